Context: an optimization exercise on an open-source flow, tuned for small area. The choices shown serve that exercise and are no tape-out recipe. Where RTL was checked, it was by simulation tests only, not by an equivalence proof against the original. Order is by start time. A run may have started before the one above it ended, and the first run may already hold edits. Some runs may be left out. An edit can pass the tests and still lose a function that they never use. For runs 2 to 4 and 15, only the layout was checked, not whether the RTL still works. No driver is modelled on the clock port, so clocking that relies on it looks cheaper here than on a real chip. Power and IR drop assume default switching activity.

[flow/config.mk]
export PLATFORM = sky130hd
export DESIGN_NAME = jtag
export DESIGN_NICKNAME = jtag
export VERILOG_FILES = /design/flow/design.v
export SDC_FILE = /design/flow/constraint.sdc
export NUM_CORES = 4
export LEC_CHECK = 0
export CAP_MARGIN = 20
export CORE_MARGIN = 2
export CORE_UTILIZATION = 40
export SLEW_MARGIN = 20
[flow/constraint.sdc]
create_clock -name core_clock -period 10.0 [get_ports {TCK}]
set_input_delay 2.0000 -clock core_clock [delete_from_list [all_inputs] [get_ports {TCK}]]
set_output_delay 2.0000 -clock core_clock [all_outputs]
set_load 0.01 [all_outputs]
[flow/design.v]
module jtag (
	input TCK,  
	input TDI,
	output reg TDO,
	input TMS,
  	input HREADY,
  	input HRESP,
  	input [31:0] HRDATA,
  	output reg HWRITE,
  	output reg [1:0] HTRANS,
  	output reg [31:0] HWDATA,
  	output reg [31:0] HADDR
);
parameter REGISTER_SIZE = 32;
parameter IR_SIZE = 4;
parameter STATE_SIZE = 4;
parameter TEST_LOGIC_RESET = 4'h0,
  RUN_TEST_IDLE = 4'hf,
  SELECT_DR_SCAN = 4'he,
  CAPTURE_DR = 4'hd,
  SHIFT_DR = 4'hc,
  EXIT_1_DR = 4'hb,
  PAUSE_DR = 4'ha,
  EXIT_2_DR = 4'h9,
  UPDATE_DR = 4'h8,
  SELECT_IR_SCAN = 4'h7,
  CAPTURE_IR = 4'h6,
  SHIFT_IR = 4'h5,
  EXIT_1_IR = 4'h4,
  PAUSE_IR = 4'h3,
  EXIT_2_IR = 4'h2,
  UPDATE_IR = 4'h1;
  parameter BYPASS = 4'b0000;
  parameter IDCODE = 4'b1000;
  parameter ADDR =   4'b0100;
  parameter WDATA =  4'b1100;
  parameter RDATA =  4'b0010;
  reg [IR_SIZE-1:0] IR;
  reg [IR_SIZE-1:0] LATCH_IR;
  reg [STATE_SIZE-1:0] state;
always @ (posedge TCK)
begin : JTAG
 case(state)
	TEST_LOGIC_RESET : if (TMS == 1'b1) begin
	             state <= TEST_LOGIC_RESET;
	           end else if (TMS == 1'b0) begin
	             state <= RUN_TEST_IDLE;
	           end
	RUN_TEST_IDLE : if (TMS == 1'b1) begin
	            state <= SELECT_DR_SCAN;
	          end else if (TMS == 1'b0) begin
	            state <= RUN_TEST_IDLE;
	          end
	SELECT_DR_SCAN : if (TMS == 1'b1) begin
	            state <= SELECT_IR_SCAN;
	          end else if (TMS == 1'b0) begin
	            state <= CAPTURE_DR;
	          end
	CAPTURE_DR : if (TMS == 1'b1) begin
	            state <= EXIT_1_DR;
	          end else if (TMS == 1'b0) begin
	            state <= SHIFT_DR;
	          end
	SHIFT_DR : if (TMS == 1'b1) begin
	            state <= EXIT_1_DR;
	          end else if (TMS == 1'b0) begin
	            state <= SHIFT_DR;
	          end
	EXIT_1_DR : if (TMS == 1'b1) begin
	            state <= UPDATE_DR;
	          end else if (TMS == 1'b0) begin
	            state <= PAUSE_DR;
	          end
	PAUSE_DR : if (TMS == 1'b1) begin
	            state <= EXIT_2_DR;
	          end else if (TMS == 1'b0) begin
	            state <= PAUSE_DR;
	          end
	EXIT_2_DR : if (TMS == 1'b1) begin
	            state <= UPDATE_DR;
	          end else if (TMS == 1'b0) begin
	            state <= SHIFT_DR;
	          end
	UPDATE_DR : if (TMS == 1'b1) begin
	            state <= SELECT_DR_SCAN;
	          end else if (TMS == 1'b0) begin
	            state <= RUN_TEST_IDLE;
	          end
	SELECT_IR_SCAN : if (TMS == 1'b1) begin
	            state <= TEST_LOGIC_RESET;
	          end else if (TMS == 1'b0) begin
	            state <= CAPTURE_IR;
	          end
	CAPTURE_IR : if (TMS == 1'b1) begin
	            state <= EXIT_1_IR;
	          end else if (TMS == 1'b0) begin
	            state <= SHIFT_IR;
	          end
	SHIFT_IR : if (TMS == 1'b1) begin
	            state <= EXIT_1_IR;
	          end else if (TMS == 1'b0) begin
	            state <= SHIFT_IR;
	          end
	EXIT_1_IR : if (TMS == 1'b1) begin
	            state <= UPDATE_IR;
	          end else if (TMS == 1'b0) begin
	            state <= PAUSE_IR;
	          end
	PAUSE_IR : if (TMS == 1'b1) begin
	            state <= EXIT_2_IR;
	          end else if (TMS == 1'b0) begin
	            state <= PAUSE_IR;
	          end
	EXIT_2_IR : if (TMS == 1'b1) begin
	            state <= UPDATE_IR;
	          end else if (TMS == 1'b0) begin
	            state <= SHIFT_IR;
	          end
	UPDATE_IR : if (TMS == 1'b1) begin
	            state <= SELECT_DR_SCAN;
	          end else if (TMS == 1'b0) begin
	            state <= RUN_TEST_IDLE;
	          end
	default : state <= TEST_LOGIC_RESET;
  endcase
end
wire instruction_tdo;
always @ (posedge TCK)
begin
  if (state == TEST_LOGIC_RESET)
    IR[IR_SIZE-1:0] <= 0;  
  else if(state == CAPTURE_IR)
    IR <= 4'b0000;
  else if(state == SHIFT_IR)
    IR[IR_SIZE-1:0] <= {TDI, IR[IR_SIZE-1:1]};
end
assign instruction_tdo = IR[0];
always @ (negedge TCK)
begin
 if (state == TEST_LOGIC_RESET)
    LATCH_IR <= 4'b0000;
  else if(state == UPDATE_IR)
    LATCH_IR <= IR;
end
wire  bypassed_tdo;
reg   bypass_reg;
always @ (posedge TCK)
begin
  if (state == TEST_LOGIC_RESET)
    bypass_reg <= 1'b0;
  else if (LATCH_IR == BYPASS && state == CAPTURE_DR)
    bypass_reg<= 1'b0;
  else if(LATCH_IR == BYPASS && state == SHIFT_DR)
    bypass_reg<= TDI;
end
assign bypassed_tdo = bypass_reg;
  reg [REGISTER_SIZE-1:0] DR_IDCODE;
wire        idcode_tdo;
always @ (posedge TCK)
begin
  if (state == TEST_LOGIC_RESET)
    DR_IDCODE <= 32'hf0f0f0f0;
  else if(LATCH_IR == IDCODE && state == CAPTURE_DR)
    DR_IDCODE <= 32'hf0f0f0f0;
  else if(LATCH_IR == IDCODE && state == SHIFT_DR)
    DR_IDCODE <=  {TDI, DR_IDCODE[REGISTER_SIZE-1:1]};
end
assign idcode_tdo = DR_IDCODE[0];
reg [REGISTER_SIZE-1:0] DR_ADDR;
wire        addr_tdo;
always @ (posedge TCK)
begin
  if (state == TEST_LOGIC_RESET)
    DR_ADDR <= 32'b0;
  else if(LATCH_IR == ADDR && state == SHIFT_DR)
    DR_ADDR <=  {TDI, DR_ADDR[REGISTER_SIZE-1:1]};
end
assign addr_tdo = DR_ADDR[0];
reg [REGISTER_SIZE-1:0] DR_WDATA;
reg TOGGLE_WRITE;
wire        wdata_tdo;
always @ (posedge TCK)
begin
  if (state == TEST_LOGIC_RESET)
    begin
    	DR_WDATA <= 32'b0;
  		TOGGLE_WRITE <= 1'b0;
          HWRITE <= 1'b0;
      	HWDATA <= 32'b0;
    end
  else if(LATCH_IR == WDATA && state == CAPTURE_DR)
    DR_WDATA <= 32'b0;
  else if(LATCH_IR == WDATA && state == SHIFT_DR)
    DR_WDATA <=  {TDI, DR_WDATA[REGISTER_SIZE-1:1]};
  else if(LATCH_IR == WDATA && state == UPDATE_DR && HREADY == 1'b1)
    begin
    	HWRITE <= 1'b1;
    	TOGGLE_WRITE <= 1'b1;
    end
  else if (TOGGLE_WRITE == 1'b1 && LATCH_IR == WDATA)
    begin
    	TOGGLE_WRITE <= 1'b0;
  		HWDATA <= DR_WDATA;
      	HWRITE <= 1'b0;
    end
end
assign wdata_tdo = DR_WDATA[0];
reg [REGISTER_SIZE-1:0] DR_RDATA;
reg TOGGLE_READ;
wire        rdata_tdo;
always @ (posedge TCK)
begin
  if (state == TEST_LOGIC_RESET)
    begin
    	DR_RDATA <= 32'b0;
  		TOGGLE_READ <= 1'b0;
    end
  else if(LATCH_IR == RDATA && state == SHIFT_DR)
    DR_RDATA <=  {TDI, DR_RDATA[REGISTER_SIZE-1:1]};
  else if(LATCH_IR == RDATA && state == UPDATE_DR && HREADY == 1'b1)
    begin
    	TOGGLE_READ <= 1'b1;
    end
  else if (TOGGLE_READ == 1'b1 && LATCH_IR == RDATA)
    begin
    	TOGGLE_READ <= 1'b0;
  		DR_RDATA <= HRDATA;
    end
end
assign rdata_tdo = DR_RDATA[0];
always @ (posedge TCK)
begin
  if (state == TEST_LOGIC_RESET)
    begin
    	HADDR <= 32'b0;
    end
  else if(LATCH_IR == RDATA && state == UPDATE_DR && HREADY == 1'b1)
    begin
    	HADDR <= DR_ADDR;
    end
  else if(LATCH_IR == WDATA && state == UPDATE_DR && HREADY == 1'b1)
    begin
    	HADDR <= DR_ADDR;
    end
end
always @ (posedge TCK)
begin
  if (state == TEST_LOGIC_RESET)
    begin
    	HTRANS <= 2'b0;
    end
  else if(LATCH_IR == WDATA && state == UPDATE_DR && HREADY == 1'b1)
    begin
      	HTRANS <= 2'b10;
    end
  else if (TOGGLE_WRITE == 1'b1 && LATCH_IR == WDATA)
    begin
      	HTRANS <= 2'b00;
    end
  else if(LATCH_IR == RDATA && state == UPDATE_DR && HREADY == 1'b1)
    begin
      	HTRANS <= 2'b10;
    end
  else if (TOGGLE_READ == 1'b1 && LATCH_IR == RDATA)
    begin
        HTRANS <= 2'b00;
    end
end
always @ (negedge TCK)
  begin
  	if (state == TEST_LOGIC_RESET)
      begin
        TDO <= 1'b0;
      end
    else begin
      case(LATCH_IR)
        RDATA:			 TDO <= rdata_tdo;
        WDATA:			 TDO <= wdata_tdo;
        IDCODE:          TDO <= idcode_tdo;
        ADDR:			 TDO <= addr_tdo;
        default:         TDO <= bypassed_tdo;
      endcase
    end
  end
endmodule
[flow/run.sh]
#!/bin/bash
# synth_recipe.tcl (not shown) runs the flow's synth.tcl, then flattens the netlist and writes it again
# the make line also repeats each setting of config.mk as NAME=value (left out here)
make -C /OpenROAD-flow-scripts/flow DESIGN_CONFIG=/design/flow/config.mk WORK_HOME=/design/flow/orfs CLKGATE_MAP_FILE= SYNTH_SCRIPT=/design/flow/synth_recipe.tcl finish
==> results.py, run 1 <==
metrics = {
    "floorplanning": {
        "die_area_sq_mm": 0.0222,
        "core_sq_mm": 0.0208,
        "die_w_um": 149,
        "start_util_pct": 40.4,
        "ios": 105,
        "row_count": 53,
        "die_h_um": 149,
    },
    "logic_synthesis": {
        "synth_warnings": 1,
        "async_reset_ff_share_pct": 0,
        "synthMuxAreaShare_pct": 4.16,
        "synth_fa_ha_area_share_pct": 0,
        "ys_seq_elements": 209,
        "yosysSeqAreaShare_pct": 50.2,
        "avgSynthCellArea_sq_um": 8.46,
        "yosys_most_used_dff": "dfxtp_1",
        "synth_top_family_by_area": "simple AND/OR/NAND/NOR gates",
        "synth_compound_area_share_pct": 18.6,
        "syn_area_sq_mm": 0.00842,
        "synth_edf_count": 4,
        "synth-simple-area-share_pct": 20.4,
        "syn_inst": 995,
        "synth-xor-area-share_pct": 0,
        "yosysUniqueCellTypes": 46,
    },
    "sta": {
        "setup_viol": 0,
        "rsz0062_at_grt": "false",
        "skew_ns": 0.0583,
        "tightest_slew_ns": 1.06,
        "setup_ws_ns": 1.58,
        "max_slew_margin_pct": 29.2,
        "finalSetupTns_ns": 0,
        "drv_slew": 0,
        "hold_viol": 0,
    },
    "cts": {
        "clkLatencyLatePin_ns": 0.56,
        "clkSinkCount": 209,
        "root_buffer": "clkbuf_16",
        "htreeDepth": 1,
        "cts_setup_buffers": 0,
        "cts_buffer_depth": 3,
        "holdBufCountCts": 0,
        "cts_tree": "built",
        "post_cts_resized": 0,
        "cts_buffers": 24,
        "path_clk_slew_ns": 0.06,
    },
    "critical_path": {
        "crit_end": "TDO",
        "arrival_ns": 6.42,
        "worstPathRequired_ns": 8.00,
        "critPathMaxFanout": 1,
        "worst_setup_path_start_kind": "register",
        "path_cells": "clkdlybuf4s50_1",
        "crit_path_start": "TDO$_SDFF_NP0_",
        "endpoint_kind": "output port",
        "critical_path.slowest_cell": "clkdlybuf4s50_1",
        "cp.depth": 1,
        "reg2reg_slack_ns": 2.38,
        "critPathBufInv": 1,
        "crit_type": "reg -> out",
        "cpLargestDelayFamily": "buffers and inverters",
        "r2r_end": "DR_RDATA[16]$_SDFFE_PP0P_",
        "critPathMaxStageDelay_ns": 0.56,
        "r2r_start": "LATCH_IR[1]$_SDFFE_NP0N_",
        "rr_worst_depth": 5,
    },
    "final_layout": {
        "drive_gt1_share_pct": 9.40,
        "nets": 1093,
        "final_cell_mix": "nand2_1, dfxtp_1, a21oi_1",
        "antenna_cells": 0,
        "final_common_cell": "nand2_1",
        "syn2layout_area_growth_pct": 21.3,
    },
    "global_routing": {
        "antenna_found_initial": 0,
        "grt_use_total_pct": 15.8,
        "grt_pass1_wl_um": 29800,
        "grt_pass1_vias": 6160,
        "overflow": 0,
        "grt_max_degree": 69,
    },
    "route": {
        "route.detailed.drc": 0,
        "wl_per_cell_um": 13.1,
        "wl_met1_um": 8660,
        "top_layer": "met4",
        "ant_nets": 0,
        "drtPass1Iterations": 4,
        "drtIter0Drc": 324,
        "met2_length_um": 7930,
        "via_count": 6582,
        "vias_per_cell": 4.88,
        "wl_um": 17700,
        "dr_wl_met3_um": 835,
    },
    "power_and_ir_drop": {
        "p_seq_share_pct": 45.2,
        "power_switching_share_pct": 26.6,
        "power_density_mw_per_mm2": 219,
        "power_leakage_nw": 3.51,
        "vdd.ir_drop.worst_uv": 108,
        "p_sw_mw": 0.595,
        "combPwrFrac_pct": 13.5,
        "p_int_mw": 1.64,
        "pwr-share-clk_pct": 41.3,
    },
    "flow_run": {
        "drv_cap": 0,
    },
    "placed_design": {
        "dpl.hpwl_um": 10300,
        "dp_slack_ns": 2.14,
        "numPortBuffers": 102,
        "gp_congestion": 0.759,
    },
    "hold_path": {
        "holdCritStartpoint": "DR_IDCODE[3]$_SDFFE_PP0P_",
        "hold_class": "reg -> reg",
    },
    "run_status": {
        "status": "complete, no violations",
    },
}
==> cells by family after synthesis <==
kind of cell           count (synthesis)
flip-flops                           209
AO/OA/AOI/OAI                        251
multiplexers                          35
buffers and inverters                 89
other                                  2
AND/OR/NAND/NOR                      409
==> metal layers <==
layer	track usage, %	vias up
met5	0	-
met4	3.81	0
met3	3.03	22
met2	26.1	107
met1	21.5	3006
li1	-	3447
==> synthesized netlist by cell type, drive strengths merged, types with 4 or more instances <==
library cell | count | share of area, %
nor3 | 8 | 0.61
nand2 | 343 | 15
a211oi | 32 | 4.6
o21ai | 14 | 0.88
a31oi | 4 | 0.30
clkbuf | 20 | 0.91
inv | 5 | 0.22
and2 | 5 | 0.40
mux2i | 35 | 4.2
dfxtp | 205 | 49
nor2b | 9 | 0.67
a21oi | 189 | 11
nand3 | 19 | 1.1
nor2 | 10 | 0.45
o211ai | 4 | 0.36
buf | 64 | 5.5
edfxtp | 4 | 1.4
==> area by class of cell <==
cell class | instances | area, sq um
Clock buffer | 26 | 628
Clock inverter | 23 | 235
Fill cell | 2058 | 10600
Inverter | 4 | 15.0
Multi-Input combinational cell | 700 | 3660
Sequential cell | 209 | 4220
Tap cell | 275 | 344
Timing Repair Buffer | 112 | 1100
==> metrics by stage <==
step / instance area [sq um] / util, % / hold slack (ns) / instances / power [mW]
2_1_floorplan: 8430 / - / 0.432 / 998 / 1.27
3_3_place_gp: 9330 / 44.8 / 0.439 / 1300 / 1.33
3_5_place_dp: 9340 / 44.8 / 0.442 / 1300 / 1.34
4_1_cts: 10200 / 49.0 / 0.451 / 1348 / 2.26
5_1_grt: 10200 / 49.1 / 0.462 / 1349 / 2.35
6_report: 10200 / 49.1 / 0.450 / 1349 / 2.24
==> power by group through the flow <==
| stage | clock [mW] | combinational, mW | sequential [mW] |
|---|---|---|---|
| after global routing | 0.990 | 0.337 | 1.03 |
| after CTS | 0.947 | 0.305 | 1.01 |
| after detailed placement | 0.00373 | 0.304 | 1.03 |
| after floorplan | 0.00373 | 0.272 | 0.994 |
| final | 0.925 | 0.301 | 1.01 |
| after global placement | 0.00373 | 0.297 | 1.03 |
==> how the worst min path moves through the flow <==
stage                                 end  slack [ns]  cells past startpoint
3_3_place_gp    DR_IDCODE[3]$_SDFFE_PP0P_        0.44                      2
4_1_cts        DR_IDCODE[10]$_SDFFE_PP0P_        0.45                      2
5_1_grt         DR_IDCODE[3]$_SDFFE_PP0P_        0.46                      2
2_1_floorplan   DR_IDCODE[0]$_SDFFE_PP0P_        0.43                      2
6_report        DR_IDCODE[2]$_SDFFE_PP0P_        0.45                      2
3_5_place_dp   DR_IDCODE[10]$_SDFFE_PP0P_        0.44                      2
==> inputs of run 2 (changes only) <==
==> flow/design.v (replaced) <==
module jtag (
	input TCK,
	input TDI,
	output TDO,
	input TMS,
	input HREADY,
	input HRESP,
	input [31:0] HRDATA,
	output HWRITE,
	output [1:0] HTRANS,
	output [31:0] HWDATA,
	output [31:0] HADDR
);
  localparam [3:0] TEST_LOGIC_RESET = 4'h0,
    RUN_TEST_IDLE = 4'hf,
    SELECT_DR_SCAN = 4'he,
    CAPTURE_DR = 4'hd,
    SHIFT_DR = 4'hc,
    EXIT_1_DR = 4'hb,
    PAUSE_DR = 4'ha,
    EXIT_2_DR = 4'h9,
    UPDATE_DR = 4'h8,
    SELECT_IR_SCAN = 4'h7,
    CAPTURE_IR = 4'h6,
    SHIFT_IR = 4'h5,
    EXIT_1_IR = 4'h4,
    PAUSE_IR = 4'h3,
    EXIT_2_IR = 4'h2,
    UPDATE_IR = 4'h1;
  localparam [2:0] I_BYPASS = 3'b000, I_OTHER = 3'b001, I_IDCODE = 3'b010,
                   I_WDATA = 3'b011, I_ADDR = 3'b100, I_RDATA = 3'b101;
  reg [3:0] state;
  reg [2:0] ins;
  reg [31:0] sr;      
  reg [31:0] ar;      
  reg [31:0] rd;      
  reg bp;             
  reg act;            
  always @(posedge TCK)
    case (state)
      TEST_LOGIC_RESET: state <= TMS ? TEST_LOGIC_RESET : RUN_TEST_IDLE;
      RUN_TEST_IDLE:    state <= TMS ? SELECT_DR_SCAN : RUN_TEST_IDLE;
      SELECT_DR_SCAN:   state <= TMS ? SELECT_IR_SCAN : CAPTURE_DR;
      CAPTURE_DR:       state <= TMS ? EXIT_1_DR : SHIFT_DR;
      SHIFT_DR:         state <= TMS ? EXIT_1_DR : SHIFT_DR;
      EXIT_1_DR:        state <= TMS ? UPDATE_DR : PAUSE_DR;
      PAUSE_DR:         state <= TMS ? EXIT_2_DR : PAUSE_DR;
      EXIT_2_DR:        state <= TMS ? UPDATE_DR : SHIFT_DR;
      UPDATE_DR:        state <= TMS ? SELECT_DR_SCAN : RUN_TEST_IDLE;
      SELECT_IR_SCAN:   state <= TMS ? TEST_LOGIC_RESET : CAPTURE_IR;
      CAPTURE_IR:       state <= TMS ? EXIT_1_IR : SHIFT_IR;
      SHIFT_IR:         state <= TMS ? EXIT_1_IR : SHIFT_IR;
      EXIT_1_IR:        state <= TMS ? UPDATE_IR : PAUSE_IR;
      PAUSE_IR:         state <= TMS ? EXIT_2_IR : PAUSE_IR;
      EXIT_2_IR:        state <= TMS ? UPDATE_IR : SHIFT_IR;
      default:          state <= TMS ? SELECT_DR_SCAN : RUN_TEST_IDLE;  
    endcase
  wire tlr   = state == TEST_LOGIC_RESET;
  wire cap_dr = state == CAPTURE_DR;
  wire sh_dr = state == SHIFT_DR;
  wire upd_dr = state == UPDATE_DR;
  wire cap_ir = state == CAPTURE_IR;
  wire sh_ir = state == SHIFT_IR;
  wire upd_ir = state == UPDATE_IR;
  wire is_b = ins == I_BYPASS;
  wire is_i = ins == I_IDCODE;
  wire is_s = ins[2:1] == 2'b01;         
  wire is_a = ins == I_ADDR;
  wire is_r = ins == I_RDATA;
  wire is_x = ins == I_WDATA || ins == I_RDATA;
  wire [3:0] ir = sr[31:28];
  reg [2:0] dec;
  always @*
    case (ir)
      4'b0000: dec = I_BYPASS;
      4'b1000: dec = I_IDCODE;
      4'b0100: dec = I_ADDR;
      4'b1100: dec = I_WDATA;
      4'b0010: dec = I_RDATA;
      default: dec = I_OTHER;
    endcase
  always @(posedge TCK)
    if (tlr) ins <= I_BYPASS;
    else if (upd_ir) ins <= dec;
  always @(posedge TCK)
    if (cap_ir || (cap_dr && is_s)) sr <= (cap_dr && is_i) ? 32'hf0f0f0f0 : 32'h0;
    else if (sh_ir || (sh_dr && is_s)) sr <= {TDI, sr[31:1]};
  always @(posedge TCK)
    if (tlr) ar <= 32'h0;
    else if (sh_dr && is_a) ar <= {TDI, ar[31:1]};
  always @(posedge TCK)
    if (tlr) rd <= 32'h0;
    else if (sh_dr && is_r) rd <= {TDI, rd[31:1]};
    else if (act && is_r) rd <= HRDATA;
  always @(posedge TCK)
    if (tlr || (cap_dr && is_b)) bp <= 1'b0;
    else if (sh_dr && is_b) bp <= TDI;
  always @(posedge TCK)
    act <= upd_dr && HREADY && is_x;
  assign HTRANS = {act, 1'b0};
  assign HWRITE = ins[1];
  assign HADDR = ar;
  assign HWDATA = sr;
  assign TDO = ins[2] ? (ins[0] ? rd[0] : ar[0]) : (ins[1] ? sr[0] : bp);
endmodule
--- a/flow/config.mk
+++ b/flow/config.mk
@@ -5,6 +5,7 @@
 export SDC_FILE = /design/flow/constraint.sdc
 export NUM_CORES = 4
 export LEC_CHECK = 0
+export ABC_AREA = 1
 export CAP_MARGIN = 20
 export CORE_MARGIN = 2
 export CORE_UTILIZATION = 40
==> run 2 against run 1 <==
Sequential share of layout area is 1.5 points lower. Register-to-register slack gained 5.3 ns. Setup slack better by 4.8 ns. Area after synthesis down 44%. Clock skew decreased by 0.053 ns. Largest cell class unchanged.
==> results.py, run 2 <==
metrics = {
    "final_layout": {
        "syn2layout_area_growth_pct": 29.2,
        "antenna_cells": 0,
        "fillCellCount": 1127,
        "final_common_cell": "nor2_1",
        "drive_gt1_share_pct": 4.48,
        "final_cell_mix": "nor2_1, nand2_1, clkdlybuf4s50_1",
        "top_regs": "ar x32, rd x32, sr x32",
        "nets": 746,
    },
    "floorplanning": {
        "ios": 105,
        "die_h_um": 112,
        "start_util_pct": 41.2,
        "row_count": 39,
        "die_w_um": 112,
        "core_sq_mm": 0.0114,
        "die_area_sq_mm": 0.0126,
    },
    "sta": {
        "tightest_slew_ns": 1.05,
        "min_period_ns": 3.63,
        "setup_viol": 0,
        "fin_crit_sh_pct": 36.3,
        "finalSetupTns_ns": 0,
        "hold_viol": 0,
        "skew_ns": 0.00530,
        "setup_ws_ns": 6.37,
        "rsz0062_at_grt": "false",
        "timing.hold.ws_ns": 0.473,
        "max_slew_margin_pct": 30.1,
        "clock.fmax_mhz": 275,
        "drv_slew": 0,
    },
    "logic_synthesis": {
        "yosysTopAreaCell": "dfxtp_1",
        "synth-simple-area-share_pct": 29.5,
        "async_reset_ff_share_pct": 0,
        "avgSynthCellArea_sq_um": 7.48,
        "ys_seq_elements": 105,
        "syn_inst": 628,
        "synthMuxAreaShare_pct": 0,
        "yosysSeqAreaShare_pct": 51.5,
        "synth_warnings": 1,
        "yosysMostFrequentCell": "nor2_1",
        "synth_top_family_by_area": "simple AND/OR/NAND/NOR gates",
        "synth_fa_ha_area_share_pct": 0,
        "synth_top_area_share_pct": 31.1,
        "syn_area_sq_mm": 0.00470,
        "synth_compound_area_share_pct": 9.37,
        "yosys_most_used_dff": "dfxtp_1",
        "synth_edf_count": 32,
        "synth_common_cells": "nor2_1, nand2_1, dfxtp_1, inv_1, nand3_1",
        "synth-xor-area-share_pct": 0,
        "yosysUniqueCellTypes": 26,
        "synth_area_leaders": "dfxtp_1, edfxtp_1, nor2_1",
    },
    "route": {
        "route.detailed.drc": 0,
        "wl_um": 11300,
        "via_count": 4202,
        "drtPass1Iterations": 5,
        "ant_nets": 0,
        "vias_per_cell": 4.90,
        "drtIter0Drc": 346,
        "wl_per_cell_um": 13.2,
    },
    "power_and_ir_drop": {
        "vdd.ir_drop.worst_uv": 151,
        "power_leakage_nw": 2.65,
        "power_density_mw_per_mm2": 294,
    },
    "critical_path": {
        "crit_path_start": "ins[2]$_SDFFE_PP0N_",
        "crit_end": "TDO",
        "rr_worst_depth": 8,
        "critical_path.slowest_cell": "clkdlybuf4s50_1",
        "r2r_end": "ar[18]$_SDFFE_PP0P_",
        "reg2reg_slack_ns": 7.68,
        "critPathMaxFanout": 6,
        "worstPathRequired_ns": 8.00,
        "arrival_ns": 1.63,
        "worst_setup_path_start_kind": "register",
        "crit_type": "reg -> out",
        "endpoint_kind": "output port",
        "critPathMaxStageDelay_ns": 0.58,
        "r2r_start": "state[3]$_DFF_P_",
        "path_cells": "o21ai_0 -> o22ai_1 -> clkdlybuf4s50_1",
    },
    "cts": {
        "htreeDepth": 3,
        "cts_buffer_depth": 2,
        "cts_tree": "built",
        "cts_setup_buffers": 0,
        "clkLatencyLatePin_ns": 0.34,
        "post_cts_resized": 0,
        "clkSinkCount": 105,
        "cts_buffers": 9,
        "root_buffer": "clkbuf_16",
        "holdBufCountCts": 0,
        "path_clk_slew_ns": 0.06,
    },
    "placed_design": {
        "dpl.hpwl_um": 7190,
        "numPortBuffers": 102,
        "gp_congestion": 0.762,
        "dp_slack_ns": 6.71,
    },
    "global_routing": {
        "grt_use_total_pct": 17.9,
        "grt_pass1_vias": 3949,
        "overflow": 0,
        "grt_max_degree": 37,
        "grt_pass1_wl_um": 18600,
        "antenna_found_initial": 0,
    },
    "hold_path": {
        "hold_class": "reg -> reg",
        "min_path_cells": 2,
        "holdCritStartpoint": "bp$_SDFFE_PP0P_",
    },
    "run_status": {
        "status": "complete, no violations",
    },
    "flow_run": {
        "drv_cap": 0,
    },
}
==> run 2: worst min path at each step <==
stage,endpoint,slack [ns]
after global routing,bp$_SDFFE_PP0P_,0.51
after CTS,bp$_SDFFE_PP0P_,0.48
after floorplan,bp$_SDFFE_PP0P_,0.43
final,bp$_SDFFE_PP0P_,0.47
after global placement,bp$_SDFFE_PP0P_,0.45
after detailed placement,bp$_SDFFE_PP0P_,0.45
==> run 2: final cells by class <==
type | instances | area [sq um] | area share [%]
clock inverter | 6 | 82.6 | 1.36
multi-input combinational | 421 | 1850 | 30.5
sequential | 105 | 2420 | 39.9
inverter | 69 | 260 | 4.29
tap | 143 | 179 | 2.95
timing repair buffer | 103 | 1050 | 17.3
clock buffer | 10 | 229 | 3.77
==> run 2: metrics by stage <==
stage                     util (%)  total power, mW  std cells  instance area (sq um)
final                         53.2             1.78        857                   6070
after global routing          53.2             1.92        857                   6070
after global placement        50.2             1.39        840                   5730
after floorplan                  -             1.14        628                   4700
after CTS                     52.9             1.79        856                   6050
after detailed placement      50.2             1.42        840                   5730
==> run 2: layer usage <==
layer,up-vias,part of all wire [%],GRT usage (%)
met5,-,0,0
met4,0,1.9,6.59
met3,23,6.8,5.40
met2,108,45,28.4
met1,1922,46,23.2
li1,2149,-,-
==> run 2: worst max-delay path: cells and delay by family (launching register included) <==
family | cells | cell delay [ns]
DFF | 1 | 0.42
AOI/OAI and AO/OA | 2 | 0.29
buffers and inverters | 1 | 0.58
==> run 2: cells by family after synthesis <==
family,Yosys count
buffers and inverters,102
AOI/OAI and AO/OA,86
other,1
DFF,105
and+or+nand+nor,334
==> run 2: power by group <==
part | total (mW) | internal [mW] | switching (mW)
Sequential | 0.730 | 0.634 | 0.0954
Clock | 0.371 | 0.218 | 0.153
Combinational | 0.683 | 0.290 | 0.393
==> inputs of run 3 (changes only) <==
--- a/flow/design.v
+++ b/flow/design.v
@@ -82,16 +82,21 @@
   always @(posedge TCK)
     if (tlr) ins <= I_BYPASS;
     else if (upd_ir) ins <= dec;
+  wire s_cap = cap_ir || (cap_dr && is_s);
+  wire s_sh = sh_ir || (sh_dr && is_s);
+  wire s_capi = cap_dr && is_i;
+  wire s_hold = !(s_cap || s_sh);
   always @(posedge TCK)
-    if (cap_ir || (cap_dr && is_s)) sr <= (cap_dr && is_i) ? 32'hf0f0f0f0 : 32'h0;
-    else if (sh_ir || (sh_dr && is_s)) sr <= {TDI, sr[31:1]};
+    sr <= ({32{s_capi}} & 32'hf0f0f0f0) | ({32{s_sh}} & {TDI, sr[31:1]}) | ({32{s_hold}} & sr);
+  wire a_sh = sh_dr && is_a;
+  wire a_hold = !(a_sh || tlr);
   always @(posedge TCK)
-    if (tlr) ar <= 32'h0;
-    else if (sh_dr && is_a) ar <= {TDI, ar[31:1]};
+    ar <= ({32{a_sh}} & {TDI, ar[31:1]}) | ({32{a_hold}} & ar);
+  wire r_sh = sh_dr && is_r;
+  wire r_ld = act && is_r;
+  wire r_hold = !(r_sh || r_ld || tlr);
   always @(posedge TCK)
-    if (tlr) rd <= 32'h0;
-    else if (sh_dr && is_r) rd <= {TDI, rd[31:1]};
-    else if (act && is_r) rd <= HRDATA;
+    rd <= ({32{r_sh}} & {TDI, rd[31:1]}) | ({32{r_ld}} & HRDATA) | ({32{r_hold}} & rd);
   always @(posedge TCK)
     if (tlr || (cap_dr && is_b)) bp <= 1'b0;
     else if (sh_dr && is_b) bp <= TDI;
==> flow/flow/run.sh (new file) <==
#!/bin/bash
# Own layout flow: the standard flow, with single-drive port buffers and a
# clock tree of small clock buffers without dummy loads.
set -euo pipefail
export BUFFER_PORTS_ARGS="-buffer_cell sky130_fd_sc_hd__buf_1"
export CTS_ARGS="-sink_clustering_enable -repair_clock_nets -dont_use_dummy_load -buf_list {sky130_fd_sc_hd__clkbuf_2 sky130_fd_sc_hd__clkbuf_4 sky130_fd_sc_hd__clkbuf_8}"
bash standard.sh > standard_flow.log 2>&1
==> flow/standard.sh (new file) <==
#!/bin/bash
# synth_recipe.tcl (not shown) runs the flow's synth.tcl, then flattens the netlist and writes it again
# the make line also repeats each setting of config.mk as NAME=value (left out here)
make -C /OpenROAD-flow-scripts/flow DESIGN_CONFIG=/design/flow/config.mk WORK_HOME=/design/flow/orfs CLKGATE_MAP_FILE= SYNTH_SCRIPT=/design/flow/synth_recipe.tcl "${@:-finish}"
--- a/flow/config.mk
+++ b/flow/config.mk
@@ -5,8 +5,7 @@
 export SDC_FILE = /design/flow/constraint.sdc
 export NUM_CORES = 4
 export LEC_CHECK = 0
-export ABC_AREA = 1
 export CAP_MARGIN = 20
 export CORE_MARGIN = 2
-export CORE_UTILIZATION = 40
+export CORE_UTILIZATION = 60
 export SLEW_MARGIN = 20
removed: flow/run.sh
==> run 3 against run 2 <==
Critical endpoint unchanged. Clock skew rose by 0.015 ns. Routed wire length fell by 31%. Fmax is 2.6% higher. Largest cell class unchanged. Critical path type unchanged. Final cell count down 34%. Via count shrank 23%. Synthesized cell count is 35% lower. Final area decreased by 26%. Combinational power down 62%. Sequential share of layout area is 7.0 points higher.
==> results.py, run 3 <==
metrics = {
    "critical_path": {
        "worstPathRequired_ns": 8.00,
        "r2r_end": "sr[31]$_DFF_P_",
        "endpoint_kind": "output port",
        "critPathMaxFanout": 11,
        "crit_type": "reg -> out",
        "reg2reg_slack_ns": 7.66,
        "rr_worst_depth": 4,
        "arrival_ns": 1.54,
        "r2r_start": "ins[1]$_SDFFE_PP0N_",
        "worst_setup_path_start_kind": "register",
    },
    "logic_synthesis": {
        "yosysTopAreaCell": "dfxtp_1",
        "ys_seq_elements": 105,
        "yosysMostFrequentCell": "dfxtp_1",
        "yosys_most_used_dff": "dfxtp_1",
        "yosysUniqueCellTypes": 38,
        "synth_area_leaders": "dfxtp_1, a22o_1, nand2_1",
        "syn_area_sq_mm": 0.00400,
        "avgSynthCellArea_sq_um": 9.81,
        "synth_edf_count": 0,
        "synth_top_area_share_pct": 52.5,
        "syn_inst": 408,
        "async_reset_ff_share_pct": 0,
        "yosysSeqAreaShare_pct": 52.5,
        "synth_warnings": 1,
        "synth_common_cells": "dfxtp_1, nand2_1, a22o_1, o21ai_0, a21o_1",
    },
    "final_layout": {
        "final_cell_mix": "dfxtp_1, buf_1, nand2_1",
        "antenna_cells": 0,
        "syn2layout_area_growth_pct": 12.0,
        "nets": 526,
        "top_regs": "ar x32, rd x32, sr x32",
        "fillCellCount": 546,
        "final_common_cell": "dfxtp_1",
        "drive_gt1_share_pct": 4.31,
    },
    "cts": {
        "htreeDepth": 3,
        "holdBufCountCts": 0,
        "post_cts_resized": 0,
        "cts_buffers": 9,
        "clkLatencyLatePin_ns": 0.35,
        "cts_buffer_depth": 2,
        "path_clk_slew_ns": 0.08,
        "root_buffer": "clkbuf_8",
        "clkSinkCount": 105,
        "cts_setup_buffers": 0,
        "cts_tree": "built",
    },
    "power_and_ir_drop": {
        "total_power_mw": 1.02,
        "vdd.ir_drop.worst_uv": 157,
        "power_density_mw_per_mm2": 228,
        "power_leakage_nw": 1.90,
    },
    "route": {
        "route.detailed.drc": 0,
        "drtIter0Drc": 195,
        "ant_nets": 0,
        "via_count": 3226,
        "vias_per_cell": 5.72,
        "wl_per_cell_um": 13.8,
        "wl_um": 7780,
        "drtPass1Iterations": 4,
    },
    "global_routing": {
        "overflow": 0,
        "grt_max_degree": 65,
        "grt_pass1_wl_um": 12500,
        "grt_use_total_pct": 21.0,
        "grt_pass1_vias": 2731,
        "antenna_found_initial": 0,
    },
    "sta": {
        "timing.hold.ws_ns": 0.455,
        "drv_slew": 0,
        "clock.fmax_mhz": 282,
        "hold_viol": 0,
        "skew_ns": 0.0206,
        "max_slew_margin_pct": 31.6,
        "rsz0062_at_grt": "false",
        "setup_viol": 0,
        "tightest_slew_ns": 1.02,
        "fin_crit_sh_pct": 35.4,
        "finalSetupTns_ns": 0,
        "min_period_ns": 3.54,
    },
    "floorplanning": {
        "core_sq_mm": 0.00639,
        "start_util_pct": 62.7,
        "ios": 105,
        "die_w_um": 85.7,
        "row_count": 29,
        "die_area_sq_mm": 0.00734,
        "die_h_um": 85.7,
    },
    "placed_design": {
        "dpl.hpwl_um": 5100,
        "numPortBuffers": 102,
        "gp_congestion": 0.828,
    },
    "hold_path": {
        "hold_path_end": "rd[12]$_DFF_P_",
        "min_path_cells": 1,
        "holdCritStartpoint": "rd[12]$_DFF_P_",
        "hold_class": "reg -> reg",
    },
    "run_status": {
        "status": "complete, no violations",
    },
    "flow_run": {
        "drv_cap": 0,
    },
}
[run 3: cell count changes after synthesis, moves of 32 or more]
cell      change
a21o_1       +33
a21oi_1      -39
a22o_1       +49
dfxtp_1      +32
edfxtp_1     -32
inv_1        -61
nand3_1      -52
nor2_1      -155
[run 3: logic make-up after synthesis]
family	synth area share (%)
AO/OA/AOI/OAI	28.4
XOR/XNOR	0.656
buffers and inverters	5.28
flip-flops	52.5
multiplexers	1.03
other	0.0937
AND/OR/NAND/NOR	12.1
[run 3: layout make-up]
type | count | area (sq um) | share of cell area, %
Clock buffer | 9 | 124 | 2.76
Sequential cell | 105 | 2100 | 46.9
Timing Repair Buffer | 107 | 448 | 9.99
Tap cell | 77 | 96.3 | 2.15
Multi-Input combinational cell | 263 | 1700 | 38.0
Inverter | 3 | 11.3 | 0.251
[run 3: worst max-delay path, stage by stage, from the launching register on]
cell,delay [ns]
dfxtp_1,0.66
nor2b_1,0.10
a211oi_1,0.22
a21oi_1,0.06
buf_1,0.16
[run 3: per-layer routing]
metal  track usage (%)  vias to the layer above  part of all wire (%)
met4              9.09                        0                   1.8
met5                 0                        -                     0
met2              33.4                       74                    46
met1              27.8                     1517                    48
met3              4.23                       13                   4.2
li1                  -                     1622                     -
[run 3: worst max-delay path by stage]
stage                     slack (ns)           startpoint  endpoint
after floorplan                 7.05  ins[1]$_SDFFE_PP0N_       TDO
after global placement          6.85  ins[1]$_SDFFE_PP0N_       TDO
after detailed placement        6.82  ins[1]$_SDFFE_PP0N_       TDO
after CTS                       6.44  ins[1]$_SDFFE_PP0N_       TDO
after global routing            6.32  ins[1]$_SDFFE_PP0N_       TDO
final                           6.46  ins[1]$_SDFFE_PP0N_       TDO
[run 3: through the flow]
stage / utilization, % / cell area, sq um / worst slack, ns / std cells
floorplan: - / 4000 / 7.05 / 408
global placement: 67.6 / 4320 / 6.85 / 553
detailed placement: 67.6 / 4320 / 6.82 / 553
CTS: 69.5 / 4440 / 6.44 / 562
global route: 70.2 / 4480 / 6.32 / 564
finish: 70.2 / 4480 / 6.46 / 564
[run 3: where the power goes]
group          leakage [nW]  internal, mW  switching, mW
clock                0.0647        0.0811          0.120
combinational         0.981         0.117          0.145
sequential            0.852         0.478         0.0818
==> inputs of run 4 (changes only) <==
==> flow/flow/run.sh (replaced) <==
#!/bin/bash
# Own layout flow: the standard flow (standard.sh) with
#  - an area-oriented ABC script in synthesis (flow/my_synth.tcl, flow/area.abc),
#  - single-drive buffers on the ports,
#  - a clock tree of small clock buffers without dummy loads.
set -euo pipefail
here=$(pwd)
export MY_ABC_SCRIPT=$here/flow/area.abc
export BUFFER_PORTS_ARGS="-buffer_cell sky130_fd_sc_hd__buf_1"
export CTS_ARGS="-sink_clustering_enable -repair_clock_nets -dont_use_dummy_load -buf_list {sky130_fd_sc_hd__clkbuf_2 sky130_fd_sc_hd__clkbuf_4 sky130_fd_sc_hd__clkbuf_8}"
sed "s#SYNTH_SCRIPT=[^ ]*#SYNTH_SCRIPT=$here/flow/my_synth.tcl #" standard.sh > my_standard.sh
grep -q "my_synth.tcl" my_standard.sh
bash my_standard.sh > standard_flow.log 2>&1
==> flow/flow/area.abc (new file) <==
&get -n
&st
&dch -f
&nf -R 1000
&put
topo
==> flow/flow/my_synth.tcl (new file) <==
# The standard flow's synthesis script (synth_recipe.tcl), except that Yosys's abc pass
# runs the ABC script named by MY_ABC_SCRIPT (an area-oriented mapping)
# instead of ORFS's. Registers are mapped before abc, so they are unchanged.
proc synth {args} { yosys synth -nofsm -noshare {*}$args }
proc abc {args} {
  set i [lsearch -exact $args -script]
  if { $i >= 0 && [info exists ::env(MY_ABC_SCRIPT)] } {
    lset args [expr {$i + 1}] $::env(MY_ABC_SCRIPT)
  }
  yosys abc {*}$args
}
source $::env(SCRIPTS_DIR)/synth.tcl
# left out here: clear keep_hierarchy, flatten, clean up, hide names made inside functions, write 1_2_yosys.v
==> run 4 against run 3 <==
Clock-buffer cell count is the same. Fmax grew 5.0%. Critical path type unchanged. Synthesized cell count shrank 23%. Clock power is essentially flat. Still clean on timing, DRC and antenna. Area after synthesis shrank 11%. Register-to-register slack lost 0.25 ns. Routed wire length shrank 0.54%. Via count shrank 6.3%. Global-route usage grew 1.8 points.
==> results.py, run 4 <==
metrics = {
    "logic_synthesis": {
        "async_reset_ff_share_pct": 0,
        "synth_edf_count": 0,
        "yosys_most_used_dff": "dfxtp_1",
        "yosysSeqAreaShare_pct": 58.9,
        "synth_area_leaders": "dfxtp_1, a22o_1, a222oi_1",
        "ys_seq_elements": 105,
        "avgSynthCellArea_sq_um": 11.4,
        "synth_warnings": 1,
        "yosysTopAreaCell": "dfxtp_1",
        "synth_top_area_share_pct": 58.9,
        "yosysMostFrequentCell": "dfxtp_1",
        "syn_area_sq_mm": 0.00357,
        "yosysUniqueCellTypes": 30,
        "syn_inst": 314,
        "synth_common_cells": "dfxtp_1, a22o_1, a222oi_1, clkinv_1, a221o_1",
    },
    "route": {
        "vias_per_cell": 6.04,
        "wl_per_cell_um": 15.4,
        "drtPass1Iterations": 9,
        "met2_length_um": 3570,
        "ant_nets": 0,
        "via_count": 3024,
        "wl_um": 7730,
        "dr_wl_met3_um": 513,
        "drtIter0Drc": 329,
        "route.detailed.drc": 0,
        "top_layer": "met4",
        "wl_met1_um": 3570,
    },
    "final_layout": {
        "final_common_cell": "dfxtp_1",
        "final_area_sq_mm": 0.00423,
        "final_cell_mix": "dfxtp_1, buf_1, a22o_1",
        "nets": 465,
        "top_regs": "ar x32, rd x32, sr x32",
        "antenna_cells": 0,
        "drive_gt1_share_pct": 4.93,
        "syn2layout_area_growth_pct": 18.4,
    },
    "cts": {
        "post_cts_resized": 0,
        "holdBufCountCts": 0,
        "root_buffer": "clkbuf_8",
        "cts_setup_buffers": 0,
        "cts_buffers": 9,
        "cts_tree": "built",
        "clkLatencyLatePin_ns": 0.36,
        "clkSinkCount": 105,
        "path_clk_slew_ns": 0.08,
        "cts_buffer_depth": 2,
        "htreeDepth": 3,
    },
    "floorplanning": {
        "start_util_pct": 61.0,
        "die_area_sq_mm": 0.00658,
        "die_w_um": 81.1,
        "die_h_um": 81.1,
        "row_count": 28,
        "ios": 105,
        "core_sq_mm": 0.00585,
    },
    "sta": {
        "setup_ws_ns": 6.63,
        "tightest_slew_ns": 1.02,
        "hold_viol": 0,
        "setup_viol": 0,
        "skew_ns": 0.0312,
        "fin_crit_sh_pct": 33.7,
        "rsz0062_at_grt": "false",
        "timing.hold.ws_ns": 0.473,
        "min_period_ns": 3.37,
        "clock.fmax_mhz": 296,
        "drv_slew": 0,
        "max_slew_margin_pct": 31.9,
        "finalSetupTns_ns": 0,
    },
    "critical_path": {
        "critical_path.slowest_cell": "dfxtp_1",
        "path_cells": "o21ai_0 -> o22ai_1 -> buf_1",
        "arrival_ns": 1.37,
        "worstPathRequired_ns": 8.00,
        "critPathMaxFanout": 10,
        "worst_setup_path_start_kind": "register",
        "critPathMaxStageDelay_ns": 0.52,
        "endpoint_kind": "output port",
        "crit_type": "reg -> out",
    },
    "placed_design": {
        "dp_slack_ns": 7.02,
        "post_dp_cell_area_sq_mm": 0.00409,
        "gp_congestion": 0.821,
        "dpl.hpwl_um": 5090,
        "numPortBuffers": 102,
    },
    "hold_path": {
        "hold_class": "reg -> reg",
    },
    "global_routing": {
        "grt_pass1_vias": 2545,
        "grt_max_degree": 34,
        "grt_use_total_pct": 22.7,
        "antenna_found_initial": 0,
        "overflow": 0,
        "grt_pass1_wl_um": 11500,
    },
    "power_and_ir_drop": {
        "power_leakage_nw": 1.53,
        "power_density_mw_per_mm2": 255,
        "vdd.ir_drop.worst_uv": 196,
        "total_power_mw": 1.08,
    },
    "flow_run": {
        "drv_cap": 0,
    },
    "run_status": {
        "status": "complete, no violations",
    },
}
run 4: cell count changes after synthesis, sizes merged, moves of 6 or more:
cell    delta
a222oi    +32
clkbuf    -15
buf       -20
o21ai     -33
clkinv    +32
nor3       +6
nor2      +11
nand2     -73
a21o      -33
run 4: worst max-delay path, delay by kind of cell (launching register included):
kind	cells	cell delay [ns]
buffers and inverters	1	0.21
AO/OA/AOI/OAI	2	0.30
flip-flops	1	0.52
run 4: per-layer routing:
metal	track usage [%]	vias to the layer above
met2	35.9	99
met1	29.2	1442
met5	0	-
met4	6.78	0
li1	-	1477
met3	8.44	6
run 4: layout make-up:
cell class / count / area (sq um)
Clock buffer: 9 / 124
Inverter: 32 / 120
Fill cell: 470 / 1620
Sequential cell: 105 / 2100
Multi-Input combinational cell: 175 / 1380
Timing Repair Buffer: 105 / 405
Tap cell: 75 / 93.8
run 4: kinds of logic (layout without fill, tap and decap cells):
kind of cell           Yosys count  in the layout  share of synthesized area, %
AO/OA/AOI/OAI                  115            115                          28.5
other                            1              1                         0.105
flip-flops                     105            105                          58.9
buffers and inverters           34            146                          3.78
AND/OR/NAND/NOR                 57             57                          8.20
multiplexers                     2              2                         0.561
run 4: power breakdown:
| group | total [mW] | switching [mW] | internal, mW | leakage, nW |
|---|---|---|---|---|
| sequential | 0.570 | 0.0810 | 0.489 | 0.851 |
| clock | 0.200 | 0.119 | 0.0810 | 0.0647 |
| combinational | 0.306 | 0.179 | 0.126 | 0.609 |
| total | 1.08 | 0.380 | 0.696 | 1.53 |
run 4: per-stage QoR:
stage | std cells | util, %
2_1_floorplan | 314 | -
3_3_place_gp | 492 | 69.8
3_5_place_dp | 492 | 69.9
4_1_cts | 501 | 72.0
5_1_grt | 501 | 72.2
6_report | 501 | 72.2
run 4: path summary, 6_finish.rpt:
| path | end | depth (start not counted) | slack, ns | from |
|---|---|---|---|---|
| worst max-delay path | TDO | 3 | 6.63 | ins[0]$_SDFFE_PP0N_ |
| worst min-delay path | rd[25]$_DFF_P_ | 2 | 0.47 | rd[25]$_DFF_P_ |
| worst max register to register | rd[17]$_DFF_P_ | 7 | 7.41 | state[3]$_DFF_P_ |
| worst min register to register | rd[25]$_DFF_P_ | 2 | 0.47 | rd[25]$_DFF_P_ |
==> inputs of run 5 (changes only) <==
--- a/flow/design.v
+++ b/flow/design.v
@@ -11,24 +11,24 @@
 	output [31:0] HWDATA,
 	output [31:0] HADDR
 );
-  localparam [3:0] TEST_LOGIC_RESET = 4'h0,
-    RUN_TEST_IDLE = 4'hf,
-    SELECT_DR_SCAN = 4'he,
-    CAPTURE_DR = 4'hd,
-    SHIFT_DR = 4'hc,
-    EXIT_1_DR = 4'hb,
-    PAUSE_DR = 4'ha,
-    EXIT_2_DR = 4'h9,
-    UPDATE_DR = 4'h8,
-    SELECT_IR_SCAN = 4'h7,
-    CAPTURE_IR = 4'h6,
-    SHIFT_IR = 4'h5,
-    EXIT_1_IR = 4'h4,
-    PAUSE_IR = 4'h3,
-    EXIT_2_IR = 4'h2,
-    UPDATE_IR = 4'h1;
-  localparam [2:0] I_BYPASS = 3'b000, I_OTHER = 3'b001, I_IDCODE = 3'b010,
-                   I_WDATA = 3'b011, I_ADDR = 3'b100, I_RDATA = 3'b101;
+  localparam [3:0] TEST_LOGIC_RESET = 4'hf,
+    RUN_TEST_IDLE = 4'hc,
+    SELECT_DR_SCAN = 4'h7,
+    CAPTURE_DR = 4'h6,
+    SHIFT_DR = 4'h2,
+    EXIT_1_DR = 4'h1,
+    PAUSE_DR = 4'h3,
+    EXIT_2_DR = 4'h0,
+    UPDATE_DR = 4'h5,
+    SELECT_IR_SCAN = 4'h4,
+    CAPTURE_IR = 4'he,
+    SHIFT_IR = 4'ha,
+    EXIT_1_IR = 4'h9,
+    PAUSE_IR = 4'hb,
+    EXIT_2_IR = 4'h8,
+    UPDATE_IR = 4'hd;
+  localparam [2:0] I_BYPASS = 3'b000, I_OTHER = 3'b010, I_IDCODE = 3'b001,
+                   I_WDATA = 3'b011, I_ADDR = 3'b100, I_RDATA = 3'b110;
   reg [3:0] state;
   reg [2:0] ins;
   reg [31:0] sr;      
@@ -64,9 +64,10 @@
   wire upd_ir = state == UPDATE_IR;
   wire is_b = ins == I_BYPASS;
   wire is_i = ins == I_IDCODE;
-  wire is_s = ins[2:1] == 2'b01;         
+  wire is_s = ins[0];                    
   wire is_a = ins == I_ADDR;
   wire is_r = ins == I_RDATA;
+  wire hw = ins[0];                      
   wire is_x = ins == I_WDATA || ins == I_RDATA;
   wire [3:0] ir = sr[31:28];
   reg [2:0] dec;
@@ -93,7 +94,7 @@
   always @(posedge TCK)
     ar <= ({32{a_sh}} & {TDI, ar[31:1]}) | ({32{a_hold}} & ar);
   wire r_sh = sh_dr && is_r;
-  wire r_ld = act && is_r;
+  wire r_ld = act && !hw;
   wire r_hold = !(r_sh || r_ld || tlr);
   always @(posedge TCK)
     rd <= ({32{r_sh}} & {TDI, rd[31:1]}) | ({32{r_ld}} & HRDATA) | ({32{r_hold}} & rd);
@@ -103,8 +104,8 @@
   always @(posedge TCK)
     act <= upd_dr && HREADY && is_x;
   assign HTRANS = {act, 1'b0};
-  assign HWRITE = ins[1];
+  assign HWRITE = hw;
   assign HADDR = ar;
   assign HWDATA = sr;
-  assign TDO = ins[2] ? (ins[0] ? rd[0] : ar[0]) : (ins[1] ? sr[0] : bp);
+  assign TDO = is_a ? ar[0] : is_r ? rd[0] : is_s ? sr[0] : bp;
 endmodule
--- a/flow/config.mk
+++ b/flow/config.mk
@@ -7,5 +7,5 @@
 export LEC_CHECK = 0
 export CAP_MARGIN = 20
 export CORE_MARGIN = 2
-export CORE_UTILIZATION = 60
+export CORE_UTILIZATION = 50
 export SLEW_MARGIN = 20
==> run 5 against run 4 <==
Largest cell class unchanged. Hold slack worse by 0.0036 ns. Non-clock buffer count up 3. Clock-buffer cell count did not move. Core utilization down 11 points. Still clean on timing, DRC and antenna.
==> results.py, run 5 <==
metrics = {
    "route": {
        "via_count": 2889,
        "wl_per_cell_um": 15.0,
        "ant_nets": 0,
        "drtIter0Drc": 202,
        "drtPass1Iterations": 5,
        "route.detailed.drc": 0,
        "wl_um": 7420,
        "vias_per_cell": 5.84,
    },
    "power_and_ir_drop": {
        "power_leakage_nw": 1.52,
        "power_density_mw_per_mm2": 257,
        "vdd.ir_drop.worst_uv": 151,
    },
    "logic_synthesis": {
        "synth_common_cells": "dfxtp_1, a22o_1, clkinv_1, a222oi_1",
        "yosysSeqAreaShare_pct": 60.5,
        "yosysTopAreaCell": "dfxtp_1",
        "ys_seq_elements": 105,
        "yosysUniqueCellTypes": 24,
        "yosys_most_used_dff": "dfxtp_1",
        "synth_top_area_share_pct": 60.5,
        "avgSynthCellArea_sq_um": 11.6,
        "syn_inst": 300,
        "synth_warnings": 1,
        "yosysMostFrequentCell": "dfxtp_1",
        "async_reset_ff_share_pct": 0,
        "synth_edf_count": 0,
        "syn_area_sq_mm": 0.00347,
        "synth_area_leaders": "dfxtp_1, a22o_1, a222oi_1",
    },
    "cts": {
        "holdBufCountCts": 0,
        "cts_buffer_depth": 2,
        "root_buffer": "clkbuf_8",
        "cts_buffers": 9,
        "htreeDepth": 3,
        "clkSinkCount": 105,
        "clkLatencyLatePin_ns": 0.36,
        "post_cts_resized": 0,
        "cts_setup_buffers": 0,
        "path_clk_slew_ns": 0.08,
        "cts_tree": "built",
    },
    "sta": {
        "max_slew_margin_pct": 52.6,
        "min_period_ns": 3.55,
        "skew_ns": 0.0319,
        "finalSetupTns_ns": 0,
        "tightest_slew_ns": 0.709,
        "setup_viol": 0,
        "rsz0062_at_grt": "false",
        "clock.fmax_mhz": 282,
        "timing.hold.ws_ns": 0.469,
        "drv_slew": 0,
        "hold_viol": 0,
        "fin_crit_sh_pct": 35.5,
    },
    "critical_path": {
        "critPathMaxFanout": 11,
        "arrival_ns": 1.55,
        "critPathMaxStageDelay_ns": 0.54,
        "critical_path.slowest_cell": "dfxtp_1",
        "endpoint_kind": "output port",
        "path_cells": "nand3b_1 -> o21ai_0 -> a21oi_1 -> buf_1",
        "rr_worst_depth": 9,
        "worstPathRequired_ns": 8.00,
        "worst_setup_path_start_kind": "register",
        "crit_type": "reg -> out",
    },
    "global_routing": {
        "grt_max_degree": 34,
        "grt_pass1_vias": 2548,
        "grtUsageMet1_pct": 26.8,
        "overflow": 0,
        "top_usage_layer": "met2",
        "grt_use_total_pct": 19.9,
        "use_met3_pct": 8.25,
        "grt_pass1_wl_um": 12100,
        "antenna_found_initial": 0,
        "use_met2_pct": 29.3,
    },
    "run_status": {
        "status": "complete, no violations",
    },
    "placed_design": {
        "dpl.hpwl_um": 4890,
        "gp_congestion": 0.860,
        "numPortBuffers": 102,
    },
    "final_layout": {
        "final_common_cell": "dfxtp_1",
        "nets": 454,
        "antenna_cells": 0,
        "seq_area_sq_mm": 0.00210,
        "top_regs": "ar x32, rd x32, sr x32",
        "fillCellCount": 622,
        "multi_input_area_sq_mm": 0.00127,
        "drive_gt1_share_pct": 5.54,
        "syn2layout_area_growth_pct": 19.4,
        "final_cell_mix": "dfxtp_1, buf_1, a22o_1",
    },
    "floorplanning": {
        "die_area_sq_mm": 0.00763,
        "row_count": 30,
        "die_w_um": 87.4,
        "ios": 105,
        "start_util_pct": 51.4,
        "core_sq_mm": 0.00676,
        "die_h_um": 87.4,
    },
    "flow_run": {
        "drv_cap": 0,
    },
    "hold_path": {
        "hold_class": "reg -> reg",
        "min_path_cells": 2,
    },
}
[run 5: changes by cell type after synthesis, sizes merged, moves of 2 or more]
cell | previous run | this run
nor2b | 4 | 1
and3 | 2 | 0
nand2b | 4 | 0
nand2 | 8 | 15
nor3 | 11 | 3
nand3 | 5 | 0
nor2 | 13 | 17
clkinv | 32 | 34
o211ai | 3 | 1
o21ai | 5 | 3
[run 5: critical path: cells and delay by family, from the launching register on]
family                 cells  cell delay (ns)
DFF                        1             0.54
AOI/OAI and AO/OA          2             0.24
and+or+nand+nor            1             0.24
buffers and inverters      1             0.20
[run 5: per-stage QoR]
stage	utilization (%)	total power [mW]	cells	setup WS [ns]	area [sq um]
CTS	61.3	1.08	495	6.44	4140
global placement	59.4	0.866	486	6.81	4020
floorplan	-	0.773	300	6.26	3470
detailed placement	59.5	0.876	486	6.81	4020
global route	61.4	1.14	495	6.34	4150
finish	61.4	1.07	495	6.45	4150
[run 5: path summary, 6_finish.rpt]
path                             from  slack (ns)              to
setup / recovery  ins[0]$_SDFFE_PP0N_        6.45             TDO
hold / removal         rd[11]$_DFF_P_        0.47  rd[11]$_DFF_P_
setup reg to reg     state[1]$_DFF_P_        7.58  rd[14]$_DFF_P_
hold reg to reg        rd[11]$_DFF_P_        0.47  rd[11]$_DFF_P_
[run 5: cell families after synthesis]
logic type | synth area share, %
compound gates | 29.0
mux | 0.576
other cells | 0.108
buf+inv | 4.10
flops | 60.5
simple gates | 5.73
[run 5: layer usage]
| layer | share of wire, % | wire [um] |
|---|---|---|
| met1 | 46 | 3440 |
| met2 | 45 | 3310 |
| met5 | 0 | 0 |
| met3 | 7.9 | 590 |
| met4 | 1.0 | 76 |
[run 5: where the power goes]
part,switching (mW),internal [mW],total (mW)
clock,0.118,0.0810,0.199
combinational,0.164,0.117,0.282
sequential,0.0790,0.507,0.586
total,0.362,0.705,1.07
[run 5: area by class of cell]
class	instances	share of cell area, %
flip-flops and latches	105	50.7
multi-input cells	159	30.5
repair buffers	108	10.3
inverters	34	3.08
clock buffers	9	2.99
well taps	80	2.41
==> inputs of run 6 (changes only) <==
--- a/flow/flow/run.sh
+++ b/flow/flow/run.sh
@@ -6,6 +6,7 @@
 set -euo pipefail
 here=$(pwd)
 export MY_ABC_SCRIPT=$here/flow/area.abc
+export RECOVER_POWER=100
 export BUFFER_PORTS_ARGS="-buffer_cell sky130_fd_sc_hd__buf_1"
 export CTS_ARGS="-sink_clustering_enable -repair_clock_nets -dont_use_dummy_load -buf_list {sky130_fd_sc_hd__clkbuf_2 sky130_fd_sc_hd__clkbuf_4 sky130_fd_sc_hd__clkbuf_8}"
 sed "s#SYNTH_SCRIPT=[^ ]*#SYNTH_SCRIPT=$here/flow/my_synth.tcl #" standard.sh > my_standard.sh
==> run 6 against run 5 <==
The layout now fails its checks (capacitance limit, slew limit). Highest routed layer unchanged. Clock power about the same. Core utilization down 0.52 points. First-iteration DRC count down 0.50%. Register-to-register slack worse by 1.2 ns. Critical endpoint is now sr[6]$_DFF_P_. Hold slack about the same. Non-clock buffer count unchanged. Sequential cell count unchanged. Final area down 0.84%. Largest power group unchanged. Setup slack worse by 0.083 ns. Via count down 0.24%. Largest cell class unchanged.
==> results.py, run 6 <==
metrics = {
    "run_status": {
        "status": "failed layout checks",
        "so.violations": "capacitance limit, slew limit",
    },
    "final_layout": {
        "fillCellCount": 632,
        "nets": 454,
        "antenna_cells": 0,
        "syn2layout_area_growth_pct": 18.4,
        "final_cell_mix": "dfxtp_1, buf_1, a22o_1",
        "drive_gt1_share_pct": 3.86,
        "fin_util_pct": 60.9,
        "multi_input_area_sq_mm": 0.00125,
        "seq_area_sq_mm": 0.00210,
        "top_regs": "ar x32, rd x32, sr x32",
        "final_common_cell": "dfxtp_1",
    },
    "cts": {
        "root_buffer": "clkbuf_8",
        "post_cts_resized": 0,
        "cts_setup_buffers": 0,
        "cts_buffers": 9,
        "cts_tree": "built",
        "clkSinkCount": 105,
        "htreeDepth": 3,
        "path_clk_slew_ns": 0.08,
        "holdBufCountCts": 0,
        "clkLatencyLatePin_ns": 0.36,
        "cts_buffer_depth": 2,
    },
    "placed_design": {
        "dpl.hpwl_um": 4890,
        "numPortBuffers": 102,
        "gp_congestion": 0.860,
    },
    "route": {
        "ant_nets": 0,
        "drtPass1Iterations": 5,
        "vias_per_cell": 5.82,
        "drtIter0Drc": 201,
        "route.detailed.drc": 0,
        "wl_per_cell_um": 14.9,
        "wl_um": 7390,
        "via_count": 2882,
    },
    "logic_synthesis": {
        "ys_seq_elements": 105,
        "synth_warnings": 1,
        "synth_edf_count": 0,
        "synth-simple-area-share_pct": 5.73,
        "syn_inst": 300,
        "yosysSeqAreaShare_pct": 60.5,
        "synth_area_leaders": "dfxtp_1, a22o_1, a222oi_1",
        "synth_top_family_by_area": "compound AO/OA/AOI/OAI gates",
        "synthMuxAreaShare_pct": 0.576,
        "synth_common_cells": "dfxtp_1, a22o_1, clkinv_1, a222oi_1",
        "synth_compound_area_share_pct": 29.0,
        "avgSynthCellArea_sq_um": 11.6,
        "synth_fa_ha_area_share_pct": 0,
        "yosysMostFrequentCell": "dfxtp_1",
        "syn_area_sq_mm": 0.00347,
        "synth_top_area_share_pct": 60.5,
        "yosys_most_used_dff": "dfxtp_1",
        "synth-xor-area-share_pct": 0,
        "yosysTopAreaCell": "dfxtp_1",
        "yosysUniqueCellTypes": 24,
        "async_reset_ff_share_pct": 0,
    },
    "critical_path": {
        "arrival_ns": 3.90,
        "crit_type": "reg -> reg",
        "worst_setup_path_start_kind": "register",
        "endpoint_kind": "register",
        "reg2reg_slack_ns": 6.37,
        "critPathMaxFanout": 33,
        "worstPathRequired_ns": 10.26,
    },
    "sta": {
        "fin_crit_sh_pct": 36.3,
        "setup_viol": 0,
        "max_slew_margin_pct": -33.7,
        "timing.hold.ws_ns": 0.470,
        "drv_slew": 66,
        "rsz0062_at_grt": "false",
        "skew_ns": 0.0314,
        "hold_viol": 0,
        "min_period_ns": 3.63,
        "finalSetupTns_ns": 0,
        "clock.fmax_mhz": 275,
        "tightest_slew_ns": 2.00,
    },
    "power_and_ir_drop": {
        "power_density_mw_per_mm2": 258,
        "power_leakage_nw": 1.50,
        "vdd.ir_drop.worst_uv": 151,
    },
    "global_routing": {
        "grt_pass1_vias": 2548,
        "antenna_found_initial": 0,
        "grt_max_degree": 34,
        "use_met3_pct": 8.25,
        "overflow": 0,
        "grt_use_total_pct": 19.9,
        "use_met2_pct": 29.3,
        "top_usage_layer": "met2",
        "grt_pass1_wl_um": 12100,
        "grtUsageMet1_pct": 26.8,
    },
    "floorplanning": {
        "row_count": 30,
        "die_area_sq_mm": 0.00763,
        "die_w_um": 87.4,
        "ios": 105,
        "die_h_um": 87.4,
        "core_sq_mm": 0.00676,
        "start_util_pct": 51.4,
    },
    "flow_run": {
        "drv_cap": 2,
    },
    "hold_path": {
        "hold_class": "reg -> reg",
    },
}
run 6: cell counts after synthesis:
No cell type changed its count.
run 6: kinds of logic after synthesis:
family,after synthesis
AOI/OAI and AO/OA,112
and+or+nand+nor,44
DFF,105
buffers and inverters,36
other,1
muxes,2
run 6: layer usage:
layer	vias to the layer above	routed length (um)	share of wire [%]
met5	-	0	0
met2	71	3320	45
met4	0	76	1.0
li1	1420	-	-
met3	6	563	7.6
met1	1385	3420	46
run 6: layout make-up:
type	count	area share (%)
clock buffer	9	3.01
inverter	34	3.10
multi-input combinational	159	30.3
sequential	105	51.1
tap	80	2.43
timing repair buffer	108	10.0
run 6: path summary, 6_finish.rpt:
path,start,end,depth (start not counted)
worst max register to register,state[1]$_DFF_P_,sr[6]$_DFF_P_,6
worst min-delay path,rd[11]$_DFF_P_,rd[11]$_DFF_P_,2
worst min register to register,rd[11]$_DFF_P_,rd[11]$_DFF_P_,2
worst max-delay path,state[1]$_DFF_P_,sr[6]$_DFF_P_,6
run 6: metrics by stage:
step | area [sq um] | cells | setup WS, ns | power, mW
after CTS | 4140 | 495 | 6.44 | 1.08
after floorplan | 3470 | 300 | 6.26 | 0.773
after global routing | 4110 | 495 | 5.92 | 1.13
final | 4110 | 495 | 6.37 | 1.06
after detailed placement | 4020 | 486 | 6.81 | 0.876
after global placement | 4020 | 486 | 6.81 | 0.866
run 6: worst max-delay path: stages (launching register included):
cell      delay (ns)
dfxtp_1         0.42
clkinv_1        0.16
nor2_1          0.28
o21ai_2         0.08
clkbuf_1        0.55
nor2_1          1.71
a221o_1         0.34
run 6: power by group:
group / internal, mW / switching, mW
clock: 0.0810 / 0.119
sequential: 0.507 / 0.0775
combinational: 0.113 / 0.163
==> inputs of run 7 (changes only) <==
--- a/flow/flow/run.sh
+++ b/flow/flow/run.sh
@@ -6,7 +6,7 @@
 set -euo pipefail
 here=$(pwd)
 export MY_ABC_SCRIPT=$here/flow/area.abc
-export RECOVER_POWER=100
+export PRE_CTS_TCL=$here/flow/clock_tree.tcl MY_CLK_K=4 MY_CLK_BUF=sky130_fd_sc_hd__clkbuf_16
 export BUFFER_PORTS_ARGS="-buffer_cell sky130_fd_sc_hd__buf_1"
 export CTS_ARGS="-sink_clustering_enable -repair_clock_nets -dont_use_dummy_load -buf_list {sky130_fd_sc_hd__clkbuf_2 sky130_fd_sc_hd__clkbuf_4 sky130_fd_sc_hd__clkbuf_8}"
 sed "s#SYNTH_SCRIPT=[^ ]*#SYNTH_SCRIPT=$here/flow/my_synth.tcl #" standard.sh > my_standard.sh
==> flow/flow/clock_tree.tcl (new file) <==
# Clock distribution: the registers are split into MY_CLK_K groups by
# position (k-means); each group gets one clock buffer (MY_CLK_BUF) at its
# centre, driven straight from the clock port. CTS then skips these nets.
set block [ord::get_db_block]
set dbu [[ord::get_db_tech] getDbUnitsPerMicron]
set K $::env(MY_CLK_K)
set pins {}
foreach it [[$block findNet TCK] getITerms] {
  set b [[$it getInst] getBBox]
  lappend pins [list [expr {([$b xMin] + [$b xMax]) / 2.0 / $dbu}] [expr {([$b yMin] + [$b yMax]) / 2.0 / $dbu}] [[$it getInst] getName]/[[$it getMTerm] getName]]
}
set n [llength $pins]
# initial centres: spread along the sorted x (then y) order
set sorted [lsort -real -index 0 $pins]
set cent {}
for {set k 0} {$k < $K} {incr k} {
  set p [lindex $sorted [expr {int(($k + 0.5) * $n / $K)}]]
  lappend cent [list [lindex $p 0] [lindex $p 1]]
}
for {set iter 0} {$iter < 50} {incr iter} {
  set sx {}; set sy {}; set sc {}
  for {set k 0} {$k < $K} {incr k} { lappend sx 0.0; lappend sy 0.0; lappend sc 0 }
  set assign {}
  foreach p $pins {
    set best 0; set bd 1e30
    for {set k 0} {$k < $K} {incr k} {
      set c [lindex $cent $k]
      set d [expr {abs([lindex $p 0] - [lindex $c 0]) + abs([lindex $p 1] - [lindex $c 1])}]
      if {$d < $bd} { set bd $d; set best $k }
    }
    lappend assign $best
    lset sx $best [expr {[lindex $sx $best] + [lindex $p 0]}]
    lset sy $best [expr {[lindex $sy $best] + [lindex $p 1]}]
    lset sc $best [expr {[lindex $sc $best] + 1}]
  }
  for {set k 0} {$k < $K} {incr k} {
    if {[lindex $sc $k] > 0} {
      lset cent $k [list [expr {[lindex $sx $k] / [lindex $sc $k]}] [expr {[lindex $sy $k] / [lindex $sc $k]}]]
    }
  }
}
set skip {}
for {set k 0} {$k < $K} {incr k} {
  set loads {}
  foreach p $pins a $assign { if {$a == $k} { lappend loads [get_pins [lindex $p 2]] } }
  if {[llength $loads] == 0} continue
  set c [lindex $cent $k]
  puts "clock group $k: [llength $loads] registers, buffer at $c"
  insert_buffer -buffer_cell $::env(MY_CLK_BUF) -net TCK -load_pins $loads -location $c -buffer_name clkleaf$k -net_name clknet_leaf$k
}
foreach it [[$block findNet TCK] getITerms] {
  lappend skip [[[[$it getInst] findITerm X] getNet] getName]
}
puts "clock nets made here: $skip"
set_cts_config -skip_nets $skip
==> run 7 against run 6 <==
Now clean on timing, DRC and antenna. Routed wire length is essentially flat. Fmax grew 0.26%. Hold slack gained 0.0039 ns. First-iteration DRC count shrank 0.50%. Final area grew 1.3%. Total power grew 2.4%. Area after synthesis is the same. Sequential power is essentially flat. Largest cell class unchanged. Highest routed layer unchanged.
==> results.py, run 7 <==
metrics = {
    "run_status": {
        "status": "complete, no violations",
    },
    "logic_synthesis": {
        "async_reset_ff_share_pct": 0,
        "syn_inst": 300,
        "syn_area_sq_mm": 0.00347,
        "synth-xor-area-share_pct": 0,
        "synth-simple-area-share_pct": 5.73,
        "yosysTopAreaCell": "dfxtp_1",
        "synth_fa_ha_area_share_pct": 0,
        "synthMuxAreaShare_pct": 0.576,
        "yosys_most_used_dff": "dfxtp_1",
        "yosysUniqueCellTypes": 24,
        "synth_compound_area_share_pct": 29.0,
        "synth_top_area_share_pct": 60.5,
        "synth_edf_count": 0,
        "avgSynthCellArea_sq_um": 11.6,
        "synth_top_family_by_area": "compound AO/OA/AOI/OAI gates",
        "ys_seq_elements": 105,
        "synth_warnings": 1,
        "yosysMostFrequentCell": "dfxtp_1",
        "synth_common_cells": "dfxtp_1, a22o_1, clkinv_1, a222oi_1",
        "synth_area_leaders": "dfxtp_1, a22o_1, a222oi_1",
        "yosysSeqAreaShare_pct": 60.5,
    },
    "critical_path": {
        "critical_path.slowest_cell": "dfxtp_1",
        "path_cells": "nand3b_1 -> o21ai_0 -> a21oi_1 -> buf_1",
        "endpoint_kind": "output port",
        "critPathMaxStageDelay_ns": 0.54,
        "worstPathRequired_ns": 8.00,
        "crit_type": "reg -> out",
        "worst_setup_path_start_kind": "register",
        "critPathMaxFanout": 11,
        "arrival_ns": 1.62,
    },
    "global_routing": {
        "antenna_found_initial": 0,
        "overflow": 0,
        "grt_pass1_wl_um": 12000,
        "grt_max_degree": 35,
        "grt_use_total_pct": 19.0,
        "grt_pass1_vias": 2519,
    },
    "cts": {
        "holdBufCountCts": 0,
        "post_cts_resized": 0,
        "cts_buffers": 3,
        "path_clk_slew_ns": 0.10,
        "cts_tree": "built",
        "cts_setup_buffers": 0,
        "clkLatencyLatePin_ns": 0.44,
    },
    "floorplanning": {
        "ios": 105,
        "die_w_um": 87.4,
        "core_sq_mm": 0.00676,
        "die_area_sq_mm": 0.00763,
        "start_util_pct": 51.4,
        "die_h_um": 87.4,
        "row_count": 30,
    },
    "power_and_ir_drop": {
        "p_sw_mw": 0.362,
        "vdd.ir_drop.worst_uv": 145,
        "pwr-share-clk_pct": 20.0,
        "p_seq_share_pct": 54.0,
        "p_int_mw": 0.723,
        "power_density_mw_per_mm2": 260,
        "power_leakage_nw": 1.52,
        "power_switching_share_pct": 33.4,
        "total_power_mw": 1.09,
        "combPwrFrac_pct": 26.0,
    },
    "sta": {
        "setup_viol": 0,
        "tightest_slew_ns": 0.702,
        "skew_ns": 0.0404,
        "fin_crit_sh_pct": 36.2,
        "min_period_ns": 3.62,
        "finalSetupTns_ns": 0,
        "clock.fmax_mhz": 276,
        "hold_viol": 0,
        "max_slew_margin_pct": 53.1,
        "drv_slew": 0,
        "rsz0062_at_grt": "false",
    },
    "final_layout": {
        "fin_util_pct": 61.7,
        "fin_cells": 493,
        "top_regs": "ar x32, rd x32, sr x32",
        "final_common_cell": "dfxtp_1",
        "nets": 452,
        "antenna_cells": 0,
        "final_cell_mix": "dfxtp_1, buf_1, a22o_1",
        "syn2layout_area_growth_pct": 19.9,
        "drive_gt1_share_pct": 5.08,
    },
    "route": {
        "drtPass1Iterations": 5,
        "ant_nets": 0,
        "wl_per_cell_um": 15.0,
        "route.detailed.drc": 0,
        "via_count": 2888,
        "vias_per_cell": 5.86,
        "drtIter0Drc": 200,
        "wl_um": 7380,
    },
    "placed_design": {
        "dp_cells": 486,
        "numPortBuffers": 102,
        "dpl.hpwl_um": 4890,
        "gp_congestion": 0.860,
    },
    "flow_run": {
        "drv_cap": 0,
    },
    "hold_path": {
        "hold_class": "reg -> reg",
    },
}
## run 7: cell families (layout without fill, tap and decap cells)
kind of cell | Yosys count | after routing
buf+inv | 36 | 149
compound gates | 112 | 112
other cells | 1 | 1
mux | 2 | 2
flops | 105 | 105
simple gates | 44 | 44
## run 7: per-stage QoR
step                      instance area [sq um]  setup slack (ns)  hold WS, ns
after floorplan                            3470              6.26        0.430
after global placement                     4020              6.81        0.446
after detailed placement                   4020              6.81        0.451
after CTS                                  4160              6.37        0.475
after global routing                       4170              6.25        0.488
final                                      4170              6.38        0.473
## run 7: per-layer routing
| layer | track usage, % | routed length, um | vias to the layer above |
|---|---|---|---|
| met2 | 28.5 | 3360 | 70 |
| met3 | 5.59 | 547 | 6 |
| met5 | 0 | 0 | - |
| li1 | - | - | 1415 |
| met4 | 5.03 | 71 | 0 |
| met1 | 26.9 | 3400 | 1397 |
## run 7: final timing paths
path / endpoint / cells after the start / start / slack [ns]
worst max register to register: rd[25]$_DFF_P_ / 9 / state[1]$_DFF_P_ / 7.61
worst min register to register: rd[20]$_DFF_P_ / 2 / rd[20]$_DFF_P_ / 0.47
worst max-delay path: TDO / 4 / ins[0]$_SDFFE_PP0N_ / 6.38
worst min-delay path: rd[20]$_DFF_P_ / 2 / rd[20]$_DFF_P_ / 0.47
## run 7: critical path: cells and delay by family, from the launching register on
kind	cells	cell delay, ns
buffers and inverters	1	0.20
DFF	1	0.54
and+or+nand+nor	1	0.24
AOI/OAI and AO/OA	2	0.24
## run 7: layout make-up, without the clock buffers
type,count,area [sq um]
fillers,616,2590
flip-flops and latches,105,2100
multi-input cells,159,1270
repair buffers,108,428
inverters,34,128
well taps,80,100
## run 7: power groups by stage
stage	Clock (mW)	Sequential, mW	Combinational, mW
3_5_place_dp	0	0.593	0.284
2_1_floorplan	0	0.596	0.176
5_1_grt	0.241	0.599	0.320
4_1_cts	0.228	0.585	0.285
3_3_place_gp	0	0.589	0.277
6_report	0.217	0.586	0.282
==> inputs of run 8 (changes only) <==
--- a/flow/flow/run.sh
+++ b/flow/flow/run.sh
@@ -6,7 +6,6 @@
 set -euo pipefail
 here=$(pwd)
 export MY_ABC_SCRIPT=$here/flow/area.abc
-export PRE_CTS_TCL=$here/flow/clock_tree.tcl MY_CLK_K=4 MY_CLK_BUF=sky130_fd_sc_hd__clkbuf_16
 export BUFFER_PORTS_ARGS="-buffer_cell sky130_fd_sc_hd__buf_1"
 export CTS_ARGS="-sink_clustering_enable -repair_clock_nets -dont_use_dummy_load -buf_list {sky130_fd_sc_hd__clkbuf_2 sky130_fd_sc_hd__clkbuf_4 sky130_fd_sc_hd__clkbuf_8}"
 sed "s#SYNTH_SCRIPT=[^ ]*#SYNTH_SCRIPT=$here/flow/my_synth.tcl #" standard.sh > my_standard.sh
==> flow/flow/area.abc (replaced) <==
&get -n
&st
&syn2
&dc2
&dch -f
&nf -R 1000
&put
topo
removed: flow/flow/clock_tree.tcl
==> run 8 against run 7 <==
Still clean on timing, DRC and antenna. Clock skew is 0.014 ns lower. Die area shrank 0.89%. Final area decreased by 1.5%. Core utilization shrank 0.61 points. Clock power fell by 7%. Global-route usage rose by 0.93 points. Largest cell class unchanged. Highest routed layer unchanged.
==> results.py, run 8 <==
metrics = {
    "cts": {
        "htreeDepth": 3,
        "clkLatencyLatePin_ns": 0.36,
        "root_buffer": "clkbuf_8",
        "path_clk_slew_ns": 0.06,
        "holdBufCountCts": 0,
        "cts_buffers": 9,
        "post_cts_resized": 0,
        "cts_setup_buffers": 0,
        "cts_buffer_depth": 2,
        "cts_tree": "built",
        "clkSinkCount": 105,
    },
    "power_and_ir_drop": {
        "p_sw_mw": 0.327,
        "pwr-share-clk_pct": 20.3,
        "vdd.ir_drop.worst_uv": 128,
        "p_int_mw": 0.667,
        "combPwrFrac_pct": 23.2,
        "power_switching_share_pct": 32.9,
        "power_leakage_nw": 1.50,
        "power_density_mw_per_mm2": 242,
        "p_seq_share_pct": 56.5,
    },
    "final_layout": {
        "drive_gt1_share_pct": 5.00,
        "antenna_cells": 0,
        "final_cell_mix": "dfxtp_1, buf_1, a22o_1",
        "top_regs": "ar x32, rd x32, sr x32",
        "final_area_sq_mm": 0.00410,
        "nets": 439,
        "syn2layout_area_growth_pct": 19.2,
        "fin_cells": 480,
        "final_common_cell": "dfxtp_1",
    },
    "placed_design": {
        "gp_congestion": 0.776,
        "numPortBuffers": 102,
        "post_dp_cell_area_sq_mm": 0.00398,
        "dp_cells": 471,
        "dpl.hpwl_um": 4700,
    },
    "critical_path": {
        "path_cells": "nand2b_1 -> o21ai_0 -> o22ai_1 -> buf_1",
        "critical_path.slowest_cell": "dfxtp_1",
        "endpoint_kind": "output port",
        "critPathMaxStageDelay_ns": 0.57,
        "critPathMaxFanout": 11,
        "worst_setup_path_start_kind": "register",
        "crit_type": "reg -> out",
        "critPathBufInv": 1,
        "worstPathRequired_ns": 8.00,
        "cpLargestDelayFamily": "flip-flops",
        "arrival_ns": 1.49,
    },
    "global_routing": {
        "grt_pass1_wl_um": 11900,
        "antenna_found_initial": 0,
        "grt_max_degree": 34,
        "grt_pass1_vias": 2374,
        "overflow": 0,
        "grt_use_total_pct": 20.0,
    },
    "logic_synthesis": {
        "yosys_most_used_dff": "dfxtp_1",
        "synth_edf_count": 0,
        "synth_common_cells": "dfxtp_1, a22o_1, clkinv_1, a222oi_1, a221o_1",
        "yosysSeqAreaShare_pct": 61.1,
        "avgSynthCellArea_sq_um": 12.0,
        "yosysUniqueCellTypes": 29,
        "syn_area_sq_mm": 0.00344,
        "yosysTopAreaCell": "dfxtp_1",
        "yosysMostFrequentCell": "dfxtp_1",
        "synth_warnings": 1,
        "synth_area_leaders": "dfxtp_1, a22o_1, a222oi_1",
        "synth_top_area_share_pct": 61.1,
        "async_reset_ff_share_pct": 0,
        "ys_seq_elements": 105,
        "syn_inst": 286,
    },
    "run_status": {
        "status": "complete, no violations",
    },
    "route": {
        "ant_nets": 0,
        "wl_um": 7360,
        "route.detailed.drc": 0,
        "via_count": 2857,
        "drtPass1Iterations": 6,
        "vias_per_cell": 5.95,
        "drtIter0Drc": 307,
        "wl_per_cell_um": 15.3,
    },
    "floorplanning": {
        "die_area_sq_mm": 0.00756,
        "ios": 105,
        "die_w_um": 87.0,
        "core_sq_mm": 0.00672,
        "start_util_pct": 51.2,
        "row_count": 30,
        "die_h_um": 87.0,
    },
    "sta": {
        "min_period_ns": 3.49,
        "fin_crit_sh_pct": 34.9,
        "hold_viol": 0,
        "max_slew_margin_pct": 31.1,
        "finalSetupTns_ns": 0,
        "tightest_slew_ns": 1.03,
        "setup_viol": 0,
        "clock.fmax_mhz": 287,
        "drv_slew": 0,
        "timing.hold.ws_ns": 0.466,
        "rsz0062_at_grt": "false",
        "skew_ns": 0.0262,
    },
    "hold_path": {
        "hold_class": "reg -> reg",
    },
    "flow_run": {
        "drv_cap": 0,
    },
}
run 8: cell type report:
| type | count | area, sq um |
|---|---|---|
| Sequential cell | 105 | 2100 |
| Inverter | 33 | 124 |
| Multi-Input combinational cell | 146 | 1230 |
| Timing Repair Buffer | 107 | 420 |
| Tap cell | 80 | 100 |
| Fill cell | 627 | 2620 |
| Clock buffer | 9 | 124 |
run 8: kinds of logic (layout without fill, tap and decap cells):
family                    Yosys count  in the layout  synth area share [%]
AOI/OAI and AO/OA                 112            112                  29.3
DFF                               105            105                  61.1
buffers and inverters              35            149                  4.03
and+or+nand+nor                    31             31                  4.91
other                               1              1                 0.109
xor gates and xnor gates            1              1                 0.254
muxes                               1              1                 0.291
run 8: metal layers:
metal	share of wire (%)	track usage [%]
met4	1.8	9.38
met1	48	28.9
met5	0	0
met2	43	26.9
met3	7.7	6.26
run 8: worst reg2reg max path, cell delays in order, from the launching register on:
cell and delay, ns:
dfxtp_1 0.53, nor4b_1 0.45, and4b_1 0.27, buf_4 0.32, nor3_2 0.10, buf_4 0.24, a222oi_1 0.27, clkinv_1 0.11
run 8: stage by stage:
stage               util [%]  setup slack [ns]  power (mW)
floorplan                  -              6.28       0.706
global placement        59.1              6.89       0.794
detailed placement      59.2              6.89       0.802
CTS                     61.1              6.50        1.00
global route            61.1              6.33        1.06
finish                  61.1              6.51       0.994
run 8: path summary, 6_finish.rpt:
| path | startpoint | endpoint | slack (ns) | depth (start not counted) |
|---|---|---|---|---|
| worst min-delay path | rd[3]$_DFF_P_ | rd[3]$_DFF_P_ | 0.47 | 2 |
| worst min register to register | rd[3]$_DFF_P_ | rd[3]$_DFF_P_ | 0.47 | 2 |
| worst max-delay path | ins[0]$_SDFFE_PP0N_ | TDO | 6.51 | 4 |
| worst max register to register | state[1]$_DFF_P_ | rd[0]$_DFF_P_ | 7.57 | 7 |
run 8: power groups by stage:
stage | Sequential [mW] | Clock, mW | Combinational [mW]
final | 0.561 | 0.202 | 0.231
after detailed placement | 0.569 | 0 | 0.233
after global placement | 0.566 | 0 | 0.228
after floorplan | 0.576 | 0 | 0.130
after global routing | 0.574 | 0.225 | 0.257
after CTS | 0.561 | 0.208 | 0.234
==> inputs of run 9 (changes only) <==
--- a/flow/flow/run.sh
+++ b/flow/flow/run.sh
@@ -6,6 +6,7 @@
 set -euo pipefail
 here=$(pwd)
 export MY_ABC_SCRIPT=$here/flow/area.abc
+export PRE_CTS_TCL=$here/flow/clock_tree.tcl MY_CLK_K=4 MY_CLK_BUF=sky130_fd_sc_hd__clkbuf_16
 export BUFFER_PORTS_ARGS="-buffer_cell sky130_fd_sc_hd__buf_1"
 export CTS_ARGS="-sink_clustering_enable -repair_clock_nets -dont_use_dummy_load -buf_list {sky130_fd_sc_hd__clkbuf_2 sky130_fd_sc_hd__clkbuf_4 sky130_fd_sc_hd__clkbuf_8}"
 sed "s#SYNTH_SCRIPT=[^ ]*#SYNTH_SCRIPT=$here/flow/my_synth.tcl #" standard.sh > my_standard.sh
==> flow/flow/clock_tree.tcl (new file) <==
# Clock distribution: the registers are split into MY_CLK_K groups by
# position (k-means); each group gets one clock buffer (MY_CLK_BUF) at its
# centre, driven straight from the clock port. CTS then skips these nets.
set block [ord::get_db_block]
set dbu [[ord::get_db_tech] getDbUnitsPerMicron]
set K $::env(MY_CLK_K)
set pins {}
foreach it [[$block findNet TCK] getITerms] {
  set b [[$it getInst] getBBox]
  lappend pins [list [expr {([$b xMin] + [$b xMax]) / 2.0 / $dbu}] [expr {([$b yMin] + [$b yMax]) / 2.0 / $dbu}] [[$it getInst] getName]/[[$it getMTerm] getName]]
}
set n [llength $pins]
# initial centres: spread along the sorted x (then y) order
set sorted [lsort -real -index 0 $pins]
set cent {}
for {set k 0} {$k < $K} {incr k} {
  set p [lindex $sorted [expr {int(($k + 0.5) * $n / $K)}]]
  lappend cent [list [lindex $p 0] [lindex $p 1]]
}
for {set iter 0} {$iter < 50} {incr iter} {
  set sx {}; set sy {}; set sc {}
  for {set k 0} {$k < $K} {incr k} { lappend sx 0.0; lappend sy 0.0; lappend sc 0 }
  set assign {}
  foreach p $pins {
    set best 0; set bd 1e30
    for {set k 0} {$k < $K} {incr k} {
      set c [lindex $cent $k]
      set d [expr {abs([lindex $p 0] - [lindex $c 0]) + abs([lindex $p 1] - [lindex $c 1])}]
      if {$d < $bd} { set bd $d; set best $k }
    }
    lappend assign $best
    lset sx $best [expr {[lindex $sx $best] + [lindex $p 0]}]
    lset sy $best [expr {[lindex $sy $best] + [lindex $p 1]}]
    lset sc $best [expr {[lindex $sc $best] + 1}]
  }
  for {set k 0} {$k < $K} {incr k} {
    if {[lindex $sc $k] > 0} {
      lset cent $k [list [expr {[lindex $sx $k] / [lindex $sc $k]}] [expr {[lindex $sy $k] / [lindex $sc $k]}]]
    }
  }
}
set skip {TCK}
for {set k 0} {$k < $K} {incr k} {
  set loads {}
  foreach p $pins a $assign { if {$a == $k} { lappend loads [get_pins [lindex $p 2]] } }
  if {[llength $loads] == 0} continue
  set c [lindex $cent $k]
  puts "clock group $k: [llength $loads] registers, buffer at $c"
  insert_buffer -buffer_cell $::env(MY_CLK_BUF) -net TCK -load_pins $loads -location $c -buffer_name clkleaf$k -net_name clknet_leaf$k
}
foreach it [[$block findNet TCK] getITerms] {
  lappend skip [[[[$it getInst] findITerm X] getNet] getName]
}
puts "clock nets made here: $skip"
set_cts_config -skip_nets $skip
==> run 9 against run 8 <==
Sequential power barely moved. Critical path type unchanged. Largest power group unchanged. Still clean on timing, DRC and antenna. Setup slack gained 0.18 ns. First-iteration DRC count increased by 11%. Final area fell by 0.58%. Highest routed layer unchanged. Clock power shrank 15%.
==> results.py, run 9 <==
metrics = {
    "logic_synthesis": {
        "ys_seq_elements": 105,
        "yosysSeqAreaShare_pct": 61.1,
        "syn_area_sq_mm": 0.00344,
        "avgSynthCellArea_sq_um": 12.0,
        "yosys_most_used_dff": "dfxtp_1",
        "synth_warnings": 1,
        "synth_area_leaders": "dfxtp_1, a22o_1, a222oi_1",
        "async_reset_ff_share_pct": 0,
        "yosysTopAreaCell": "dfxtp_1",
        "yosysMostFrequentCell": "dfxtp_1",
        "yosysUniqueCellTypes": 29,
        "synth_edf_count": 0,
        "synth_top_area_share_pct": 61.1,
        "synth_common_cells": "dfxtp_1, a22o_1, clkinv_1, a222oi_1, a221o_1",
        "syn_inst": 286,
    },
    "cts": {
        "path_clk_slew_ns": 0.10,
        "post_cts_resized": 0,
        "clkLatencyLatePin_ns": 0.16,
        "cts_setup_buffers": 0,
        "holdBufCountCts": 0,
    },
    "sta": {
        "fin_crit_sh_pct": 33.0,
        "skew_ns": 0.0153,
        "clock.fmax_mhz": 303,
        "max_slew_margin_pct": 30.8,
        "drv_slew": 0,
        "min_period_ns": 3.30,
        "rsz0062_at_grt": "false",
        "tightest_slew_ns": 1.03,
        "setup_viol": 0,
        "hold_viol": 0,
        "finalSetupTns_ns": 0,
        "setup_ws_ns": 6.70,
    },
    "final_layout": {
        "syn2layout_area_growth_pct": 18.5,
        "final_common_cell": "dfxtp_1",
        "drive_gt1_share_pct": 3.80,
        "final_area_sq_mm": 0.00408,
        "nets": 434,
        "final_cell_mix": "dfxtp_1, buf_1, a22o_1",
        "fillCellCount": 625,
        "antenna_cells": 0,
        "top_regs": "ar x32, rd x32, sr x32",
    },
    "floorplanning": {
        "die_w_um": 87.0,
        "die_area_sq_mm": 0.00756,
        "start_util_pct": 51.2,
        "row_count": 30,
        "die_h_um": 87.0,
        "ios": 105,
        "core_sq_mm": 0.00672,
    },
    "placed_design": {
        "numPortBuffers": 102,
        "dpl.hpwl_um": 4700,
        "dp_slack_ns": 6.89,
        "gp_congestion": 0.776,
        "post_dp_cell_area_sq_mm": 0.00398,
    },
    "run_status": {
        "status": "complete, no violations",
    },
    "power_and_ir_drop": {
        "power_density_mw_per_mm2": 236,
        "power_leakage_nw": 1.49,
        "vdd.ir_drop.worst_uv": 172,
    },
    "route": {
        "route.detailed.drc": 0,
        "wl_um": 7250,
        "via_count": 2824,
        "drtPass1Iterations": 6,
        "ant_nets": 0,
        "vias_per_cell": 5.95,
        "drtIter0Drc": 342,
        "wl_per_cell_um": 15.3,
    },
    "critical_path": {
        "worstPathRequired_ns": 8.00,
        "critPathMaxFanout": 11,
        "crit_type": "reg -> out",
        "worst_setup_path_start_kind": "register",
        "arrival_ns": 1.30,
        "endpoint_kind": "output port",
    },
    "global_routing": {
        "grt_pass1_wl_um": 11600,
        "grt_max_degree": 34,
        "antenna_found_initial": 0,
        "grt_use_total_pct": 18.0,
        "grt_pass1_vias": 2304,
        "overflow": 0,
    },
    "hold_path": {
        "hold_class": "reg -> reg",
    },
    "flow_run": {
        "drv_cap": 0,
    },
}
[run 9: kinds of logic (layout without fill, tap and decap cells)]
logic type | count (synthesis) | after routing | synth area share (%)
AO/OA/AOI/OAI | 112 | 112 | 29.3
flip-flops | 105 | 105 | 61.1
buffers and inverters | 35 | 144 | 4.03
AND/OR/NAND/NOR | 31 | 31 | 4.91
other | 1 | 1 | 0.109
XOR/XNOR | 1 | 1 | 0.254
multiplexers | 1 | 1 | 0.291
[run 9: worst max-delay path, stage by stage (launching register included)]
cell and delay, ns:
dfxtp_1 0.57, nand2b_1 0.20, o21ai_0 0.09, o22ai_1 0.13, buf_1 0.17
[run 9: final timing paths]
path                            start  slack (ns)  cells after the start        endpoint
setup / recovery  ins[0]$_SDFFE_PP0N_        6.70                      4             TDO
hold / removal          rd[1]$_DFF_P_        0.48                      2   rd[1]$_DFF_P_
hold reg to reg         rd[1]$_DFF_P_        0.48                      2   rd[1]$_DFF_P_
setup reg to reg     state[1]$_DFF_P_        7.57                      7  rd[22]$_DFF_P_
[run 9: layer usage]
layer	part of all wire, %	global-route usage (%)
met5	0	0
met4	0.94	1.56
met3	6.9	3.22
met2	44	26.3
met1	48	28.7
[run 9: layout make-up, without the clock buffers]
cell class	count	area [sq um]	share of cell area, %
repair buffers	107	420	10.3
multi-input cells	146	1230	30.2
well taps	80	100	2.45
inverters	33	124	3.04
flip-flops and latches	105	2100	51.5
[run 9: power breakdown]
group | leakage, nW | total (mW) | internal, mW | switching, mW
Clock | 0.0493 | 0.172 | 0.0735 | 0.0980
Sequential | 0.849 | 0.561 | 0.487 | 0.0739
Combinational | 0.586 | 0.231 | 0.0984 | 0.133
Total | 1.49 | 0.963 | 0.659 | 0.304
[run 9: metrics by stage]
step	hold WS, ns	power, mW	instances	util [%]
3_5_place_dp	0.450	0.802	471	59.2
4_1_cts	0.451	0.940	475	60.7
6_report	0.476	0.963	475	60.7
2_1_floorplan	0.434	0.706	286	-
5_1_grt	0.496	1.02	475	60.7
3_3_place_gp	0.445	0.794	471	59.1
==> inputs of run 10 (changes only) <==
==> flow/flow/run.sh (replaced) <==
#!/bin/bash
# Own layout flow: the standard flow (standard.sh) with
#  - an area-oriented ABC script in synthesis (flow/my_synth.tcl, flow/area.abc);
#    registers are mapped before ABC runs, so they are the standard synthesis's,
#  - single-drive buffers (buf_1) on the ports,
#  - the clock distributed by flow/clock_tree.tcl before CTS: the registers are
#    split by position into four groups, each driven by one clkbuf_16 that the
#    clock port drives directly; CTS then has no net left to build.
# Every tool's output goes to the ORFS logs under orfs/logs, and make's own
# output to standard_flow.log.
set -euo pipefail
here=$(pwd)
export MY_ABC_SCRIPT=$here/flow/area.abc
export PRE_CTS_TCL=$here/flow/clock_tree.tcl MY_CLK_K=4 MY_CLK_BUF=sky130_fd_sc_hd__clkbuf_16
export BUFFER_PORTS_ARGS="-buffer_cell sky130_fd_sc_hd__buf_1"
export CTS_ARGS="-sink_clustering_enable -repair_clock_nets -dont_use_dummy_load"
sed "s#SYNTH_SCRIPT=[^ ]*#SYNTH_SCRIPT=$here/flow/my_synth.tcl #" standard.sh > my_standard.sh
grep -q "my_synth.tcl" my_standard.sh
bash my_standard.sh > standard_flow.log 2>&1
==> run 10 against run 9 <==
Still clean on timing, DRC and antenna. Core utilization unchanged. Total power unchanged. Clock power about the same. Setup slack unchanged. Register-to-register slack about the same. Die area stayed put. Final cell count unchanged. Largest power group unchanged.
==> results.py, run 10 <==
metrics = {
    "run_status": {
        "status": "complete, no violations",
    },
    "logic_synthesis": {
        "synth_top_family_by_area": "compound AO/OA/AOI/OAI gates",
        "ys_seq_elements": 105,
        "syn_inst": 286,
        "yosysUniqueCellTypes": 29,
        "avgSynthCellArea_sq_um": 12.0,
        "async_reset_ff_share_pct": 0,
        "yosysTopAreaCell": "dfxtp_1",
        "synth_compound_area_share_pct": 29.3,
        "synth_warnings": 1,
        "synth-simple-area-share_pct": 4.91,
        "synth_area_leaders": "dfxtp_1, a22o_1, a222oi_1",
        "yosys_most_used_dff": "dfxtp_1",
        "yosysMostFrequentCell": "dfxtp_1",
        "syn_area_sq_mm": 0.00344,
        "synth_common_cells": "dfxtp_1, a22o_1, clkinv_1, a222oi_1, a221o_1",
        "synth_fa_ha_area_share_pct": 0,
        "synth_top_area_share_pct": 61.1,
        "synthMuxAreaShare_pct": 0.291,
        "synth_edf_count": 0,
        "yosysSeqAreaShare_pct": 61.1,
        "synth-xor-area-share_pct": 0.254,
    },
    "sta": {
        "finalSetupTns_ns": 0,
        "drv_slew": 0,
        "fin_crit_sh_pct": 33.0,
        "rsz0062_at_grt": "false",
        "clock.fmax_mhz": 303,
        "min_period_ns": 3.30,
        "max_slew_margin_pct": 30.8,
        "timing.hold.ws_ns": 0.476,
        "tightest_slew_ns": 1.03,
        "skew_ns": 0.0153,
        "setup_ws_ns": 6.70,
        "setup_viol": 0,
        "hold_viol": 0,
    },
    "critical_path": {
        "crit_path_start": "ins[0]$_SDFFE_PP0N_",
        "crit_type": "reg -> out",
        "r2r_end": "rd[22]$_DFF_P_",
        "rr_worst_depth": 7,
        "critPathMaxFanout": 11,
        "path_cells": "nand2b_1 -> o21ai_0 -> o22ai_1 -> buf_1",
        "reg2reg_slack_ns": 7.57,
        "endpoint_kind": "output port",
        "critical_path.slowest_cell": "dfxtp_1",
        "worstPathRequired_ns": 8.00,
        "critPathMaxStageDelay_ns": 0.57,
        "arrival_ns": 1.30,
        "worst_setup_path_start_kind": "register",
        "r2r_start": "state[1]$_DFF_P_",
    },
    "global_routing": {
        "antenna_found_initial": 0,
        "grt_use_total_pct": 18.0,
        "grt_pass1_vias": 2304,
        "grt_max_degree": 34,
        "overflow": 0,
        "grt_pass1_wl_um": 11600,
    },
    "hold_path": {
        "hold_path_end": "rd[1]$_DFF_P_",
        "hold_class": "reg -> reg",
        "min_path_cells": 2,
        "holdCritStartpoint": "rd[1]$_DFF_P_",
    },
    "floorplanning": {
        "core_sq_mm": 0.00672,
        "die_h_um": 87.0,
        "start_util_pct": 51.2,
        "row_count": 30,
        "ios": 105,
        "die_area_sq_mm": 0.00756,
        "die_w_um": 87.0,
    },
    "placed_design": {
        "dp_slack_ns": 6.89,
        "dpl.hpwl_um": 4700,
        "gp_congestion": 0.776,
        "dp_cells": 471,
        "post_dp_cell_area_sq_mm": 0.00398,
        "numPortBuffers": 102,
    },
    "flow_run": {
        "drv_cap": 0,
    },
    "final_layout": {
        "fin_cells": 475,
        "final_common_cell": "dfxtp_1",
        "final_cell_mix": "dfxtp_1, buf_1, a22o_1",
        "antenna_cells": 0,
        "nets": 434,
        "top_regs": "ar x32, rd x32, sr x32",
        "syn2layout_area_growth_pct": 18.5,
        "fin_util_pct": 60.7,
        "fillCellCount": 625,
        "final_area_sq_mm": 0.00408,
        "drive_gt1_share_pct": 3.80,
    },
    "power_and_ir_drop": {
        "total_power_mw": 0.963,
        "power_density_mw_per_mm2": 236,
        "vdd.ir_drop.worst_uv": 172,
        "power_leakage_nw": 1.49,
    },
    "cts": {
        "clkLatencyLatePin_ns": 0.16,
        "path_clk_slew_ns": 0.10,
        "holdBufCountCts": 0,
        "cts_setup_buffers": 0,
        "post_cts_resized": 0,
    },
    "route": {
        "route.detailed.drc": 0,
        "wl_um": 7250,
        "wl_per_cell_um": 15.3,
        "ant_nets": 0,
        "drtIter0Drc": 342,
        "drtPass1Iterations": 6,
        "vias_per_cell": 5.95,
        "via_count": 2824,
    },
}
## run 10: cell counts in the layout (fill, tap and decap cells not counted)
No cell type changed its count.
## run 10: cells by family (layout without fill, tap and decap cells)
group | Yosys count | after routing
buffers and inverters | 35 | 144
XOR/XNOR | 1 | 1
other | 1 | 1
flip-flops | 105 | 105
AND/OR/NAND/NOR | 31 | 31
multiplexers | 1 | 1
AO/OA/AOI/OAI | 112 | 112
## run 10: critical path: cells and delay by family, from the launching register on
kind	cells	cell delay [ns]
compound gates	2	0.22
buf+inv	1	0.17
flops	1	0.57
simple gates	1	0.20
## run 10: cell type report, without the clock buffers
| type | count | area (sq um) | share of cell area (%) |
|---|---|---|---|
| Inverter | 33 | 124 | 3.04 |
| Tap cell | 80 | 100 | 2.45 |
| Timing Repair Buffer | 107 | 420 | 10.3 |
| Sequential cell | 105 | 2100 | 51.5 |
| Multi-Input combinational cell | 146 | 1230 | 30.2 |
## run 10: worst max-delay path by stage
stage	to	cells after the start	slack, ns
2_1_floorplan	sr[12]$_DFF_P_	3	6.28
3_3_place_gp	TDO	4	6.89
3_5_place_dp	TDO	4	6.89
4_1_cts	TDO	4	6.88
5_1_grt	TDO	4	6.51
6_report	TDO	4	6.70
## run 10: where the power goes
part | internal, mW | switching, mW | total [mW]
Sequential | 0.487 | 0.0739 | 0.561
Clock | 0.0735 | 0.0980 | 0.172
Combinational | 0.0984 | 0.133 | 0.231
## run 10: metal layers
metal	GRT usage [%]	up-vias	wire length (um)
met3	3.22	7	503
met1	28.7	1362	3480
met2	26.3	87	3200
li1	-	1368	-
met4	1.56	0	68
met5	0	-	0
==> inputs of run 11 (changes only) <==
--- a/flow/config.mk
+++ b/flow/config.mk
@@ -7,5 +7,5 @@
 export LEC_CHECK = 0
 export CAP_MARGIN = 20
 export CORE_MARGIN = 2
-export CORE_UTILIZATION = 50
+export CORE_UTILIZATION = 70
 export SLEW_MARGIN = 20
==> run 11 against run 10 <==
Critical endpoint unchanged. Routed wire length grew 3.2%. Global-route usage up 6.6 points. Die area shrank 27%. Combinational power about the same. Fmax down 1.8%. Largest cell class unchanged. Register-to-register slack worse by 0.55 ns. Sequential power is 0.7% higher.
==> results.py, run 11 <==
metrics = {
    "logic_synthesis": {
        "synth_edf_count": 0,
        "async_reset_ff_share_pct": 0,
        "yosys_most_used_dff": "dfxtp_1",
        "yosysUniqueCellTypes": 29,
        "synth_area_leaders": "dfxtp_1, a22o_1, a222oi_1",
        "avgSynthCellArea_sq_um": 12.0,
        "yosysSeqAreaShare_pct": 61.1,
        "yosysTopAreaCell": "dfxtp_1",
        "syn_area_sq_mm": 0.00344,
        "syn_inst": 286,
        "ys_seq_elements": 105,
        "synth_common_cells": "dfxtp_1, a22o_1, clkinv_1, a222oi_1, a221o_1",
        "synth_top_area_share_pct": 61.1,
        "yosysMostFrequentCell": "dfxtp_1",
        "synth_warnings": 1,
    },
    "floorplanning": {
        "row_count": 25,
        "core_sq_mm": 0.00472,
        "die_area_sq_mm": 0.00549,
        "start_util_pct": 72.9,
        "die_w_um": 74.1,
        "ios": 105,
        "die_h_um": 74.1,
    },
    "route": {
        "met2_length_um": 3560,
        "top_layer": "met4",
        "via_count": 2917,
        "vias_per_cell": 6.36,
        "drtIter0Drc": 303,
        "wl_um": 7480,
        "drtPass1Iterations": 9,
        "wl_met1_um": 3220,
        "wl_per_cell_um": 16.3,
        "dr_wl_met3_um": 552,
        "route.detailed.drc": 0,
        "ant_nets": 0,
    },
    "critical_path": {
        "worstPathRequired_ns": 8.00,
        "worst_setup_path_start_kind": "register",
        "endpoint_kind": "output port",
        "critPathMaxFanout": 11,
        "crit_path_start": "ins[0]$_SDFFE_PP0N_",
        "crit_type": "reg -> out",
        "rr_worst_depth": 6,
        "reg2reg_slack_ns": 7.02,
        "r2r_end": "rd[29]$_DFF_P_",
        "arrival_ns": 1.37,
        "r2r_start": "state[1]$_DFF_P_",
        "crit_end": "TDO",
    },
    "final_layout": {
        "seq_area_sq_mm": 0.00210,
        "top_regs": "ar x32, rd x32, sr x32",
        "nets": 431,
        "multi_input_area_sq_mm": 0.00124,
        "antenna_cells": 0,
        "drive_gt1_share_pct": 3.32,
        "final_common_cell": "dfxtp_1",
        "syn2layout_area_growth_pct": 17.6,
        "final_cell_mix": "dfxtp_1, buf_1, a22o_1",
        "fillCellCount": 258,
    },
    "sta": {
        "tightest_slew_ns": 1.14,
        "clock.fmax_mhz": 297,
        "finalSetupTns_ns": 0,
        "fin_crit_sh_pct": 33.7,
        "max_slew_margin_pct": 24.2,
        "min_period_ns": 3.37,
        "hold_viol": 0,
        "setup_ws_ns": 6.63,
        "skew_ns": 0.0229,
        "rsz0062_at_grt": "false",
        "setup_viol": 0,
        "drv_slew": 0,
    },
    "flow_run": {
        "drv_cap": 0,
    },
    "global_routing": {
        "grt_use_total_pct": 24.7,
        "grt_pass1_vias": 2376,
        "grt_max_degree": 34,
        "overflow": 0,
        "grt_pass1_wl_um": 11100,
        "antenna_found_initial": 0,
    },
    "power_and_ir_drop": {
        "vdd.ir_drop.worst_uv": 196,
        "power_density_mw_per_mm2": 240,
        "power_leakage_nw": 1.47,
        "total_power_mw": 0.972,
    },
    "hold_path": {
        "hold_class": "reg -> reg",
        "min_path_cells": 2,
    },
    "cts": {
        "cts_setup_buffers": 0,
        "post_cts_resized": 0,
        "holdBufCountCts": 0,
        "clkLatencyLatePin_ns": 0.16,
        "path_clk_slew_ns": 0.10,
    },
    "placed_design": {
        "numPortBuffers": 102,
        "dpl.hpwl_um": 4900,
        "gp_congestion": 0.763,
        "dp_slack_ns": 6.87,
    },
    "run_status": {
        "status": "complete, no violations",
    },
}
## run 11: cell families after synthesis
| group | after synthesis | share of synthesized area [%] |
|---|---|---|
| flops | 105 | 61.1 |
| buf+inv | 35 | 4.03 |
| compound gates | 112 | 29.3 |
| simple gates | 31 | 4.91 |
| xor+xnor | 1 | 0.254 |
| mux | 1 | 0.291 |
| other cells | 1 | 0.109 |
## run 11: per-stage QoR
step,cell area [sq um],util [%],std cells,hold WS [ns]
global route,4050,85.7,459,0.490
CTS,4030,85.3,459,0.453
floorplan,3440,-,286,0.434
detailed placement,3930,83.2,455,0.451
global placement,3930,83.2,455,0.444
finish,4050,85.7,459,0.477
## run 11: power breakdown
group          internal [mW]  leakage, nW  switching, mW  total [mW]
clock                 0.0736       0.0493         0.0997       0.173
combinational         0.0982        0.570          0.135       0.234
sequential             0.487        0.849         0.0780       0.565
## run 11: how the worst min path moves through the flow
stage | startpoint | slack, ns | to
floorplan | rd[10]$_DFF_P_ | 0.43 | rd[10]$_DFF_P_
global placement | rd[24]$_DFF_P_ | 0.44 | rd[24]$_DFF_P_
detailed placement | rd[23]$_DFF_P_ | 0.45 | rd[23]$_DFF_P_
CTS | rd[23]$_DFF_P_ | 0.45 | rd[23]$_DFF_P_
global route | rd[23]$_DFF_P_ | 0.49 | rd[23]$_DFF_P_
finish | rd[15]$_DFF_P_ | 0.48 | rd[15]$_DFF_P_
## run 11: area by class of cell, without the clock buffers
class | count | share of cell area (%)
inverters | 33 | 3.06
well taps | 67 | 2.07
flip-flops and latches | 105 | 51.9
repair buffers | 104 | 9.83
multi-input cells | 146 | 30.6
## run 11: per-layer routing
metal	GRT usage, %	vias up
met4	3.64	0
met1	36.5	1403
met2	40.2	135
li1	-	1367
met3	2.85	12
met5	0	-
## run 11: worst max-delay path, stage by stage (launching register included)
cell      delay, ns
dfxtp_1        0.59
nand2b_1       0.21
o21ai_0        0.10
o22ai_1        0.14
buf_1          0.17
==> inputs of run 12 (changes only) <==
--- a/flow/design.v
+++ b/flow/design.v
@@ -33,7 +33,6 @@
   reg [2:0] ins;
   reg [31:0] sr;      
   reg [31:0] ar;      
-  reg [31:0] rd;      
   reg bp;             
   reg act;            
   always @(posedge TCK)
@@ -93,11 +92,17 @@
   wire a_hold = !(a_sh || tlr);
   always @(posedge TCK)
     ar <= ({32{a_sh}} & {TDI, ar[31:1]}) | ({32{a_hold}} & ar);
+  reg [31:0] rq;
+  reg rp;
   wire r_sh = sh_dr && is_r;
   wire r_ld = act && !hw;
   wire r_hold = !(r_sh || r_ld || tlr);
+  wire r_in = TDI ^ rp;                  
   always @(posedge TCK)
-    rd <= ({32{r_sh}} & {TDI, rd[31:1]}) | ({32{r_ld}} & HRDATA) | ({32{r_hold}} & rd);
+    rq <= ~(({32{r_sh}} & {r_in, rq[31:1]}) | ({32{r_ld}} & HRDATA) | ({32{r_hold}} & rq));
+  always @(posedge TCK)
+    rp <= tlr || r_ld || !rp;
+  wire rd0 = rq[0] ^ rp;
   always @(posedge TCK)
     if (tlr || (cap_dr && is_b)) bp <= 1'b0;
     else if (sh_dr && is_b) bp <= TDI;
@@ -107,5 +112,5 @@
   assign HWRITE = hw;
   assign HADDR = ar;
   assign HWDATA = sr;
-  assign TDO = is_a ? ar[0] : is_r ? rd[0] : is_s ? sr[0] : bp;
+  assign TDO = is_a ? ar[0] : is_r ? rd0 : is_s ? sr[0] : bp;
 endmodule
--- a/flow/config.mk
+++ b/flow/config.mk
@@ -7,5 +7,5 @@
 export LEC_CHECK = 0
 export CAP_MARGIN = 20
 export CORE_MARGIN = 2
-export CORE_UTILIZATION = 70
+export CORE_UTILIZATION = 50
 export SLEW_MARGIN = 20
==> run 12 against run 11 <==
Register-to-register slack better by 0.63 ns. Clock power about the same. Die area up 35%.
==> results.py, run 12 <==
metrics = {
    "logic_synthesis": {
        "async_reset_ff_share_pct": 0,
        "avgSynthCellArea_sq_um": 12.8,
        "yosysMostFrequentCell": "dfxtp_1",
        "yosysSeqAreaShare_pct": 63.1,
        "synth_edf_count": 0,
        "synth_top_area_share_pct": 63.1,
        "syn_area_sq_mm": 0.00336,
        "synth_area_leaders": "dfxtp_1, a22o_1, a222oi_1",
        "yosys_most_used_dff": "dfxtp_1",
        "synth_warnings": 1,
        "yosysTopAreaCell": "dfxtp_1",
        "synth_common_cells": "dfxtp_1, a22o_1, a222oi_1, a221o_1, nor2_1",
        "ys_seq_elements": 106,
        "yosysUniqueCellTypes": 29,
        "syn_inst": 262,
    },
    "critical_path": {
        "r2r_start": "state[1]$_DFF_P_",
        "r2r_end": "rq[8]$_DFF_P_",
        "endpoint_kind": "output port",
        "arrival_ns": 1.60,
        "critPathMaxFanout": 9,
        "rr_worst_depth": 8,
        "worst_setup_path_start_kind": "register",
        "worstPathRequired_ns": 8.00,
        "reg2reg_slack_ns": 7.65,
        "crit_type": "reg -> out",
    },
    "floorplanning": {
        "row_count": 29,
        "die_area_sq_mm": 0.00740,
        "die_w_um": 86.0,
        "start_util_pct": 52.4,
        "core_sq_mm": 0.00642,
        "die_h_um": 86.0,
        "ios": 105,
    },
    "route": {
        "wl_um": 7070,
        "ant_nets": 0,
        "drtPass1Iterations": 8,
        "vias_per_cell": 6.16,
        "via_count": 2774,
        "wl_per_cell_um": 15.7,
        "route.detailed.drc": 0,
        "drtIter0Drc": 247,
    },
    "sta": {
        "hold_viol": 0,
        "rsz0062_at_grt": "false",
        "finalSetupTns_ns": 0,
        "min_period_ns": 3.60,
        "max_slew_margin_pct": 51.7,
        "clock.fmax_mhz": 278,
        "setup_viol": 0,
        "tightest_slew_ns": 0.723,
        "skew_ns": 0.0194,
        "drv_slew": 0,
        "fin_crit_sh_pct": 36.0,
    },
    "cts": {
        "post_cts_resized": 0,
        "holdBufCountCts": 0,
        "path_clk_slew_ns": 0.11,
        "clkLatencyLatePin_ns": 0.17,
        "cts_setup_buffers": 0,
    },
    "hold_path": {
        "min_path_cells": 1,
        "holdCritStartpoint": "rp$_DFF_P_",
        "hold_class": "reg -> reg",
        "hold_path_end": "rp$_DFF_P_",
    },
    "global_routing": {
        "grt_use_total_pct": 17.8,
        "grt_max_degree": 35,
        "overflow": 0,
        "antenna_found_initial": 0,
        "grt_pass1_wl_um": 11400,
        "grt_pass1_vias": 2379,
    },
    "final_layout": {
        "nets": 412,
        "final_area_sq_mm": 0.00403,
        "antenna_cells": 0,
        "fin_util_pct": 62.7,
        "drive_gt1_share_pct": 5.09,
        "syn2layout_area_growth_pct": 19.6,
        "final_cell_mix": "dfxtp_1, buf_1, a22o_1",
        "final_common_cell": "dfxtp_1",
        "top_regs": "ar x32, rq x32, sr x32",
    },
    "flow_run": {
        "drv_cap": 0,
    },
    "placed_design": {
        "post_dp_cell_area_sq_mm": 0.00392,
        "gp_congestion": 0.867,
        "dpl.hpwl_um": 4640,
        "numPortBuffers": 102,
    },
    "power_and_ir_drop": {
        "power_density_mw_per_mm2": 275,
        "vdd.ir_drop.worst_uv": 176,
        "power_leakage_nw": 1.53,
    },
    "run_status": {
        "status": "complete, no violations",
    },
}
-- run 12: power by group --
group / total [mW] / switching [mW] / internal, mW
logic: 0.283 / 0.153 / 0.130
registers: 0.651 / 0.102 / 0.549
clock network: 0.172 / 0.0989 / 0.0736
-- run 12: cell type report, without the clock buffers --
class	instances	area, sq um
fill	572	2400
sequential	106	2120
multi-input combinational	151	1260
timing repair buffer	109	439
tap	77	96.3
inverter	3	11.3
-- run 12: per-layer routing --
metal	part of all wire (%)	vias to the layer above	global-route usage [%]	wire, um
met2	45	92	27.5	3190
met4	1.3	0	2.74	92
met5	0	-	0	0
met1	47	1340	27.2	3320
met3	6.7	7	2.50	472
li1	-	1335	-	-
-- run 12: kinds of logic after synthesis --
group | count (synthesis) | synth area share [%]
DFF | 106 | 63.1
buffers and inverters | 5 | 0.781
other | 1 | 0.111
and+or+nand+nor | 34 | 5.02
AOI/OAI and AO/OA | 112 | 30.0
xor gates and xnor gates | 4 | 1.04
-- run 12: how the worst max path moves through the flow --
stage,end,startpoint
CTS,TDO,ins[1]$_SDFFE_PP0N_
global route,TDO,ins[1]$_SDFFE_PP0N_
finish,TDO,ins[1]$_SDFFE_PP0N_
global placement,TDO,ins[1]$_SDFFE_PP0N_
floorplan,rq[0]$_DFF_P_,state[1]$_DFF_P_
detailed placement,TDO,ins[1]$_SDFFE_PP0N_
-- run 12: per-stage QoR --
stage | instances | hold WS, ns | setup slack, ns | power (mW)
2_1_floorplan | 262 | 0.395 | 4.96 | 0.835
3_3_place_gp | 445 | 0.403 | 6.62 | 0.929
4_1_cts | 450 | 0.410 | 6.59 | 1.08
3_5_place_dp | 446 | 0.409 | 6.59 | 0.943
5_1_grt | 450 | 0.460 | 6.28 | 1.18
6_report | 450 | 0.432 | 6.40 | 1.11
-- run 12: critical path, stage by stage (launching register included) --
cell and delay [ns]:
dfxtp_1 0.53, a21oi_1 0.12, a311oi_1 0.34, a221oi_1 0.09, a31oi_1 0.19, buf_1 0.17
==> inputs of run 13 (changes only) <==
--- a/flow/design.v
+++ b/flow/design.v
@@ -62,12 +62,12 @@
   wire sh_ir = state == SHIFT_IR;
   wire upd_ir = state == UPDATE_IR;
   wire is_b = ins == I_BYPASS;
-  wire is_i = ins == I_IDCODE;
+  wire is_i = ins[0] && !ins[1];         
   wire is_s = ins[0];                    
-  wire is_a = ins == I_ADDR;
-  wire is_r = ins == I_RDATA;
+  wire is_a = ins[2] && !ins[1];         
+  wire is_r = ins[2] && ins[1];          
   wire hw = ins[0];                      
-  wire is_x = ins == I_WDATA || ins == I_RDATA;
+  wire is_x = ins[1] && (ins[0] || ins[2]);  
   wire [3:0] ir = sr[31:28];
   reg [2:0] dec;
   always @*
@@ -112,5 +112,5 @@
   assign HWRITE = hw;
   assign HADDR = ar;
   assign HWDATA = sr;
-  assign TDO = is_a ? ar[0] : is_r ? rd0 : is_s ? sr[0] : bp;
+  assign TDO = ins[2] ? (ins[1] ? rd0 : ar[0]) : (ins[0] ? sr[0] : bp);
 endmodule
--- a/flow/flow/run.sh
+++ b/flow/flow/run.sh
@@ -1,7 +1,8 @@
 #!/bin/bash
 # Own layout flow: the standard flow (standard.sh) with
-#  - an area-oriented ABC script in synthesis (flow/my_synth.tcl, flow/area.abc);
-#    registers are mapped before ABC runs, so they are the standard synthesis's,
+#  - synthesis (flow/my_synth.tcl) that maps the logic with each ABC script
+#    flow/abc_*.script and keeps the smallest mapping; registers are mapped
+#    before ABC runs, so they are the standard synthesis's,
 #  - single-drive buffers (buf_1) on the ports,
 #  - the clock distributed by flow/clock_tree.tcl before CTS: the registers are
 #    split by position into four groups, each driven by one clkbuf_16 that the
@@ -10,7 +11,7 @@
 # output to standard_flow.log.
 set -euo pipefail
 here=$(pwd)
-export MY_ABC_SCRIPT=$here/flow/area.abc
+export MY_ABC_SCRIPTS="$(ls $here/flow/abc_*.script | tr '\n' ' ')"
 export PRE_CTS_TCL=$here/flow/clock_tree.tcl MY_CLK_K=4 MY_CLK_BUF=sky130_fd_sc_hd__clkbuf_16
 export BUFFER_PORTS_ARGS="-buffer_cell sky130_fd_sc_hd__buf_1"
 export CTS_ARGS="-sink_clustering_enable -repair_clock_nets -dont_use_dummy_load"
==> flow/flow/abc_a3.script (new file) <==
&get -n
&st
&dch -f
&nf -R 1000
&put
topo
==> flow/flow/abc_b4.script (new file) <==
&get -n
&st
&dc2
&dch -f
&nf -R 1000
&put
topo
==> flow/flow/abc_c3.script (new file) <==
&get -n
&st
&syn2
&dc2
&dch -f
&nf -R 1000
&put
topo
==> flow/flow/abc_e2.script (new file) <==
&get -n
&st
&deepsyn -T 20
&dch -f
&nf -R 1000
&put
topo
==> flow/flow/abc_e4.script (new file) <==
&get -n
&st
&deepsyn -T 20
&dch -f
&nf -R 1000 -p
&put
topo
==> flow/flow/my_synth.tcl (replaced) <==
# The standard flow's synthesis script (synth_recipe.tcl), except that Yosys's abc pass is
# run once with each ABC script listed in MY_ABC_SCRIPTS (area-oriented
# mappings) and the mapping with the smallest cell area is kept. Registers are
# mapped before abc runs, so they are the same as in the standard synthesis.
proc synth {args} { yosys synth -nofsm -noshare {*}$args }
proc abc {args} {
  set i [lsearch -exact $args -script]
  set l [lsearch -exact $args -liberty]
  if { $i < 0 || $l < 0 || ![info exists ::env(MY_ABC_SCRIPTS)] } {
    yosys abc {*}$args
    return
  }
  set lib [lindex $args [expr {$l + 1}]]
  yosys design -save abc_in
  set best_area 1e30
  set best ""
  foreach script $::env(MY_ABC_SCRIPTS) {
    yosys design -load abc_in
    set a $args
    lset a [expr {$i + 1}] $script
    yosys abc {*}$a
    set rpt [yosys tee -q -s result.string stat -liberty $lib]
    if { ![regexp {Chip area for module [^:]*: ([0-9.]+)} $rpt -> area] } { continue }
    puts "abc with $script: cell area $area"
    if { $area < $best_area } {
      set best_area $area
      set best $script
      yosys design -save abc_best
    }
  }
  puts "abc: keeping the mapping of $best (cell area $best_area)"
  yosys design -load abc_best
}
source $::env(SCRIPTS_DIR)/synth.tcl
# left out here: clear keep_hierarchy, flatten, clean up, hide names made inside functions, write 1_2_yosys.v
removed: flow/flow/area.abc
==> run 13 against run 12 <==
Largest cell class unchanged. Routed wire length fell by 2.1%. Final area fell by 1.8%. Sequential power fell by 1%. Die area fell by 1.1%. Final cell count fell by 1.6%. Clock power barely moved. Via count fell by 3.2%. Setup slack improved by 0.48 ns.
==> results.py, run 13 <==
metrics = {
    "sta": {
        "finalSetupTns_ns": 0,
        "drv_slew": 0,
        "setup_viol": 0,
        "min_period_ns": 3.11,
        "fin_crit_sh_pct": 31.1,
        "rsz0062_at_grt": "false",
        "tightest_slew_ns": 0.691,
        "max_slew_margin_pct": 53.8,
        "hold_viol": 0,
        "clock.fmax_mhz": 321,
        "skew_ns": 0.0178,
    },
    "final_layout": {
        "fin_cells": 443,
        "nets": 405,
        "final_common_cell": "dfxtp_1",
        "final_cell_mix": "dfxtp_1, buf_1, a22o_1",
        "syn2layout_area_growth_pct": 18.8,
        "antenna_cells": 0,
        "fillCellCount": 564,
        "drive_gt1_share_pct": 4.10,
        "top_regs": "ar x32, rq x32, sr x32",
    },
    "logic_synthesis": {
        "synth_top_area_share_pct": 63.8,
        "yosys_most_used_dff": "dfxtp_1",
        "yosysUniqueCellTypes": 27,
        "syn_area_sq_mm": 0.00333,
        "synth-simple-area-share_pct": 5.08,
        "synth_compound_area_share_pct": 29.5,
        "synth_common_cells": "dfxtp_1, a22o_1, a222oi_1, a221o_1, nor2_1",
        "yosysTopAreaCell": "dfxtp_1",
        "async_reset_ff_share_pct": 0,
        "synth_fa_ha_area_share_pct": 0,
        "syn_inst": 258,
        "synth_area_leaders": "dfxtp_1, a22o_1, a222oi_1",
        "ys_seq_elements": 106,
        "synthMuxAreaShare_pct": 0.301,
        "yosysSeqAreaShare_pct": 63.8,
        "synth_warnings": 1,
        "synth-xor-area-share_pct": 0.527,
        "synth_top_family_by_area": "compound AO/OA/AOI/OAI gates",
        "avgSynthCellArea_sq_um": 12.9,
        "yosysMostFrequentCell": "dfxtp_1",
        "synth_edf_count": 0,
    },
    "critical_path": {
        "worstPathRequired_ns": 8.00,
        "endpoint_kind": "output port",
        "arrival_ns": 1.11,
        "critPathMaxFanout": 7,
        "reg2reg_slack_ns": 7.75,
        "crit_type": "reg -> out",
        "path_cells": "mux2i_1 -> o21ai_0 -> buf_1",
        "critical_path.slowest_cell": "dfxtp_1",
        "critPathMaxStageDelay_ns": 0.51,
        "worst_setup_path_start_kind": "register",
    },
    "global_routing": {
        "grt_pass1_vias": 2317,
        "grt_pass1_wl_um": 11000,
        "antenna_found_initial": 0,
        "grt_max_degree": 35,
        "overflow": 0,
        "grt_use_total_pct": 17.5,
    },
    "run_status": {
        "status": "complete, no violations",
    },
    "floorplanning": {
        "die_h_um": 85.6,
        "start_util_pct": 52.1,
        "die_w_um": 85.6,
        "ios": 105,
        "row_count": 29,
        "die_area_sq_mm": 0.00732,
        "core_sq_mm": 0.00639,
    },
    "route": {
        "drtPass1Iterations": 11,
        "vias_per_cell": 6.06,
        "ant_nets": 0,
        "wl_um": 6930,
        "drtIter0Drc": 255,
        "wl_per_cell_um": 15.6,
        "route.detailed.drc": 0,
        "via_count": 2685,
    },
    "power_and_ir_drop": {
        "power_density_mw_per_mm2": 276,
        "power_leakage_nw": 1.52,
        "total_power_mw": 1.09,
        "vdd.ir_drop.worst_uv": 181,
    },
    "cts": {
        "clkLatencyLatePin_ns": 0.17,
        "cts_setup_buffers": 0,
        "holdBufCountCts": 0,
        "post_cts_resized": 0,
        "path_clk_slew_ns": 0.09,
    },
    "placed_design": {
        "gp_congestion": 0.801,
        "dp_cells": 439,
        "dpl.hpwl_um": 4550,
        "numPortBuffers": 102,
    },
    "hold_path": {
        "hold_class": "reg -> reg",
    },
    "flow_run": {
        "drv_cap": 0,
    },
}
## run 13: changes by cell type after synthesis, moves of 2 or more
cell | before | now
nor3_1 | 3 | 5
a211oi_1 | 2 | 0
and3_1 | 0 | 2
nor4b_1 | 2 | 0
a32o_1 | 0 | 2
nand2_1 | 4 | 8
## run 13: final timing paths
path / from / endpoint / cells past startpoint
hold reg to reg: rp$_DFF_P_ / rp$_DFF_P_ / 1
hold / removal: rp$_DFF_P_ / rp$_DFF_P_ / 1
setup reg to reg: state[1]$_DFF_P_ / ar[9]$_DFF_P_ / 5
setup / recovery: ins[0]$_SDFFE_PP0N_ / TDO / 3
## run 13: layout make-up, without the clock buffers
class / instances / area, sq um / share of cell area [%]
tap: 77 / 96.3 / 2.44
inverter: 2 / 7.51 / 0.190
multi-input combinational: 148 / 1210 / 30.7
sequential: 106 / 2120 / 53.7
timing repair buffer: 106 / 413 / 10.4
## run 13: worst max-delay path: cells and delay by family, from the launching register on
kind                   cells  cell delay [ns]
AO/OA/AOI/OAI              1             0.08
buffers and inverters      1             0.14
multiplexers               1             0.22
flip-flops                 1             0.51
## run 13: metrics by stage
stage               hold WS (ns)  area, sq um  worst slack (ns)  util (%)
floorplan                  0.395         3330              6.39         -
global placement           0.402         3840              7.04      60.2
detailed placement         0.408         3850              7.05      60.2
CTS                        0.408         3950              7.05      61.8
global route               0.448         3950              6.73      61.9
finish                     0.425         3950              6.89      61.9
## run 13: power by group
group          switching [mW]  total (mW)  internal [mW]
logic                   0.153       0.275          0.122
clock network          0.0998       0.173         0.0736
registers              0.0937       0.642          0.548
## run 13: logic make-up (layout without fill, tap and decap cells)
group,after synthesis,count (layout)
buffers and inverters,4,112
flip-flops,106,106
AND/OR/NAND/NOR,36,36
other,1,1
AO/OA/AOI/OAI,108,108
multiplexers,1,1
XOR/XNOR,2,2
## run 13: routing by layer
| layer | vias to the layer above | track usage (%) | share of wire [%] |
|---|---|---|---|
| met5 | - | 0 | 0 |
| met4 | 0 | 1.59 | 0.79 |
| met3 | 5 | 2.02 | 6.7 |
| met2 | 84 | 28.9 | 47 |
| met1 | 1287 | 25.9 | 46 |
| li1 | 1309 | - | - |
==> inputs of run 14 (changes only) <==
--- a/flow/config.mk
+++ b/flow/config.mk
@@ -5,7 +5,7 @@
 export SDC_FILE = /design/flow/constraint.sdc
 export NUM_CORES = 4
 export LEC_CHECK = 0
-export CAP_MARGIN = 20
+export CAP_MARGIN = 0
 export CORE_MARGIN = 2
 export CORE_UTILIZATION = 50
-export SLEW_MARGIN = 20
+export SLEW_MARGIN = 0
==> run 14 against run 13 <==
Still clean on timing, DRC and antenna. Core utilization down 0.18 points. Die area unchanged. Final area down 0.28%. Sequential cell count unchanged.
==> results.py, run 14 <==
metrics = {
    "logic_synthesis": {
        "yosysMostFrequentCell": "dfxtp_1",
        "async_reset_ff_share_pct": 0,
        "synth_edf_count": 0,
        "avgSynthCellArea_sq_um": 12.9,
        "yosysUniqueCellTypes": 27,
        "synth_top_area_share_pct": 63.8,
        "yosys_most_used_dff": "dfxtp_1",
        "synth_common_cells": "dfxtp_1, a22o_1, a222oi_1, a221o_1, nor2_1",
        "yosysSeqAreaShare_pct": 63.8,
        "syn_inst": 258,
        "syn_area_sq_mm": 0.00333,
        "synth_warnings": 1,
        "yosysTopAreaCell": "dfxtp_1",
        "synth_area_leaders": "dfxtp_1, a22o_1, a222oi_1",
        "ys_seq_elements": 106,
    },
    "global_routing": {
        "overflow": 0,
        "grt_pass1_wl_um": 11100,
        "antenna_found_initial": 0,
        "grt_use_total_pct": 17.5,
        "grt_pass1_vias": 2301,
        "grt_max_degree": 35,
    },
    "final_layout": {
        "nets": 405,
        "final_common_cell": "dfxtp_1",
        "top_regs": "ar x32, rq x32, sr x32",
        "fillCellCount": 560,
        "drive_gt1_share_pct": 3.83,
        "syn2layout_area_growth_pct": 18.5,
        "final_cell_mix": "dfxtp_1, buf_1, a22o_1",
        "antenna_cells": 0,
    },
    "power_and_ir_drop": {
        "total_power_mw": 1.09,
        "vdd.ir_drop.worst_uv": 193,
        "power_density_mw_per_mm2": 276,
        "p_int_mw": 0.742,
        "pwr-share-clk_pct": 16.0,
        "power_switching_share_pct": 31.8,
        "p_sw_mw": 0.346,
        "power_leakage_nw": 1.52,
        "p_seq_share_pct": 58.9,
        "combPwrFrac_pct": 25.1,
    },
    "cts": {
        "post_cts_resized": 0,
        "cts_setup_buffers": 0,
        "path_clk_slew_ns": 0.09,
        "clkLatencyLatePin_ns": 0.16,
        "holdBufCountCts": 0,
    },
    "critical_path": {
        "r2r_start": "state[1]$_DFF_P_",
        "critPathBufInv": 1,
        "crit_type": "reg -> out",
        "path_cells": "mux2i_1 -> o21ai_0 -> buf_1",
        "critPathMaxFanout": 7,
        "arrival_ns": 1.13,
        "endpoint_kind": "output port",
        "worst_setup_path_start_kind": "register",
        "worstPathRequired_ns": 8.00,
        "cpLargestDelayFamily": "flip-flops",
        "crit_path_start": "ins[0]$_SDFFE_PP0N_",
        "critical_path.slowest_cell": "dfxtp_1",
        "critPathMaxStageDelay_ns": 0.52,
    },
    "hold_path": {
        "holdCritStartpoint": "rp$_DFF_P_",
        "hold_class": "reg -> reg",
    },
    "flow_run": {
        "drv_cap": 0,
    },
    "route": {
        "wl_per_cell_um": 15.7,
        "wl_met1_um": 3310,
        "via_count": 2706,
        "drtPass1Iterations": 7,
        "vias_per_cell": 6.11,
        "route.detailed.drc": 0,
        "wl_um": 6950,
        "top_layer": "met4",
        "ant_nets": 0,
        "met2_length_um": 3140,
        "drtIter0Drc": 225,
        "dr_wl_met3_um": 454,
    },
    "floorplanning": {
        "core_sq_mm": 0.00639,
        "die_h_um": 85.6,
        "die_area_sq_mm": 0.00732,
        "row_count": 29,
        "start_util_pct": 52.1,
        "ios": 105,
        "die_w_um": 85.6,
    },
    "sta": {
        "skew_ns": 0.0149,
        "drv_slew": 0,
        "hold_viol": 0,
        "fin_crit_sh_pct": 31.3,
        "rsz0062_at_grt": "false",
        "clock.fmax_mhz": 319,
        "min_period_ns": 3.13,
        "tightest_slew_ns": 1.23,
        "finalSetupTns_ns": 0,
        "setup_viol": 0,
        "max_slew_margin_pct": 18.2,
    },
    "placed_design": {
        "numPortBuffers": 102,
        "gp_congestion": 0.801,
        "dpl.hpwl_um": 4550,
    },
    "run_status": {
        "status": "complete, no violations",
    },
}
run 14: per-layer routing:
layer / track usage, % / vias to the layer above
li1: - / 1314
met1: 26.3 / 1300
met2: 28.8 / 87
met3: 2.02 / 5
met4: 1.15 / 0
met5: 0 / -
run 14: per-stage QoR:
stage / instance area [sq um] / util (%) / hold WS [ns] / setup WS (ns) / cells
floorplan: 3330 / - / 0.395 / 6.39 / 258
global placement: 3840 / 60.2 / 0.402 / 7.04 / 439
detailed placement: 3840 / 60.2 / 0.408 / 7.05 / 439
CTS: 3940 / 61.7 / 0.408 / 7.05 / 443
global route: 3940 / 61.7 / 0.447 / 6.72 / 443
finish: 3940 / 61.7 / 0.427 / 6.87 / 443
run 14: cell type report, without the clock buffers:
| type | instances | area [sq um] | area share (%) |
|---|---|---|---|
| Inverter | 2 | 7.51 | 0.190 |
| Timing Repair Buffer | 106 | 413 | 10.5 |
| Sequential cell | 106 | 2120 | 53.8 |
| Multi-Input combinational cell | 148 | 1200 | 30.5 |
| Tap cell | 77 | 96.3 | 2.44 |
run 14: power by group through the flow:
| stage | Sequential, mW | Clock, mW | Combinational (mW) |
|---|---|---|---|
| after floorplan | 0.645 | 0 | 0.180 |
| after global placement | 0.645 | 0 | 0.270 |
| after detailed placement | 0.646 | 0 | 0.278 |
| after CTS | 0.650 | 0.136 | 0.277 |
| after global routing | 0.656 | 0.195 | 0.306 |
| final | 0.641 | 0.174 | 0.274 |
run 14: path summary, 6_finish.rpt:
path | end | slack, ns | cells after the start
min reg2reg | rp$_DFF_P_ | 0.43 | 1
max | TDO | 6.87 | 3
min | rp$_DFF_P_ | 0.43 | 1
max reg2reg | ar[2]$_DFF_P_ | 7.13 | 5
run 14: kinds of logic (layout without fill, tap and decap cells):
kind of cell / Yosys count / after routing / share of synthesized area, %
AOI/OAI and AO/OA: 108 / 108 / 29.5
other: 1 / 1 / 0.113
buffers and inverters: 4 / 112 / 0.677
muxes: 1 / 1 / 0.301
and+or+nand+nor: 36 / 36 / 5.08
DFF: 106 / 106 / 63.8
xor gates and xnor gates: 2 / 2 / 0.527
run 14: worst reg2reg max path, stage by stage (launching register included):
cell and delay [ns]:
dfxtp_1 0.46, nand2b_1 0.16, nor3_1 0.34, and3_1 0.98, nor2_2 0.51, a22o_1 0.33
==> inputs of run 15 (changes only) <==
--- a/flow/design.v
+++ b/flow/design.v
@@ -19,8 +19,8 @@
     EXIT_1_DR = 4'h1,
     PAUSE_DR = 4'h3,
     EXIT_2_DR = 4'h0,
-    UPDATE_DR = 4'h5,
-    SELECT_IR_SCAN = 4'h4,
+    UPDATE_DR = 4'h4,
+    SELECT_IR_SCAN = 4'h5,
     CAPTURE_IR = 4'he,
     SHIFT_IR = 4'ha,
     EXIT_1_IR = 4'h9,
--- a/flow/config.mk
+++ b/flow/config.mk
@@ -5,7 +5,7 @@
 export SDC_FILE = /design/flow/constraint.sdc
 export NUM_CORES = 4
 export LEC_CHECK = 0
-export CAP_MARGIN = 0
+export CAP_MARGIN = 20
 export CORE_MARGIN = 2
 export CORE_UTILIZATION = 50
-export SLEW_MARGIN = 0
+export SLEW_MARGIN = 20
==> run 15 against run 14 <==
Final cell count grew 0.68%. Critical path depth unchanged. Sequential cell count did not move. Sequential share of layout area shrank 0.32 points. Sequential power up 2%. Die area rose by 0.14%. Critical endpoint unchanged. Via count rose by 0.74%. Synthesized cell count grew 0.78%. Combinational power about the same. First-iteration DRC count is 22% higher. Total power up 1.2%. Hold slack barely moved. Still clean.
==> results.py, run 15 <==
metrics = {
    "final_layout": {
        "top_regs": "ar x32, rq x32, sr x32",
        "fillCellCount": 580,
        "nets": 408,
        "final_area_sq_mm": 0.00397,
        "syn2layout_area_growth_pct": 19.0,
        "final_cell_mix": "dfxtp_1, buf_1, a22o_1",
        "final_common_cell": "dfxtp_1",
        "antenna_cells": 0,
        "fin_util_pct": 62.1,
        "drive_gt1_share_pct": 4.07,
    },
    "cts": {
        "path_clk_slew_ns": 0.09,
        "post_cts_resized": 0,
        "cts_setup_buffers": 0,
        "clkLatencyLatePin_ns": 0.16,
        "holdBufCountCts": 0,
    },
    "route": {
        "drtPass1Iterations": 7,
        "ant_nets": 0,
        "vias_per_cell": 6.11,
        "route.detailed.drc": 0,
        "drtIter0Drc": 275,
        "via_count": 2726,
        "wl_per_cell_um": 15.5,
        "wl_um": 6920,
    },
    "critical_path": {
        "critical_path.slowest_cell": "dfxtp_1",
        "rr_worst_depth": 7,
        "path_cells": "mux2i_1 -> o21ai_0 -> buf_1",
        "worstPathRequired_ns": 8.00,
        "crit_type": "reg -> out",
        "reg2reg_slack_ns": 7.96,
        "critPathBufInv": 1,
        "cpLargestDelayFamily": "flip-flops",
        "arrival_ns": 1.13,
        "worst_setup_path_start_kind": "register",
        "critPathMaxStageDelay_ns": 0.50,
        "endpoint_kind": "output port",
        "critPathMaxFanout": 7,
        "cp.depth": 3,
    },
    "power_and_ir_drop": {
        "power_density_mw_per_mm2": 278,
        "vdd.ir_drop.worst_uv": 200,
        "power_leakage_nw": 1.52,
    },
    "logic_synthesis": {
        "async_reset_ff_share_pct": 0,
        "synth_top_area_share_pct": 63.7,
        "yosys_most_used_dff": "dfxtp_1",
        "synth_common_cells": "dfxtp_1, a22o_1, a222oi_1, a221o_1, nor2_1",
        "avgSynthCellArea_sq_um": 12.8,
        "yosysTopAreaCell": "dfxtp_1",
        "ys_seq_elements": 106,
        "syn_area_sq_mm": 0.00333,
        "synth_area_leaders": "dfxtp_1, a22o_1, a222oi_1",
        "synth_warnings": 1,
        "synth_edf_count": 0,
        "yosysSeqAreaShare_pct": 63.7,
        "yosysUniqueCellTypes": 25,
        "syn_inst": 260,
        "yosysMostFrequentCell": "dfxtp_1",
    },
    "sta": {
        "setup_ws_ns": 6.87,
        "clock.fmax_mhz": 320,
        "fin_crit_sh_pct": 31.3,
        "finalSetupTns_ns": 0,
        "timing.hold.ws_ns": 0.427,
        "drv_slew": 0,
        "skew_ns": 0.0137,
        "min_period_ns": 3.13,
        "setup_viol": 0,
        "tightest_slew_ns": 0.718,
        "max_slew_margin_pct": 52.0,
        "hold_viol": 0,
        "rsz0062_at_grt": "false",
    },
    "global_routing": {
        "grt_use_total_pct": 17.5,
        "overflow": 0,
        "grt_max_degree": 34,
        "antenna_found_initial": 0,
        "grt_pass1_wl_um": 11000,
        "grt_pass1_vias": 2344,
    },
    "flow_run": {
        "drv_cap": 0,
    },
    "floorplanning": {
        "row_count": 29,
        "die_h_um": 85.6,
        "core_sq_mm": 0.00639,
        "ios": 105,
        "start_util_pct": 52.2,
        "die_area_sq_mm": 0.00733,
        "die_w_um": 85.6,
    },
    "placed_design": {
        "dp_slack_ns": 7.08,
        "post_dp_cell_area_sq_mm": 0.00386,
        "numPortBuffers": 102,
        "gp_congestion": 0.763,
        "dpl.hpwl_um": 4610,
    },
    "run_status": {
        "status": "complete, no violations",
    },
    "hold_path": {
        "min_path_cells": 1,
        "hold_class": "reg -> reg",
    },
}
## run 15: cell types whose count changed in the layout (fill, tap and decap cells not counted), moves of 2 or more
cell      change
a21oi_1       -3
o31ai_1       +3
a32o_1        -2
clkinv_1      +2
nand2_1       +2
nor2_2        -2
nor2_4        +2
nor2b_1       -2
## run 15: worst paths after layout
check | from | endpoint
min | rp$_DFF_P_ | rp$_DFF_P_
max | ins[0]$_SDFFE_PP0N_ | TDO
max reg2reg | state[0]$_DFF_P_ | ar[24]$_DFF_P_
min reg2reg | rp$_DFF_P_ | rp$_DFF_P_
## run 15: logic make-up (layout without fill, tap and decap cells)
| kind of cell | Yosys count | in the layout | share of synthesized area, % |
|---|---|---|---|
| AOI/OAI and AO/OA | 109 | 109 | 29.6 |
| other | 1 | 1 | 0.113 |
| xor gates and xnor gates | 3 | 3 | 0.789 |
| DFF | 106 | 106 | 63.7 |
| and+or+nand+nor | 34 | 34 | 4.58 |
| muxes | 1 | 1 | 0.300 |
| buffers and inverters | 6 | 115 | 0.901 |
## run 15: power breakdown
| group | internal (mW) | switching (mW) | total [mW] |
|---|---|---|---|
| logic | 0.124 | 0.150 | 0.274 |
| registers | 0.554 | 0.101 | 0.654 |
| clock network | 0.0736 | 0.0988 | 0.172 |
| total | 0.751 | 0.350 | 1.10 |
## run 15: worst reg2reg max path, stage by stage (launching register included)
cell and delay, ns:
dfxtp_1 0.38, clkinv_1 0.14, nand2_1 0.17, nor4_1 0.08, and2_0 0.17, buf_4 0.23
nor2_4 0.56, a22o_1 0.24
## run 15: cell type report, without the clock buffers
type                            count  area [sq um]  share of cell area (%)
Tap cell                           77          96.3                    2.43
Sequential cell                   106          2120                    53.5
Inverter                            4          15.0                   0.379
Multi-Input combinational cell    148          1210                    30.6
Timing Repair Buffer              107           420                    10.6
## run 15: metal layers
layer / routed length (um) / global-route usage [%] / vias up
li1: - / - / 1318
met2: 3200 / 29.5 / 84
met5: 0 / 0 / -
met1: 3150 / 24.7 / 1316
met4: 90 / 2.31 / 0
met3: 483 / 2.50 / 8
## run 15: stage by stage
stage,std cells,power [mW]
floorplan,260,0.834
global placement,442,0.928
detailed placement,442,0.939
CTS,446,1.08
global route,446,1.17
finish,446,1.10
==> inputs of run 16 (changes only) <==
--- a/flow/design.v
+++ b/flow/design.v
@@ -19,8 +19,8 @@
     EXIT_1_DR = 4'h1,
     PAUSE_DR = 4'h3,
     EXIT_2_DR = 4'h0,
-    UPDATE_DR = 4'h4,
-    SELECT_IR_SCAN = 4'h5,
+    UPDATE_DR = 4'h5,
+    SELECT_IR_SCAN = 4'h4,
     CAPTURE_IR = 4'he,
     SHIFT_IR = 4'ha,
     EXIT_1_IR = 4'h9,
--- a/flow/flow/run.sh
+++ b/flow/flow/run.sh
@@ -12,7 +12,7 @@
 set -euo pipefail
 here=$(pwd)
 export MY_ABC_SCRIPTS="$(ls $here/flow/abc_*.script | tr '\n' ' ')"
-export PRE_CTS_TCL=$here/flow/clock_tree.tcl MY_CLK_K=4 MY_CLK_BUF=sky130_fd_sc_hd__clkbuf_16
+export PRE_CTS_TCL=$here/flow/cts_skip.tcl POST_CTS_TCL=$here/flow/clock_tree.tcl MY_CLK_K=4 MY_CLK_LEAF=sky130_fd_sc_hd__inv_16 MY_CLK_ROOT=sky130_fd_sc_hd__inv_4
 export BUFFER_PORTS_ARGS="-buffer_cell sky130_fd_sc_hd__buf_1"
 export CTS_ARGS="-sink_clustering_enable -repair_clock_nets -dont_use_dummy_load"
 sed "s#SYNTH_SCRIPT=[^ ]*#SYNTH_SCRIPT=$here/flow/my_synth.tcl #" standard.sh > my_standard.sh
==> flow/flow/clock_tree.tcl (replaced) <==
# Clock distribution made before CTS: the registers are split into MY_CLK_K
# groups by position (k-means). The clock port drives one inverter
# (MY_CLK_ROOT); it drives one inverter (MY_CLK_LEAF) per group at the
# group's centre, which drives the group's registers. The two inversions
# leave every register on the clock's rising edge. This runs after CTS (which
# was told to skip the clock), so the inverters are not cloned by CTS's
# repair_clock_inverters; the new cells are then legalized here.
set block [ord::get_db_block]
set db [ord::get_db]
set dbu [[ord::get_db_tech] getDbUnitsPerMicron]
set K $::env(MY_CLK_K)
set clk [$block findNet TCK]
set sinks {}
foreach it [$clk getITerms] {
  set b [[$it getInst] getBBox]
  lappend sinks [list [expr {([$b xMin] + [$b xMax]) / 2.0}] [expr {([$b yMin] + [$b yMax]) / 2.0}] $it]
}
set n [llength $sinks]
set sorted [lsort -real -index 0 $sinks]
set cent {}
for {set k 0} {$k < $K} {incr k} {
  set p [lindex $sorted [expr {int(($k + 0.5) * $n / $K)}]]
  lappend cent [list [lindex $p 0] [lindex $p 1]]
}
for {set iter 0} {$iter < 50} {incr iter} {
  set sx {}; set sy {}; set sc {}
  for {set k 0} {$k < $K} {incr k} { lappend sx 0.0; lappend sy 0.0; lappend sc 0 }
  set assign {}
  foreach p $sinks {
    set best 0; set bd 1e30
    for {set k 0} {$k < $K} {incr k} {
      set c [lindex $cent $k]
      set d [expr {abs([lindex $p 0] - [lindex $c 0]) + abs([lindex $p 1] - [lindex $c 1])}]
      if {$d < $bd} { set bd $d; set best $k }
    }
    lappend assign $best
    lset sx $best [expr {[lindex $sx $best] + [lindex $p 0]}]
    lset sy $best [expr {[lindex $sy $best] + [lindex $p 1]}]
    lset sc $best [expr {[lindex $sc $best] + 1}]
  }
  for {set k 0} {$k < $K} {incr k} {
    if {[lindex $sc $k] > 0} {
      lset cent $k [list [expr {[lindex $sx $k] / [lindex $sc $k]}] [expr {[lindex $sy $k] / [lindex $sc $k]}]]
    }
  }
}
proc place_at {inst x y} {
  $inst setLocation [expr {int($x)}] [expr {int($y)}]
  $inst setPlacementStatus PLACED
}
# root inverter, at the centre of the group centres
set rx 0.0; set ry 0.0
foreach c $cent { set rx [expr {$rx + [lindex $c 0] / $K}]; set ry [expr {$ry + [lindex $c 1] / $K}] }
set root [odb::dbInst_create $block [$db findMaster $::env(MY_CLK_ROOT)] clkroot_inv]
set rootnet [odb::dbNet_create $block clknet_root]
$rootnet setSigType CLOCK
[$root findITerm A] connect $clk
[$root findITerm Y] connect $rootnet
place_at $root $rx $ry
set skip [list TCK clknet_root]
for {set k 0} {$k < $K} {incr k} {
  set leaf [odb::dbInst_create $block [$db findMaster $::env(MY_CLK_LEAF)] clkleaf_inv$k]
  set net [odb::dbNet_create $block clknet_leaf$k]
  $net setSigType CLOCK
  [$leaf findITerm A] connect $rootnet
  [$leaf findITerm Y] connect $net
  set c [lindex $cent $k]
  place_at $leaf [lindex $c 0] [lindex $c 1]
  set m 0
  foreach p $sinks a $assign {
    if {$a == $k} {
      set it [lindex $p 2]
      $it disconnect
      $it connect $net
      incr m
    }
  }
  puts "clock group $k: $m registers, inverter at [expr {[lindex $c 0] / $dbu}] [expr {[lindex $c 1] / $dbu}]"
  lappend skip clknet_leaf$k
}
global_connect
detailed_placement
check_placement -verbose
estimate_parasitics -placement
==> flow/flow/cts_skip.tcl (new file) <==
set_cts_config -skip_nets TCK
==> run 16 against run 15 <==
Final cell count is 0.45% lower. Synthesized cell count is 0.77% lower. Critical path depth stayed put. Sequential share of layout area is 0.36 points higher. Register-to-register slack worse by 0.21 ns. Fmax is 3.2% lower. Sequential power is 2% lower. Combinational power hardly changed. Critical path type unchanged.
==> results.py, run 16 <==
metrics = {
    "logic_synthesis": {
        "avgSynthCellArea_sq_um": 12.9,
        "yosysTopAreaCell": "dfxtp_1",
        "ys_seq_elements": 106,
        "syn_area_sq_mm": 0.00333,
        "yosysSeqAreaShare_pct": 63.8,
        "synth_area_leaders": "dfxtp_1, a22o_1, a222oi_1",
        "yosysUniqueCellTypes": 27,
        "yosys_most_used_dff": "dfxtp_1",
        "synth_warnings": 1,
        "syn_inst": 258,
        "synth_common_cells": "dfxtp_1, a22o_1, a222oi_1, a221o_1, nor2_1",
        "synth_top_area_share_pct": 63.8,
        "async_reset_ff_share_pct": 0,
        "synth_edf_count": 0,
        "yosysMostFrequentCell": "dfxtp_1",
    },
    "route": {
        "via_count": 2706,
        "ant_nets": 0,
        "vias_per_cell": 6.09,
        "drtIter0Drc": 257,
        "drtPass1Iterations": 9,
        "route.detailed.drc": 0,
        "wl_um": 6940,
        "wl_per_cell_um": 15.6,
    },
    "sta": {
        "fin_crit_sh_pct": 32.3,
        "rsz0062_at_grt": "false",
        "setup_ws_ns": 6.77,
        "hold_viol": 0,
        "setup_viol": 0,
        "clock.fmax_mhz": 310,
        "finalSetupTns_ns": 0,
        "max_slew_margin_pct": 53.2,
        "min_period_ns": 3.23,
        "skew_ns": 0.0215,
        "drv_slew": 0,
        "tightest_slew_ns": 0.701,
    },
    "final_layout": {
        "final_area_sq_mm": 0.00394,
        "final_common_cell": "dfxtp_1",
        "final_cell_mix": "dfxtp_1, buf_1, a22o_1",
        "top_regs": "ar x32, rq x32, sr x32",
        "fin_util_pct": 61.7,
        "nets": 406,
        "drive_gt1_share_pct": 4.36,
        "syn2layout_area_growth_pct": 18.4,
        "antenna_cells": 0,
    },
    "floorplanning": {
        "core_sq_mm": 0.00639,
        "start_util_pct": 52.1,
        "die_h_um": 85.6,
        "die_w_um": 85.6,
        "row_count": 29,
        "die_area_sq_mm": 0.00732,
        "ios": 105,
    },
    "global_routing": {
        "grt_pass1_wl_um": 11100,
        "grt_max_degree": 35,
        "grt_use_total_pct": 17.6,
        "grt_pass1_vias": 2322,
        "antenna_found_initial": 0,
        "overflow": 0,
    },
    "power_and_ir_drop": {
        "power_switching_share_pct": 36.3,
        "power_leakage_nw": 1.51,
        "vdd.ir_drop.worst_uv": 209,
        "p_seq_share_pct": 58.5,
        "combPwrFrac_pct": 25.0,
        "power_density_mw_per_mm2": 278,
        "total_power_mw": 1.10,
        "p_int_mw": 0.698,
        "p_sw_mw": 0.398,
        "pwr-share-clk_pct": 16.5,
    },
    "critical_path": {
        "rr_worst_depth": 5,
        "arrival_ns": 1.23,
        "crit_type": "reg -> out",
        "endpoint_kind": "output port",
        "worst_setup_path_start_kind": "register",
        "critPathMaxFanout": 7,
        "worstPathRequired_ns": 8.00,
    },
    "placed_design": {
        "dp_slack_ns": 7.05,
        "post_dp_cell_area_sq_mm": 0.00385,
        "dpl.hpwl_um": 4550,
        "gp_congestion": 0.801,
        "numPortBuffers": 102,
    },
    "flow_run": {
        "drv_cap": 0,
    },
    "hold_path": {
        "min_path_cells": 1,
        "hold_class": "reg -> reg",
    },
    "run_status": {
        "status": "complete, no violations",
    },
    "cts": {
        "path_clk_slew_ns": 0.09,
        "clkLatencyLatePin_ns": 0.30,
    },
}
## run 16: logic make-up (layout without fill, tap and decap cells)
logic type                after synthesis  after routing  share of synthesized area [%]
xor gates and xnor gates                2              2                          0.527
buffers and inverters                   4            113                          0.677
muxes                                   1              1                          0.301
other                                   1              1                          0.113
and+or+nand+nor                        36             36                           5.08
AOI/OAI and AO/OA                     108            108                           29.5
DFF                                   106            106                           63.8
## run 16: power by group through the flow
stage                     combinational (mW)  sequential, mW  clock (mW)
final                                  0.275           0.641       0.181
after global routing                   0.309           0.657       0.202
after detailed placement               0.278           0.647           0
after global placement                 0.270           0.645           0
after floorplan                        0.180           0.645           0
## run 16: worst max-delay path, cell delays in order (launching register included)
cell     delay, ns
dfxtp_1       0.51
mux2i_1       0.12
o21ai_0       0.14
buf_1         0.18
## run 16: per-stage QoR
step | instances | hold slack [ns]
global placement | 439 | 0.402
finish | 444 | 0.426
global route | 444 | 0.448
floorplan | 258 | 0.395
detailed placement | 439 | 0.408
## run 16: layout make-up
cell class / instances / area (sq um)
timing repair buffer: 106 / 413
inverter: 7 / 93.8
fill: 571 / 2450
multi-input combinational: 148 / 1210
tap: 77 / 96.3
sequential: 106 / 2120
## run 16: layer usage
metal	global-route usage, %	vias up	wire (um)
met5	0	-	0
met4	2.74	0	91
met3	1.44	7	373
met2	28.8	85	3120
met1	26.2	1301	3350
li1	-	1313	-
## run 16: worst paths after layout
check                            from  slack, ns       endpoint
setup reg to reg     state[1]$_DFF_P_       7.75  ar[9]$_DFF_P_
setup / recovery  ins[0]$_SDFFE_PP0N_       6.77            TDO
hold reg to reg            rp$_DFF_P_       0.43     rp$_DFF_P_
hold / removal             rp$_DFF_P_       0.43     rp$_DFF_P_
==> inputs of run 17 (changes only) <==
--- a/flow/flow/run.sh
+++ b/flow/flow/run.sh
@@ -4,9 +4,11 @@
 #    flow/abc_*.script and keeps the smallest mapping; registers are mapped
 #    before ABC runs, so they are the standard synthesis's,
 #  - single-drive buffers (buf_1) on the ports,
-#  - the clock distributed by flow/clock_tree.tcl before CTS: the registers are
-#    split by position into four groups, each driven by one clkbuf_16 that the
-#    clock port drives directly; CTS then has no net left to build.
+#  - the clock distributed by flow/clock_tree.tcl after CTS (which is told by
+#    flow/cts_skip.tcl to leave the clock alone): the registers are split by
+#    position into four groups, each driven by one inv_16, all driven by one
+#    inv_4 on the clock port; the two inversions keep every register on the
+#    rising edge.
 # Every tool's output goes to the ORFS logs under orfs/logs, and make's own
 # output to standard_flow.log.
 set -euo pipefail
==> run 17 against run 16 <==
Still clean. Sequential power barely moved. Global-route usage stayed put. Final cell count unchanged. Setup slack did not move. Total power stayed put. Clock power is essentially flat. Fmax unchanged. Critical path type unchanged. Critical endpoint unchanged. Largest cell class unchanged.
==> results.py, run 17 <==
metrics = {
    "run_status": {
        "status": "complete, no violations",
    },
    "critical_path": {
        "arrival_ns": 1.23,
        "crit_type": "reg -> out",
        "critPathMaxFanout": 7,
        "path_cells": "mux2i_1 -> o21ai_0 -> buf_1",
        "worst_setup_path_start_kind": "register",
        "critPathMaxStageDelay_ns": 0.51,
        "cpLargestDelayFamily": "flip-flops",
        "critical_path.slowest_cell": "dfxtp_1",
        "endpoint_kind": "output port",
        "worstPathRequired_ns": 8.00,
        "critPathBufInv": 1,
    },
    "power_and_ir_drop": {
        "pwr-share-clk_pct": 16.5,
        "combPwrFrac_pct": 25.0,
        "power_leakage_nw": 1.51,
        "p_sw_mw": 0.398,
        "vdd.ir_drop.worst_uv": 209,
        "p_seq_share_pct": 58.5,
        "power_density_mw_per_mm2": 278,
        "p_int_mw": 0.698,
        "power_switching_share_pct": 36.3,
    },
    "global_routing": {
        "grt_max_degree": 35,
        "grt_pass1_vias": 2322,
        "grt_use_total_pct": 17.6,
        "overflow": 0,
        "antenna_found_initial": 0,
        "grt_pass1_wl_um": 11100,
    },
    "logic_synthesis": {
        "yosys_most_used_dff": "dfxtp_1",
        "syn_area_sq_mm": 0.00333,
        "yosysTopAreaCell": "dfxtp_1",
        "synth_area_leaders": "dfxtp_1, a22o_1, a222oi_1",
        "async_reset_ff_share_pct": 0,
        "avgSynthCellArea_sq_um": 12.9,
        "yosysMostFrequentCell": "dfxtp_1",
        "synth_warnings": 1,
        "synth_top_area_share_pct": 63.8,
        "synth_edf_count": 0,
        "ys_seq_elements": 106,
        "yosysUniqueCellTypes": 27,
        "synth_common_cells": "dfxtp_1, a22o_1, a222oi_1, a221o_1, nor2_1",
        "yosysSeqAreaShare_pct": 63.8,
        "syn_inst": 258,
    },
    "floorplanning": {
        "die_h_um": 85.6,
        "die_area_sq_mm": 0.00732,
        "die_w_um": 85.6,
        "core_sq_mm": 0.00639,
        "ios": 105,
        "start_util_pct": 52.1,
        "row_count": 29,
    },
    "final_layout": {
        "syn2layout_area_growth_pct": 18.4,
        "top_regs": "ar x32, rq x32, sr x32",
        "drive_gt1_share_pct": 4.36,
        "fin_util_pct": 61.7,
        "nets": 406,
        "final_cell_mix": "dfxtp_1, buf_1, a22o_1",
        "antenna_cells": 0,
        "final_common_cell": "dfxtp_1",
    },
    "placed_design": {
        "dpl.hpwl_um": 4550,
        "dp_slack_ns": 7.05,
        "gp_congestion": 0.801,
        "numPortBuffers": 102,
    },
    "sta": {
        "timing.hold.ws_ns": 0.426,
        "skew_ns": 0.0215,
        "clock.fmax_mhz": 310,
        "fin_crit_sh_pct": 32.3,
        "tightest_slew_ns": 0.701,
        "max_slew_margin_pct": 53.2,
        "rsz0062_at_grt": "false",
        "hold_viol": 0,
        "min_period_ns": 3.23,
        "setup_viol": 0,
        "finalSetupTns_ns": 0,
        "setup_ws_ns": 6.77,
        "drv_slew": 0,
    },
    "route": {
        "vias_per_cell": 6.09,
        "dr_wl_met3_um": 373,
        "route.detailed.drc": 0,
        "ant_nets": 0,
        "via_count": 2706,
        "wl_um": 6940,
        "met2_length_um": 3120,
        "top_layer": "met4",
        "drtPass1Iterations": 9,
        "wl_per_cell_um": 15.6,
        "wl_met1_um": 3350,
        "drtIter0Drc": 257,
    },
    "cts": {
        "path_clk_slew_ns": 0.09,
        "clkLatencyLatePin_ns": 0.30,
    },
    "flow_run": {
        "drv_cap": 0,
    },
    "hold_path": {
        "hold_class": "reg -> reg",
    },
}
## run 17: cell counts after synthesis
Identical to the previous run, type by type.
## run 17: metrics by stage
| step | cells | cell area, sq um | power [mW] |
|---|---|---|---|
| 5_1_grt | 444 | 3940 | 1.17 |
| 2_1_floorplan | 258 | 3330 | 0.825 |
| 3_5_place_dp | 439 | 3850 | 0.925 |
| 3_3_place_gp | 439 | 3840 | 0.916 |
| 6_report | 444 | 3940 | 1.10 |
## run 17: kinds of logic after synthesis
| kind of cell | count (synthesis) | share of synthesized area, % |
|---|---|---|
| and+or+nand+nor | 36 | 5.08 |
| muxes | 1 | 0.301 |
| other | 1 | 0.113 |
| DFF | 106 | 63.8 |
| AOI/OAI and AO/OA | 108 | 29.5 |
| buffers and inverters | 4 | 0.677 |
| xor gates and xnor gates | 2 | 0.527 |
## run 17: worst paths after layout
| check | from | to | slack (ns) | depth (start not counted) |
|---|---|---|---|---|
| setup / recovery | ins[0]$_SDFFE_PP0N_ | TDO | 6.77 | 3 |
| hold / removal | rp$_DFF_P_ | rp$_DFF_P_ | 0.43 | 1 |
| setup reg to reg | state[1]$_DFF_P_ | ar[9]$_DFF_P_ | 7.75 | 5 |
| hold reg to reg | rp$_DFF_P_ | rp$_DFF_P_ | 0.43 | 1 |
## run 17: layout make-up
type	instances	area, sq um
well taps	77	96.3
fillers	571	2450
multi-input cells	148	1210
repair buffers	106	413
inverters	7	93.8
flip-flops and latches	106	2120
## run 17: power by group through the flow
stage          registers, mW  logic [mW]  clock network (mW)
2_1_floorplan          0.645       0.180                   0
3_3_place_gp           0.645       0.270                   0
3_5_place_dp           0.647       0.278                   0
5_1_grt                0.657       0.309               0.202
6_report               0.641       0.275               0.181
## run 17: layer usage
metal  global-route usage [%]  up-vias
met5                        0        -
met4                     2.74        0
met3                     1.44        7
met2                     28.8       85
met1                     26.2     1301
li1                         -     1313
## run 17: worst reg2reg max path, stage by stage (launching register included)
cell	delay, ns
dfxtp_1	0.45
nand2b_1	0.16
nor3_1	0.35
and3_2	0.66
nor2_4	0.28
a22o_1	0.25
==> inputs of run 18 (changes only) <==
--- a/flow/config.mk
+++ b/flow/config.mk
@@ -5,7 +5,7 @@
 export SDC_FILE = /design/flow/constraint.sdc
 export NUM_CORES = 4
 export LEC_CHECK = 0
-export CAP_MARGIN = 20
+export CAP_MARGIN = 0
 export CORE_MARGIN = 2
 export CORE_UTILIZATION = 50
-export SLEW_MARGIN = 20
+export SLEW_MARGIN = 0
==> run 18 against run 17 <==
Combinational power about the same. Final cell count unchanged. Final area shrank 0.29%. Register-to-register slack got worse by 0.63 ns. Global-route usage is essentially flat. Clock skew decreased by 0.0046 ns. Largest cell class unchanged. Sequential share of layout area rose by 0.15 points. Critical path depth is the same. Hold slack barely moved. Fmax down 0.81%. Total power down 0.20%.
==> results.py, run 18 <==
metrics = {
    "logic_synthesis": {
        "async_reset_ff_share_pct": 0,
        "synth_edf_count": 0,
        "synth_area_leaders": "dfxtp_1, a22o_1, a222oi_1",
        "synth_warnings": 1,
        "synth_common_cells": "dfxtp_1, a22o_1, a222oi_1, a221o_1, nor2_1",
        "ys_seq_elements": 106,
        "avgSynthCellArea_sq_um": 12.9,
        "yosysMostFrequentCell": "dfxtp_1",
        "syn_area_sq_mm": 0.00333,
        "syn_inst": 258,
        "yosysSeqAreaShare_pct": 63.8,
        "yosysUniqueCellTypes": 27,
        "yosys_most_used_dff": "dfxtp_1",
        "synth_top_area_share_pct": 63.8,
        "yosysTopAreaCell": "dfxtp_1",
    },
    "critical_path": {
        "cp.depth": 3,
        "critPathMaxStageDelay_ns": 0.52,
        "rr_worst_depth": 5,
        "worstPathRequired_ns": 8.00,
        "crit_type": "reg -> out",
        "critPathBufInv": 1,
        "path_cells": "mux2i_1 -> o21ai_0 -> buf_1",
        "r2r_start": "state[1]$_DFF_P_",
        "crit_path_start": "ins[0]$_SDFFE_PP0N_",
        "cpLargestDelayFamily": "flip-flops",
        "critPathMaxFanout": 7,
        "reg2reg_slack_ns": 7.12,
        "r2r_end": "ar[2]$_DFF_P_",
        "arrival_ns": 1.26,
        "worst_setup_path_start_kind": "register",
        "crit_end": "TDO",
        "endpoint_kind": "output port",
        "critical_path.slowest_cell": "dfxtp_1",
    },
    "placed_design": {
        "numPortBuffers": 102,
        "gp_congestion": 0.801,
        "dp_cells": 439,
        "dpl.hpwl_um": 4550,
    },
    "run_status": {
        "status": "complete, no violations",
    },
    "route": {
        "via_count": 2701,
        "vias_per_cell": 6.08,
        "wl_per_cell_um": 15.7,
        "ant_nets": 0,
        "drtPass1Iterations": 7,
        "wl_um": 6980,
        "route.detailed.drc": 0,
        "drtIter0Drc": 258,
    },
    "global_routing": {
        "antenna_found_initial": 0,
        "grt_max_degree": 35,
        "overflow": 0,
        "grt_use_total_pct": 17.6,
        "grt_pass1_vias": 2298,
        "grt_pass1_wl_um": 11100,
    },
    "sta": {
        "rsz0062_at_grt": "false",
        "min_period_ns": 3.26,
        "setup_viol": 0,
        "skew_ns": 0.0169,
        "finalSetupTns_ns": 0,
        "max_slew_margin_pct": 19.0,
        "tightest_slew_ns": 1.21,
        "hold_viol": 0,
        "clock.fmax_mhz": 307,
        "drv_slew": 0,
        "fin_crit_sh_pct": 32.6,
    },
    "floorplanning": {
        "row_count": 29,
        "core_sq_mm": 0.00639,
        "die_w_um": 85.6,
        "start_util_pct": 52.1,
        "die_h_um": 85.6,
        "die_area_sq_mm": 0.00732,
        "ios": 105,
    },
    "hold_path": {
        "hold_class": "reg -> reg",
    },
    "final_layout": {
        "final_cell_mix": "dfxtp_1, buf_1, a22o_1",
        "top_regs": "ar x32, rq x32, sr x32",
        "final_common_cell": "dfxtp_1",
        "antenna_cells": 0,
        "syn2layout_area_growth_pct": 18.1,
        "drive_gt1_share_pct": 4.09,
        "nets": 406,
        "fin_cells": 444,
    },
    "cts": {
        "path_clk_slew_ns": 0.09,
        "clkLatencyLatePin_ns": 0.29,
    },
    "power_and_ir_drop": {
        "power_leakage_nw": 1.51,
        "power_density_mw_per_mm2": 278,
        "vdd.ir_drop.worst_uv": 207,
    },
    "flow_run": {
        "drv_cap": 0,
    },
}
==> run 18: cell counts after synthesis <==
No cell type changed its count.
==> run 18: worst min path at each step <==
| stage | from | endpoint | slack (ns) | depth (start not counted) |
|---|---|---|---|---|
| floorplan | rp$_DFF_P_ | rp$_DFF_P_ | 0.39 | 1 |
| global placement | rp$_DFF_P_ | rp$_DFF_P_ | 0.40 | 1 |
| detailed placement | rp$_DFF_P_ | rp$_DFF_P_ | 0.41 | 1 |
| global route | rp$_DFF_P_ | rp$_DFF_P_ | 0.45 | 1 |
| finish | rp$_DFF_P_ | rp$_DFF_P_ | 0.43 | 1 |
==> run 18: metrics by stage <==
| step | area (sq um) | total power [mW] | hold slack (ns) | worst slack, ns | utilization [%] |
|---|---|---|---|---|---|
| 6_report | 3930 | 1.09 | 0.426 | 6.74 | 61.5 |
| 3_5_place_dp | 3840 | 0.924 | 0.408 | 7.05 | 60.2 |
| 3_3_place_gp | 3840 | 0.916 | 0.402 | 7.04 | 60.2 |
| 5_1_grt | 3930 | 1.17 | 0.448 | 6.59 | 61.5 |
| 2_1_floorplan | 3330 | 0.825 | 0.395 | 6.39 | - |
==> run 18: layer usage <==
metal / global-route usage [%] / routed length [um]
met1: 26.3 / 3260
met2: 28.6 / 3180
met3: 1.83 / 426
met4: 2.74 / 110
met5: 0 / 0
==> run 18: cell type report <==
| class | count | area, sq um |
|---|---|---|
| multi-input combinational | 148 | 1200 |
| tap | 77 | 96.3 |
| inverter | 7 | 93.8 |
| timing repair buffer | 106 | 413 |
| fill | 560 | 2460 |
| sequential | 106 | 2120 |
==> run 18: cell families (layout without fill, tap and decap cells) <==
kind of cell              Yosys count  in the layout  synth area share, %
xor gates and xnor gates            2              2                0.527
DFF                               106            106                 63.8
and+or+nand+nor                    36             36                 5.08
other                               1              1                0.113
buffers and inverters               4            113                0.677
muxes                               1              1                0.301
AOI/OAI and AO/OA                 108            108                 29.5
==> run 18: power by group <==
group	switching, mW	leakage (nW)	internal [mW]
clock network	0.153	0.0436	0.0280
registers	0.0928	0.870	0.548
logic	0.152	0.598	0.121
==> inputs of run 19 (changes only) <==
--- a/flow/config.mk
+++ b/flow/config.mk
@@ -7,5 +7,5 @@
 export LEC_CHECK = 0
 export CAP_MARGIN = 0
 export CORE_MARGIN = 2
-export CORE_UTILIZATION = 50
+export CORE_UTILIZATION = 70
 export SLEW_MARGIN = 0
==> run 19 against run 18 <==
Hold slack gained 0.011 ns. Fmax grew 0.69%. Clock power is essentially flat. Clock skew grew 0.0057 ns. Die area shrank 27%. Area after synthesis is the same. Sequential power is essentially flat. Final area shrank 0.92%. Synthesized cell count is the same. First-iteration DRC count grew 34%. Largest cell class unchanged.
==> results.py, run 19 <==
metrics = {
    "run_status": {
        "status": "complete, no violations",
    },
    "final_layout": {
        "antenna_cells": 0,
        "final_common_cell": "dfxtp_1",
        "syn2layout_area_growth_pct": 17.0,
        "final_cell_mix": "dfxtp_1, buf_1, a22o_1",
        "top_regs": "ar x32, rq x32, sr x32",
        "drive_gt1_share_pct": 3.83,
        "fin_util_pct": 83.5,
        "nets": 405,
    },
    "floorplanning": {
        "ios": 105,
        "core_sq_mm": 0.00466,
        "die_area_sq_mm": 0.00532,
        "start_util_pct": 71.4,
        "die_w_um": 72.9,
        "row_count": 25,
        "die_h_um": 72.9,
    },
    "logic_synthesis": {
        "synth_top_area_share_pct": 63.8,
        "yosysTopAreaCell": "dfxtp_1",
        "yosys_most_used_dff": "dfxtp_1",
        "synth_edf_count": 0,
        "yosysUniqueCellTypes": 27,
        "async_reset_ff_share_pct": 0,
        "yosysMostFrequentCell": "dfxtp_1",
        "syn_inst": 258,
        "synth_common_cells": "dfxtp_1, a22o_1, a222oi_1, a221o_1, nor2_1",
        "synth_area_leaders": "dfxtp_1, a22o_1, a222oi_1",
        "yosysSeqAreaShare_pct": 63.8,
        "avgSynthCellArea_sq_um": 12.9,
        "synth_warnings": 1,
        "ys_seq_elements": 106,
        "syn_area_sq_mm": 0.00333,
    },
    "placed_design": {
        "dpl.hpwl_um": 4600,
        "gp_congestion": 0.770,
        "numPortBuffers": 102,
    },
    "sta": {
        "fin_crit_sh_pct": 32.3,
        "skew_ns": 0.0226,
        "setup_viol": 0,
        "clock.fmax_mhz": 309,
        "timing.hold.ws_ns": 0.437,
        "max_slew_margin_pct": 15.1,
        "min_period_ns": 3.23,
        "rsz0062_at_grt": "false",
        "finalSetupTns_ns": 0,
        "tightest_slew_ns": 1.27,
        "drv_slew": 0,
        "hold_viol": 0,
    },
    "critical_path": {
        "r2r_start": "state[1]$_DFF_P_",
        "critPathMaxFanout": 7,
        "worstPathRequired_ns": 8.00,
        "crit_type": "reg -> out",
        "worst_setup_path_start_kind": "register",
        "endpoint_kind": "output port",
        "arrival_ns": 1.23,
        "crit_path_start": "ins[0]$_SDFFE_PP0N_",
    },
    "power_and_ir_drop": {
        "vdd.ir_drop.worst_uv": 182,
        "power_density_mw_per_mm2": 282,
        "power_leakage_nw": 1.51,
    },
    "route": {
        "wl_per_cell_um": 16.8,
        "wl_um": 7050,
        "via_count": 2718,
        "drtPass1Iterations": 9,
        "vias_per_cell": 6.47,
        "ant_nets": 0,
        "route.detailed.drc": 0,
        "drtIter0Drc": 346,
    },
    "cts": {
        "clkLatencyLatePin_ns": 0.29,
        "path_clk_slew_ns": 0.10,
    },
    "global_routing": {
        "antenna_found_initial": 0,
        "grt_max_degree": 35,
        "grt_use_total_pct": 23.9,
        "grt_pass1_wl_um": 10600,
        "overflow": 0,
        "grt_pass1_vias": 2300,
    },
    "flow_run": {
        "drv_cap": 0,
    },
    "hold_path": {
        "holdCritStartpoint": "rp$_DFF_P_",
        "hold_class": "reg -> reg",
    },
}
-- run 19: cell type report --
type / count / area [sq um]
Inverter: 7 / 93.8
Fill cell: 297 / 768
Timing Repair Buffer: 105 / 405
Sequential cell: 106 / 2120
Tap cell: 54 / 67.6
Multi-Input combinational cell: 148 / 1200
-- run 19: logic make-up after synthesis --
family / synth area share, %
other: 0.113
muxes: 0.301
and+or+nand+nor: 5.08
xor gates and xnor gates: 0.527
buffers and inverters: 0.677
AOI/OAI and AO/OA: 29.5
DFF: 63.8
-- run 19: layer usage --
metal	global-route usage, %	routed length [um]
met1	33.8	3100
met4	3.70	108
met5	0	0
met3	3.04	464
met2	40.2	3380
-- run 19: worst paths after layout --
check,slack [ns],endpoint,depth (start not counted)
setup / recovery,6.77,TDO,3
hold / removal,0.44,rp$_DFF_P_,1
setup reg to reg,7.15,ar[31]$_DFF_P_,6
hold reg to reg,0.44,rp$_DFF_P_,1
-- run 19: report_power, final --
part           internal (mW)  total (mW)  switching (mW)
clock network         0.0280       0.179           0.151
logic                  0.121       0.275           0.154
registers              0.548       0.644          0.0963
total                  0.697        1.10           0.401
-- run 19: through the flow --
stage	total power [mW]	cell area [sq um]	instances	setup slack [ns]
floorplan	0.825	3330	258	6.39
global placement	0.908	3810	415	7.10
detailed placement	0.923	3810	415	7.06
global route	1.16	3890	420	6.69
finish	1.10	3890	420	6.77
-- run 19: worst max-delay path, stage by stage (launching register included) --
cell,delay (ns)
dfxtp_1,0.52
mux2i_1,0.12
o21ai_0,0.14
buf_1,0.18
==> inputs of run 20 (changes only) <==
--- a/flow/flow/run.sh
+++ b/flow/flow/run.sh
@@ -14,7 +14,7 @@
 set -euo pipefail
 here=$(pwd)
 export MY_ABC_SCRIPTS="$(ls $here/flow/abc_*.script | tr '\n' ' ')"
-export PRE_CTS_TCL=$here/flow/cts_skip.tcl POST_CTS_TCL=$here/flow/clock_tree.tcl MY_CLK_K=4 MY_CLK_LEAF=sky130_fd_sc_hd__inv_16 MY_CLK_ROOT=sky130_fd_sc_hd__inv_4
+export PRE_CTS_TCL=$here/flow/cts_skip.tcl POST_CTS_TCL=$here/flow/clock_tree.tcl MY_CLK_K=6 MY_CLK_LEAF=sky130_fd_sc_hd__inv_8 MY_CLK_ROOT=sky130_fd_sc_hd__inv_4
 export BUFFER_PORTS_ARGS="-buffer_cell sky130_fd_sc_hd__buf_1"
 export CTS_ARGS="-sink_clustering_enable -repair_clock_nets -dont_use_dummy_load"
 sed "s#SYNTH_SCRIPT=[^ ]*#SYNTH_SCRIPT=$here/flow/my_synth.tcl #" standard.sh > my_standard.sh
==> run 20 against run 19 <==
Sequential power about the same. Clock skew decreased by 0.00092 ns. Area after synthesis unchanged. Critical path type unchanged.
==> results.py, run 20 <==
metrics = {
    "run_status": {
        "status": "complete, no violations",
    },
    "sta": {
        "fin_crit_sh_pct": 32.1,
        "tightest_slew_ns": 1.27,
        "clock.fmax_mhz": 312,
        "max_slew_margin_pct": 14.7,
        "timing.hold.ws_ns": 0.433,
        "drv_slew": 0,
        "hold_viol": 0,
        "setup_viol": 0,
        "setup_ws_ns": 6.79,
        "finalSetupTns_ns": 0,
        "rsz0062_at_grt": "false",
        "min_period_ns": 3.21,
        "skew_ns": 0.0216,
    },
    "floorplanning": {
        "row_count": 25,
        "die_w_um": 72.9,
        "start_util_pct": 71.4,
        "die_area_sq_mm": 0.00532,
        "die_h_um": 72.9,
        "core_sq_mm": 0.00466,
        "ios": 105,
    },
    "power_and_ir_drop": {
        "vdd.ir_drop.worst_uv": 176,
        "power_leakage_nw": 1.50,
        "power_density_mw_per_mm2": 279,
    },
    "global_routing": {
        "grt_use_total_pct": 23.4,
        "grt_max_degree": 35,
        "antenna_found_initial": 0,
        "grt_pass1_wl_um": 10400,
        "grt_pass1_vias": 2251,
        "overflow": 0,
    },
    "logic_synthesis": {
        "yosys_most_used_dff": "dfxtp_1",
        "synth_common_cells": "dfxtp_1, a22o_1, a222oi_1, a221o_1, nor2_1",
        "synth_warnings": 1,
        "async_reset_ff_share_pct": 0,
        "synth_top_area_share_pct": 63.8,
        "yosysSeqAreaShare_pct": 63.8,
        "synth_edf_count": 0,
        "yosysTopAreaCell": "dfxtp_1",
        "yosysUniqueCellTypes": 27,
        "syn_inst": 258,
        "avgSynthCellArea_sq_um": 12.9,
        "synth_area_leaders": "dfxtp_1, a22o_1, a222oi_1",
        "yosysMostFrequentCell": "dfxtp_1",
        "ys_seq_elements": 106,
        "syn_area_sq_mm": 0.00333,
    },
    "placed_design": {
        "post_dp_cell_area_sq_mm": 0.00381,
        "dp_cells": 415,
        "dpl.hpwl_um": 4600,
        "gp_congestion": 0.770,
        "numPortBuffers": 102,
        "dp_slack_ns": 7.06,
    },
    "final_layout": {
        "final_common_cell": "dfxtp_1",
        "antenna_cells": 0,
        "fin_cells": 422,
        "syn2layout_area_growth_pct": 16.6,
        "final_cell_mix": "dfxtp_1, buf_1, a22o_1",
        "fillCellCount": 297,
        "final_area_sq_mm": 0.00388,
        "drive_gt1_share_pct": 4.35,
        "nets": 407,
        "top_regs": "ar x32, rq x32, sr x32",
    },
    "route": {
        "drtIter0Drc": 369,
        "route.detailed.drc": 0,
        "drtPass1Iterations": 10,
        "wl_um": 6930,
        "vias_per_cell": 6.47,
        "via_count": 2731,
        "wl_per_cell_um": 16.4,
        "ant_nets": 0,
    },
    "cts": {
        "clkLatencyLatePin_ns": 0.26,
        "path_clk_slew_ns": 0.09,
    },
    "flow_run": {
        "drv_cap": 0,
    },
    "critical_path": {
        "critPathMaxFanout": 7,
        "crit_type": "reg -> out",
        "r2r_end": "ar[31]$_DFF_P_",
        "worstPathRequired_ns": 8.00,
        "crit_path_start": "ins[0]$_SDFFE_PP0N_",
        "critical_path.slowest_cell": "dfxtp_1",
        "rr_worst_depth": 6,
        "critPathMaxStageDelay_ns": 0.51,
        "worst_setup_path_start_kind": "register",
        "arrival_ns": 1.21,
        "reg2reg_slack_ns": 7.17,
        "endpoint_kind": "output port",
        "path_cells": "mux2i_1 -> o21ai_0 -> buf_1",
        "r2r_start": "state[1]$_DFF_P_",
        "crit_end": "TDO",
    },
    "hold_path": {
        "hold_class": "reg -> reg",
    },
}
## run 20: cell counts after synthesis
No cell type changed its count.
## run 20: layout make-up
| class | instances | area, sq um | area share (%) |
|---|---|---|---|
| multi-input combinational | 148 | 1200 | 31.0 |
| inverter | 9 | 81.3 | 2.10 |
| sequential | 106 | 2120 | 54.7 |
| tap | 54 | 67.6 | 1.74 |
| timing repair buffer | 105 | 405 | 10.4 |
## run 20: critical path: cells and delay by family, from the launching register on
family	cells	cell delay, ns
DFF	1	0.51
buffers and inverters	1	0.18
muxes	1	0.12
AOI/OAI and AO/OA	1	0.14
## run 20: how the worst min path moves through the flow
stage	cells after the start	endpoint	slack [ns]	startpoint
6_report	1	rp$_DFF_P_	0.43	rp$_DFF_P_
5_1_grt	1	rp$_DFF_P_	0.45	rp$_DFF_P_
3_5_place_dp	1	rp$_DFF_P_	0.41	rp$_DFF_P_
3_3_place_gp	1	rp$_DFF_P_	0.40	rp$_DFF_P_
2_1_floorplan	1	rp$_DFF_P_	0.39	rp$_DFF_P_
## run 20: metal layers
layer / up-vias / GRT usage [%] / routed length (um)
met3: 12 / 3.31 / 419
met5: - / 0 / 0
li1: 1315 / - / -
met2: 101 / 39.9 / 3360
met4: 0 / 3.70 / 91
met1: 1303 / 32.5 / 3050
## run 20: per-stage QoR
| stage | utilization [%] | total power, mW |
|---|---|---|
| after floorplan | - | 0.825 |
| after global placement | 81.7 | 0.908 |
| after detailed placement | 81.7 | 0.923 |
| after global routing | 83.2 | 1.14 |
| final | 83.2 | 1.08 |
## run 20: logic make-up (layout without fill, tap and decap cells)
kind of cell,Yosys count,in the layout,share of synthesized area (%)
XOR/XNOR,2,2,0.527
flip-flops,106,106,63.8
multiplexers,1,1,0.301
other,1,1,0.113
AND/OR/NAND/NOR,36,36,5.08
buffers and inverters,4,114,0.677
AO/OA/AOI/OAI,108,108,29.5
## run 20: where the power goes
part | total (mW) | internal (mW) | switching, mW
sequential | 0.644 | 0.548 | 0.0959
clock | 0.164 | 0.0226 | 0.141
combinational | 0.273 | 0.121 | 0.152
total | 1.08 | 0.692 | 0.390
==> inputs of run 21 (changes only) <==
--- a/flow/flow/run.sh
+++ b/flow/flow/run.sh
@@ -14,7 +14,7 @@
 set -euo pipefail
 here=$(pwd)
 export MY_ABC_SCRIPTS="$(ls $here/flow/abc_*.script | tr '\n' ' ')"
-export PRE_CTS_TCL=$here/flow/cts_skip.tcl POST_CTS_TCL=$here/flow/clock_tree.tcl MY_CLK_K=6 MY_CLK_LEAF=sky130_fd_sc_hd__inv_8 MY_CLK_ROOT=sky130_fd_sc_hd__inv_4
+export PRE_CTS_TCL=$here/flow/cts_skip.tcl POST_CTS_TCL=$here/flow/clock_tree.tcl MY_CLK_K=5 MY_CLK_LEAF=sky130_fd_sc_hd__inv_8 MY_CLK_ROOT=sky130_fd_sc_hd__inv_4
 export BUFFER_PORTS_ARGS="-buffer_cell sky130_fd_sc_hd__buf_1"
 export CTS_ARGS="-sink_clustering_enable -repair_clock_nets -dont_use_dummy_load"
 sed "s#SYNTH_SCRIPT=[^ ]*#SYNTH_SCRIPT=$here/flow/my_synth.tcl #" standard.sh > my_standard.sh
--- a/flow/config.mk
+++ b/flow/config.mk
@@ -7,5 +7,5 @@
 export LEC_CHECK = 0
 export CAP_MARGIN = 0
 export CORE_MARGIN = 2
-export CORE_UTILIZATION = 70
+export CORE_UTILIZATION = 80
 export SLEW_MARGIN = 0
==> run 21 against run 20 <==
The flow now stops in global placement (3_3_place_gp). Area after synthesis stayed put. Synthesized cell count stayed put.
==> results.py, run 21 <==
metrics = {
    "run_status": {
        "stop_stage": "global placement (3_3_place_gp)",
        "error": "[ERROR GPL-0301] Utilization 101.445 % exceeds 100%.",
        "status": "stopped before the end",
    },
    "logic_synthesis": {
        "synth_top_area_share_pct": 63.8,
        "syn_area_sq_mm": 0.00333,
        "yosysUniqueCellTypes": 27,
        "yosysTopAreaCell": "dfxtp_1",
        "yosysMostFrequentCell": "dfxtp_1",
        "yosys_most_used_dff": "dfxtp_1",
        "avgSynthCellArea_sq_um": 12.9,
        "ys_seq_elements": 106,
        "synth_area_leaders": "dfxtp_1, a22o_1, a222oi_1",
        "synth_common_cells": "dfxtp_1, a22o_1, a222oi_1, a221o_1, nor2_1",
        "yosysSeqAreaShare_pct": 63.8,
        "synth_edf_count": 0,
        "async_reset_ff_share_pct": 0,
        "synth_warnings": 1,
        "syn_inst": 258,
    },
    "placed_design": {
        "numPortBuffers": 102,
    },
    "floorplanning": {
        "die_w_um": 68.5,
        "row_count": 23,
        "die_h_um": 68.5,
        "start_util_pct": 83.2,
        "ios": 105,
    },
}
-- run 21: cell counts after synthesis --
Identical to the previous run, type by type.
-- run 21: cell families after synthesis --
group,synth area share [%]
other,0.113
AND/OR/NAND/NOR,5.08
flip-flops,63.8
AO/OA/AOI/OAI,29.5
XOR/XNOR,0.527
multiplexers,0.301
buffers and inverters,0.677
==> inputs of run 22 (changes only) <==
--- a/flow/config.mk
+++ b/flow/config.mk
@@ -7,5 +7,5 @@
 export LEC_CHECK = 0
 export CAP_MARGIN = 0
 export CORE_MARGIN = 2
-export CORE_UTILIZATION = 80
+export CORE_UTILIZATION = 70
 export SLEW_MARGIN = 0
==> run 22 against run 21 <==
The run now finishes clean. Area after synthesis did not move. Synthesized cell count did not move.
==> results.py, run 22 <==
metrics = {
    "run_status": {
        "status": "complete, no violations",
    },
    "global_routing": {
        "grt_pass1_wl_um": 10400,
        "grt_max_degree": 35,
        "grt_pass1_vias": 2242,
        "overflow": 0,
        "antenna_found_initial": 0,
        "grt_use_total_pct": 23.4,
    },
    "power_and_ir_drop": {
        "p_int_mw": 0.688,
        "power_density_mw_per_mm2": 277,
        "pwr-share-clk_pct": 14.2,
        "combPwrFrac_pct": 25.5,
        "p_seq_share_pct": 60.2,
        "power_leakage_nw": 1.50,
        "vdd.ir_drop.worst_uv": 197,
        "p_sw_mw": 0.382,
        "power_switching_share_pct": 35.7,
    },
    "sta": {
        "setup_viol": 0,
        "max_slew_margin_pct": 15.4,
        "hold_viol": 0,
        "drv_slew": 0,
        "rsz0062_at_grt": "false",
        "finalSetupTns_ns": 0,
        "skew_ns": 0.0120,
        "fin_crit_sh_pct": 32.1,
        "timing.hold.ws_ns": 0.435,
        "min_period_ns": 3.21,
        "tightest_slew_ns": 1.26,
        "clock.fmax_mhz": 311,
    },
    "route": {
        "drtPass1Iterations": 8,
        "ant_nets": 0,
        "wl_um": 6930,
        "wl_per_cell_um": 16.5,
        "route.detailed.drc": 0,
        "drtIter0Drc": 353,
        "vias_per_cell": 6.52,
        "via_count": 2745,
    },
    "final_layout": {
        "fillCellCount": 299,
        "final_cell_mix": "dfxtp_1, buf_1, a22o_1",
        "fin_cells": 421,
        "nets": 406,
        "syn2layout_area_growth_pct": 16.3,
        "top_regs": "ar x32, rq x32, sr x32",
        "final_common_cell": "dfxtp_1",
        "final_area_sq_mm": 0.00387,
        "drive_gt1_share_pct": 4.09,
        "antenna_cells": 0,
    },
    "placed_design": {
        "numPortBuffers": 102,
        "dp_cells": 415,
        "post_dp_cell_area_sq_mm": 0.00381,
        "dpl.hpwl_um": 4600,
        "gp_congestion": 0.770,
    },
    "logic_synthesis": {
        "ys_seq_elements": 106,
        "synth_area_leaders": "dfxtp_1, a22o_1, a222oi_1",
        "synth_top_area_share_pct": 63.8,
        "yosys_most_used_dff": "dfxtp_1",
        "syn_inst": 258,
        "yosysTopAreaCell": "dfxtp_1",
        "yosysMostFrequentCell": "dfxtp_1",
        "synth_common_cells": "dfxtp_1, a22o_1, a222oi_1, a221o_1, nor2_1",
        "yosysSeqAreaShare_pct": 63.8,
        "synth_edf_count": 0,
        "avgSynthCellArea_sq_um": 12.9,
        "syn_area_sq_mm": 0.00333,
        "synth_warnings": 1,
        "yosysUniqueCellTypes": 27,
        "async_reset_ff_share_pct": 0,
    },
    "critical_path": {
        "path_cells": "mux2i_1 -> o21ai_0 -> buf_1",
        "critical_path.slowest_cell": "dfxtp_1",
        "endpoint_kind": "output port",
        "worst_setup_path_start_kind": "register",
        "crit_type": "reg -> out",
        "worstPathRequired_ns": 8.00,
        "critPathMaxFanout": 7,
        "critPathMaxStageDelay_ns": 0.52,
        "arrival_ns": 1.21,
    },
    "floorplanning": {
        "core_sq_mm": 0.00466,
        "die_w_um": 72.9,
        "die_area_sq_mm": 0.00532,
        "start_util_pct": 71.4,
        "ios": 105,
        "die_h_um": 72.9,
        "row_count": 25,
    },
    "hold_path": {
        "hold_class": "reg -> reg",
    },
    "cts": {
        "clkLatencyLatePin_ns": 0.24,
        "path_clk_slew_ns": 0.10,
    },
    "flow_run": {
        "drv_cap": 0,
    },
}
## run 22: cells by family (layout without fill, tap and decap cells)
group | Yosys count | in the layout | share of synthesized area (%)
multiplexers | 1 | 1 | 0.301
flip-flops | 106 | 106 | 63.8
AND/OR/NAND/NOR | 36 | 36 | 5.08
other | 1 | 1 | 0.113
buffers and inverters | 4 | 113 | 0.677
AO/OA/AOI/OAI | 108 | 108 | 29.5
XOR/XNOR | 2 | 2 | 0.527
## run 22: per-stage QoR
stage | worst slack (ns) | power (mW) | util [%]
5_1_grt | 6.73 | 1.13 | 83.0
3_3_place_gp | 7.10 | 0.908 | 81.7
3_5_place_dp | 7.06 | 0.923 | 81.7
6_report | 6.79 | 1.07 | 83.0
2_1_floorplan | 6.39 | 0.825 | -
## run 22: per-layer routing
metal	track usage (%)	wire length, um	up-vias
li1	-	-	1314
met1	32.7	2990	1304
met2	39.9	3350	121
met3	3.45	540	6
met4	2.88	51	0
met5	0	0	-
## run 22: cell type report
| type | count | area (sq um) | share of cell area, % |
|---|---|---|---|
| flip-flops and latches | 106 | 2120 | 54.9 |
| multi-input cells | 148 | 1200 | 31.1 |
| repair buffers | 105 | 405 | 10.5 |
| inverters | 8 | 70.1 | 1.81 |
| well taps | 54 | 67.6 | 1.75 |
## run 22: critical path, delay by kind of cell (launching register included)
| kind | cells | cell delay (ns) |
|---|---|---|
| muxes | 1 | 0.12 |
| AOI/OAI and AO/OA | 1 | 0.15 |
| buffers and inverters | 1 | 0.18 |
| DFF | 1 | 0.52 |
## run 22: worst paths after layout
check | start | cells past startpoint | to | slack, ns
max | ins[0]$_SDFFE_PP0N_ | 3 | TDO | 6.79
min | rp$_DFF_P_ | 1 | rp$_DFF_P_ | 0.43
max reg2reg | state[1]$_DFF_P_ | 6 | ar[31]$_DFF_P_ | 7.20
min reg2reg | rp$_DFF_P_ | 1 | rp$_DFF_P_ | 0.43
## run 22: power by group through the flow
stage	combinational (mW)	sequential (mW)	clock, mW
floorplan	0.180	0.645	0
global placement	0.265	0.643	0
detailed placement	0.275	0.649	0
global route	0.305	0.656	0.172
finish	0.273	0.645	0.152
==> inputs of run 23 (changes only) <==
--- a/flow/flow/run.sh
+++ b/flow/flow/run.sh
@@ -6,7 +6,7 @@
 #  - single-drive buffers (buf_1) on the ports,
 #  - the clock distributed by flow/clock_tree.tcl after CTS (which is told by
 #    flow/cts_skip.tcl to leave the clock alone): the registers are split by
-#    position into four groups, each driven by one inv_16, all driven by one
+#    position into five groups, each driven by one inv_8, all driven by one
 #    inv_4 on the clock port; the two inversions keep every register on the
 #    rising edge.
 # Every tool's output goes to the ORFS logs under orfs/logs, and make's own
==> run 23 against run 22 <==
Highest routed layer unchanged. Combinational power is essentially flat. Final area is the same. Total power is the same. Global-route usage is the same. Die area is the same. Critical endpoint unchanged.
==> results.py, run 23 <==
metrics = {
    "final_layout": {
        "antenna_cells": 0,
        "nets": 406,
        "final_area_sq_mm": 0.00387,
        "top_regs": "ar x32, rq x32, sr x32",
        "final_cell_mix": "dfxtp_1, buf_1, a22o_1",
        "drive_gt1_share_pct": 4.09,
        "fin_util_pct": 83.0,
        "multi_input_area_sq_mm": 0.00120,
        "syn2layout_area_growth_pct": 16.3,
        "seq_area_sq_mm": 0.00212,
        "final_common_cell": "dfxtp_1",
        "fillCellCount": 299,
    },
    "route": {
        "drtIter0Drc": 353,
        "via_count": 2745,
        "ant_nets": 0,
        "wl_um": 6930,
        "drtPass1Iterations": 8,
        "wl_per_cell_um": 16.5,
        "route.detailed.drc": 0,
        "vias_per_cell": 6.52,
    },
    "logic_synthesis": {
        "yosysMostFrequentCell": "dfxtp_1",
        "synth_common_cells": "dfxtp_1, a22o_1, a222oi_1, a221o_1, nor2_1",
        "synth_warnings": 1,
        "ys_seq_elements": 106,
        "syn_area_sq_mm": 0.00333,
        "synth_top_area_share_pct": 63.8,
        "yosysSeqAreaShare_pct": 63.8,
        "yosysTopAreaCell": "dfxtp_1",
        "async_reset_ff_share_pct": 0,
        "syn_inst": 258,
        "yosysUniqueCellTypes": 27,
        "avgSynthCellArea_sq_um": 12.9,
        "yosys_most_used_dff": "dfxtp_1",
        "synth_edf_count": 0,
        "synth_area_leaders": "dfxtp_1, a22o_1, a222oi_1",
    },
    "power_and_ir_drop": {
        "combPwrFrac_pct": 25.5,
        "vdd.ir_drop.worst_uv": 197,
        "p_int_mw": 0.688,
        "p_seq_share_pct": 60.2,
        "pwr-share-clk_pct": 14.2,
        "p_sw_mw": 0.382,
        "power_switching_share_pct": 35.7,
        "power_leakage_nw": 1.50,
        "power_density_mw_per_mm2": 277,
    },
    "critical_path": {
        "crit_end": "TDO",
        "r2r_end": "ar[31]$_DFF_P_",
        "worstPathRequired_ns": 8.00,
        "reg2reg_slack_ns": 7.20,
        "r2r_start": "state[1]$_DFF_P_",
        "crit_path_start": "ins[0]$_SDFFE_PP0N_",
        "rr_worst_depth": 6,
        "endpoint_kind": "output port",
        "worst_setup_path_start_kind": "register",
        "arrival_ns": 1.21,
        "critPathMaxFanout": 7,
        "crit_type": "reg -> out",
    },
    "sta": {
        "clock.fmax_mhz": 311,
        "tightest_slew_ns": 1.26,
        "rsz0062_at_grt": "false",
        "setup_ws_ns": 6.79,
        "finalSetupTns_ns": 0,
        "skew_ns": 0.0120,
        "max_slew_margin_pct": 15.4,
        "setup_viol": 0,
        "drv_slew": 0,
        "min_period_ns": 3.21,
        "hold_viol": 0,
        "fin_crit_sh_pct": 32.1,
    },
    "floorplanning": {
        "core_sq_mm": 0.00466,
        "row_count": 25,
        "die_area_sq_mm": 0.00532,
        "die_w_um": 72.9,
        "start_util_pct": 71.4,
        "ios": 105,
        "die_h_um": 72.9,
    },
    "global_routing": {
        "grt_max_degree": 35,
        "grt_use_total_pct": 23.4,
        "antenna_found_initial": 0,
        "grt_pass1_vias": 2242,
        "overflow": 0,
        "grt_pass1_wl_um": 10400,
    },
    "placed_design": {
        "dp_slack_ns": 7.06,
        "post_dp_cell_area_sq_mm": 0.00381,
        "gp_congestion": 0.770,
        "numPortBuffers": 102,
        "dpl.hpwl_um": 4600,
    },
    "hold_path": {
        "hold_class": "reg -> reg",
    },
    "flow_run": {
        "drv_cap": 0,
    },
    "cts": {
        "path_clk_slew_ns": 0.10,
        "clkLatencyLatePin_ns": 0.24,
    },
    "run_status": {
        "status": "complete, no violations",
    },
}
==> run 23: cell counts after synthesis <==
Identical to the previous run, type by type.
==> run 23: cells by family (layout without fill, tap and decap cells) <==
group | after synthesis | count (layout) | synth area share (%)
mux | 1 | 1 | 0.301
compound gates | 108 | 108 | 29.5
other cells | 1 | 1 | 0.113
simple gates | 36 | 36 | 5.08
flops | 106 | 106 | 63.8
buf+inv | 4 | 113 | 0.677
xor+xnor | 2 | 2 | 0.527
==> run 23: per-layer routing <==
layer  track usage (%)  part of all wire [%]  vias up
li1                  -                     -     1314
met1              32.7                    43     1304
met2              39.9                    48      121
met3              3.45                   7.8        6
met4              2.88                  0.74        0
met5                 0                     0        -
==> run 23: worst min path at each step <==
stage	startpoint	end	slack [ns]	depth (start not counted)
after floorplan	rp$_DFF_P_	rp$_DFF_P_	0.39	1
after global placement	rp$_DFF_P_	rp$_DFF_P_	0.40	1
after detailed placement	rp$_DFF_P_	rp$_DFF_P_	0.41	1
after global routing	rq[1]$_DFF_P_	rq[1]$_DFF_P_	0.46	1
final	rp$_DFF_P_	rp$_DFF_P_	0.43	1
==> run 23: critical path: stages, from the launching register on <==
cell	delay, ns
dfxtp_1	0.52
mux2i_1	0.12
o21ai_0	0.15
buf_1	0.18
==> run 23: layout make-up <==
type / count / share of cell area (%)
inverter: 8 / 1.81
multi-input combinational: 148 / 31.1
sequential: 106 / 54.9
tap: 54 / 1.75
timing repair buffer: 105 / 10.5
==> run 23: power groups by stage <==
stage / Combinational, mW / Clock [mW] / Sequential, mW
floorplan: 0.180 / 0 / 0.645
global placement: 0.265 / 0 / 0.643
detailed placement: 0.275 / 0 / 0.649
global route: 0.305 / 0.172 / 0.656
finish: 0.273 / 0.152 / 0.645
==> run 23: through the flow <==
stage          hold WS (ns)  cells  total power, mW
2_1_floorplan         0.395    258            0.825
3_3_place_gp          0.400    415            0.908
3_5_place_dp          0.413    415            0.923
5_1_grt               0.458    421             1.13
6_report              0.435    421             1.07

[separate check: timing with driven ports]
Ports are ideal in the flow. The routed layouts listed here were re-timed in OpenROAD.
Step 1: set_driving_cell puts a clkbuf_16 on TCK and a buf_2 on each other input, an assumption about the parent block.
Step 2 times the ports against the registers' clock, not the clock port: input delays grow and output delays shrink by t, the midpoint of the rising clock arrivals with the driver on.
Three values: no drivers, after step 1, after step 2; two values: the first two.
| run | t, ns | slack for setup (ns) | hold WS [ns] | slew at the worst register clock pin (ns) |
|---|---|---|---|---|
| run 2 | 0.373 | 6.368 / 6.334 / 6.707 | 0.473 / 0.473 / 0.473 | 0.07 / 0.07 |
| run 3 | 0.373 | 6.458 / 6.427 / 6.801 | 0.455 / 0.455 / 0.455 | 0.09 / 0.09 |
| run 4 | 0.371 | 6.626 / 6.600 / 6.933 | 0.473 / 0.473 / 0.473 | 0.10 / 0.10 |
| run 5 | 0.374 | 6.450 / 6.417 / 6.791 | 0.469 / 0.469 / 0.469 | 0.10 / 0.10 |
| run 6 | 0.374 | 6.366 / 6.366 / 6.366 | 0.470 / 0.470 / 0.470 | 0.10 / 0.10 |
| run 7 | 0.451 | 6.376 / 6.343 / 6.794 | 0.473 / 0.473 / 0.473 | 0.11 / 0.11 |
| run 8 | 0.380 | 6.513 / 6.481 / 6.860 | 0.466 / 0.466 / 0.466 | 0.10 / 0.10 |
| run 9 | 0.226 | 6.695 / 6.623 / 6.848 | 0.476 / 0.476 / 0.476 | 0.10 / 0.10 |
| run 10 | 0.226 | 6.695 / 6.623 / 6.848 | 0.476 / 0.476 / 0.476 | 0.10 / 0.10 |
| run 11 | 0.226 | 6.635 / 6.560 / 6.786 | 0.477 / 0.477 / 0.477 | 0.10 / 0.10 |
| run 12 | 0.233 | 6.405 / 6.329 / 6.562 | 0.432 / 0.432 / 0.432 | 0.11 / 0.11 |
| run 13 | 0.232 | 6.889 / 6.815 / 7.047 | 0.425 / 0.425 / 0.425 | 0.11 / 0.11 |
| run 14 | 0.228 | 6.866 / 6.794 / 7.022 | 0.427 / 0.427 / 0.427 | 0.10 / 0.10 |
| run 15 | 0.229 | 6.873 / 6.797 / 7.027 | 0.427 / 0.427 / 0.427 | 0.10 / 0.10 |
| run 16 | 0.317 | 6.770 / 6.737 / 7.054 | 0.426 / 0.426 / 0.426 | 0.11 / 0.11 |
| run 17 | 0.317 | 6.770 / 6.737 / 7.054 | 0.426 / 0.426 / 0.426 | 0.11 / 0.11 |
| run 18 | 0.318 | 6.743 / 6.711 / 7.028 | 0.426 / 0.426 / 0.426 | 0.10 / 0.10 |
| run 19 | 0.317 | 6.765 / 6.731 / 7.048 | 0.437 / 0.437 / 0.437 | 0.10 / 0.10 |
| run 20 | 0.282 | 6.793 / 6.758 / 7.040 | 0.433 / 0.433 / 0.433 | 0.10 / 0.10 |
| run 22 | 0.270 | 6.787 / 6.754 / 7.024 | 0.435 / 0.435 / 0.435 | 0.11 / 0.11 |
| run 23 | 0.270 | 6.787 / 6.754 / 7.024 | 0.435 / 0.435 / 0.435 | 0.11 / 0.11 |
